Source: an optimization exercise on an open RTL-to-GDS flow (aim: small area, a short achievable clock period and few clock cycles). Production flows keep margins and buffers that such runs may drop. In this exercise RTL edits were held to simulation tests only and were not proved equivalent to the original. Runs are listed by start time; runs that overlapped did not see each other's results, and the first one shown may already differ from the original design. Some runs may be left out. An edit can pass the tests and still lose a function that they never use.

## flow/design.v

```verilog
module fadder(
  input [WIDTH-1 : 0] a,
  input [WIDTH - 1 : 0] b,
  input sub_enable,
  input carry_in,
  output [WIDTH - 1 : 0] res,
  output carry_out);
  parameter WIDTH = 8;
  wire [WIDTH - 1 : 0] carry;
  wire [WIDTH - 1 : 0] b_in;
  assign carry_out = carry[WIDTH-1];
  assign b_in = sub_enable ? ~(b) : b;
  genvar i;
  generate
    for (i = 0; i < WIDTH; i = i + 1) begin
      if (i == 0) begin
        assign res[i] = (a[i] ^ b_in[i]) ^ carry_in;
        assign carry[i] = ((a[i] ^ b_in[i]) & carry_in) | (a[i] & b_in[i]);
      end else begin
        assign res[i] = (a[i] ^ b_in[i]) ^ carry[i-1];
        assign carry[i] = ((a[i] ^ b_in[i]) & carry[i-1]) | (a[i] & b_in[i]);
      end
    end
  endgenerate
endmodule
module shl8(
  input [7 : 0] a,
  input [2 : 0] shift,
  output [7 : 0] res,
  output carry);
  assign {carry, res} = (shift == 3'b000) ? {1'b0, a} :
                        (shift == 3'b001) ? {a[7 : 0], {1'b0}}:
                        (shift == 3'b010) ? {a[6 : 0], {2'b0}}:
                        (shift == 3'b011) ? {a[5 : 0], {3'b0}}:
                        (shift == 3'b100) ? {a[4 : 0], {4'b0}}:
                        (shift == 3'b101) ? {a[3 : 0], {5'b0}}:
                        (shift == 3'b110) ? {a[2 : 0], {6'b0}}:
                        {a[1 : 0], {7'b0}};
endmodule
module mul4x4(
  input [3 : 0] a,
  input [3 : 0] b,
  output [7 : 0] res);
  wire [2 : 0] shift_carry, sum_carry;
  wire [7 : 0] a0, a1, a2, a3, sum0, sum1;
  assign a0 = {4'b0, b[0] ? a : {3'b0}};
  shl8 shifta1(
    .a({4'b0, b[1] ? a : {3'b0}}),
    .shift(3'b001),
    .res(a1),
    .carry(shift_carry[0]));
  shl8 shifta2(
    .a({4'b0, b[2] ? a : {3'b0}}),
    .shift(3'b010),
    .res(a2),
    .carry(shift_carry[1]));
  shl8 shifta3(
    .a({4'b0, b[3] ? a : {3'b0}}),
    .shift(3'b011),
    .res(a3),
    .carry(shift_carry[2]));
  fadder #(.WIDTH(8)) adder1(
    .a(a0),
    .b(a1),
    .sub_enable(1'b0),
    .carry_in(1'b0),
    .res(sum0),
    .carry_out(sum_carry[0]));
  fadder #(.WIDTH(8)) adder2(
    .a(sum0),
    .b(a2),
    .sub_enable(1'b0),
    .carry_in(1'b0),
    .res(sum1),
    .carry_out(sum_carry[1]));
  fadder #(.WIDTH(8)) adder3(
    .a(sum1),
    .b(a3),
    .sub_enable(1'b0),
    .carry_in(1'b0),
    .res(res),
    .carry_out(sum_carry[2]));
endmodule
module alu(
  input [WIDTH-1 : 0] a,
  input [WIDTH-1 : 0] b,
  input mul_enable,
  input sub_enable,
  input shift_enable,
  input [2 : 0] shift_pos,
  output [WIDTH-1 : 0] result,
  output carry_out);
  parameter WIDTH = 8;
  wire [WIDTH-1 : 0] adder_res;
  wire adder_carry;
  wire [7 : 0] shift_res;
  wire shift_carry;
  wire [7: 0] mul_res;
  assign result = (mul_enable) ? mul_res :
                  (shift_enable) ? shift_res :
                  (adder_res);
  assign carry_out = (shift_enable) ? shift_carry :
                     adder_carry;
  fadder #(.WIDTH(WIDTH)) ripple_adder(
    .a(a),
    .b(b),
    .sub_enable(sub_enable),
    .carry_in(sub_enable),
    .res(adder_res),
    .carry_out(adder_carry));
  shl8 left_shift(
    .a(a),
    .shift(shift_pos),
    .res(shift_res),
    .carry(shift_carry));
  mul4x4 multiply(a[3:0], a[7:4], mul_res);
endmodule
module pcounter(
  input rst,
  input clk,
  input enable,
  input jump,
  input out_enable,
  input [ADDRESS_WIDTH-1 : 0] bus_in,
  output [ADDRESS_WIDTH-1 : 0] bus_out);
  parameter ADDRESS_WIDTH = 4;
  reg [ADDRESS_WIDTH-1 : 0] counter;
  assign bus_out = (out_enable) ? counter : 0;
  always @(posedge clk) begin
    if (rst) begin
      counter <= 0;
    end else begin
      if (enable) begin
        counter <= counter + 1;
      end else if (jump) begin
        counter <= bus_in;
      end
    end
  end
endmodule
module ram(
  input clk,
  input enable,
  input write_enable,
  input [WIDTH-1 : 0] addr,
  input [WIDTH-1 : 0] data_in,
  output [WIDTH-1 : 0] data_out);
  parameter ADDRESS_WIDTH = 4;
  parameter WIDTH = 8;
  parameter MEMORY_SIZE = 1 << ADDRESS_WIDTH;
  reg [WIDTH-1 : 0] mem [0 : MEMORY_SIZE-1];
  assign data_out = (enable) ? mem[addr] : {WIDTH{1'b0}};
  always @(posedge clk) begin
    if (write_enable) begin
      mem[addr] <= data_in;
    end
  end
endmodule
module cpu(
  input clk,
  input rst,                 
  input prog_we,             
  input [3 : 0] prog_addr,   
  input [7 : 0] prog_data,   
  input out_ready,           
  output out_valid,          
  output [7 : 0] out_data,   
  output halted);            
  localparam INSTR_SIZE = 4;
  localparam WIDTH = 8;
  localparam ADDRESS_WIDTH = WIDTH - INSTR_SIZE;
  localparam NOP = 4'b0000;  
  localparam LDA = 4'b0001;  
  localparam ADD = 4'b0010;  
  localparam SUB = 4'b0011;  
  localparam STA = 4'b0100;  
  localparam OUT = 4'b0101;  
  localparam JMP = 4'b0110;  
  localparam LDI = 4'b0111;  
  localparam JC  = 4'b1000;  
  localparam SHLA= 4'b1001;  
  localparam MULA= 4'b1010;  
  localparam HLT = 4'b1111;  
  localparam j   = 0;   
  localparam co  = 1;   
  localparam ce  = 2;   
  localparam oi  = 3;   
  localparam su  = 4;   
  localparam ao  = 5;   
  localparam io  = 6;   
  localparam ro  = 7;   
  localparam ri  = 8;   
  localparam mi  = 9;   
  localparam she = 10;  
  localparam mul = 11;  
  localparam SIG_COUNT = mul + 1;
  localparam STAGE_T0 = 0;
  localparam STAGE_T1 = 1;
  localparam STAGE_T2 = 2;
  localparam STAGE_T3 = 3;
  localparam STAGE_T4 = 4;
  localparam STAGE_COUNT = STAGE_T4 + 1;
  localparam STAGE_WIDTH = $clog2(STAGE_COUNT);
  wire rstn = !rst;
  reg [WIDTH-1 : 0] ir;                
  reg [SIG_COUNT-1 : 0] ctrl_reg;      
  reg [STAGE_WIDTH-1 : 0] stage_reg;   
  reg [WIDTH-1 : 0] reg_a;             
  reg [WIDTH-1 : 0] reg_b;             
  reg carry_status;
  wire [WIDTH-1 : 0] alu_out;          
  wire alu_carry;                     
  wire [ADDRESS_WIDTH-1 : 0] pc_in;    
  wire [ADDRESS_WIDTH-1 : 0] pc_out;  
  wire [WIDTH-1 : 0] mem_in;           
  wire [WIDTH-1 : 0] mem_out;         
  wire [WIDTH-1 : 0] mem_addr;        
  wire ram_we;                         
  wire [WIDTH-1 : 0] ram_addr;        
  wire [WIDTH-1 : 0] ram_data_in;     
  pcounter #(.ADDRESS_WIDTH(ADDRESS_WIDTH)) pc(
    .rst(!rstn),
    .clk(clk),
    .enable(ctrl_reg[ce]),
    .jump(ctrl_reg[j]),
    .out_enable(ctrl_reg[co]),
    .bus_in(pc_in),
    .bus_out(pc_out));
  alu #(.WIDTH(WIDTH)) alu(
    .a(reg_a),
    .b(reg_b),
    .mul_enable(ctrl_reg[mul]),
    .sub_enable(ctrl_reg[su]),
    .shift_enable(ctrl_reg[she]),
    .shift_pos(ir[2 : 0]),
    .result(alu_out),
    .carry_out(alu_carry));
  ram #(.WIDTH(WIDTH),.ADDRESS_WIDTH(ADDRESS_WIDTH)) memory(
    .clk(clk),
    .enable(ctrl_reg[ro]),
    .write_enable(ram_we),
    .addr(ram_addr),
    .data_in(ram_data_in),
    .data_out(mem_out));
  assign out_valid = ctrl_reg[oi];
  assign out_data = reg_a;
  assign halted = (stage_reg == STAGE_COUNT);
  assign ram_we = prog_we || ctrl_reg[ri];
  assign ram_addr = prog_we ? {{(WIDTH-ADDRESS_WIDTH){1'b0}}, prog_addr} : mem_addr;
  assign ram_data_in = prog_we ? prog_data : mem_in;
  assign pc_in = (ctrl_reg[j] && ctrl_reg[io]) ? ir[ADDRESS_WIDTH-1 : 0] : 0;
  assign mem_addr = (ctrl_reg[mi] && ctrl_reg[io]) ? ir[ADDRESS_WIDTH-1 : 0] :
                    (ctrl_reg[mi] && ctrl_reg[co]) ? pc_out : 0;
  assign mem_in = (ctrl_reg[ri] && ctrl_reg[ao]) ? reg_a : 0;
  always @(posedge clk) begin
    if (rstn) begin
      case (stage_reg)
        STAGE_T0: begin
          ctrl_reg <= (1 << ro) | (1 << mi) | (1 << co);
          stage_reg <= STAGE_T1;
        end
        STAGE_T1: begin
          ctrl_reg <= 1 << ce;
          ir <= mem_out;
          stage_reg <= STAGE_T2;
        end
        STAGE_T2: begin
          case (ir[WIDTH-1 : ADDRESS_WIDTH])
            MULA: begin
              ctrl_reg <= (1 << mul);
              stage_reg <= STAGE_T3;
            end
            SHLA: begin
              ctrl_reg <= (1 << she);
              stage_reg <= STAGE_T3;
            end
            LDA: begin
              ctrl_reg <= (1 << ro) | (1 << mi) | (1 << io);
              stage_reg <= STAGE_T3;
            end
            STA: begin
              ctrl_reg <= (1 << ri) | (1 << ao) | (1 << mi) | (1 << io);
              stage_reg <= STAGE_T0;
            end
            ADD: begin
              ctrl_reg <= (1 << ro) | (1 << mi) | (1 << io);
              stage_reg <= STAGE_T3;
            end
            SUB: begin
              ctrl_reg <= (1 << ro) | (1 << mi) | (1 << io);
              stage_reg <= STAGE_T3;
            end
            OUT: begin
              ctrl_reg <= 1 << oi;
              stage_reg <= STAGE_T3;
            end
            JMP: begin
              ctrl_reg <= (1 << j) | (1 << io);
              stage_reg <= STAGE_T0;
            end
            JC:  begin
              if (carry_status) begin
                ctrl_reg <= (1 << j) | (1 << io);
              end else begin
                ctrl_reg <= 0;
              end
              stage_reg <= STAGE_T0;
            end
            LDI: begin
              ctrl_reg <= 0;
              reg_a <= {4'b0, ir[3 : 0]};
              stage_reg <= STAGE_T0;
            end
            NOP: begin
              ctrl_reg <= 0;
              stage_reg <= STAGE_T0;
            end
            HLT: begin
              ctrl_reg <= 0;
              stage_reg <= STAGE_COUNT;
            end
            default: begin
              stage_reg <= STAGE_COUNT;
            end
          endcase
        end
        STAGE_T3: begin
          case (ir[WIDTH-1 : ADDRESS_WIDTH])
            MULA: begin
              reg_a <= alu_out;
              carry_status <= alu_carry;
              stage_reg <= STAGE_T0;
            end
            SHLA: begin
              reg_a <= alu_out;
              carry_status <= alu_carry;
              stage_reg <= STAGE_T0;
            end
            LDA: begin
              reg_a <= mem_out;
              stage_reg <= STAGE_T0;
            end
            ADD: begin
              ctrl_reg <= 0;
              reg_b <= mem_out;
              stage_reg <= STAGE_T4;
            end
            SUB: begin
              ctrl_reg <= 1 << su;
              reg_b <= mem_out;
              stage_reg <= STAGE_T4;
            end
            OUT: begin
              if (out_ready) begin
                ctrl_reg <= 0;
                stage_reg <= STAGE_T0;
              end else begin
                stage_reg <= STAGE_T3;
              end
            end
            default: begin
              stage_reg <= STAGE_COUNT;
            end
          endcase
        end
        STAGE_T4: begin
          case (ir[WIDTH-1 : ADDRESS_WIDTH])
            ADD: begin
              reg_a <= alu_out;
              carry_status <= alu_carry;
              stage_reg <= STAGE_T0;
            end
            SUB: begin
              reg_a <= alu_out;
              stage_reg <= STAGE_T0;
            end
            default: begin
              stage_reg <= STAGE_COUNT;
            end
          endcase
        end
        default: begin
          stage_reg <= STAGE_COUNT;
        end
      endcase
    end else begin
      ir <= 0;
      carry_status <= 0;
      ctrl_reg <= 0;
      reg_a <= 0;
      reg_b <= 0;
      stage_reg <= STAGE_T0;
    end
  end
endmodule
```

## flow/run.sh

```bash
#!/bin/bash
# synth_recipe.tcl (not shown) runs the flow's synth.tcl, then flattens the netlist and writes it again
# the make line also repeats each setting of config.mk as NAME=value (left out here)
make -C /OpenROAD-flow-scripts/flow DESIGN_CONFIG=/design/flow/config.mk WORK_HOME=/design/flow/orfs CLKGATE_MAP_FILE= SYNTH_SCRIPT=/design/flow/synth_recipe.tcl finish
```

## flow/config.mk

```make
export PLATFORM = sky130hd
export DESIGN_NAME = cpu
export DESIGN_NICKNAME = cpu
export VERILOG_FILES = /design/flow/design.v
export SDC_FILE = /design/flow/constraint.sdc
export NUM_CORES = 4
export LEC_CHECK = 0
export CAP_MARGIN = 20
export CORE_MARGIN = 2
export CORE_UTILIZATION = 40
export SLEW_MARGIN = 20
```

## flow/constraint.sdc

```tcl
create_clock -name core_clock -period 5.0 [get_ports {clk}]
set_input_delay 1.0000 -clock core_clock [delete_from_list [all_inputs] [get_ports {clk}]]
set_output_delay 1.0000 -clock core_clock [all_outputs]
set_load 0.01 [all_outputs]
```

==> run summary, run 1 <==
outcome=finished clean; Root Driver=clkbuf_16; Layout Nets=812; final hold slack=495 ps; Inserted Clock Buffers=17; Synth Warn #=3; die span in y=150 um; Fin Setup TNS=0 ps; syn nets=789; CP max-delay cell=fa_1; synth top area cells=edfxtp_1 (45%), dfxtp_1 (10%), fa_1 (3.5%); Max Slew Vio Count=0; worst slew pin tran=941 ps; number of port buffers=25; synthesized flop and latch total=171; area share of fa/ha/maj cells after synthesis=4.28%; Die X-Extent=150 um; drt total wl=22.3 mm; Sink Count=171; r2r endpoint=reg_a[7]; FF-to-FF path depth=14; Max stage delay on crit path=490 ps; Post-synth EDFFs=128; most frequent cell after synthesis=edfxtp_1; max_cap viols=0; largest net degree at the start of global routing=50; Post-Syn Instances=753; Resize count post-CTS=0; CTS H-Tree Depth=4; initial antenna violation count=0; post-route setup slack=566 ps; number of nets still failing antenna checks after routing=0; pre-CTS WS=562 ps; Setup crit start=reg_a[1]; Layout Area Growth over Synthesis=14.5%; CTS tree=built; simple-gate portion of the synthesized area=14.2%; # Post-CTS Setup Buffers=0; proportion of layout cells with a drive suffix above 1=12.7%; first-pass GRT wire length=34.0 mm; CTS max path bufs=2; Die Area=22400 um^2; async set-reset flop share out of synthesis=0%; worst skew pair latency=430 ps; number of global-route vias before repair=5902; cell taking the most area after synthesis=edfxtp_1; Clk pin slew, worst setup/hold paths=70 ps; CP most frequent cell=fa_1; Fillers=1935; fmax=0.226 GHz; Final GP Congestion=0.849; synth unique cells=84; Final Hold Vio Count=0; Cell Area, Synth=8480 um^2; grt ovf=0; Post-Synth XOR/XNOR Area=1.14%; Std-Cell Rows=53; WL/cell=21.0 um; # hold bufs at CTS=0; largest family of logic cells by synthesized area=compound AO/OA/AOI/OAI gates; CP Max Fanout=13; initial DRC count=581; Crit path buffers/inverters=3; CP top delay family=adder cells; critical path launch point type=flop; CP cell instances=buf_4, nand2_1, fa_1, fa_1, inv_1, fa_1, fa_1, inv_1, fa_1, fa_1, fa_1, a22oi_1, a31oi_1, a221oi_2; Worst path depth=14; max_slew headroom=37.2%; Post-Route Skew=15.9 ps; DR vias/cell=5.90; Ant. Diodes=0; Final Cycle Share=88.7%; Seq/Total Area, Yosys=55.5%; Pre-antenna DRT Iters=5; CP required=5340 ps; area share of the largest cell type after synthesis=45.3%; # DRC=0; r2r startpoint=reg_a[1]; post-synthesis compound-gate area fraction=19.0%; syn avg cell area=11.3 um^2; vias=6280; CP Capture Type=flop; post-synthesis mux area share=1.36%; Top Ports=26; minimum clock period=4430 ps; crit path to=reg_a[7]; final setup violating endpoints=0; GR Util All Layers=20.2%; max reg flops=128; initial core utilization=40.6%; Commonest cells post-synth=edfxtp_1 (128), nand2_1 (66), o22ai_1 (47); ys flop type=edfxtp_1; R2R setup slack=570 ps; hpwl dp=15.4 mm; critical path arrival=4770 ps; Tightest Hold Check Type=reg2reg; RSZ-0062 raised after global routing=no; Core Box Area=20900 um^2; WS Path Type=reg2reg
-- stage by stage --
step | utilization, % | cell area (um^2) | instances
floorplan | - | 8480 | 753
global placement | 43.3 | 9050 | 1031
detailed placement | 43.4 | 9060 | 1031
CTS | 46.4 | 9680 | 1063
global route | 46.5 | 9710 | 1064
finish | 46.5 | 9710 | 1064
-- worst min-delay path, stage by stage, from the launching register on --
cell and delay (ps):
dfxtp_1 320, o21ai_0 70, a21oi_1 60
-- layout by cell type (no fill, tap or decap), drive strengths merged, types with 8 or more instances in the layout --
cell / count
clkdlybuf4s50: 24
o21ai: 41
a31oi: 11
o32ai: 8
nor2b: 8
buf: 36
nor2: 45
nand2: 69
a22oi: 16
a21oi: 33
o22ai: 49
a221oi: 8
nand4: 8
clkbuf: 17
inv: 37
nor3: 29
dfxtp: 43
nand2b: 11
fa: 15
and2: 12
edfxtp: 128
-- cell type report --
type,instances,area (um^2),share of cell area (%)
well taps,275,344,3.54
clock inverters,15,195,2.01
clock buffers,17,425,4.38
multi-input cells,497,3410,35.1
flip-flops and latches,171,4700,48.4
inverters,29,109,1.12
repair buffers,60,528,5.44
-- kinds of logic after synthesis --
| kind of cell | Yosys count |
|---|---|
| flip-flops | 171 |
| XOR/XNOR | 11 |
| adder cells (fa/ha/maj) | 20 |
| multiplexers | 10 |
| AND/OR/NAND/NOR | 228 |
| AO/OA/AOI/OAI | 228 |
| buffers and inverters | 85 |
-- worst min path at each step --
stage / startpoint / to / cells past startpoint
floorplan: carry_status / carry_status / 2
global placement: carry_status / carry_status / 2
detailed placement: carry_status / carry_status / 2
CTS: carry_status / carry_status / 2
global route: carry_status / carry_status / 2
finish: carry_status / carry_status / 2
-- per-layer routing --
metal | GRT usage [%] | routed length (um)
met4 | 4.90 | 329
met1 | 27.7 | 9810
met3 | 4.70 | 1320
met5 | 0 | 0
met2 | 32.8 | 10900
Testbench counts, summed over its fixed seeds: cycles 27,501.
Power of run 1 is not shown: the default activity estimate is doubtful for this run.
==> run 2: changes to the inputs <==
==> flow/design.v (replaced) <==
module fadder(
  input [WIDTH-1 : 0] a,
  input [WIDTH - 1 : 0] b,
  input sub_enable,
  input carry_in,
  output [WIDTH - 1 : 0] res,
  output carry_out);
  parameter WIDTH = 8;
  wire [WIDTH - 1 : 0] carry;
  wire [WIDTH - 1 : 0] b_in;
  assign carry_out = carry[WIDTH-1];
  assign b_in = sub_enable ? ~(b) : b;
  genvar i;
  generate
    for (i = 0; i < WIDTH; i = i + 1) begin
      if (i == 0) begin
        assign res[i] = (a[i] ^ b_in[i]) ^ carry_in;
        assign carry[i] = ((a[i] ^ b_in[i]) & carry_in) | (a[i] & b_in[i]);
      end else begin
        assign res[i] = (a[i] ^ b_in[i]) ^ carry[i-1];
        assign carry[i] = ((a[i] ^ b_in[i]) & carry[i-1]) | (a[i] & b_in[i]);
      end
    end
  endgenerate
endmodule
module shl8(
  input [7 : 0] a,
  input [2 : 0] shift,
  output [7 : 0] res,
  output carry);
  assign {carry, res} = (shift == 3'b000) ? {1'b0, a} :
                        (shift == 3'b001) ? {a[7 : 0], {1'b0}}:
                        (shift == 3'b010) ? {a[6 : 0], {2'b0}}:
                        (shift == 3'b011) ? {a[5 : 0], {3'b0}}:
                        (shift == 3'b100) ? {a[4 : 0], {4'b0}}:
                        (shift == 3'b101) ? {a[3 : 0], {5'b0}}:
                        (shift == 3'b110) ? {a[2 : 0], {6'b0}}:
                        {a[1 : 0], {7'b0}};
endmodule
module mul4x4(
  input [3 : 0] a,
  input [3 : 0] b,
  output [7 : 0] res);
  wire [2 : 0] shift_carry, sum_carry;
  wire [7 : 0] a0, a1, a2, a3, sum0, sum1;
  assign a0 = {4'b0, b[0] ? a : {3'b0}};
  shl8 shifta1(
    .a({4'b0, b[1] ? a : {3'b0}}),
    .shift(3'b001),
    .res(a1),
    .carry(shift_carry[0]));
  shl8 shifta2(
    .a({4'b0, b[2] ? a : {3'b0}}),
    .shift(3'b010),
    .res(a2),
    .carry(shift_carry[1]));
  shl8 shifta3(
    .a({4'b0, b[3] ? a : {3'b0}}),
    .shift(3'b011),
    .res(a3),
    .carry(shift_carry[2]));
  fadder #(.WIDTH(8)) adder1(
    .a(a0),
    .b(a1),
    .sub_enable(1'b0),
    .carry_in(1'b0),
    .res(sum0),
    .carry_out(sum_carry[0]));
  fadder #(.WIDTH(8)) adder2(
    .a(sum0),
    .b(a2),
    .sub_enable(1'b0),
    .carry_in(1'b0),
    .res(sum1),
    .carry_out(sum_carry[1]));
  fadder #(.WIDTH(8)) adder3(
    .a(sum1),
    .b(a3),
    .sub_enable(1'b0),
    .carry_in(1'b0),
    .res(res),
    .carry_out(sum_carry[2]));
endmodule
module alu(
  input [WIDTH-1 : 0] a,
  input [WIDTH-1 : 0] b,
  input mul_enable,
  input sub_enable,
  input shift_enable,
  input [2 : 0] shift_pos,
  output [WIDTH-1 : 0] result,
  output carry_out);
  parameter WIDTH = 8;
  wire [WIDTH-1 : 0] adder_res;
  wire adder_carry;
  wire [7 : 0] shift_res;
  wire shift_carry;
  wire [7: 0] mul_res;
  assign result = (mul_enable) ? mul_res :
                  (shift_enable) ? shift_res :
                  (adder_res);
  assign carry_out = (shift_enable) ? shift_carry :
                     adder_carry;
  fadder #(.WIDTH(WIDTH)) ripple_adder(
    .a(a),
    .b(b),
    .sub_enable(sub_enable),
    .carry_in(sub_enable),
    .res(adder_res),
    .carry_out(adder_carry));
  shl8 left_shift(
    .a(a),
    .shift(shift_pos),
    .res(shift_res),
    .carry(shift_carry));
  mul4x4 multiply(a[3:0], a[7:4], mul_res);
endmodule
module pcounter(
  input rst,
  input clk,
  input enable,
  input jump,
  input out_enable,
  input [ADDRESS_WIDTH-1 : 0] bus_in,
  output [ADDRESS_WIDTH-1 : 0] bus_out);
  parameter ADDRESS_WIDTH = 4;
  reg [ADDRESS_WIDTH-1 : 0] counter;
  assign bus_out = (out_enable) ? counter : 0;
  always @(posedge clk) begin
    if (rst) begin
      counter <= 0;
    end else begin
      if (enable) begin
        counter <= counter + 1;
      end else if (jump) begin
        counter <= bus_in;
      end
    end
  end
endmodule
module ram(
  input clk,
  input enable,
  input write_enable,
  input [WIDTH-1 : 0] addr,
  input [WIDTH-1 : 0] data_in,
  output [WIDTH-1 : 0] data_out);
  parameter ADDRESS_WIDTH = 4;
  parameter WIDTH = 8;
  parameter MEMORY_SIZE = 1 << ADDRESS_WIDTH;
  reg [WIDTH-1 : 0] mem [0 : MEMORY_SIZE-1];
  assign data_out = (enable) ? mem[addr] : {WIDTH{1'b0}};
  always @(posedge clk) begin
    if (write_enable) begin
      mem[addr] <= data_in;
    end
  end
endmodule
module cpu(
  input clk,
  input rst,                 
  input prog_we,             
  input [3 : 0] prog_addr,   
  input [7 : 0] prog_data,   
  input out_ready,           
  output out_valid,          
  output [7 : 0] out_data,   
  output halted);            
  localparam NOP = 4'h0, LDA = 4'h1, ADD = 4'h2, SUB = 4'h3, STA = 4'h4,
             OUT = 4'h5, JMP = 4'h6, LDI = 4'h7, JC = 4'h8, SHLA = 4'h9,
             MULA = 4'ha;
  reg [7 : 0] mem [0 : 15];
  reg [7 : 0] ir;
  reg [3 : 0] pcn;
  reg [7 : 0] reg_a;
  reg [7 : 0] reg_b;
  reg carry;
  wire [3 : 0] op = ir[7 : 4];
  wire [3 : 0] x = ir[3 : 0];
  wire is_lda = (op == LDA);
  wire is_add = (op == ADD);
  wire is_sub = (op == SUB);
  wire is_sta = (op == STA);
  wire is_out = (op == OUT);
  wire is_jmp = (op == JMP);
  wire is_ldi = (op == LDI);
  wire is_jc = (op == JC);
  wire is_shl = (op == SHLA);
  wire is_mul = (op == MULA);
  wire is_hlt = (op > MULA);
  assign halted = is_hlt;
  assign out_valid = is_out;
  assign out_data = reg_a;
  wire [7 : 0] rd_x = mem[x];
  wire [7 : 0] rd_p = mem[pcn];
  wire cpu_we = is_sta & ~rst;
  wire [3 : 0] wa = prog_we ? prog_addr : x;
  wire [7 : 0] wd = prog_we ? prog_data : reg_a;
  always @(posedge clk) begin
    if (prog_we | cpu_we)
      mem[wa] <= wd;
  end
  wire [8 : 0] sum = {1'b0, reg_a} + {1'b0, rd_x};
  wire [7 : 0] diff = reg_a - rd_x;
  wire [8 : 0] shl = {1'b0, reg_a} << x[2 : 0];
  wire [7 : 0] prod = reg_a[3 : 0] * reg_a[7 : 4];
  wire [8 : 0] ab = {1'b0, reg_a} + {1'b0, reg_b};
  wire taken = is_jmp | (is_jc & carry);
  wire stall = is_hlt | (is_out & ~out_ready);
  wire fwd = is_sta & (x == pcn);
  wire [7 : 0] ir_seq = fwd ? reg_a : rd_p;
  wire [7 : 0] ir0 = (prog_we && prog_addr == 4'd0) ? prog_data : mem[0];
  always @(posedge clk) begin
    if (rst) begin
      ir <= ir0;
      pcn <= 4'd1;
    end else if (!stall) begin
      ir <= taken ? rd_x : ir_seq;
      pcn <= taken ? x + 4'd1 : pcn + 4'd1;
    end
  end
  always @(posedge clk) begin
    if (rst) begin
      reg_a <= 8'd0;
      reg_b <= 8'd0;
      carry <= 1'b0;
    end else begin
      case (op)
        LDA: reg_a <= rd_x;
        ADD: begin
          reg_a <= sum[7 : 0];
          reg_b <= rd_x;
          carry <= sum[8];
        end
        SUB: begin
          reg_a <= diff;
          reg_b <= rd_x;
        end
        LDI: reg_a <= {4'd0, x};
        SHLA: begin
          reg_a <= shl[7 : 0];
          carry <= shl[8];
        end
        MULA: begin
          reg_a <= prod;
          carry <= ab[8];
        end
        default: ;
      endcase
    end
  end
endmodule
==> run 2 against run 1 <==
Effect of this change:
- flip-flop and latch count decreased by 6
- critical path depth decreased by 4
- sequential share of layout area decreased by 6.6 points
- synthesized area increased by 18%
- synthesized cell count increased by 8.2%
- final area increased by 15%
- register-to-register slack improved by 680 ps
- maximum frequency increased by 18%
- global-route usage increased by 0.32 points
- non-clock buffer count decreased by 11
- first-iteration DRC count decreased by 3.1%
- clock skew decreased by 0.59 ps
- critical path type unchanged
- critical endpoint is now reg_a[5]
- largest cell class is now multi-input gates
- highest routed layer unchanged
==> run summary, run 2 <==
outcome=finished clean (unchanged); top register by number of flip-flops=mem; Fillers=2177 (was 1935); fmax=0.267 GHz (was 0.226 GHz); Seq/Total Area, Yosys=46.6% (was 55.5%); syn nets=872 (was 789); CTS tree=built (unchanged); critical path arrival=4100 ps (was 4770 ps); Fin Setup TNS=0 ps (unchanged); minimum clock period=3750 ps (was 4430 ps); WS Path Type=reg2reg (unchanged); initial core utilization=40.9% (was 40.6%); met3 Track Usage GR=3.63% (was 4.70%); drt total wl=26.4 mm (was 22.3 mm); Tightest Hold Check Type=reg2reg (unchanged); global routing's busiest layer=met2 (unchanged); Resize count post-CTS=0 (unchanged); hpwl dp=18.8 mm (was 15.4 mm); max reg flops=128 (unchanged); met1 usage=28.6% (was 27.7%); CP required=5350 ps (was 5340 ps); post-route design area=11200 um^2 (was 9710 um^2); Final Cycle Share=75.0% (was 88.7%); number of nets still failing antenna checks after routing=0 (unchanged); Commonest cells post-synth=edfxtp_1 (136), nand2_1 (64), mux2i_1 (55) (was edfxtp_1 (128), nand2_1 (66), o22ai_1 (47)); area share of the largest cell type after synthesis=40.8% (was 45.3%); Ant. Diodes=0 (unchanged); proportion of layout cells with a drive suffix above 1=13.7% (was 12.7%); most frequent cell after synthesis=edfxtp_1 (unchanged); Core Box Area=24500 um^2 (was 20900 um^2); Cell Area, Synth=10000 um^2 (was 8480 um^2); # Post-CTS Setup Buffers=0 (unchanged); Std-Cell Rows=57 (was 53); initial DRC count=563 (was 581); synth unique cells=75 (was 84); Post-synth EDFFs=136 (was 128); largest net degree at the start of global routing=44 (was 50); RSZ-0062 raised after global routing=no (unchanged); Inserted Clock Buffers=17 (unchanged); GR Util All Layers=20.6% (was 20.2%); Pre-antenna DRT Iters=6 (was 5); Clk pin slew, worst setup/hold paths=80 ps (was 70 ps); Root Driver=clkbuf_16 (unchanged); CTS H-Tree Depth=4 (unchanged); grt ovf=0 (unchanged); die span in y=162 um (was 150 um); worst slew pin tran=1070 ps (was 941 ps); Die Area=26300 um^2 (was 22400 um^2); CTS max path bufs=2 (unchanged); first-pass GRT wire length=40.8 mm (was 34.0 mm); CP Max Fanout=34 (was 13); async set-reset flop share out of synthesis=0% (unchanged); Die X-Extent=162 um (was 150 um); cell taking the most area after synthesis=edfxtp_1 (unchanged); syn avg cell area=12.3 um^2 (was 11.3 um^2); Post-Syn Instances=815 (was 753); synth top area cells=edfxtp_1 (41%), mux4_2 (8.3%), dfxtp_1 (5.8%) (was edfxtp_1 (45%), dfxtp_1 (10%), fa_1 (3.5%)); max_slew headroom=28.2% (was 37.2%); synthesized flop and latch total=165 (was 171); Max Slew Vio Count=0 (unchanged); WL/cell=22.6 um (was 21.0 um); initial antenna violation count=0 (unchanged); # DRC=0 (unchanged); final setup violating endpoints=0 (unchanged); Final GP Congestion=0.893 (was 0.849); Sink Count=165 (was 171); Final Hold Vio Count=0 (unchanged); met2 GRT Util=32.7% (was 32.8%); # hold bufs at CTS=0 (unchanged); Top Ports=26 (unchanged); Layout Nets=885 (was 812); ys flop type=edfxtp_1 (unchanged); worst skew pair latency=440 ps (was 430 ps); max_cap viols=0 (unchanged); number of port buffers=25 (unchanged); Post-DP Area=10600 um^2 (was 9060 um^2); number of global-route vias before repair=6842 (was 5902); Post-Route Skew=15.3 ps (was 15.9 ps); most common cell after layout, fill and taps aside=edfxtp_1 (unchanged); DR vias/cell=6.05 (was 5.90); CP Capture Type=flop (unchanged); Synth Warn #=1 (was 3); critical path launch point type=flop (unchanged); most frequent cells in the layout=edfxtp_1 (136), nand2_1 (64), mux2i_1 (55) (was edfxtp_1 (128), nand2_1 (66), o22ai_1 (47)); Layout Area Growth over Synthesis=11.5% (was 14.5%); vias=7047 (was 6280)
run 2: changes by cell type in the layout (fill, tap and decap cells not counted), moves of 9 or more:
cell and change:
a211oi_1 +17, a22oi_1 +9, buf_4 -11, dfxtp_1 -16
fa_1 -9, ha_1 +30, mux2i_1 +48, mux4_1 +18
mux4_2 +36, nor3_1 -12, o22ai_1 -46
run 2: cells by family after synthesis:
family	share of synthesized area [%]
AO/OA/AOI/OAI	12.1
buffers and inverters	4.05
flip-flops	46.6
multiplexers	19.8
adder cells (fa/ha/maj)	5.57
AND/OR/NAND/NOR	11.3
XOR/XNOR	0.612
run 2: area by class of cell:
type                    count  area [um^2]  share of cell area [%]
clock inverters            14          176                    1.58
inverters                  27          101                   0.908
clock buffers              18          429                    3.84
well taps                 324          405                    3.63
flip-flops and latches    165         4670                    41.8
repair buffers             49          443                    3.97
multi-input cells         568         4940                    44.3
run 2: metrics by stage:
stage	worst slack [ps]	util (%)	hold WS (ps)	instances
finish	1250	45.6	461	1165
CTS	1260	45.6	462	1165
detailed placement	1280	43.2	452	1133
global route	1030	45.6	484	1165
global placement	1340	43.2	450	1133
floorplan	1490	-	440	815
run 2: worst paths after layout:
path | from | endpoint | slack (ps) | cells past startpoint
worst max-delay path | flop | reg_a[5] | 1250 | 10
worst min-delay path | reg_b[7] | reg_b[7] | 460 | 2
worst max register to register | flop | reg_a[5] | 1250 | 10
worst min register to register | reg_b[7] | reg_b[7] | 460 | 2
run 2: per-layer routing:
metal  up-vias  share of wire (%)
met5         -                  0
met4         0                2.5
met3        40                6.1
met2       268                 47
met1      3517                 44
li1       3222                  -
run 2: critical path: stages, from the launching register on:
cell and delay, ps:
dfxtp_2 650, buf_12 330, mux4_2 530, mux4_2 580, inv_1 90, ha_1 290
inv_1 160, or3_1 390, o31ai_1 210, nor4_1 100, o41ai_2 300
Testbench counts for the RTL of run 2, summed over its fixed seeds: cycles 7,409.
Power of run 2 is not shown: the default activity estimate is doubtful for this run.
==> run 3: changes to the inputs <==
--- a/flow/design.v
+++ b/flow/design.v
@@ -172,26 +172,32 @@
   reg [7 : 0] mem [0 : 15];
   reg [7 : 0] ir;
+  reg [7 : 0] ir2;
+  reg [7 : 0] m;
   reg [3 : 0] pcn;
+  reg minv;
   reg [7 : 0] reg_a;
   reg [7 : 0] reg_b;
   reg carry;
+  reg valid_q;
+  reg halted_q;
   wire [3 : 0] op = ir[7 : 4];
   wire [3 : 0] x = ir[3 : 0];
-  wire is_lda = (op == LDA);
-  wire is_add = (op == ADD);
-  wire is_sub = (op == SUB);
   wire is_sta = (op == STA);
   wire is_out = (op == OUT);
-  wire is_jmp = (op == JMP);
-  wire is_ldi = (op == LDI);
-  wire is_jc = (op == JC);
-  wire is_shl = (op == SHLA);
-  wire is_mul = (op == MULA);
   wire is_hlt = (op > MULA);
-  assign halted = is_hlt;
-  assign out_valid = is_out;
+  wire taken = (op == JMP) | ((op == JC) & carry);
+  wire needs_m = (op == LDA) | (op == ADD) | (op == SUB) | taken;
+  assign halted = halted_q;
+  assign out_valid = valid_q;
   assign out_data = reg_a;
-  wire [7 : 0] rd_x = mem[x];
-  wire [7 : 0] rd_p = mem[pcn];
+  wire stall = is_hlt | (is_out & ~out_ready);
+  wire bub = minv & needs_m;
+  wire fwd = is_sta & (x == pcn);
+  wire [3 : 0] pcn1 = pcn + 4'd1;
+  wire [3 : 0] x1 = x + 4'd1;
+  wire [3 : 0] ma = bub ? x : taken ? m[3 : 0] : ir2[3 : 0];
+  wire [3 : 0] na = taken ? x1 : pcn1;
+  wire [7 : 0] rd_m = mem[ma];
+  wire [7 : 0] rd_n = mem[na];
   wire cpu_we = is_sta & ~rst;
   wire [3 : 0] wa = prog_we ? prog_addr : x;
@@ -201,23 +207,36 @@
       mem[wa] <= wd;
   end
-  wire [8 : 0] sum = {1'b0, reg_a} + {1'b0, rd_x};
-  wire [7 : 0] diff = reg_a - rd_x;
+  wire [7 : 0] ir_n = taken ? m : fwd ? reg_a : ir2;
+  wire [7 : 0] ir2_n = (is_sta & (x == pcn1)) ? reg_a : rd_n;
+  wire [7 : 0] m_n = (is_sta & (x == ir2[3 : 0])) ? reg_a : rd_m;
+  wire [7 : 0] ir_r = (prog_we && prog_addr == 4'd0) ? prog_data : mem[0];
+  wire [7 : 0] ir2_r = (prog_we && prog_addr == 4'd1) ? prog_data : mem[1];
+  always @(posedge clk) begin
+    if (rst) begin
+      ir <= ir_r;
+      ir2 <= ir2_r;
+      pcn <= 4'd1;
+      minv <= 1'b1;
+      valid_q <= (ir_r[7 : 4] == OUT);
+      halted_q <= (ir_r[7 : 4] > MULA);
+    end else if (!stall) begin
+      m <= m_n;
+      if (bub) begin
+        minv <= 1'b0;
+      end else begin
+        ir <= ir_n;
+        ir2 <= ir2_n;
+        pcn <= na;
+        minv <= fwd & ~taken;
+        valid_q <= (ir_n[7 : 4] == OUT);
+        halted_q <= (ir_n[7 : 4] > MULA);
+      end
+    end
+  end
+  wire [8 : 0] sum = {1'b0, reg_a} + {1'b0, m};
+  wire [7 : 0] diff = reg_a - m;
   wire [8 : 0] shl = {1'b0, reg_a} << x[2 : 0];
   wire [7 : 0] prod = reg_a[3 : 0] * reg_a[7 : 4];
   wire [8 : 0] ab = {1'b0, reg_a} + {1'b0, reg_b};
-  wire taken = is_jmp | (is_jc & carry);
-  wire stall = is_hlt | (is_out & ~out_ready);
-  wire fwd = is_sta & (x == pcn);
-  wire [7 : 0] ir_seq = fwd ? reg_a : rd_p;
-  wire [7 : 0] ir0 = (prog_we && prog_addr == 4'd0) ? prog_data : mem[0];
-  always @(posedge clk) begin
-    if (rst) begin
-      ir <= ir0;
-      pcn <= 4'd1;
-    end else if (!stall) begin
-      ir <= taken ? rd_x : ir_seq;
-      pcn <= taken ? x + 4'd1 : pcn + 4'd1;
-    end
-  end
   always @(posedge clk) begin
     if (rst) begin
@@ -225,15 +244,15 @@
       reg_b <= 8'd0;
       carry <= 1'b0;
-    end else begin
+    end else if (!bub) begin
       case (op)
-        LDA: reg_a <= rd_x;
+        LDA: reg_a <= m;
         ADD: begin
           reg_a <= sum[7 : 0];
-          reg_b <= rd_x;
+          reg_b <= m;
           carry <= sum[8];
         end
         SUB: begin
           reg_a <= diff;
-          reg_b <= rd_x;
+          reg_b <= m;
         end
         LDI: reg_a <= {4'd0, x};
==> run 3 against run 2 <==
Effect of this change:
- critical path depth is 4 higher
- synthesized cell count is 19% higher
- global-route usage is 2.4 points higher
- die area is 8.5% higher
- clock skew is 6.4 ps higher
- utilization is 0.71 points lower
- maximum frequency is 0.60% higher
- final area is 8.2% higher
==> run summary, run 3 <==
hpwl dp=22.1 mm (was 18.8 mm); first-pass GRT wire length=48.7 mm (was 40.8 mm); synth unique cells=71 (was 75); Clk pin slew, worst setup/hold paths=80 ps (about the same); max_slew headroom=30.6% (was 28.2%); initial antenna violation count=0 (unchanged); WS Path Type=reg2reg (unchanged); initial DRC count=813 (was 563); CTS H-Tree Depth=4 (unchanged); Layout Nets=1039 (was 885); largest net degree at the start of global routing=66 (was 44); Core Box Area=26900 um^2 (was 24500 um^2); CTS tree=built (unchanged); Top Ports=26 (unchanged); die span in y=169 um (was 162 um); Synth Warn #=1 (unchanged); number of global-route vias before repair=7851 (was 6842); cell taking the most area after synthesis=edfxtp_1 (unchanged); vias=8017 (was 7047); worst skew pair latency=450 ps (was 440 ps); Sink Count=176 (was 165); number of nets still failing antenna checks after routing=0 (unchanged); Post-DP Area=11500 um^2 (was 10600 um^2); RSZ-0062 raised after global routing=no (unchanged); Tightest Hold Check Type=reg2reg (unchanged); number of port buffers=25 (unchanged); max_cap viols=0 (unchanged); top register by number of flip-flops=mem (unchanged); proportion of layout cells with a drive suffix above 1=9.86% (was 13.7%); outcome=finished clean (unchanged); CP Max Fanout=16 (was 34); Final Hold Vio Count=0 (unchanged); most frequent cells in the layout=mux2i_1 (186), edfxtp_1 (154), nor2_1 (73) (was edfxtp_1 (136), nand2_1 (64), mux2i_1 (55)); # Post-CTS Setup Buffers=0 (unchanged); Post-Syn Instances=970 (was 815); Root Driver=clkbuf_16 (unchanged); Layout Area Growth over Synthesis=10.9% (was 11.5%); final setup violating endpoints=0 (unchanged); Post-synth EDFFs=154 (was 136); Final Cycle Share=74.6% (was 75.0%); worst slew pin tran=1040 ps (was 1070 ps); fmax=0.268 GHz (was 0.267 GHz); # hold bufs at CTS=0 (unchanged); critical path arrival=4030 ps (was 4100 ps); grt ovf=0 (unchanged); syn nets=1028 (was 872); Post-Route Skew=21.7 ps (was 15.3 ps); most frequent cell after synthesis=mux2i_1 (was edfxtp_1); Resize count post-CTS=0 (unchanged); GR Util All Layers=22.9% (was 20.6%); most common cell after layout, fill and taps aside=mux2i_1 (was edfxtp_1); minimum clock period=3730 ps (was 3750 ps); WL/cell=24.1 um (was 22.6 um); area share of the largest cell type after synthesis=42.5% (was 40.8%); async set-reset flop share out of synthesis=0% (unchanged); Cell Area, Synth=10900 um^2 (was 10000 um^2); Die X-Extent=169 um (was 162 um); drt total wl=32.2 mm (was 26.4 mm); Commonest cells post-synth=mux2i_1 (188), edfxtp_1 (154), nor2_1 (73) (was edfxtp_1 (136), nand2_1 (64), mux2i_1 (55)); CP Capture Type=flop (unchanged); Fin Setup TNS=0 ps (unchanged); Ant. Diodes=0 (unchanged); Fillers=2465 (was 2177); initial core utilization=40.5% (was 40.9%); post-route design area=12100 um^2 (was 11200 um^2); Inserted Clock Buffers=17 (unchanged); max reg flops=128 (unchanged); Max Slew Vio Count=0 (unchanged); Pre-antenna DRT Iters=7 (was 6); Final GP Congestion=0.916 (was 0.893); # DRC=0 (unchanged); synthesized flop and latch total=176 (was 165); synth top area cells=edfxtp_1 (42%), mux2i_1 (17%), ha_1 (4.1%) (was edfxtp_1 (41%), mux4_2 (8.3%), dfxtp_1 (5.8%)); Seq/Total Area, Yosys=46.5% (was 46.6%); critical path launch point type=flop (unchanged); Die Area=28600 um^2 (was 26300 um^2); syn avg cell area=11.2 um^2 (was 12.3 um^2); DR vias/cell=6.01 (was 6.05); CTS max path bufs=2 (unchanged); ys flop type=edfxtp_1 (unchanged); Std-Cell Rows=60 (was 57); CP required=5300 ps (was 5350 ps)
[run 3: routing by layer]
| metal | global-route usage [%] | vias to the layer above | wire [um] |
|---|---|---|---|
| met4 | 8.44 | 0 | 975 |
| met2 | 36.5 | 346 | 14800 |
| met3 | 3.93 | 55 | 2170 |
| met5 | 0 | - | 0 |
| li1 | - | 3693 | - |
| met1 | 31.5 | 3923 | 14300 |
[run 3: area by class of cell]
class | instances | area, um^2 | area share (%)
timing repair buffer | 51 | 465 | 3.85
inverter | 30 | 113 | 0.932
multi-input combinational | 705 | 5390 | 44.6
sequential | 176 | 5060 | 41.9
tap | 341 | 427 | 3.53
clock inverter | 15 | 191 | 1.59
clock buffer | 17 | 425 | 3.52
[run 3: final timing paths]
path | cells past startpoint | slack [ps] | from | to
setup / recovery | 14 | 1270 | reg_a[5] | reg_a[6]
hold / removal | 2 | 460 | reg_b[0] | reg_b[0]
setup reg to reg | 14 | 1270 | reg_a[5] | reg_a[6]
hold reg to reg | 2 | 460 | reg_b[0] | reg_b[0]
[run 3: through the flow]
step | hold WS [ps] | std cells | setup slack [ps] | utilization (%)
after floorplan | 437 | 970 | 1590 | -
after global placement | 447 | 1303 | 1390 | 42.6
after detailed placement | 453 | 1303 | 1270 | 42.6
after CTS | 464 | 1335 | 1260 | 44.9
after global routing | 479 | 1335 | 1030 | 44.9
final | 464 | 1335 | 1270 | 44.9
[run 3: critical path: stages (launching register included)]
cell and delay [ps]:
dfxtp_1 800, nand2_1 170, fa_1 560, inv_1 50, fa_1 500, inv_1 50, fa_1 390, inv_1 70
a21o_1 100, a21oi_1 70, xnor2_1 130, a211oi_1 220, o21ai_0 140, a221oi_1 260, nor4_1 70
[run 3: logic make-up (layout without fill, tap and decap cells)]
logic type / count (synthesis) / after routing / synth area share, %
XOR/XNOR: 25 / 25 / 2.01
AO/OA/AOI/OAI: 206 / 206 / 12.8
AND/OR/NAND/NOR: 223 / 223 / 9.59
adder cells (fa/ha/maj): 42 / 42 / 5.24
multiplexers: 209 / 209 / 19.7
buffers and inverters: 89 / 113 / 4.22
flip-flops: 176 / 176 / 46.5
Testbench counts for the RTL of run 3, summed over its fixed seeds: cycles 7,489.
Power of run 3 is not shown: the default activity estimate is doubtful for this run.
==> run 4: changes to the inputs <==
--- a/flow/design.v
+++ b/flow/design.v
@@ -181,23 +181,32 @@
   reg valid_q;
   reg halted_q;
+  reg f_jmp, f_jc, f_mem, f_sub, f_mul, f_sta;
+  reg g_jmp;
   wire [3 : 0] op = ir[7 : 4];
   wire [3 : 0] x = ir[3 : 0];
-  wire is_sta = (op == STA);
+  wire is_sta = f_sta;
   wire is_out = (op == OUT);
   wire is_hlt = (op > MULA);
-  wire taken = (op == JMP) | ((op == JC) & carry);
-  wire needs_m = (op == LDA) | (op == ADD) | (op == SUB) | taken;
+  wire taken = f_jmp | (f_jc & carry);
+  wire needs_m = f_mem | taken;
   assign halted = halted_q;
   assign out_valid = valid_q;
   assign out_data = reg_a;
-  wire stall = is_hlt | (is_out & ~out_ready);
+  wire stall = halted_q | (valid_q & ~out_ready);
   wire bub = minv & needs_m;
   wire fwd = is_sta & (x == pcn);
-  wire [3 : 0] pcn1 = pcn + 4'd1;
-  wire [3 : 0] x1 = x + 4'd1;
-  wire [3 : 0] ma = bub ? x : taken ? m[3 : 0] : ir2[3 : 0];
-  wire [3 : 0] na = taken ? x1 : pcn1;
+  wire fold = g_jmp & ~taken & ~is_sta;
+  wire [3 : 0] ma = bub ? x : ir2[3 : 0];
+  wire [3 : 0] nb = taken ? x : fold ? ir2[3 : 0] : pcn;
+  wire [3 : 0] na = nb + 4'd1;
   wire [7 : 0] rd_m = mem[ma];
-  wire [7 : 0] rd_n = mem[na];
+  wire [7 : 0] memr [0 : 15];
+  genvar gi;
+  generate
+    for (gi = 0; gi < 16; gi = gi + 1) begin : rot
+      assign memr[gi] = mem[(gi + 1) % 16];
+    end
+  endgenerate
+  wire [7 : 0] rd_n = memr[nb];
   wire cpu_we = is_sta & ~rst;
   wire [3 : 0] wa = prog_we ? prog_addr : x;
@@ -207,9 +216,12 @@
       mem[wa] <= wd;
   end
-  wire [7 : 0] ir_n = taken ? m : fwd ? reg_a : ir2;
-  wire [7 : 0] ir2_n = (is_sta & (x == pcn1)) ? reg_a : rd_n;
+  wire [3 : 0] xm1 = x - 4'd1;
+  wire [7 : 0] ir2_n = (is_sta & (xm1 == pcn)) ? reg_a : rd_n;
   wire [7 : 0] m_n = (is_sta & (x == ir2[3 : 0])) ? reg_a : rd_m;
+  wire [7 : 0] ir_n = taken ? m : fwd ? reg_a : fold ? m_n : ir2;
   wire [7 : 0] ir_r = (prog_we && prog_addr == 4'd0) ? prog_data : mem[0];
   wire [7 : 0] ir2_r = (prog_we && prog_addr == 4'd1) ? prog_data : mem[1];
+  always @(posedge clk)
+    m <= m_n;
   always @(posedge clk) begin
     if (rst) begin
@@ -220,6 +232,12 @@
       valid_q <= (ir_r[7 : 4] == OUT);
       halted_q <= (ir_r[7 : 4] > MULA);
+      f_jmp <= (ir_r[7 : 4] == JMP);
+      f_jc <= (ir_r[7 : 4] == JC);
+      f_mem <= (ir_r[7 : 4] == LDA) | (ir_r[7 : 4] == ADD) | (ir_r[7 : 4] == SUB);
+      f_sub <= (ir_r[7 : 4] == SUB);
+      f_mul <= (ir_r[7 : 4] == MULA);
+      f_sta <= (ir_r[7 : 4] == STA);
+      g_jmp <= (ir2_r[7 : 4] == JMP);
     end else if (!stall) begin
-      m <= m_n;
       if (bub) begin
         minv <= 1'b0;
@@ -228,15 +246,39 @@
         ir2 <= ir2_n;
         pcn <= na;
-        minv <= fwd & ~taken;
+        minv <= fwd | fold | taken;
         valid_q <= (ir_n[7 : 4] == OUT);
         halted_q <= (ir_n[7 : 4] > MULA);
+        f_jmp <= (ir_n[7 : 4] == JMP);
+        f_jc <= (ir_n[7 : 4] == JC);
+        f_mem <= (ir_n[7 : 4] == LDA) | (ir_n[7 : 4] == ADD) | (ir_n[7 : 4] == SUB);
+        f_sub <= (ir_n[7 : 4] == SUB);
+        f_mul <= (ir_n[7 : 4] == MULA);
+        f_sta <= (ir_n[7 : 4] == STA);
+        g_jmp <= (ir2_n[7 : 4] == JMP);
       end
     end
   end
-  wire [8 : 0] sum = {1'b0, reg_a} + {1'b0, m};
-  wire [7 : 0] diff = reg_a - m;
+  wire [7 : 0] opnd = (f_mul ? reg_b : m) ^ {8{f_sub}};
+  wire [8 : 0] sum = {1'b0, reg_a} + {1'b0, opnd} + {8'd0, f_sub};
   wire [8 : 0] shl = {1'b0, reg_a} << x[2 : 0];
-  wire [7 : 0] prod = reg_a[3 : 0] * reg_a[7 : 4];
-  wire [8 : 0] ab = {1'b0, reg_a} + {1'b0, reg_b};
+  wire [3 : 0] lo = reg_a[3 : 0];
+  wire [3 : 0] hi = reg_a[7 : 4];
+  wire [5 : 0] lo3 = {2'b0, lo} + {1'b0, lo, 1'b0};
+  reg [5 : 0] pp0, pp1;
+  always @(*) begin
+    case (hi[1 : 0])
+      2'd0: pp0 = 6'd0;
+      2'd1: pp0 = {2'b0, lo};
+      2'd2: pp0 = {1'b0, lo, 1'b0};
+      default: pp0 = lo3;
+    endcase
+    case (hi[3 : 2])
+      2'd0: pp1 = 6'd0;
+      2'd1: pp1 = {2'b0, lo};
+      2'd2: pp1 = {1'b0, lo, 1'b0};
+      default: pp1 = lo3;
+    endcase
+  end
+  wire [7 : 0] prod = {2'b0, pp0} + {pp1, 2'b0};
   always @(posedge clk) begin
     if (rst) begin
@@ -253,5 +295,5 @@
         end
         SUB: begin
-          reg_a <= diff;
+          reg_a <= sum[7 : 0];
           reg_b <= m;
         end
@@ -263,5 +305,5 @@
         MULA: begin
           reg_a <= prod;
-          carry <= ab[8];
+          carry <= sum[8];
         end
         default: ;
--- a/flow/config.mk
+++ b/flow/config.mk
@@ -9,3 +9,5 @@
 export CORE_MARGIN = 2
 export CORE_UTILIZATION = 40
+export SETUP_SLACK_MARGIN = 2.5
 export SLEW_MARGIN = 20
+export TNS_END_PERCENT = 5
==> run 4 against run 3 <==
Effect of this change:
- final area is 15% higher
- register-to-register slack better by 420 ps
- worst setup slack improved by 420 ps
- die area is 4.3% higher
- non-clock buffer count increased by 99
- cell count rose by 24%
- first-iteration DRC count increased by 75%
- critical path type unchanged
- largest cell class unchanged
==> run summary, run 4 <==
outcome=finished clean (unchanged); CTS max path bufs=2 (unchanged); Post-synth EDFFs=153 (was 154); grt ovf=0 (unchanged); Final Hold Vio Count=0 (unchanged); met3 routed WL=4.23 mm (was 2.17 mm); drt total wl=44.8 mm (was 32.2 mm); Core Box Area=27900 um^2 (was 26900 um^2); r2r endpoint=f_jc (was reg_a[6]); proportion of layout cells with a drive suffix above 1=21.4% (was 9.86%); max_cap viols=0 (unchanged); final hold slack=459 ps (was 464 ps); worst slew pin tran=1150 ps (was 1040 ps); hold_sp=reg_b[6] (was reg_b[0]); Synth Warn #=1 (unchanged); post-synthesis mux area share=6.70% (was 19.7%); synthesized flop and latch total=183 (was 176); GR Util All Layers=28.9% (was 22.9%); Post-Synth XOR/XNOR Area=2.39% (was 2.01%); Final GP Congestion=0.967 (was 0.916); R2R setup slack=1690 ps (was 1270 ps); cell taking the most area after synthesis=edfxtp_1 (unchanged); Post-Syn Instances=1179 (was 970); Die X-Extent=173 um (was 169 um); final setup violating endpoints=0 (unchanged); WL/cell=27.0 um (was 24.1 um); CTS H-Tree Depth=4 (unchanged); max reg flops=128 (unchanged); Commonest cells post-synth=nand2_1 (187), edfxtp_1 (153), nor2_1 (91) (was mux2i_1 (188), edfxtp_1 (154), nor2_1 (73)); fmax=0.302 GHz (was 0.268 GHz); most frequent cells in the layout=nand2_1 (186), edfxtp_1 (153), buf_4 (111) (was mux2i_1 (186), edfxtp_1 (154), nor2_1 (73)); Cell Area, Synth=11400 um^2 (was 10900 um^2); number of nets still failing antenna checks after routing=0 (unchanged); critical path launch point type=flop (unchanged); die span in y=173 um (was 169 um); number of global-route vias before repair=10100 (was 7851); Fillers=2564 (was 2465); Pre-antenna DRT Iters=8 (was 7); Root Driver=clkbuf_16 (unchanged); max_slew headroom=23.3% (was 30.6%); Max Slew Vio Count=0 (unchanged); Seq/Total Area, Yosys=45.7% (was 46.5%); Clk pin slew, worst setup/hold paths=80 ps (about the same); WS Path Type=reg2reg (unchanged); post-synthesis compound-gate area fraction=21.1% (was 12.8%); most common cell after layout, fill and taps aside=nand2_1 (was mux2i_1); Top Ports=26 (unchanged); DR WL met2=20.4 mm (was 14.8 mm); hpwl dp=29.4 mm (was 22.1 mm); syn nets=1218 (was 1028); CTS tree=built (unchanged); ys flop type=edfxtp_1 (unchanged); FF-to-FF path depth=11 (was 14); largest family of logic cells by synthesized area=compound AO/OA/AOI/OAI gates (was multiplexers); minimum clock period=3310 ps (was 3730 ps); CP required=5190 ps (was 5300 ps); Tightest Hold Check Type=reg2reg (unchanged); Layout Nets=1303 (was 1039); top register by number of flip-flops=mem (unchanged); worst skew pair latency=450 ps (about the same); largest net degree at the start of global routing=42 (was 66); Sink Count=183 (was 176); initial DRC count=1421 (was 813); CP Max Fanout=6 (was 16); synth unique cells=91 (was 71); critical path arrival=3500 ps (was 4030 ps); async set-reset flop share out of synthesis=0% (unchanged); wire length on met1=17.1 mm (was 14.3 mm); post-route design area=13900 um^2 (was 12100 um^2); Die Area=29800 um^2 (was 28600 um^2); simple-gate portion of the synthesized area=17.5% (was 9.59%); area share of the largest cell type after synthesis=40.4% (was 42.5%); synth top area cells=edfxtp_1 (40%), nand2_1 (6.2%), dfxtp_1 (5.3%) (was edfxtp_1 (42%), mux2i_1 (17%), ha_1 (4.1%)); WHS Path Cells=2 (unchanged); # DRC=0 (unchanged); number of port buffers=25 (unchanged); Layout Area Growth over Synthesis=22.1% (was 10.9%); Post-DP Area=12100 um^2 (was 11500 um^2); Post-Route Skew=13.5 ps (was 21.7 ps); RSZ-0062 raised after global routing=yes (was no); most frequent cell after synthesis=nand2_1 (was mux2i_1); initial core utilization=40.8% (was 40.5%); Max Used Layer=met4 (unchanged); vias=10700 (was 8017); Final Cycle Share=66.2% (was 74.6%); Std-Cell Rows=61 (was 60); Fin Setup TNS=0 ps (unchanged); CP Capture Type=flop (unchanged); syn avg cell area=9.64 um^2 (was 11.2 um^2); Ant. Diodes=0 (unchanged); r2r startpoint=f_jc (was reg_a[5]); Min-Delay Endpoint=reg_b[6] (was reg_b[0]); Inserted Clock Buffers=17 (unchanged); first-pass GRT wire length=64.2 mm (was 48.7 mm); DR vias/cell=6.47 (was 6.01); area share of fa/ha/maj cells after synthesis=2.73% (was 5.24%); initial antenna violation count=0 (unchanged)
-- run 4: metrics by stage --
stage	utilization, %	worst slack [ps]	cells
after floorplan	-	2090	1179
after global placement	43.6	1110	1538
after detailed placement	43.6	1020	1538
after CTS	48.5	1770	1628
after global routing	49.8	1710	1655
final	49.8	1690	1655
-- run 4: repair_timing --
action,in CTS,in global routing
buffers inserted,57,27
gates resized for setup,67,40
endpoints found under the setup margin,104,174
cloned,1,0
hold buffers,0,0
pin swaps,23,32
-- run 4: final cells by class --
type / count / area [um^2] / share of cell area (%)
Sequential cell: 183 / 5210 / 37.6
Clock buffer: 18 / 429 / 3.09
Clock inverter: 14 / 174 / 1.25
Multi-Input combinational cell: 886 / 6240 / 44.9
Timing Repair Buffer: 150 / 1250 / 9.02
Tap cell: 378 / 473 / 3.41
Inverter: 26 / 101 / 0.730
-- run 4: worst max path at each step --
stage,from,endpoint
6_report,f_jc,f_jc
2_1_floorplan,reg_a[1],reg_a[7]
3_3_place_gp,f_jc,f_jc
5_1_grt,f_jc,f_mem
3_5_place_dp,f_jc,f_jc
4_1_cts,f_jc,f_jc
-- run 4: cell families after synthesis --
| group | Yosys count |
|---|---|
| adders and majority gates | 23 |
| xor gates and xnor gates | 31 |
| and+or+nand+nor | 428 |
| buffers and inverters | 111 |
| muxes | 69 |
| DFF | 183 |
| AOI/OAI and AO/OA | 334 |
-- run 4: metal layers --
layer  vias up  track usage (%)
met5         -                0
met4         0             17.2
met3       186             5.47
met2       694             46.7
met1      5193             36.2
li1       4630                -
-- run 4: worst max-delay path: stages (launching register included) --
cell	delay [ps]
edfxtp_1	490
a211o_4	420
buf_4	160
nand3_4	90
buf_4	160
and3_4	190
a2111oi_2	50
a311oi_2	410
o22ai_2	180
o31ai_4	400
a31oi_4	170
and4bb_2	310
Testbench counts for the RTL of run 4, summed over its fixed seeds: cycles 7,055.
Power of run 4 is not shown: the default activity estimate is doubtful for this run.
==> run 5: changes to the inputs <==
--- a/flow/design.v
+++ b/flow/design.v
@@ -172,113 +172,59 @@
   reg [7 : 0] mem [0 : 15];
   reg [7 : 0] ir;
-  reg [7 : 0] ir2;
-  reg [7 : 0] m;
-  reg [3 : 0] pcn;
-  reg minv;
+  reg [15 : 0] xs;
+  reg [15 : 0] ps;
   reg [7 : 0] reg_a;
   reg [7 : 0] reg_b;
   reg carry;
-  reg valid_q;
-  reg halted_q;
-  reg f_jmp, f_jc, f_mem, f_sub, f_mul, f_sta;
-  reg g_jmp;
   wire [3 : 0] op = ir[7 : 4];
   wire [3 : 0] x = ir[3 : 0];
-  wire is_sta = f_sta;
+  wire is_sta = (op == STA);
   wire is_out = (op == OUT);
+  wire is_jmp = (op == JMP);
+  wire is_jc = (op == JC);
   wire is_hlt = (op > MULA);
-  wire taken = f_jmp | (f_jc & carry);
-  wire needs_m = f_mem | taken;
-  assign halted = halted_q;
-  assign out_valid = valid_q;
+  assign halted = is_hlt;
+  assign out_valid = is_out;
   assign out_data = reg_a;
-  wire stall = halted_q | (valid_q & ~out_ready);
-  wire bub = minv & needs_m;
-  wire fwd = is_sta & (x == pcn);
-  wire fold = g_jmp & ~taken & ~is_sta;
-  wire [3 : 0] ma = bub ? x : ir2[3 : 0];
-  wire [3 : 0] nb = taken ? x : fold ? ir2[3 : 0] : pcn;
-  wire [3 : 0] na = nb + 4'd1;
-  wire [7 : 0] rd_m = mem[ma];
-  wire [7 : 0] memr [0 : 15];
-  genvar gi;
-  generate
-    for (gi = 0; gi < 16; gi = gi + 1) begin : rot
-      assign memr[gi] = mem[(gi + 1) % 16];
-    end
-  endgenerate
-  wire [7 : 0] rd_n = memr[nb];
+  reg [7 : 0] rd_x;
+  reg [7 : 0] rd_p;
+  integer i;
+  always @(*) begin
+    rd_x = 8'd0;
+    rd_p = 8'd0;
+    for (i = 0; i < 16; i = i + 1) begin
+      rd_x = rd_x | ({8{xs[i]}} & mem[i]);
+      rd_p = rd_p | ({8{ps[i]}} & mem[i]);
+    end
+  end
   wire cpu_we = is_sta & ~rst;
-  wire [3 : 0] wa = prog_we ? prog_addr : x;
+  wire [15 : 0] pa = 16'd1 << prog_addr;
   wire [7 : 0] wd = prog_we ? prog_data : reg_a;
   always @(posedge clk) begin
-    if (prog_we | cpu_we)
-      mem[wa] <= wd;
-  end
-  wire [3 : 0] xm1 = x - 4'd1;
-  wire [7 : 0] ir2_n = (is_sta & (xm1 == pcn)) ? reg_a : rd_n;
-  wire [7 : 0] m_n = (is_sta & (x == ir2[3 : 0])) ? reg_a : rd_m;
-  wire [7 : 0] ir_n = taken ? m : fwd ? reg_a : fold ? m_n : ir2;
-  wire [7 : 0] ir_r = (prog_we && prog_addr == 4'd0) ? prog_data : mem[0];
-  wire [7 : 0] ir2_r = (prog_we && prog_addr == 4'd1) ? prog_data : mem[1];
-  always @(posedge clk)
-    m <= m_n;
-  always @(posedge clk) begin
-    if (rst) begin
-      ir <= ir_r;
-      ir2 <= ir2_r;
-      pcn <= 4'd1;
-      minv <= 1'b1;
-      valid_q <= (ir_r[7 : 4] == OUT);
-      halted_q <= (ir_r[7 : 4] > MULA);
-      f_jmp <= (ir_r[7 : 4] == JMP);
-      f_jc <= (ir_r[7 : 4] == JC);
-      f_mem <= (ir_r[7 : 4] == LDA) | (ir_r[7 : 4] == ADD) | (ir_r[7 : 4] == SUB);
-      f_sub <= (ir_r[7 : 4] == SUB);
-      f_mul <= (ir_r[7 : 4] == MULA);
-      f_sta <= (ir_r[7 : 4] == STA);
-      g_jmp <= (ir2_r[7 : 4] == JMP);
-    end else if (!stall) begin
-      if (bub) begin
-        minv <= 1'b0;
-      end else begin
-        ir <= ir_n;
-        ir2 <= ir2_n;
-        pcn <= na;
-        minv <= fwd | fold | taken;
-        valid_q <= (ir_n[7 : 4] == OUT);
-        halted_q <= (ir_n[7 : 4] > MULA);
-        f_jmp <= (ir_n[7 : 4] == JMP);
-        f_jc <= (ir_n[7 : 4] == JC);
-        f_mem <= (ir_n[7 : 4] == LDA) | (ir_n[7 : 4] == ADD) | (ir_n[7 : 4] == SUB);
-        f_sub <= (ir_n[7 : 4] == SUB);
-        f_mul <= (ir_n[7 : 4] == MULA);
-        f_sta <= (ir_n[7 : 4] == STA);
-        g_jmp <= (ir2_n[7 : 4] == JMP);
-      end
-    end
-  end
-  wire [7 : 0] opnd = (f_mul ? reg_b : m) ^ {8{f_sub}};
-  wire [8 : 0] sum = {1'b0, reg_a} + {1'b0, opnd} + {8'd0, f_sub};
+    for (i = 0; i < 16; i = i + 1)
+      if (prog_we ? pa[i] : (cpu_we & xs[i]))
+        mem[i] <= wd;
+  end
+  wire [8 : 0] sum = {1'b0, reg_a} + {1'b0, rd_x};
+  wire [7 : 0] diff = reg_a - rd_x;
   wire [8 : 0] shl = {1'b0, reg_a} << x[2 : 0];
-  wire [3 : 0] lo = reg_a[3 : 0];
-  wire [3 : 0] hi = reg_a[7 : 4];
-  wire [5 : 0] lo3 = {2'b0, lo} + {1'b0, lo, 1'b0};
-  reg [5 : 0] pp0, pp1;
-  always @(*) begin
-    case (hi[1 : 0])
-      2'd0: pp0 = 6'd0;
-      2'd1: pp0 = {2'b0, lo};
-      2'd2: pp0 = {1'b0, lo, 1'b0};
-      default: pp0 = lo3;
-    endcase
-    case (hi[3 : 2])
-      2'd0: pp1 = 6'd0;
-      2'd1: pp1 = {2'b0, lo};
-      2'd2: pp1 = {1'b0, lo, 1'b0};
-      default: pp1 = lo3;
-    endcase
-  end
-  wire [7 : 0] prod = {2'b0, pp0} + {pp1, 2'b0};
+  wire [7 : 0] prod = reg_a[3 : 0] * reg_a[7 : 4];
+  wire [8 : 0] ab = {1'b0, reg_a} + {1'b0, reg_b};
+  wire taken = is_jmp | (is_jc & carry);
+  wire stall = is_hlt | (is_out & ~out_ready);
+  wire fwd = is_sta & (|(xs & ps));
+  wire [7 : 0] ir0 = (prog_we && prog_addr == 4'd0) ? prog_data : mem[0];
+  wire [15 : 0] xs_rot = {xs[14 : 0], xs[15]};
+  wire [15 : 0] ps_rot = {ps[14 : 0], ps[15]};
+  wire [7 : 0] ir_n = rst ? ir0 : fwd ? reg_a : taken ? rd_x : rd_p;
+  wire [7 : 0] ir_d = (rst || !stall) ? ir_n : ir;
+  always @(posedge clk) begin
+    ir <= ir_d;
+    xs <= 16'd1 << ir_d[3 : 0];
+    if (rst)
+      ps <= 16'd2;
+    else if (!stall)
+      ps <= taken ? xs_rot : ps_rot;
+  end
   always @(posedge clk) begin
     if (rst) begin
@@ -286,15 +232,15 @@
       reg_b <= 8'd0;
       carry <= 1'b0;
-    end else if (!bub) begin
+    end else begin
       case (op)
-        LDA: reg_a <= m;
+        LDA: reg_a <= rd_x;
         ADD: begin
           reg_a <= sum[7 : 0];
-          reg_b <= m;
+          reg_b <= rd_x;
           carry <= sum[8];
         end
         SUB: begin
-          reg_a <= sum[7 : 0];
-          reg_b <= m;
+          reg_a <= diff;
+          reg_b <= rd_x;
         end
         LDI: reg_a <= {4'd0, x};
@@ -305,5 +251,5 @@
         MULA: begin
           reg_a <= prod;
-          carry <= sum[8];
+          carry <= ab[8];
         end
         default: ;
==> flow/flow/run.sh (new file) <==
#!/bin/bash
# Layout flow: the standard flow (standard.sh) unchanged, except that
# ORFS's adder extraction is switched off (ADDER_MAP_FILE empty), so Yosys
# and ABC map the adders as plain logic instead of chains of fa/ha cells.
# The synthesis script, and so the registers and their names, are the
# standard ones.  make's full output goes to flow_make.log in the work
# folder; each ORFS step keeps its own log under orfs/logs.
set -euo pipefail
bash standard.sh ADDER_MAP_FILE= finish > flow_make.log 2>&1
==> flow/standard.sh (new file) <==
#!/bin/bash
# synth_recipe.tcl (not shown) runs the flow's synth.tcl, then flattens the netlist and writes it again
# the make line also repeats each setting of config.mk as NAME=value (left out here)
make -C /OpenROAD-flow-scripts/flow DESIGN_CONFIG=/design/flow/config.mk WORK_HOME=/design/flow/orfs CLKGATE_MAP_FILE= SYNTH_SCRIPT=/design/flow/synth_recipe.tcl "${@:-finish}"
--- a/flow/config.mk
+++ b/flow/config.mk
@@ -9,5 +9,4 @@
 export CORE_MARGIN = 2
 export CORE_UTILIZATION = 40
-export SETUP_SLACK_MARGIN = 2.5
+export SETUP_SLACK_MARGIN = 2.0
 export SLEW_MARGIN = 20
-export TNS_END_PERCENT = 5
removed: flow/run.sh
==> run 5 against run 4 <==
Effect of this change:
- die area fell by 13%
- hold slack improved by 47 ps
- via count fell by 21%
- sequential share of layout area rose by 6.8 points
- global-route usage fell by 3.4 points
- first-iteration DRC count fell by 20%
- count of clock-buffer cells in the layout rose by 1
- utilization fell by 2.4 points
- critical path depth fell by 6
- largest cell class is now sequential cells
==> run summary, run 5 <==
outcome=finished clean (unchanged); Root Driver=clkbuf_16 (unchanged); synth top area cells=edfxtp_1 (40%), dfxtp_1 (11%), a22oi_1 (4.6%) (was edfxtp_1 (40%), nand2_1 (6.2%), dfxtp_1 (5.3%)); Pre-antenna DRT Iters=5 (was 8); initial core utilization=40.7% (was 40.8%); synth unique cells=72 (was 91); WL/cell=26.0 um (was 27.0 um); Synth Warn #=2 (was 1); initial antenna violation count=0 (unchanged); hold_sp=reg_b[0] (was reg_b[6]); FF-to-FF path depth=10 (was 11); CTS H-Tree Depth=4 (unchanged); vias=8470 (was 10700); Commonest cells post-synth=edfxtp_1 (132), nand2_1 (87), nor2_1 (74) (was nand2_1 (187), edfxtp_1 (153), nor2_1 (91)); Layout Nets=992 (was 1303); proportion of layout cells with a drive suffix above 1=17.5% (was 21.4%); hpwl dp=22.9 mm (was 29.4 mm); critical path arrival=1920 ps (was 3500 ps); largest net degree at the start of global routing=52 (was 42); Final Cycle Share=58.3% (was 66.2%); worst slew pin tran=865 ps (was 1150 ps); syn nets=962 (was 1218); CP Capture Type=primary output (was flop); GR Util All Layers=25.5% (was 28.9%); global routing's busiest layer=met2 (unchanged); final setup violating endpoints=0 (unchanged); Top Ports=26 (unchanged); met3 Track Usage GR=4.96% (was 5.47%); most common cell after layout, fill and taps aside=edfxtp_1 (was nand2_1); Fin Setup TNS=0 ps (unchanged); initial DRC count=1133 (was 1421); Post-synth EDFFs=132 (was 153); max reg flops=128 (unchanged); minimum clock period=2920 ps (was 3310 ps); top register by number of flip-flops=mem (unchanged); number of global-route vias before repair=7949 (was 10100); met2 GRT Util=40.1% (was 46.7%); Min-Delay Endpoint=reg_b[0] (was reg_b[6]); Inserted Clock Buffers=17 (unchanged); WHS Path Cells=2 (unchanged); Die X-Extent=161 um (was 173 um); # hold bufs at CTS=0 (unchanged); Core Box Area=24200 um^2 (was 27900 um^2); Sink Count=185 (was 183); Max Slew Vio Count=0 (unchanged); first-pass GRT wire length=49.6 mm (was 64.2 mm); fmax=0.343 GHz (was 0.302 GHz); syn avg cell area=10.4 um^2 (was 9.64 um^2); worst skew pair latency=440 ps (was 450 ps); max_cap viols=0 (unchanged); R2R setup slack=2090 ps (was 1690 ps); CP required=4000 ps (was 5190 ps); CTS tree=built (unchanged); met1 usage=34.4% (was 36.2%); Ant. Diodes=0 (unchanged); most frequent cells in the layout=edfxtp_1 (132), nand2_1 (87), nor2_1 (72) (was nand2_1 (186), edfxtp_1 (153), buf_4 (111)); Std-Cell Rows=57 (was 61); # DRC=0 (unchanged); Post-Syn Instances=946 (was 1179); async set-reset flop share out of synthesis=0% (unchanged); grt ovf=0 (unchanged); DR vias/cell=6.46 (was 6.47); Post-Route Skew=9.25 ps (was 13.5 ps); Die Area=26000 um^2 (was 29800 um^2); Final GP Congestion=0.952 (was 0.967); Clk pin slew, worst setup/hold paths=70 ps (was 80 ps); critical path launch point type=flop (unchanged); synthesized flop and latch total=185 (was 183); RSZ-0062 raised after global routing=yes (unchanged); CTS max path bufs=2 (unchanged); Layout Area Growth over Synthesis=16.4% (was 22.1%); r2r endpoint=reg_a[7] (was f_jc); Seq/Total Area, Yosys=50.9% (was 45.7%); cell taking the most area after synthesis=edfxtp_1 (unchanged); number of nets still failing antenna checks after routing=0 (unchanged); die span in y=161 um (was 173 um); Tightest Hold Check Type=reg2reg (unchanged); WS Path Type=reg2out (was reg2reg); area share of the largest cell type after synthesis=40.2% (was 40.4%); drt total wl=34.1 mm (was 44.8 mm); Cell Area, Synth=9870 um^2 (was 11400 um^2); number of port buffers=25 (unchanged); most frequent cell after synthesis=edfxtp_1 (was nand2_1); Final Hold Vio Count=0 (unchanged); ys flop type=edfxtp_1 (unchanged); r2r startpoint=mem[4][1] (was f_jc); max_slew headroom=41.7% (was 23.3%); CP Max Fanout=6 (unchanged)
## run 5: cell families after synthesis
| kind of cell | synth area share [%] |
|---|---|
| compound gates | 24.4 |
| xor+xnor | 1.95 |
| fa+ha+maj | 0.646 |
| buf+inv | 4.97 |
| flops | 50.9 |
| mux | 3.94 |
| simple gates | 13.2 |
## run 5: critical path, cell delays in order, from the launching register on
cell and delay (ps):
edfxtp_1 460, nand2b_1 230, nor2_1 120, nand2_1 90
inv_1 60, clkdlybuf4s50_1 520
## run 5: worst max path at each step
stage	startpoint	to	slack (ps)
6_report	ir[7]	out_valid	2080
5_1_grt	xs[6]	carry	1970
3_3_place_gp	prog_we	xs[3]	1390
4_1_cts	reg_a[1]	reg_a[5]	2010
2_1_floorplan	prog_we	xs[7]	2000
3_5_place_dp	prog_we	xs[9]	1300
## run 5: repair_timing
| action | in CTS | in global routing |
|---|---|---|
| cloned | 0 | 1 |
| resized for setup | 36 | 32 |
| endpoints found under the setup margin | 26 | 23 |
| setup buffers | 9 | 29 |
| pin swaps | 2 | 7 |
## run 5: routing by layer
layer	up-vias	routed length [um]	share of wire, %
met5	-	0	0
met3	94	2910	8.5
met1	4106	14200	42
met4	0	1440	4.2
met2	519	15600	46
li1	3751	-	-
## run 5: layout make-up
cell class              count  area, um^2
multi-input cells         656        4540
clock buffers              19         433
well taps                 324         405
clock inverters            12         151
repair buffers             93         776
inverters                  23        86.3
flip-flops and latches    185        5090
fillers                  2284       12800
## run 5: per-stage QoR
stage               instances  instance area (um^2)  utilization (%)  worst slack, ps  hold WS (ps)
finish                   1312                 11500             47.4             2080           506
floorplan                 946                  9880                -             2000           479
detailed placement       1242                 10400             42.7             1300           499
global placement         1242                 10400             42.7             1390           496
CTS                      1282                 11100             45.7             2010           511
global route             1312                 11500             47.4             1970           522
Testbench counts for the RTL of run 5, summed over its fixed seeds: cycles 7,409.
Power of run 5 is not shown: the default activity estimate is doubtful for this run.
==> run 6: changes to the inputs <==
--- a/flow/design.v
+++ b/flow/design.v
@@ -177,4 +177,8 @@
   reg [7 : 0] reg_b;
   reg carry;
+  reg rs;
+  reg w0;
+  reg valid_q;
+  reg halted_q;
   wire [3 : 0] op = ir[7 : 4];
   wire [3 : 0] x = ir[3 : 0];
@@ -184,6 +188,6 @@
   wire is_jc = (op == JC);
   wire is_hlt = (op > MULA);
-  assign halted = is_hlt;
-  assign out_valid = is_out;
+  assign halted = halted_q;
+  assign out_valid = valid_q;
   assign out_data = reg_a;
   reg [7 : 0] rd_x;
@@ -198,10 +202,10 @@
     end
   end
-  wire cpu_we = is_sta & ~rst;
+  wire cpu_we = is_sta & ~rs;
   wire [15 : 0] pa = 16'd1 << prog_addr;
   wire [7 : 0] wd = prog_we ? prog_data : reg_a;
   always @(posedge clk) begin
     for (i = 0; i < 16; i = i + 1)
-      if (prog_we ? pa[i] : (cpu_we & xs[i]))
+      if ((prog_we & pa[i]) | (cpu_we & xs[i]))
         mem[i] <= wd;
   end
@@ -212,14 +216,18 @@
   wire [8 : 0] ab = {1'b0, reg_a} + {1'b0, reg_b};
   wire taken = is_jmp | (is_jc & carry);
-  wire stall = is_hlt | (is_out & ~out_ready);
+  wire stall = halted_q | (valid_q & ~out_ready) | (rs & is_sta) | w0;
   wire fwd = is_sta & (|(xs & ps));
-  wire [7 : 0] ir0 = (prog_we && prog_addr == 4'd0) ? prog_data : mem[0];
   wire [15 : 0] xs_rot = {xs[14 : 0], xs[15]};
   wire [15 : 0] ps_rot = {ps[14 : 0], ps[15]};
-  wire [7 : 0] ir_n = rst ? ir0 : fwd ? reg_a : taken ? rd_x : rd_p;
-  wire [7 : 0] ir_d = (rst || !stall) ? ir_n : ir;
-  always @(posedge clk) begin
+  wire [7 : 0] ir_n = fwd ? reg_a : taken ? rd_x : rd_p;
+  wire [7 : 0] ir_d = (rst || w0) ? mem[0] : stall ? ir : ir_n;
+  always @(posedge clk) begin
+    rs <= rst;
+    w0 <= rst & prog_we & (prog_addr == 4'd0);
+    valid_q <= (ir_d[7 : 4] == OUT) & ~(rst & prog_we & (prog_addr == 4'd0));
+    halted_q <= (ir_d[7 : 4] > MULA) & ~(rst & prog_we & (prog_addr == 4'd0));
     ir <= ir_d;
-    xs <= 16'd1 << ir_d[3 : 0];
+    xs <= (rst || w0) ? (16'd1 << mem[0][3 : 0]) :
+          stall ? (16'd1 << ir[3 : 0]) : (16'd1 << ir_n[3 : 0]);
     if (rst)
       ps <= 16'd2;
@@ -232,5 +240,5 @@
       reg_b <= 8'd0;
       carry <= 1'b0;
-    end else begin
+    end else if (!w0) begin
       case (op)
         LDA: reg_a <= rd_x;
==> flow/flow/run.sh (replaced) <==
#!/bin/bash
# Layout flow: the standard flow (standard.sh), with two changes:
#  - ORFS's adder extraction is off (ADDER_MAP_FILE empty), so Yosys and ABC
#    map the adders as plain logic instead of chains of fa/ha cells.  The
#    synthesis script, and so the registers and their names, are the
#    standard ones.
#  - the port buffers that placement inserts on every input and output are
#    buf_4 cells instead of the default clkdlybuf4s50_1 delay cells.
# make's full output goes to flow_make.log in the work folder; each ORFS
# step keeps its own log under orfs/logs.
set -euo pipefail
bash standard.sh ADDER_MAP_FILE= \
  "BUFFER_PORTS_ARGS=-buffer_cell sky130_fd_sc_hd__buf_4" \
  finish > flow_make.log 2>&1
--- a/flow/config.mk
+++ b/flow/config.mk
@@ -9,4 +9,5 @@
 export CORE_MARGIN = 2
 export CORE_UTILIZATION = 40
+export CTS_BUF_LIST = sky130_fd_sc_hd__clkbuf_4 sky130_fd_sc_hd__clkbuf_8
 export SETUP_SLACK_MARGIN = 2.0
 export SLEW_MARGIN = 20
==> run 6 against run 5 <==
Effect of this change:
- still clean
- cell count grew 0.15%
- utilization fell by 1.3 points
- sequential share of layout area grew 2.1 points
- final area fell by 3.1%
- first-iteration DRC count up 11%
- synthesized cell count increased by 0.32%
- register-to-register slack worse by 270 ps
- non-clock buffer count down 6
- count of clock-buffer cells in the layout fell by 2
- flip-flop and latch count increased by 4
- wire length grew 3.8%
- largest cell class unchanged
==> run summary, run 6 <==
number of global-route vias before repair=7936 (was 7949); max_slew headroom=32.7% (was 41.7%); synth unique cells=63 (was 72); # DRC=0 (unchanged); DR vias/cell=6.57 (was 6.46); post-route setup slack=1820 ps (was 2080 ps); top register by number of flip-flops=mem (unchanged); Core Box Area=24200 um^2 (about the same); minimum clock period=3180 ps (was 2920 ps); Synth Warn #=2 (unchanged); WHS Path Cells=2 (unchanged); CP required=5370 ps (was 4000 ps); footprint of the multi-input gates=4430 um^2 (was 4540 um^2); sequential cell area=5170 um^2 (was 5090 um^2); post-synthesis mux area share=3.72% (was 3.94%); Fillers=2242 (was 2284); CP most frequent cell=maj3_2; CTS tree=built (unchanged); Post-Synth XOR/XNOR Area=2.06% (was 1.95%); Std-Cell Rows=57 (unchanged); WL/cell=26.9 um (was 26.0 um); fmax=0.314 GHz (was 0.343 GHz); synth top area cells=edfxtp_1 (41%), dfxtp_1 (12%), a22oi_1 (5.1%) (was edfxtp_1 (40%), dfxtp_1 (11%), a22oi_1 (4.6%)); CP cell instances=a22o_1, a221oi_1, and4_4, a211oi_4, o311ai_4, a31oi_4, maj3_2, maj3_2, maj3_2, o31ai_2, a21oi_1 (was nand2b_1, nor2_1, nand2_1, inv_1, clkdlybuf4s50_1); Commonest cells post-synth=edfxtp_1 (132), nand2_1 (100), nor2_1 (78) (was edfxtp_1 (132), nand2_1 (87), nor2_1 (74)); CTS max path bufs=2 (unchanged); Tightest Hold Check Type=reg2reg (unchanged); Post-Route Skew=20.2 ps (was 9.25 ps); die span in y=160 um (was 161 um); CTS H-Tree Depth=4 (unchanged); post-synthesis compound-gate area fraction=25.2% (was 24.4%); CP Capture Type=flop (was primary output); Root Driver=clkbuf_8 (was clkbuf_16); worst skew pair latency=480 ps (was 440 ps); CP max-delay cell=edfxtp_1 (was clkdlybuf4s50_1); async set-reset flop share out of synthesis=0% (unchanged); critical path arrival=3550 ps (was 1920 ps); Max Slew Vio Count=0 (unchanged); Die Area=25700 um^2 (was 26000 um^2); Fin Setup TNS=0 ps (unchanged); Pre-antenna DRT Iters=6 (was 5); Inserted Clock Buffers=17 (unchanged); worst slew pin tran=1010 ps (was 865 ps); hpwl dp=23.6 mm (was 22.9 mm); max reg flops=128 (unchanged); ys flop type=edfxtp_1 (unchanged); Cell Area, Synth=9770 um^2 (was 9870 um^2); Clk pin slew, worst setup/hold paths=110 ps (was 70 ps); initial core utilization=40.4% (was 40.7%); cell taking the most area after synthesis=edfxtp_1 (unchanged); FF-to-FF path depth=11 (was 10); largest family of logic cells by synthesized area=compound AO/OA/AOI/OAI gates (unchanged); grt ovf=0 (unchanged); area share of the largest cell type after synthesis=40.6% (was 40.2%); drt total wl=35.4 mm (was 34.1 mm); Layout Area Growth over Synthesis=14.0% (was 16.4%); syn nets=965 (was 962); first-pass GRT wire length=51.8 mm (was 49.6 mm); max_cap viols=0 (unchanged); Die X-Extent=160 um (was 161 um); outcome=finished clean (unchanged); final setup violating endpoints=0 (unchanged); number of nets still failing antenna checks after routing=0 (unchanged); number of port buffers=25 (unchanged); area share of fa/ha/maj cells after synthesis=0.653% (was 0.646%); GR Util All Layers=27.2% (was 25.5%); proportion of layout cells with a drive suffix above 1=18.9% (was 17.5%); initial DRC count=1262 (was 1133); Top Ports=26 (unchanged); Ant. Diodes=0 (unchanged); syn avg cell area=10.3 um^2 (was 10.4 um^2); WS Path Type=reg2reg (was reg2out); Final Cycle Share=63.7% (was 58.3%); critical path launch point type=flop (unchanged); most frequent cells in the layout=edfxtp_1 (132), nand2_1 (99), buf_4 (83) (was edfxtp_1 (132), nand2_1 (87), nor2_1 (72)); Post-synth EDFFs=132 (unchanged); CP Max Fanout=4 (was 6); Final GP Congestion=0.988 (was 0.952); Post-Syn Instances=949 (was 946); Max stage delay on crit path=440 ps (was 520 ps); Final Hold Vio Count=0 (unchanged); simple-gate portion of the synthesized area=12.4% (was 13.2%); largest net degree at the start of global routing=45 (was 52); vias=8638 (was 8470); pre-CTS WS=1390 ps (was 1300 ps); most frequent cell after synthesis=edfxtp_1 (unchanged); synthesized flop and latch total=189 (was 185); initial antenna violation count=0 (unchanged); Layout Nets=993 (was 992); Seq/Total Area, Yosys=52.3% (was 50.9%); Sink Count=189 (was 185); most common cell after layout, fill and taps aside=edfxtp_1 (unchanged); # hold bufs at CTS=0 (unchanged); RSZ-0062 raised after global routing=yes (unchanged)
==> run 6: kinds of logic after synthesis <==
group | after synthesis
XOR/XNOR | 23
AO/OA/AOI/OAI | 339
AND/OR/NAND/NOR | 268
multiplexers | 33
adder cells (fa/ha/maj) | 6
flip-flops | 189
buffers and inverters | 91
==> run 6: routing by layer <==
metal	wire (um)	track usage, %	vias to the layer above
met1	14500	37.7	4104
met5	0	0	-
met4	1770	13.0	0
li1	-	-	3740
met3	4050	6.96	125
met2	15100	39.9	669
==> run 6: area by class of cell <==
| class | instances | share of cell area, % |
|---|---|---|
| Multi-Input combinational cell | 669 | 39.8 |
| Clock inverter | 15 | 1.44 |
| Clock buffer | 17 | 2.10 |
| Inverter | 13 | 0.438 |
| Tap cell | 324 | 3.64 |
| Timing Repair Buffer | 87 | 6.19 |
| Sequential cell | 189 | 46.4 |
==> run 6: timing repair <==
action	4_1_cts	5_1_grt
buffers inserted	8	21
endpoints found under the setup margin	22	27
resized for setup	39	26
pin swaps	4	15
==> run 6: through the flow <==
stage | util [%] | cells | hold WS [ps] | area [um^2]
floorplan | - | 949 | 478 | 9780
CTS | 45.0 | 1293 | 515 | 10900
finish | 46.1 | 1314 | 519 | 11100
global placement | 42.7 | 1253 | 505 | 10300
detailed placement | 42.7 | 1253 | 501 | 10300
global route | 46.1 | 1314 | 546 | 11100
==> run 6: path summary, 6_finish.rpt <==
kind,startpoint,end,slack (ps)
max,mem[5][0],carry,1820
min reg2reg,reg_b[0],reg_b[0],520
min,reg_b[0],reg_b[0],520
max reg2reg,mem[5][0],carry,1820
==> run 6: worst max-delay path, delay by kind of cell (launching register included) <==
family                   cells  cell delay, ps
flip-flops                   1             440
adder cells (fa/ha/maj)      3             910
AO/OA/AOI/OAI                7            1360
AND/OR/NAND/NOR              1             360
Testbench counts for the RTL of run 6, summed over its fixed seeds: cycles 7,420.
Power of run 6 is not shown: the default activity estimate is doubtful for this run.
==> run 7: changes to the inputs <==
--- a/flow/config.mk
+++ b/flow/config.mk
@@ -10,4 +10,4 @@
 export CORE_UTILIZATION = 40
 export CTS_BUF_LIST = sky130_fd_sc_hd__clkbuf_4 sky130_fd_sc_hd__clkbuf_8
-export SETUP_SLACK_MARGIN = 2.0
+export SETUP_SLACK_MARGIN = 2.3
 export SLEW_MARGIN = 20
==> run 7 against run 6 <==
Effect of this change:
- utilization rose by 1.0 points
- die area did not move
- final area rose by 2.3%
- worst setup slack improved by 110 ps
- critical path depth did not move
- global-route usage rose by 0.49 points
- synthesized cell count did not move
- critical endpoint unchanged
- count of clock-buffer cells in the layout did not move
- flip-flop and latch count did not move
- still clean on timing, DRC and antenna
- clock skew barely moved
==> run summary, run 7 <==
CTS max path bufs=2 (unchanged); number of nets still failing antenna checks after routing=0 (unchanged); initial core utilization=40.4% (unchanged); Top Ports=26 (unchanged); r2r endpoint=carry (unchanged); most frequent cells in the layout=edfxtp_1 (132), nand2_1 (99), buf_4 (91) (was edfxtp_1 (132), nand2_1 (99), buf_4 (83)); async set-reset flop share out of synthesis=0% (unchanged); Final Hold Vio Count=0 (unchanged); first-pass GRT wire length=52.4 mm (was 51.8 mm); Max Slew Vio Count=0 (unchanged); number of port buffers=25 (unchanged); initial antenna violation count=0 (unchanged); Sink Count=189 (unchanged); Layout Nets=1002 (was 993); drt total wl=36.1 mm (was 35.4 mm); Die X-Extent=160 um (unchanged); synthesized flop and latch total=189 (unchanged); top register by number of flip-flops=mem (unchanged); minimum clock period=3080 ps (was 3180 ps); syn avg cell area=10.3 um^2 (unchanged); largest net degree at the start of global routing=35 (was 45); Commonest cells post-synth=edfxtp_1 (132), nand2_1 (100), nor2_1 (78) (unchanged); CP required=5380 ps (was 5370 ps); Die Area=25700 um^2 (unchanged); Min-Delay Endpoint=reg_b[0] (unchanged); FF-to-FF path depth=11 (unchanged); Root Driver=clkbuf_8 (unchanged); vias=8544 (was 8638); synth unique cells=63 (unchanged); Synth Warn #=2 (unchanged); Post-Syn Instances=949 (unchanged); outcome=finished clean (unchanged); Inserted Clock Buffers=17 (unchanged); proportion of layout cells with a drive suffix above 1=22.0% (was 18.9%); max_slew headroom=27.3% (was 32.7%); synth top area cells=edfxtp_1 (41%), dfxtp_1 (12%), a22oi_1 (5.1%) (unchanged); Clk pin slew, worst setup/hold paths=110 ps (about the same); worst skew pair latency=490 ps (was 480 ps); post-route setup slack=1920 ps (was 1820 ps); final cell count without fillers=1323 (was 1314); final hold slack=514 ps (was 519 ps); GR Util All Layers=27.7% (was 27.2%); Std-Cell Rows=57 (unchanged); Ant. Diodes=0 (unchanged); fmax=0.325 GHz (was 0.314 GHz); max_cap viols=0 (unchanged); # DRC=0 (unchanged); ys flop type=edfxtp_1 (unchanged); critical path launch point type=flop (unchanged); Final Cycle Share=61.6% (was 63.7%); WS Path Type=reg2reg (unchanged); RSZ-0062 raised after global routing=yes (unchanged); number of global-route vias before repair=7922 (was 7936); Fillers=2216 (was 2242); footprint of the multi-input gates=4560 um^2 (was 4430 um^2); grt ovf=0 (unchanged); initial DRC count=1195 (was 1262); die span in y=160 um (unchanged); r2r startpoint=mem[3][1] (was mem[5][0]); WL/cell=27.3 um (was 26.9 um); CP Capture Type=flop (unchanged); Post-synth EDFFs=132 (unchanged); Cell Area, Synth=9770 um^2 (unchanged); Tightest Hold Check Type=reg2reg (unchanged); hpwl dp=24.5 mm (was 23.6 mm); DR vias/cell=6.46 (was 6.57); Pre-antenna DRT Iters=12 (was 6); Final GP Congestion=1.00 (was 0.988); most frequent cell after synthesis=edfxtp_1 (unchanged); Core Box Area=24200 um^2 (unchanged); area share of the largest cell type after synthesis=40.6% (unchanged); WHS Path Cells=2 (unchanged); syn nets=965 (unchanged); worst slew pin tran=1080 ps (was 1010 ps); sequential cell area=5180 um^2 (was 5170 um^2); cell taking the most area after synthesis=edfxtp_1 (unchanged); final setup violating endpoints=0 (unchanged); most common cell after layout, fill and taps aside=edfxtp_1 (unchanged); hold_sp=reg_b[0] (unchanged); Post-Route Skew=20.1 ps (was 20.2 ps); CTS H-Tree Depth=4 (unchanged); R2R setup slack=1920 ps (was 1820 ps); CP Max Fanout=4 (unchanged); CTS tree=built (unchanged); Seq/Total Area, Yosys=52.3% (unchanged); pre-CTS WS=1520 ps (was 1390 ps); Cells after DPL=1253 (unchanged); critical path arrival=3460 ps (was 3550 ps); Fin Setup TNS=0 ps (unchanged); Layout Area Growth over Synthesis=16.6% (was 14.0%); max reg flops=128 (unchanged)
run 7: cell types whose count changed in the layout (fill, tap and decap cells not counted), sizes merged:
cell,change
clkinv,+1
inv,-1
buf,+9
bufinv,+1
clkinvlp,-1
run 7: worst max-delay path by stage:
stage | start | end | slack (ps)
after floorplan | xs[0] | carry | 2080
after global placement | xs[15] | carry | 1570
after detailed placement | xs[12] | carry | 1520
after CTS | mem[0][2] | carry | 1990
after global routing | mem[3][1] | carry | 1870
final | mem[3][1] | carry | 1920
run 7: final cells by class:
class / count / share of cell area (%)
timing repair buffer: 96 / 6.72
inverter: 13 / 0.494
sequential: 189 / 45.5
multi-input combinational: 669 / 40.1
tap: 324 / 3.56
clock inverter: 15 / 1.60
clock buffer: 17 / 2.05
run 7: what timing repair did:
item / in CTS / in global routing
buffers inserted: 34 / 3
endpoints found under the setup margin: 165 / 53
hold buffers: 0 / 0
pin swaps: 24 / 17
gates resized for setup: 82 / 25
run 7: worst max-delay path, stage by stage (launching register included):
cell and delay (ps):
edfxtp_1 440, a22o_1 270, a221oi_2 200, and4_4 310
a211oi_4 80, o311ai_4 370, a31oi_4 130, maj3_2 320
maj3_2 300, maj3_2 300, o31ai_2 170, a21oi_1 90
run 7: cells by family (layout without fill, tap and decap cells):
| kind of cell | Yosys count | in the layout | share of synthesized area, % |
|---|---|---|---|
| flip-flops | 189 | 189 | 52.3 |
| adder cells (fa/ha/maj) | 6 | 6 | 0.653 |
| buffers and inverters | 91 | 141 | 3.75 |
| multiplexers | 33 | 33 | 3.72 |
| AND/OR/NAND/NOR | 268 | 268 | 12.4 |
| XOR/XNOR | 23 | 23 | 2.06 |
| AO/OA/AOI/OAI | 339 | 339 | 25.2 |
run 7: metrics by stage:
stage	utilization (%)	area [um^2]
final	47.1	11400
after global routing	47.1	11400
after CTS	46.7	11300
after detailed placement	42.8	10300
after global placement	42.8	10300
after floorplan	-	9830
run 7: routing by layer:
layer  share of wire, %  global-route usage [%]
met1                 41                    37.8
met2                 44                    42.6
met3                 10                    5.69
met4                5.2                    12.8
met5                  0                       0
Power of run 7 is not shown: the default activity estimate is doubtful for this run.
==> run 8: changes to the inputs <==
--- a/flow/design.v
+++ b/flow/design.v
@@ -177,8 +177,4 @@
   reg [7 : 0] reg_b;
   reg carry;
-  reg rs;
-  reg w0;
-  reg valid_q;
-  reg halted_q;
   wire [3 : 0] op = ir[7 : 4];
   wire [3 : 0] x = ir[3 : 0];
@@ -188,6 +184,6 @@
   wire is_jc = (op == JC);
   wire is_hlt = (op > MULA);
-  assign halted = halted_q;
-  assign out_valid = valid_q;
+  assign halted = is_hlt;
+  assign out_valid = is_out;
   assign out_data = reg_a;
   reg [7 : 0] rd_x;
@@ -202,10 +198,10 @@
     end
   end
-  wire cpu_we = is_sta & ~rs;
+  wire cpu_we = is_sta & ~rst;
   wire [15 : 0] pa = 16'd1 << prog_addr;
   wire [7 : 0] wd = prog_we ? prog_data : reg_a;
   always @(posedge clk) begin
     for (i = 0; i < 16; i = i + 1)
-      if ((prog_we & pa[i]) | (cpu_we & xs[i]))
+      if (prog_we ? pa[i] : (cpu_we & xs[i]))
         mem[i] <= wd;
   end
@@ -216,18 +212,14 @@
   wire [8 : 0] ab = {1'b0, reg_a} + {1'b0, reg_b};
   wire taken = is_jmp | (is_jc & carry);
-  wire stall = halted_q | (valid_q & ~out_ready) | (rs & is_sta) | w0;
+  wire stall = is_hlt | (is_out & ~out_ready);
   wire fwd = is_sta & (|(xs & ps));
+  wire [7 : 0] ir0 = (prog_we && prog_addr == 4'd0) ? prog_data : mem[0];
   wire [15 : 0] xs_rot = {xs[14 : 0], xs[15]};
   wire [15 : 0] ps_rot = {ps[14 : 0], ps[15]};
-  wire [7 : 0] ir_n = fwd ? reg_a : taken ? rd_x : rd_p;
-  wire [7 : 0] ir_d = (rst || w0) ? mem[0] : stall ? ir : ir_n;
-  always @(posedge clk) begin
-    rs <= rst;
-    w0 <= rst & prog_we & (prog_addr == 4'd0);
-    valid_q <= (ir_d[7 : 4] == OUT) & ~(rst & prog_we & (prog_addr == 4'd0));
-    halted_q <= (ir_d[7 : 4] > MULA) & ~(rst & prog_we & (prog_addr == 4'd0));
+  wire [7 : 0] ir_n = rst ? ir0 : fwd ? reg_a : taken ? rd_x : rd_p;
+  wire [7 : 0] ir_d = (rst || !stall) ? ir_n : ir;
+  always @(posedge clk) begin
     ir <= ir_d;
-    xs <= (rst || w0) ? (16'd1 << mem[0][3 : 0]) :
-          stall ? (16'd1 << ir[3 : 0]) : (16'd1 << ir_n[3 : 0]);
+    xs <= 16'd1 << ir_d[3 : 0];
     if (rst)
       ps <= 16'd2;
@@ -240,5 +232,5 @@
       reg_b <= 8'd0;
       carry <= 1'b0;
-    end else if (!w0) begin
+    end else begin
       case (op)
         LDA: reg_a <= rd_x;
--- a/flow/config.mk
+++ b/flow/config.mk
@@ -10,4 +10,4 @@
 export CORE_UTILIZATION = 40
 export CTS_BUF_LIST = sky130_fd_sc_hd__clkbuf_4 sky130_fd_sc_hd__clkbuf_8
-export SETUP_SLACK_MARGIN = 2.3
+export SETUP_SLACK_MARGIN = 2.0
 export SLEW_MARGIN = 20
==> run 8 against run 7 <==
Effect of this change:
- clock skew decreased by 0.69 ps
- cell count decreased by 1.4%
- global-route usage decreased by 2.2 points
- flip-flop and latch count decreased by 4
- critical path depth decreased by 1
- register-to-register slack improved by 140 ps
- synthesized area increased by 1.1%
- final area decreased by 1.7%
- count of clock-buffer cells in the layout unchanged
- synthesized cell count decreased by 0.32%
- non-clock buffer count decreased by 10
- die area increased by 1.1%
- critical endpoint is now reg_a[7]
- highest routed layer is now met5
==> run summary, run 8 <==
cell taking the most area after synthesis=edfxtp_1 (unchanged); CP required=5370 ps (was 5380 ps); Core Box Area=24200 um^2 (about the same); Layout Nets=985 (was 1002); critical path arrival=3300 ps (was 3460 ps); Post-Route Skew=19.4 ps (was 20.1 ps); WL/cell=26.2 um (was 27.3 um); proportion of layout cells with a drive suffix above 1=19.7% (was 22.0%); Final Cycle Share=58.7% (was 61.6%); initial DRC count=1216 (was 1195); Max Slew Vio Count=0 (unchanged); syn nets=962 (was 965); final core occ=46.2% (was 47.1%); most frequent cells in the layout=edfxtp_1 (132), nand2_1 (87), buf_4 (81) (was edfxtp_1 (132), nand2_1 (99), buf_4 (91)); initial core utilization=40.7% (was 40.4%); footprint of the multi-input gates=4530 um^2 (was 4560 um^2); Post-Syn Instances=946 (was 949); Cell Area, Synth=9870 um^2 (was 9770 um^2); most frequent cell after synthesis=edfxtp_1 (unchanged); synthesized flop and latch total=185 (was 189); outcome=finished clean (unchanged); Ant. Diodes=0 (unchanged); # DRC=0 (unchanged); Sink Count=185 (was 189); CP Max Fanout=8 (was 4); CTS max path bufs=2 (unchanged); synth unique cells=72 (was 63); first-pass GRT wire length=49.5 mm (was 52.4 mm); grt ovf=0 (unchanged); GR Util All Layers=25.5% (was 27.7%); final setup violating endpoints=0 (unchanged); Synth Warn #=2 (unchanged); drt total wl=34.2 mm (was 36.1 mm); Layout Area Growth over Synthesis=13.4% (was 16.6%); Seq/Total Area, Yosys=50.9% (was 52.3%); most common cell after layout, fill and taps aside=edfxtp_1 (unchanged); Post-synth EDFFs=132 (unchanged); worst slew pin tran=1030 ps (was 1080 ps); fmax=0.341 GHz (was 0.325 GHz); CTS H-Tree Depth=4 (unchanged); WS Path Type=reg2reg (unchanged); synth top area cells=edfxtp_1 (40%), dfxtp_1 (11%), a22oi_1 (4.6%) (was edfxtp_1 (41%), dfxtp_1 (12%), a22oi_1 (5.1%)); sequential cell area=5090 um^2 (was 5180 um^2); Inserted Clock Buffers=17 (unchanged); number of global-route vias before repair=7713 (was 7922); number of nets still failing antenna checks after routing=0 (unchanged); Top Ports=26 (unchanged); initial antenna violation count=1 (was 0); Clk pin slew, worst setup/hold paths=110 ps (about the same); Die X-Extent=161 um (was 160 um); final hold slack=509 ps (was 514 ps); Final GP Congestion=0.980 (was 1.00); top register by number of flip-flops=mem (unchanged); Std-Cell Rows=57 (unchanged); minimum clock period=2940 ps (was 3080 ps); largest net degree at the start of global routing=53 (was 35); worst skew pair latency=470 ps (was 490 ps); Root Driver=clkbuf_8 (unchanged); syn avg cell area=10.4 um^2 (was 10.3 um^2); CP Capture Type=flop (unchanged); RSZ-0062 raised after global routing=yes (unchanged); Fin Setup TNS=0 ps (unchanged); CTS tree=built (unchanged); Commonest cells post-synth=edfxtp_1 (132), nand2_1 (87), nor2_1 (74) (was edfxtp_1 (132), nand2_1 (100), nor2_1 (78)); number of port buffers=25 (unchanged); hpwl dp=23.0 mm (was 24.5 mm); DR vias/cell=6.47 (was 6.46); pre-CTS WS=1360 ps (was 1520 ps); async set-reset flop share out of synthesis=0% (unchanged); max_cap viols=0 (unchanged); area share of the largest cell type after synthesis=40.2% (was 40.6%); vias=8438 (was 8544); Pre-antenna DRT Iters=7 (was 12); Fillers=2266 (was 2216); max_slew headroom=30.5% (was 27.3%); post-route setup slack=2060 ps (was 1920 ps); Tightest Hold Check Type=reg2reg (unchanged); max reg flops=128 (unchanged); Die Area=26000 um^2 (was 25700 um^2); Final Hold Vio Count=0 (unchanged); die span in y=161 um (was 160 um); # hold bufs at CTS=0 (unchanged); ys flop type=edfxtp_1 (unchanged); critical path launch point type=flop (unchanged)
## run 8: cells by family after synthesis
family          share of synthesized area, %
compound gates                          24.4
simple gates                            13.2
flops                                   50.9
buf+inv                                 4.97
mux                                     3.94
xor+xnor                                1.95
fa+ha+maj                              0.646
## run 8: area by class of cell
| type | count | area share (%) |
|---|---|---|
| sequential | 185 | 45.5 |
| multi-input combinational | 656 | 40.5 |
| timing repair buffer | 86 | 6.12 |
| tap | 324 | 3.62 |
| clock buffer | 17 | 2.09 |
| clock inverter | 14 | 1.41 |
| inverter | 23 | 0.771 |
## run 8: worst paths after layout
check / depth (start not counted) / slack [ps] / from / end
max reg2reg: 10 / 2060 / mem[0][1] / reg_a[7]
max: 10 / 2060 / mem[0][1] / reg_a[7]
min reg2reg: 2 / 510 / reg_b[0] / reg_b[0]
min: 2 / 510 / reg_b[0] / reg_b[0]
## run 8: critical path: stages, from the launching register on
cell      delay, ps
edfxtp_1        490
a22o_1          260
a221oi_2        270
and4_4          390
a211o_1         190
a31o_1          200
o31a_1          220
a21oi_2         100
or4_1           530
nand4_1         120
a21oi_2          60
## run 8: routing by layer
layer | GRT usage, % | share of wire [%] | up-vias
met2 | 40.5 | 45 | 525
met4 | 11.2 | 4.4 | 2
met5 | 0 | 0.038 | -
li1 | - | - | 3717
met3 | 5.01 | 9.2 | 126
met1 | 34.0 | 41 | 4068
## run 8: repair_timing
item / CTS / global route
pin swaps: 2 / 15
setup endpoints to repair: 23 / 21
cloned: 0 / 1
hold endpoints to repair: 0 / 0
setup buffers: 7 / 27
gates resized for setup: 34 / 35
## run 8: metrics by stage
step	std cells	cell area [um^2]
after floorplan	946	9880
after global placement	1239	10300
after detailed placement	1239	10300
after CTS	1277	10800
after global routing	1305	11200
final	1305	11200
Testbench counts for the RTL of run 8, summed over its fixed seeds: cycles 7,409.
Power of run 8 is not shown: the default activity estimate is doubtful for this run.
==> run 9: changes to the inputs <==
--- a/flow/design.v
+++ b/flow/design.v
@@ -209,5 +209,8 @@
   wire [7 : 0] diff = reg_a - rd_x;
   wire [8 : 0] shl = {1'b0, reg_a} << x[2 : 0];
-  wire [7 : 0] prod = reg_a[3 : 0] * reg_a[7 : 4];
+  wire [3 : 0] lo = reg_a[3 : 0];
+  wire [3 : 0] hi = reg_a[7 : 4];
+  wire [7 : 0] prod = {4'd0, hi[0] ? lo : 4'd0} + {3'd0, hi[1] ? lo : 4'd0, 1'b0} +
+                      {2'd0, hi[2] ? lo : 4'd0, 2'b0} + {1'd0, hi[3] ? lo : 4'd0, 3'b0};
   wire [8 : 0] ab = {1'b0, reg_a} + {1'b0, reg_b};
   wire taken = is_jmp | (is_jc & carry);
==> run 9 against run 8 <==
Effect of this change:
- via count is 1.8% lower
- global-route usage up 0.88 points
- register-to-register slack got worse by 110 ps
- final area down 5.1%
- still clean
- sequential share of layout area increased by 2.1 points
- non-clock buffer count shrank 27
- synthesized area is 2.5% lower
- synthesized cell count fell by 2.4%
- maximum frequency fell by 3.7%
==> run summary, run 9 <==
fmax=0.328 GHz (was 0.341 GHz); Post-synth EDFFs=132 (unchanged); cell taking the most area after synthesis=edfxtp_1 (unchanged); most frequent cells in the layout=edfxtp_1 (132), nor2_1 (76), nand2_1 (67) (was edfxtp_1 (132), nand2_1 (87), buf_4 (81)); Post-Route Skew=10.2 ps (was 19.4 ps); syn nets=939 (was 962); initial DRC count=1598 (was 1216); drt total wl=33.8 mm (was 34.2 mm); CTS H-Tree Depth=4 (unchanged); syn avg cell area=10.4 um^2 (about the same); minimum clock period=3050 ps (was 2940 ps); CTS tree=built (unchanged); initial core utilization=40.9% (was 40.7%); final core occ=45.2% (was 46.2%); CP Capture Type=flop (unchanged); Fin Setup TNS=0 ps (unchanged); # hold bufs at CTS=0 (unchanged); grt ovf=0 (unchanged); Layout Area Growth over Synthesis=10.5% (was 13.4%); number of port buffers=25 (unchanged); Root Driver=clkbuf_8 (unchanged); Ant. Diodes=0 (unchanged); CTS max path bufs=2 (unchanged); Max Slew Vio Count=0 (unchanged); Die X-Extent=159 um (was 161 um); worst slew pin tran=1160 ps (was 1030 ps); top register by number of flip-flops=mem (unchanged); GR Util All Layers=26.4% (was 25.5%); Final GP Congestion=0.973 (was 0.980); Pre-antenna DRT Iters=7 (unchanged); most common cell after layout, fill and taps aside=edfxtp_1 (unchanged); max_slew headroom=21.8% (was 30.5%); CP Max Fanout=11 (was 8); Commonest cells post-synth=edfxtp_1 (132), nor2_1 (77), nand2_1 (67) (was edfxtp_1 (132), nand2_1 (87), nor2_1 (74)); number of global-route vias before repair=7632 (was 7713); Top Ports=26 (unchanged); final setup violating endpoints=0 (unchanged); Core Box Area=23500 um^2 (was 24200 um^2); hpwl dp=22.6 mm (was 23.0 mm); WL/cell=27.0 um (was 26.2 um); first-pass GRT wire length=49.8 mm (was 49.5 mm); # DRC=0 (unchanged); synth top area cells=edfxtp_1 (41%), dfxtp_1 (11%), a22oi_1 (5.1%) (was edfxtp_1 (40%), dfxtp_1 (11%), a22oi_1 (4.6%)); Final Hold Vio Count=0 (unchanged); max_cap viols=0 (unchanged); critical path launch point type=flop (unchanged); Clk pin slew, worst setup/hold paths=100 ps (was 110 ps); largest net degree at the start of global routing=50 (was 53); CP required=5400 ps (was 5370 ps); Inserted Clock Buffers=17 (unchanged); WS Path Type=reg2reg (unchanged); async set-reset flop share out of synthesis=0% (unchanged); area share of the largest cell type after synthesis=41.2% (was 40.2%); Die Area=25300 um^2 (was 26000 um^2); synthesized flop and latch total=185 (unchanged); Std-Cell Rows=56 (was 57); critical path arrival=3450 ps (was 3300 ps); ys flop type=edfxtp_1 (unchanged); Post-Syn Instances=923 (was 946); synth unique cells=63 (was 72); final hold slack=510 ps (was 509 ps); Sink Count=185 (unchanged); Synth Warn #=2 (unchanged); max reg flops=128 (unchanged); proportion of layout cells with a drive suffix above 1=16.3% (was 19.7%); most frequent cell after synthesis=edfxtp_1 (unchanged); DR vias/cell=6.62 (was 6.47); worst skew pair latency=490 ps (was 470 ps); initial antenna violation count=0 (was 1); Cell Area, Synth=9620 um^2 (was 9870 um^2); R2R setup slack=1950 ps (was 2060 ps); Tightest Hold Check Type=reg2reg (unchanged); die span in y=159 um (was 161 um); outcome=finished clean (unchanged); Final Cycle Share=61.0% (was 58.7%); number of nets still failing antenna checks after routing=0 (unchanged); vias=8286 (was 8438); RSZ-0062 raised after global routing=yes (unchanged); Seq/Total Area, Yosys=52.2% (was 50.9%); Layout Nets=935 (was 985)
-- run 9: changes by cell type after synthesis, sizes merged, moves of 8 or more --
cell    before  now
clkbuf      48   58
nor3b       10    2
nor3        18   29
buf         35   24
nand2       87   67
xnor2       11   22
-- run 9: area by class of cell --
type,count,area [um^2]
clock buffers,17,234
clock inverters,15,154
fillers,2247,12900
inverters,21,78.8
multi-input cells,635,4250
flip-flops and latches,185,5060
well taps,319,399
repair buffers,59,455
-- run 9: kinds of logic after synthesis --
logic type               after synthesis  synth area share [%]
AND/OR/NAND/NOR                      250                  12.2
AO/OA/AOI/OAI                        311                  23.6
flip-flops                           185                  52.2
adder cells (fa/ha/maj)                5                 0.559
buffers and inverters                103                  4.52
multiplexers                          40                  4.28
XOR/XNOR                              29                  2.64
-- run 9: per-layer routing --
metal / vias to the layer above / global-route usage, % / routed length, um / share of wire [%]
met5: - / 0 / 0 / 0
met4: 0 / 11.4 / 1450 / 4.3
met3: 132 / 6.30 / 4040 / 12
met2: 646 / 38.2 / 14300 / 42
met1: 3937 / 37.6 / 13900 / 41
li1: 3571 / - / - / -
-- run 9: path summary, 6_finish.rpt --
path | from | endpoint | cells after the start
max | xs[6] | reg_a[7] | 10
min | reg_b[7] | reg_b[7] | 2
max reg2reg | xs[6] | reg_a[7] | 10
min reg2reg | reg_b[7] | reg_b[7] | 2
-- run 9: timing repair --
action                     CTS  global route
setup endpoints to repair   24            22
resized for setup           28            17
gates cloned                 0             0
pin swaps                    1             2
setup buffers                4             4
-- run 9: through the flow --
stage / cell area [um^2] / cells / setup slack (ps)
finish: 10600 / 1251 / 1950
global placement: 10100 / 1211 / 1670
global route: 10600 / 1251 / 1850
floorplan: 9630 / 923 / 2140
CTS: 10600 / 1247 / 1970
detailed placement: 10100 / 1211 / 1640
-- run 9: critical path, stage by stage, from the launching register on --
cell      delay, ps
dfxtp_2         590
a22o_1          210
a221oi_1         50
and4_4          220
a211o_1         330
a22oi_2         210
o31ai_4         120
maj3_2          340
maj3_2          350
a2111o_1        360
a311oi_2        200
Testbench counts for the RTL of run 9, summed over its fixed seeds: cycles 7,409.
Power of run 9 is not shown: the default activity estimate is doubtful for this run.
==> run 10: changes to the inputs <==
--- a/flow/config.mk
+++ b/flow/config.mk
@@ -8,5 +8,5 @@
 export CAP_MARGIN = 20
 export CORE_MARGIN = 2
-export CORE_UTILIZATION = 40
+export CORE_UTILIZATION = 60
 export CTS_BUF_LIST = sky130_fd_sc_hd__clkbuf_4 sky130_fd_sc_hd__clkbuf_8
 export SETUP_SLACK_MARGIN = 2.0
==> run 10 against run 9 <==
Effect of this change:
- non-clock buffer count up 10
- via count increased by 4.0%
- utilization up 22 points
- first-iteration DRC count fell by 11%
- critical path type unchanged
==> run summary, run 10 <==
max reg flops=128 (unchanged); CP Capture Type=flop (unchanged); drt total wl=33.5 mm (was 33.8 mm); hold_sp=reg_b[7] (unchanged); CP required=5340 ps (was 5400 ps); Tightest Hold Check Type=reg2reg (unchanged); most frequent cells in the layout=edfxtp_1 (132), nor2_1 (75), buf_4 (68) (was edfxtp_1 (132), nor2_1 (76), nand2_1 (67)); Post-DP Area=9960 um^2 (was 10100 um^2); most common cell after layout, fill and taps aside=edfxtp_1 (unchanged); WS Path Type=reg2reg (unchanged); Layout Nets=946 (was 935); CP max-delay cell=and4_1 (was dfxtp_2); # DRC=0 (unchanged); r2r startpoint=xs[8] (was xs[6]); Final GP Congestion=1.12 (was 0.973); initial core utilization=61.0% (was 40.9%); most frequent cell after synthesis=edfxtp_1 (unchanged); Post-synth EDFFs=132 (unchanged); largest net degree at the start of global routing=50 (unchanged); max_slew headroom=20.8% (was 21.8%); sequential cell area=5080 um^2 (was 5060 um^2); initial antenna violation count=0 (unchanged); grt ovf=0 (unchanged); Post-Syn Instances=923 (unchanged); CTS max path bufs=2 (unchanged); syn nets=939 (unchanged); Core Box Area=15800 um^2 (was 23500 um^2); synth unique cells=63 (unchanged); Fillers=1219 (was 2247); Pre-antenna DRT Iters=9 (was 7); fmax=0.336 GHz (was 0.328 GHz); Synth Warn #=2 (unchanged); minimum clock period=2980 ps (was 3050 ps); Max stage delay on crit path=550 ps (was 590 ps); Clk pin slew, worst setup/hold paths=110 ps (was 100 ps); Cells after DPL=1110 (was 1211); Sink Count=185 (unchanged); number of global-route vias before repair=7814 (was 7632); critical path arrival=3320 ps (was 3450 ps); Final Cycle Share=59.6% (was 61.0%); proportion of layout cells with a drive suffix above 1=17.5% (was 16.3%); Top Ports=26 (unchanged); critical path launch point type=flop (unchanged); number of port buffers=25 (unchanged); die span in y=131 um (was 159 um); Final Hold Vio Count=0 (unchanged); # hold bufs at CTS=0 (unchanged); vias=8615 (was 8286); RSZ-0062 raised after global routing=yes (unchanged); top register by number of flip-flops=mem (unchanged); Fin Setup TNS=0 ps (unchanged); cell taking the most area after synthesis=edfxtp_1 (unchanged); synth top area cells=edfxtp_1 (41%), dfxtp_1 (11%), a22oi_1 (5.1%) (unchanged); final setup violating endpoints=0 (unchanged); DR vias/cell=7.43 (was 6.62); CP cell instances=a22o_1, a221oi_1, and4_1, nand2b_1, o21ai_0, a211o_1, xor2_1, a221oi_1, a311oi_1 (was a22o_1, a221oi_1, and4_4, a211o_1, a22oi_2, o31ai_4, maj3_2, maj3_2, a2111o_1, a311oi_2); CP most frequent cell=a221oi_1 (was maj3_2); post-route design area=10600 um^2 (about the same); Inserted Clock Buffers=17 (unchanged); WL/cell=28.9 um (was 27.0 um); area share of the largest cell type after synthesis=41.2% (unchanged); Max Slew Vio Count=0 (unchanged); initial DRC count=1420 (was 1598); footprint of the multi-input gates=4290 um^2 (was 4250 um^2); Post-Route Skew=13.9 ps (was 10.2 ps); async set-reset flop share out of synthesis=0% (unchanged); Die Area=17100 um^2 (was 25300 um^2); number of nets still failing antenna checks after routing=0 (unchanged); GR Util All Layers=39.4% (was 26.4%); syn avg cell area=10.4 um^2 (unchanged); final core occ=67.4% (was 45.2%); Cell Area, Synth=9620 um^2 (unchanged); Die X-Extent=131 um (was 159 um); Std-Cell Rows=46 (was 56); outcome=finished clean (unchanged); Layout Area Growth over Synthesis=10.5% (about the same); Seq/Total Area, Yosys=52.2% (unchanged); worst skew pair latency=470 ps (was 490 ps); first-pass GRT wire length=48.1 mm (was 49.8 mm); synthesized flop and latch total=185 (unchanged); Root Driver=clkbuf_8 (unchanged); final cell count without fillers=1159 (was 1251); worst slew pin tran=1180 ps (was 1160 ps); Setup crit start=xs[8] (was xs[6]); Commonest cells post-synth=edfxtp_1 (132), nor2_1 (77), nand2_1 (67) (unchanged); hpwl dp=21.9 mm (was 22.6 mm); CP Max Fanout=11 (unchanged); CTS tree=built (unchanged); ys flop type=edfxtp_1 (unchanged); CTS H-Tree Depth=4 (unchanged); Ant. Diodes=0 (unchanged); max_cap viols=0 (unchanged)
-- run 10: worst paths after layout --
check	slack, ps	depth (start not counted)	endpoint
worst max-delay path	2020	9	reg_a[6]
worst min register to register	520	2	reg_b[7]
worst max register to register	2020	9	reg_a[6]
worst min-delay path	520	2	reg_b[7]
-- run 10: repair_timing --
| item | CTS | global route |
|---|---|---|
| pin swaps | 1 | 3 |
| gates resized for setup | 35 | 21 |
| setup buffers | 4 | 12 |
| endpoints found under the setup margin | 24 | 22 |
| gates cloned | 0 | 1 |
-- run 10: worst max-delay path, delay by kind of cell (launching register included) --
family                    cells  cell delay [ps]
and+or+nand+nor               2              820
xor gates and xnor gates      1              160
AOI/OAI and AO/OA             6             1400
DFF                           1              440
-- run 10: final cells by class --
cell class / instances / area share [%]
repair buffers: 69 / 4.99
well taps: 216 / 2.54
clock inverters: 15 / 1.44
clock buffers: 17 / 2.20
inverters: 21 / 0.741
flip-flops and latches: 185 / 47.8
multi-input cells: 636 / 40.3
-- run 10: per-layer routing --
layer  track usage (%)  vias to the layer above  part of all wire, %  wire length, um
li1                  -                     3592                    -                -
met1              53.9                     3994                   37            12500
met2              55.7                      811                   41            13800
met3              13.9                      218                   15             4990
met4              20.2                        0                  6.4             2140
met5                 0                        -                    0                0
-- run 10: kinds of logic after synthesis --
family	share of synthesized area (%)
adder cells (fa/ha/maj)	0.559
XOR/XNOR	2.64
flip-flops	52.2
AO/OA/AOI/OAI	23.6
buffers and inverters	4.52
AND/OR/NAND/NOR	12.2
multiplexers	4.28
-- run 10: per-stage QoR --
stage	hold WS (ps)	worst slack, ps
after floorplan	479	2140
after global placement	492	1490
after detailed placement	511	1430
after CTS	526	1990
after global routing	557	1920
final	521	2020
Power of run 10 is not shown: the default activity estimate is doubtful for this run.
==> run 11: changes to the inputs <==
--- a/flow/config.mk
+++ b/flow/config.mk
@@ -8,5 +8,5 @@
 export CAP_MARGIN = 20
 export CORE_MARGIN = 2
-export CORE_UTILIZATION = 60
+export CORE_UTILIZATION = 70
 export CTS_BUF_LIST = sky130_fd_sc_hd__clkbuf_4 sky130_fd_sc_hd__clkbuf_8
 export SETUP_SLACK_MARGIN = 2.0
==> run 11 against run 10 <==
Effect of this change:
- still clean on timing, DRC and antenna
- sequential share of layout area up 0.78 points
- non-clock buffer count down 13
- first-iteration DRC count up 35%
- hold slack worse by 5.9 ps
- final area down 1.7%
- clock skew up 0.78 ps
- global-route usage up 5.5 points
- maximum frequency down 0.39%
- flip-flop and latch count unchanged
==> run summary, run 11 <==
outcome=finished clean (unchanged); r2r endpoint=reg_a[6] (unchanged); # DRC=0 (unchanged); # hold bufs at CTS=0 (unchanged); ys flop type=edfxtp_1 (unchanged); Final Cycle Share=59.8% (was 59.6%); initial antenna violation count=0 (unchanged); Final GP Congestion=1.06 (was 1.12); initial core utilization=72.1% (was 61.0%); CP top delay family=compound AO/OA/AOI/OAI gates (unchanged); CTS max path bufs=2 (unchanged); Die Area=14700 um^2 (was 17100 um^2); CP Max Fanout=5 (was 11); die span in y=121 um (was 131 um); FF-to-FF path depth=10 (was 9); Max stage delay on crit path=480 ps (was 550 ps); WL/cell=29.4 um (was 28.9 um); Fin Setup TNS=0 ps (unchanged); synth top area cells=edfxtp_1 (41%), dfxtp_1 (11%), a22oi_1 (5.1%) (unchanged); simple-gate portion of the synthesized area=12.2% (unchanged); Std-Cell Rows=42 (was 46); hold_sp=reg_b[7] (unchanged); number of global-route vias before repair=8046 (was 7814); DR vias/cell=7.83 (was 7.43); final hold slack=515 ps (was 521 ps); area share of the largest cell type after synthesis=41.2% (unchanged); Cells after DPL=1062 (was 1110); syn avg cell area=10.4 um^2 (unchanged); Final Hold Vio Count=0 (unchanged); Cell Area, Synth=9620 um^2 (unchanged); Post-Syn Instances=923 (unchanged); WS Path Type=reg2reg (unchanged); async set-reset flop share out of synthesis=0% (unchanged); Synth Warn #=2 (unchanged); area share of fa/ha/maj cells after synthesis=0.559% (unchanged); post-synthesis mux area share=4.28% (unchanged); number of nets still failing antenna checks after routing=0 (unchanged); cell taking the most area after synthesis=edfxtp_1 (unchanged); CP most frequent cell=a221oi_1 (unchanged); max_cap viols=0 (unchanged); Tightest Hold Check Type=reg2reg (unchanged); proportion of layout cells with a drive suffix above 1=16.9% (was 17.5%); CP Capture Type=flop (unchanged); top register by number of flip-flops=mem (unchanged); most frequent cells in the layout=edfxtp_1 (132), nor2_1 (76), nand2_1 (67) (was edfxtp_1 (132), nor2_1 (75), buf_4 (68)); Layout Nets=932 (was 946); Top Ports=26 (unchanged); fmax=0.334 GHz (was 0.336 GHz); Post-Route Skew=14.7 ps (was 13.9 ps); final core occ=78.3% (was 67.4%); Crit path buffers/inverters=0 (unchanged); initial DRC count=1918 (was 1420); grt ovf=0 (unchanged); most frequent cell after synthesis=edfxtp_1 (unchanged); Ant. Diodes=0 (unchanged); Root Driver=clkbuf_8 (unchanged); final cell count without fillers=1104 (was 1159); Min-Delay Endpoint=reg_b[7] (unchanged); CTS H-Tree Depth=4 (unchanged); Max Slew Vio Count=0 (unchanged); max_slew headroom=22.5% (was 20.8%); Commonest cells post-synth=edfxtp_1 (132), nor2_1 (77), nand2_1 (67) (unchanged); largest net degree at the start of global routing=50 (unchanged); Post-Synth XOR/XNOR Area=2.64% (unchanged); Clk pin slew, worst setup/hold paths=100 ps (was 110 ps); Post-synth EDFFs=132 (unchanged); Inserted Clock Buffers=17 (unchanged); max reg flops=128 (unchanged); drt total wl=32.5 mm (was 33.5 mm); Sink Count=185 (unchanged); most common cell after layout, fill and taps aside=edfxtp_1 (unchanged); CP cell instances=a22o_1, a221oi_1, and4_4, a211oi_2, o31ai_2, nand3_1, a211o_1, xor2_1, a221oi_1, a311oi_1 (was a22o_1, a221oi_1, and4_1, nand2b_1, o21ai_0, a211o_1, xor2_1, a221oi_1, a311oi_1); Core Box Area=13300 um^2 (was 15800 um^2); synthesized flop and latch total=185 (unchanged); synth unique cells=63 (unchanged); post-synthesis compound-gate area fraction=23.6% (unchanged); R2R setup slack=2010 ps (was 2020 ps); Fillers=847 (was 1219); final setup violating endpoints=0 (unchanged); worst slew pin tran=1150 ps (was 1180 ps); vias=8644 (was 8615); Layout Area Growth over Synthesis=8.61% (was 10.5%); WHS Path Cells=2 (unchanged); Pre-antenna DRT Iters=7 (was 9); critical path launch point type=flop (unchanged); Seq/Total Area, Yosys=52.2% (unchanged); CTS tree=built (unchanged); footprint of the multi-input gates=4290 um^2 (about the same); CP required=5350 ps (was 5340 ps); hpwl dp=21.4 mm (was 21.9 mm); GR Util All Layers=44.9% (was 39.4%); largest family of logic cells by synthesized area=compound AO/OA/AOI/OAI gates (unchanged); Die X-Extent=121 um (was 131 um); worst skew pair latency=480 ps (was 470 ps); r2r startpoint=mem[0][0] (was xs[8]); sequential cell area=5080 um^2 (about the same); number of port buffers=25 (unchanged); syn nets=939 (unchanged); critical path arrival=3340 ps (was 3320 ps); first-pass GRT wire length=47.6 mm (was 48.1 mm); CP max-delay cell=edfxtp_1 (was and4_1); minimum clock period=2990 ps (was 2980 ps); RSZ-0062 raised after global routing=yes (unchanged)
## run 11: timing repair
action | CTS | global route
gates resized for setup | 29 | 28
pin swaps | 1 | 7
hold endpoints to repair | 0 | 0
setup endpoints to repair | 24 | 21
setup buffers | 4 | 7
## run 11: cells by family (layout without fill, tap and decap cells)
family	count (synthesis)	in the layout
AOI/OAI and AO/OA	311	311
and+or+nand+nor	250	250
buffers and inverters	103	108
muxes	40	40
adders and majority gates	5	5
xor gates and xnor gates	29	29
DFF	185	185
## run 11: routing by layer
metal / part of all wire, % / up-vias / global-route usage (%)
li1: - / 3555 / -
met1: 34 / 3993 / 60.3
met2: 42 / 862 / 62.9
met3: 17 / 234 / 16.7
met4: 7.0 / 0 / 24.9
met5: 0 / - / 0
## run 11: layout make-up
cell class / count / share of cell area, %
Tap cell: 176 / 2.11
Clock buffer: 17 / 2.24
Inverter: 21 / 0.754
Sequential cell: 185 / 48.6
Clock inverter: 14 / 1.09
Timing Repair Buffer: 56 / 4.21
Multi-Input combinational cell: 635 / 41.0
## run 11: how the worst max path moves through the flow
stage / start / end / slack, ps / cells after the start
after global routing: reg_a[4] / reg_a[6] / 1940 / 10
after CTS: ps[7] / xs[11] / 2000 / 9
after floorplan: prog_we / xs[7] / 2140 / 7
after detailed placement: ps[7] / xs[11] / 1620 / 9
after global placement: ir[6] / xs[11] / 1650 / 10
final: mem[0][0] / reg_a[6] / 2010 / 10
## run 11: per-stage QoR
stage | setup WS [ps] | instance area [um^2]
2_1_floorplan | 2140 | 9630
6_report | 2010 | 10500
5_1_grt | 1940 | 10500
3_3_place_gp | 1650 | 9840
4_1_cts | 2000 | 10300
3_5_place_dp | 1620 | 9870
## run 11: worst reg2reg max path: stages, from the launching register on
cell and delay, ps:
edfxtp_1 480, a22o_1 270, a221oi_1 250, and4_4 340
a211oi_2 90, o31ai_2 320, nand3_1 140, a211o_1 380
xor2_1 160, a221oi_1 290, a311oi_1 130
Power of run 11 is not shown: the default activity estimate is doubtful for this run.
==> run 12: changes to the inputs <==
--- a/flow/config.mk
+++ b/flow/config.mk
@@ -8,5 +8,5 @@
 export CAP_MARGIN = 20
 export CORE_MARGIN = 2
-export CORE_UTILIZATION = 70
+export CORE_UTILIZATION = 80
 export CTS_BUF_LIST = sky130_fd_sc_hd__clkbuf_4 sky130_fd_sc_hd__clkbuf_8
 export SETUP_SLACK_MARGIN = 2.0
==> run 12 against run 11 <==
Effect of this change:
- still clean
- non-clock buffer count grew 8
- hold slack worse by 7.8 ps
- global-route usage increased by 6.6 points
- critical endpoint unchanged
==> run summary, run 12 <==
Die Area=12900 um^2 (was 14700 um^2); largest net degree at the start of global routing=50 (unchanged); CP Capture Type=flop (unchanged); first-pass GRT wire length=48.5 mm (was 47.6 mm); synth unique cells=63 (unchanged); die span in y=114 um (was 121 um); hpwl dp=21.0 mm (was 21.4 mm); hold_sp=reg_b[0] (was reg_b[7]); final setup violating endpoints=0 (unchanged); sequential cell area=5080 um^2 (about the same); Max Slew Vio Count=0 (unchanged); CTS H-Tree Depth=4 (unchanged); global routing's busiest layer=met2 (unchanged); Setup crit start=mem[1][0] (was mem[0][0]); CP Max Fanout=5 (unchanged); Max stage delay on crit path=450 ps (was 480 ps); initial DRC count=2495 (was 1918); Clk pin slew, worst setup/hold paths=90 ps (was 100 ps); syn nets=939 (unchanged); top register by number of flip-flops=mem (unchanged); fmax=0.323 GHz (was 0.334 GHz); grt ovf=0 (unchanged); CP max-delay cell=edfxtp_1 (unchanged); Std-Cell Rows=40 (was 42); max_slew headroom=10.6% (was 22.5%); Crit path buffers/inverters=1 (was 0); number of nets still failing antenna checks after routing=0 (unchanged); Root Driver=clkbuf_8 (unchanged); DR vias/cell=8.49 (was 7.83); Die X-Extent=114 um (was 121 um); Final GP Congestion=1.15 (was 1.06); Seq/Total Area, Yosys=52.2% (unchanged); ys flop type=edfxtp_1 (unchanged); Post-synth EDFFs=132 (unchanged); # DRC=0 (unchanged); critical path launch point type=flop (unchanged); Fillers=522 (was 847); most frequent cells in the layout=edfxtp_1 (132), nor2_1 (74), nand2_1 (67) (was edfxtp_1 (132), nor2_1 (76), nand2_1 (67)); Layout Area Growth over Synthesis=9.24% (was 8.61%); CP required=5340 ps (was 5350 ps); met3 Track Usage GR=23.6% (was 16.7%); cell taking the most area after synthesis=edfxtp_1 (unchanged); CP cell instances=a22o_4, a221oi_1, and4_4, a211oi_2, o31ai_2, buf_4, a31oi_1, a211o_1, xor2_1, a221oi_2, a311oi_1 (was a22o_1, a221oi_1, and4_4, a211oi_2, o31ai_2, nand3_1, a211o_1, xor2_1, a221oi_1, a311oi_1); Min-Delay Endpoint=reg_b[0] (was reg_b[7]); most common cell after layout, fill and taps aside=edfxtp_1 (unchanged); Pre-antenna DRT Iters=17 (was 7); max_cap viols=0 (unchanged); Post-Syn Instances=923 (unchanged); CP top delay family=compound AO/OA/AOI/OAI gates (unchanged); synth top area cells=edfxtp_1 (41%), dfxtp_1 (11%), a22oi_1 (5.1%) (unchanged); synthesized flop and latch total=185 (unchanged); r2r endpoint=reg_a[6] (unchanged); Commonest cells post-synth=edfxtp_1 (132), nor2_1 (77), nand2_1 (67) (unchanged); Post-Route Skew=16.2 ps (was 14.7 ps); CTS tree=built (unchanged); number of port buffers=25 (unchanged); WHS Path Cells=2 (unchanged); critical path arrival=3430 ps (was 3340 ps); proportion of layout cells with a drive suffix above 1=17.6% (was 16.9%); FF-to-FF path depth=11 (was 10); CTS max path bufs=2 (unchanged); async set-reset flop share out of synthesis=0% (unchanged); final hold slack=508 ps (was 515 ps); WL/cell=31.2 um (was 29.4 um); Tightest Hold Check Type=reg2reg (unchanged); RSZ-0062 raised after global routing=no (was yes); Fin Setup TNS=0 ps (unchanged); worst skew pair latency=480 ps (about the same); Cell Area, Synth=9620 um^2 (unchanged); met1 usage=65.7% (was 60.3%); met2 GRT Util=72.7% (was 62.9%); number of global-route vias before repair=8317 (was 8046); initial antenna violation count=0 (unchanged); max reg flops=128 (unchanged); syn avg cell area=10.4 um^2 (unchanged); GR Util All Layers=51.5% (was 44.9%); Cells after DPL=1033 (was 1062); most frequent cell after synthesis=edfxtp_1 (unchanged); final cell count without fillers=1085 (was 1104); WS Path Type=reg2reg (unchanged); initial core utilization=81.1% (was 72.1%); Final Cycle Share=61.9% (was 59.8%); area share of the largest cell type after synthesis=41.2% (unchanged); Core Box Area=11900 um^2 (was 13300 um^2); Final Hold Vio Count=0 (unchanged); minimum clock period=3100 ps (was 2990 ps); Synth Warn #=2 (unchanged); footprint of the multi-input gates=4300 um^2 (was 4290 um^2); outcome=finished clean (unchanged); Layout Nets=941 (was 932); Top Ports=26 (unchanged); Ant. Diodes=0 (unchanged); Inserted Clock Buffers=17 (unchanged); drt total wl=33.9 mm (was 32.5 mm); worst slew pin tran=1330 ps (was 1150 ps); Sink Count=185 (unchanged); R2R setup slack=1900 ps (was 2010 ps); r2r startpoint=mem[1][0] (was mem[0][0]); vias=9212 (was 8644)
run 12: timing repair:
| item | 4_1_cts | 5_1_grt |
|---|---|---|
| hold buffers | 0 | 0 |
| resized for setup | 29 | 32 |
| cloned | 1 | 0 |
| pin swaps | 1 | 8 |
| setup endpoints to repair | 24 | 22 |
| buffers inserted | 1 | 18 |
run 12: worst reg2reg max path, stage by stage, from the launching register on:
cell and delay, ps:
edfxtp_1 450, a22o_4 290, a221oi_1 260, and4_4 360
a211oi_2 100, o31ai_2 320, buf_4 180, a31oi_1 100
a211o_1 300, xor2_1 180, a221oi_2 300, a311oi_1 130
run 12: metrics by stage:
stage	setup slack [ps]	utilization, %	cell area (um^2)
after global routing	1900	88.6	10500
after CTS	1950	86.5	10300
final	1900	88.6	10500
after detailed placement	1460	82.8	9820
after global placement	1710	82.6	9800
after floorplan	2140	-	9630
run 12: logic make-up after synthesis:
kind of cell / synth area share (%)
AOI/OAI and AO/OA: 23.6
and+or+nand+nor: 12.2
DFF: 52.2
buffers and inverters: 4.52
muxes: 4.28
xor gates and xnor gates: 2.64
adders and majority gates: 0.559
run 12: worst max-delay path by stage:
stage	end	slack, ps	cells past startpoint
2_1_floorplan	xs[7]	2140	7
3_3_place_gp	xs[14]	1710	9
3_5_place_dp	xs[5]	1460	10
4_1_cts	xs[5]	1950	10
5_1_grt	carry	1900	11
6_report	reg_a[6]	1900	11
run 12: area by class of cell:
class | instances | area share (%)
clock buffers | 18 | 2.30
multi-input cells | 636 | 40.9
flip-flops and latches | 185 | 48.4
well taps | 147 | 1.75
repair buffers | 64 | 4.69
inverters | 21 | 0.750
clock inverters | 14 | 1.21
run 12: layer usage:
metal / vias to the layer above / wire length [um]
met4: 4 / 3260
met3: 407 / 6460
met2: 1147 / 13600
li1: 3582 / -
met1: 4072 / 10500
met5: - / 80
Power of run 12 is not shown: the default activity estimate is doubtful for this run.
==> run 13: changes to the inputs <==
--- a/flow/config.mk
+++ b/flow/config.mk
@@ -8,6 +8,6 @@
 export CAP_MARGIN = 20
 export CORE_MARGIN = 2
-export CORE_UTILIZATION = 80
+export CORE_UTILIZATION = 70
 export CTS_BUF_LIST = sky130_fd_sc_hd__clkbuf_4 sky130_fd_sc_hd__clkbuf_8
-export SETUP_SLACK_MARGIN = 2.0
+export SETUP_SLACK_MARGIN = 2.1
 export SLEW_MARGIN = 20
==> run 13 against run 12 <==
Effect of this change:
- wire length up 1.9%
- flip-flop and latch count did not move
- cell count increased by 4.9%
- register-to-register slack better by 60 ps
- via count fell by 1.7%
- first-iteration DRC count decreased by 4.6%
- highest routed layer is now met4
- die area is 14% higher
- clock skew down 0.76 ps
- critical path type unchanged
- still clean on timing, DRC and antenna
- synthesized cell count stayed put
- worst setup slack gained 65 ps
- synthesized area did not move
==> run summary, run 13 <==
grt ovf=0 (unchanged); Clk pin slew, worst setup/hold paths=100 ps (was 90 ps); synthesized flop and latch total=185 (unchanged); RSZ-0062 raised after global routing=yes (was no); r2r endpoint=xs[14] (was reg_a[6]); syn nets=939 (unchanged); Post-synth EDFFs=132 (unchanged); Ant. Diodes=0 (unchanged); Sink Count=185 (unchanged); worst slew pin tran=1190 ps (was 1330 ps); Commonest cells post-synth=edfxtp_1 (132), nor2_1 (77), nand2_1 (67) (unchanged); Fillers=776 (was 522); CP cell instances=a22o_1, a221oi_1, nand3_1, nor3_1, a21oi_1, a21oi_1, a211oi_1, a21oi_2, nand2b_1, nor3_1 (was a22o_4, a221oi_1, and4_4, a211oi_2, o31ai_2, buf_4, a31oi_1, a211o_1, xor2_1, a221oi_2, a311oi_1); Die X-Extent=121 um (was 114 um); synth top area cells=edfxtp_1 (41%), dfxtp_1 (11%), a22oi_1 (5.1%) (unchanged); max reg flops=128 (unchanged); # hold bufs at CTS=0 (unchanged); r2r startpoint=ps[2] (was mem[1][0]); final setup violating endpoints=0 (unchanged); footprint of the multi-input gates=4340 um^2 (was 4300 um^2); Fin Setup TNS=0 ps (unchanged); Final Hold Vio Count=0 (unchanged); top register by number of flip-flops=mem (unchanged); worst skew pair latency=490 ps (was 480 ps); async set-reset flop share out of synthesis=0% (unchanged); initial antenna violation count=0 (unchanged); critical path launch point type=flop (unchanged); DR vias/cell=7.95 (was 8.49); drt total wl=34.5 mm (was 33.9 mm); # DRC=0 (unchanged); max_cap viols=0 (unchanged); CP max-delay cell=dfxtp_1 (was edfxtp_1); area share of the largest cell type after synthesis=41.2% (unchanged); Layout Nets=966 (was 941); WHS Path Cells=2 (unchanged); fmax=0.330 GHz (was 0.323 GHz); syn avg cell area=10.4 um^2 (unchanged); R2R setup slack=1970 ps (was 1900 ps); CTS max path bufs=2 (unchanged); Std-Cell Rows=42 (was 40); GR Util All Layers=45.1% (was 51.5%); Inserted Clock Buffers=17 (unchanged); Final Cycle Share=60.6% (was 61.9%); CP Max Fanout=11 (was 5); initial core utilization=72.1% (was 81.1%); minimum clock period=3030 ps (was 3100 ps); Max stage delay on crit path=600 ps (was 450 ps); number of nets still failing antenna checks after routing=0 (unchanged); final core occ=80.8% (was 88.6%); WL/cell=30.3 um (was 31.2 um); critical path arrival=3410 ps (was 3430 ps); vias=9051 (was 9212); Worst path depth=10 (was 11); CP Capture Type=flop (unchanged); number of global-route vias before repair=8069 (was 8317); WS Path Type=reg2reg (unchanged); outcome=finished clean (unchanged); most frequent cell after synthesis=edfxtp_1 (unchanged); Synth Warn #=2 (unchanged); hold_sp=reg_b[7] (was reg_b[0]); Cells after DPL=1062 (was 1033); max_slew headroom=19.9% (was 10.6%); Layout Area Growth over Synthesis=12.1% (was 9.24%); proportion of layout cells with a drive suffix above 1=20.7% (was 17.6%); first-pass GRT wire length=47.8 mm (was 48.5 mm); Die Area=14700 um^2 (was 12900 um^2); Crit path buffers/inverters=0 (was 1); ys flop type=edfxtp_1 (unchanged); Post-Syn Instances=923 (unchanged); Min-Delay Endpoint=reg_b[7] (was reg_b[0]); FF-to-FF path depth=10 (was 11); hpwl dp=21.4 mm (was 21.0 mm); Max Slew Vio Count=0 (unchanged); final cell count without fillers=1138 (was 1085); cell taking the most area after synthesis=edfxtp_1 (unchanged); CP required=5380 ps (was 5340 ps); Pre-antenna DRT Iters=12 (was 17); initial DRC count=2380 (was 2495); Tightest Hold Check Type=reg2reg (unchanged); Final GP Congestion=1.06 (was 1.15); synth unique cells=63 (unchanged); number of port buffers=25 (unchanged); Post-Route Skew=15.4 ps (was 16.2 ps); Root Driver=clkbuf_8 (unchanged); Cell Area, Synth=9620 um^2 (unchanged); most common cell after layout, fill and taps aside=edfxtp_1 (unchanged); most frequent cells in the layout=edfxtp_1 (132), buf_4 (86), nor2_1 (75) (was edfxtp_1 (132), nor2_1 (74), nand2_1 (67)); Top Ports=26 (unchanged); CTS H-Tree Depth=4 (unchanged); Core Box Area=13300 um^2 (was 11900 um^2); CTS tree=built (unchanged); largest net degree at the start of global routing=50 (unchanged); sequential cell area=5100 um^2 (was 5080 um^2); Seq/Total Area, Yosys=52.2% (unchanged); die span in y=121 um (was 114 um); CP top delay family=compound AO/OA/AOI/OAI gates (unchanged)
run 13: cell families (layout without fill, tap and decap cells):
kind of cell | after synthesis | in the layout | share of synthesized area (%)
buffers and inverters | 103 | 142 | 4.52
flip-flops | 185 | 185 | 52.2
AO/OA/AOI/OAI | 311 | 311 | 23.6
XOR/XNOR | 29 | 29 | 2.64
multiplexers | 40 | 40 | 4.28
AND/OR/NAND/NOR | 250 | 250 | 12.2
adder cells (fa/ha/maj) | 5 | 5 | 0.559
run 13: worst max-delay path by stage:
stage / from / end
2_1_floorplan: prog_we / xs[7]
3_3_place_gp: ir[6] / xs[11]
4_1_cts: ps[7] / xs[5]
5_1_grt: ir[7] / xs[11]
6_report: ps[2] / xs[14]
3_5_place_dp: ps[7] / xs[11]
run 13: final cells by class:
class                   count  share of cell area, %
flip-flops and latches    185                   47.3
clock inverters            14                   1.06
clock buffers              17                   2.17
inverters                  21                  0.731
multi-input cells         635                   40.3
well taps                 176                   2.04
repair buffers             90                   6.46
run 13: what timing repair did:
item,in CTS,in global routing
resized for setup,34,46
setup buffers,9,36
endpoints found under the setup margin,26,23
pin swaps,2,17
run 13: worst reg2reg max path, delay by kind of cell (launching register included):
| family | cells | cell delay [ps] |
|---|---|---|
| simple gates | 4 | 960 |
| compound gates | 6 | 1370 |
| flops | 1 | 600 |
run 13: per-stage QoR:
stage / area, um^2 / setup slack (ps) / hold WS [ps]
CTS: 10400 / 2030 / 519
floorplan: 9630 / 2140 / 479
global route: 10800 / 1920 / 562
global placement: 9840 / 1650 / 491
detailed placement: 9870 / 1620 / 506
finish: 10800 / 1970 / 527
run 13: layer usage:
| metal | global-route usage [%] | vias to the layer above | wire [um] |
|---|---|---|---|
| li1 | - | 3630 | - |
| met1 | 60.1 | 4134 | 11600 |
| met2 | 63.6 | 973 | 14300 |
| met3 | 17.1 | 314 | 5850 |
| met4 | 25.1 | 0 | 2810 |
| met5 | 0 | - | 0 |
Power of run 13 is not shown: the default activity estimate is doubtful for this run.

separate check: timing with driven ports:
Ports are ideal in the flow. The routed layouts listed here were re-timed in OpenROAD.
Step 1 (the two cells are an assumption about what drives the block):
set clk [get_ports {clk}]
set_driving_cell -lib_cell sky130_fd_sc_hd__clkbuf_16 $clk
set_driving_cell -lib_cell sky130_fd_sc_hd__buf_2 [delete_from_list [all_inputs] $clk]
Step 2 moves the port delays by t, midway between the first and last clock arrival at a register: inputs arrive t later, outputs are due t later. That takes back most of the time a late clock gives input paths.
a / b / c = ideal ports / drivers / drivers and shift; a / b = the first two.
run | t (ns) | slack for setup (ns) | hold slack, ns | worst slew at a driven data input, ns
run 1 | 0.467 | 0.566 / 0.566 / 0.566 | 0.495 / 0.495 / 0.495 | 0.04
run 2 | 0.475 | 1.249 / 1.249 / 1.249 | 0.461 / 0.461 / 0.461 | 0.03
run 3 | 0.487 | 1.271 / 1.271 / 1.261 | 0.464 / 0.464 / 0.464 | 0.09
run 4 | 0.496 | 1.689 / 1.689 / 1.405 | 0.459 / 0.459 / 0.459 | 0.03
run 5 | 0.476 | 2.083 / 2.040 / 1.629 | 0.506 / 0.506 / 0.506 | 0.03
run 6 | 0.510 | 1.817 / 1.817 / 1.817 | 0.519 / 0.519 / 0.519 | 0.04
run 7 | 0.522 | 1.922 / 1.922 / 1.922 | 0.514 / 0.514 / 0.514 | 0.03
run 8 | 0.507 | 2.064 / 2.064 / 1.714 | 0.509 / 0.509 / 0.509 | 0.08
run 9 | 0.518 | 1.950 / 1.950 / 1.813 | 0.510 / 0.510 / 0.510 | 0.08
run 10 | 0.506 | 2.020 / 2.020 / 1.788 | 0.521 / 0.521 / 0.521 | 0.07
run 11 | 0.512 | 2.008 / 2.008 / 1.778 | 0.515 / 0.515 / 0.515 | 0.08
run 12 | 0.512 | 1.904 / 1.904 / 1.759 | 0.508 / 0.508 / 0.508 | 0.06
run 13 | 0.524 | 1.969 / 1.969 / 1.664 | 0.527 / 0.527 / 0.527 | 0.08
After both steps every run listed still meets setup and hold. The setup slack of run 5, which loses most, moves by -0.043 ns with the drivers and by -0.454 ns with both steps.
